What follows belongs to an exercise in optimizing a design on an open flow for small area; a production flow would make more cautious choices.
Where RTL was checked, it was by simulation tests only, not by an equivalence proof against the original.
Order is by start time. A run may have started before the one above it ended, and the first run may already hold edits.
Not every run is shown, and edits may drop behaviour that the tests do not exercise.
Function not checked in runs 6 and 7: the RTL went through the layout flow alone.
The clock cells of runs 16 to 20 come from the design's own scripts or RTL, not from TritonCTS.
The clock input has no modelled driver; a real chip could not lean on it and would need a root buffer or a full tree.

$ cat design/flow/run.sh
#!/bin/bash
# synth_recipe.tcl (not shown) runs the flow's synth.tcl, then flattens the netlist and writes it again
# the make line also repeats each setting of config.mk as NAME=value (left out here)
make -C /OpenROAD-flow-scripts/flow DESIGN_CONFIG=/design/flow/config.mk WORK_HOME=/design/flow/orfs CLKGATE_MAP_FILE= SYNTH_SCRIPT=/design/flow/synth_recipe.tcl finish
$ cat design/flow/config.mk
export PLATFORM = sky130hd
export DESIGN_NAME = w5300_ctrl
export DESIGN_NICKNAME = w5300_ctrl
export VERILOG_FILES = /design/flow/design.v
export SDC_FILE = /design/flow/constraint.sdc
export NUM_CORES = 4
export LEC_CHECK = 0
export CAP_MARGIN = 20
export CORE_MARGIN = 2
export CORE_UTILIZATION = 40
export SLEW_MARGIN = 20
$ cat design/flow/constraint.sdc
create_clock -name core_clock -period 10.0 [get_ports {clk}]
set_input_delay 2.0000 -clock core_clock [delete_from_list [all_inputs] [get_ports {clk}]]
set_output_delay 2.0000 -clock core_clock [all_outputs]
set_load 0.01 [all_outputs]
$ cat design/flow/design.v
module w5300_init
(
   clk,
   reset,
   w_init_done,
   w_rst,
   w_addr,
   w_wdata,
   w_wr,
   w_wr_en,
   w_rd,
   w_rdata,
   w_cs
);
   parameter P_REG_NUM = 56;
   parameter P_CHK_NUM = 4;
   parameter P_CLK_PD  = 10;
   parameter P_SIG_VD  = 7;
   input          clk;          
   input          reset;        
   output         w_init_done;  
   output         w_rst;        
   output [9:0]   w_addr;       
   output [7:0]   w_wdata;      
   output         w_wr;         
   output         w_wr_en;      
   output         w_rd;         
   input  [7:0]   w_rdata;      
   output         w_cs;         
   reg  [3:0]  clk_tick; 
   always@(posedge clk) begin
      if(reset) begin
         clk_tick <= 0;
      end
      else begin
         clk_tick <= clk_tick + 1'b1;
         if(clk_tick==P_CLK_PD-1)
            clk_tick <= 0;
      end
   end
   wire        fsm_en = (clk_tick==P_CLK_PD-1);
   reg  [1:0]  fsm_st;
   reg         fsm_start;
   reg  [9:0]  fsm_cnt;
   always@(posedge clk) begin
      if(reset) begin
         fsm_st <= 2'b11;
         fsm_start <= 1'b1;
         fsm_cnt <= 0;
      end
      else begin
         if(fsm_en) begin
            case(fsm_st)
               2'b11: begin
                  fsm_cnt <= 0;
                  if(fsm_start) begin
                     fsm_start <= 1'b0;
                     fsm_st <= 2'b00;
                  end
               end
               2'b00: begin
                  fsm_cnt <= fsm_cnt + 1'b1;
                  if(fsm_cnt==(55000/(P_CLK_PD*10))) begin  
                     fsm_cnt <= 0;
                     fsm_st <= 2'b01;
                  end
               end
               2'b01: begin
                  fsm_cnt <= fsm_cnt + 1'b1;
                  if(fsm_cnt==P_REG_NUM-1) begin
                     fsm_cnt <= 0;
                     fsm_st <= 2'b10;
                  end
               end
               2'b10: begin
                  fsm_cnt <= fsm_cnt + 1'b1;
                  if(fsm_cnt==P_CHK_NUM-1) begin
                     fsm_cnt <= 0;
                     fsm_st <= 2'b11;
                  end
               end
               default:
                  fsm_st <= 2'b11;
            endcase
         end
      end
   end
   reg         w_init_done;
   reg         w_rst;  
   reg  [9:0]  w_addr; 
   reg  [7:0]  w_wdata;
   reg         w_wr;  
   reg         w_wr_en; 
   reg         w_rd;   
   reg         w_cs;   
	wire [9:0]	regmem_addr = regmem[fsm_cnt][17:8];
	wire [7:0]	regmem_data = regmem[fsm_cnt][7:0];
	always@* begin
      case(fsm_st)
         2'b11: begin
            w_rst       <= 1'b0;  
            w_addr      <= 0; 
            w_wdata     <= 0;
            w_wr        <= 1'b0;   
            w_wr_en     <= 1'b0;
            w_rd        <= 1'b0;   
            w_cs        <= 1'b0;
            w_init_done <= 1'b0;
         end
         2'b00: begin
            w_rst       <= fsm_cnt<(5000/(P_CLK_PD*10));
            w_addr      <= 0; 
            w_wdata     <= 0;
            w_wr        <= 1'b0;   
            w_wr_en     <= 1'b0;
            w_rd        <= 1'b0;   
            w_cs        <= 1'b0;   
            w_init_done <= 1'b0;
         end
         2'b01: begin
            w_rst       <= 1'b0;  
            w_addr      <= regmem_addr; 
            w_wdata     <= regmem_data;
            w_wr        <= (clk_tick<P_SIG_VD); 
            w_wr_en     <= 1'b1;
            w_rd        <= 1'b0;   
            w_cs        <= (clk_tick<P_SIG_VD);
            w_init_done <= 1'b0;
         end
         2'b10: begin
            w_rst       <= 1'b0;  
            w_addr      <= chkmem[fsm_cnt][17:8]; 
            w_wdata     <= 0;
            w_wr        <= 1'b0;
            w_wr_en     <= 1'b0;
            w_rd        <= (clk_tick<P_SIG_VD);
            w_cs        <= (clk_tick<P_SIG_VD);
            w_init_done <= fsm_en&(fsm_cnt==P_CHK_NUM-1);
         end
         default: begin
            w_rst       <= 1'b0;
            w_addr      <= 0;
            w_wdata     <= 0;
            w_wr        <= 1'b0;
            w_wr_en     <= 1'b0;
            w_rd        <= 1'b0;
            w_cs        <= 1'b0;
            w_init_done <= 1'b0;
         end
      endcase 
   end
   reg  [17:0]    regmem[0:P_REG_NUM-1];
   reg  [17:0]    chkmem[0:P_CHK_NUM-1];
   initial begin
      regmem[0]  = {10'h000,       8'h38};           
      regmem[1]  = {10'h001,       8'h80};           
      regmem[2]  = {10'h004,      8'h00};           
      regmem[3]  = {10'h005,      8'hFF};          
      regmem[4]  = {10'h008,     8'h00};           
      regmem[5]  = {10'h009,     8'h01};          
      regmem[6]  = {10'h00A,     8'h02};          
      regmem[7]  = {10'h00B,     8'h03};          
      regmem[8]  = {10'h00C,     8'h04};          
      regmem[9]  = {10'h00D,     8'h05};          
      regmem[10] = {10'h010,      8'd192};          
      regmem[11] = {10'h011,      8'd168};         
      regmem[12] = {10'h012,      8'd199};         
      regmem[13] = {10'h013,      8'd1};           
      regmem[14] = {10'h014,     8'd255};          
      regmem[15] = {10'h015,     8'd255};         
      regmem[16] = {10'h016,     8'd255};         
      regmem[17] = {10'h017,     8'd0};           
      regmem[18] = {10'h018,     8'd192};          
      regmem[19] = {10'h019,     8'd168};         
      regmem[20] = {10'h01A,     8'd199};         
      regmem[21] = {10'h01B,     8'd110};         
      regmem[22] = {10'h020,     8'h08};           
      regmem[23] = {10'h028,     8'h08};           
      regmem[24] = {10'h021,     8'h08};           
      regmem[25] = {10'h029,     8'h08};           
      regmem[26] = {10'h030,   8'h00};           
      regmem[27] = {10'h031,   8'hFF};
      regmem[28] = {10'h200,    8'h01};  
      regmem[29] = {10'h201,    8'h01|8'h20};
      regmem[30] = {10'h20A, 8'h13};           
      regmem[31] = {10'h20B, 8'h14};      
      regmem[32] = {10'h212,8'h13};           
      regmem[33] = {10'h213,8'h14};           
      regmem[34] = {10'h214,  8'd192};          
      regmem[35] = {10'h215,  8'd168};          
      regmem[36] = {10'h216,  8'd199};      
      regmem[37] = {10'h217,  8'd196};      
      regmem[38] = {10'h204,   8'h00};           
      regmem[39] = {10'h205,   8'h1F};        
      regmem[40] = {10'h218,  8'h05};           
      regmem[41] = {10'h219,  8'hB4};       
      regmem[42] = {10'h240,    8'h00};           
      regmem[43] = {10'h241,    8'h02};  
      regmem[44] = {10'h244,   8'h00};           
      regmem[45] = {10'h245,   8'h1F};        
      regmem[46] = {10'h24A, 8'h13};           
      regmem[47] = {10'h24B, 8'h14};      
      regmem[48] = {10'h252,8'h13};           
      regmem[49] = {10'h253,8'h14};           
      regmem[50] = {10'h254,  8'd192};          
      regmem[51] = {10'h255,  8'd168};          
      regmem[52] = {10'h256,  8'd199};      
      regmem[53] = {10'h257,  8'd196};      
      regmem[54] = {10'h258,  8'h05};           
      regmem[55] = {10'h259,  8'hB4};
      chkmem[0]  = {10'h0FE,      8'h53};
      chkmem[1]  = {10'h0FF,      8'h00};
      chkmem[2]  = {10'h000,       8'h38};
      chkmem[3]  = {10'h001,       8'h00};
   end
endmodule
module w5300_datacomm
(
   clk,
   reset,
   start,
   s_rx_dv,
   s_rx_data,
   s_rx_addr,
   s_rx_done,
   c_tx_en,
   c_tx_addr,
   c_tx_rd,
   c_tx_data,
   c_tx_error,
   c_tx_done,
   w_addr,
   w_wdata,
   w_wr,
   w_wr_en,
   w_rd,
   w_rdata,
   w_cs
);
   parameter P_PROT       = 1'b1;
   parameter TX_ADDR_NBIT = 14;
   parameter RX_ADDR_NBIT = 14;
   parameter P_CLK_PD     = 10;
   parameter P_SIG_VD     = 7;
   parameter P_TIMEOUT    = 32'h0026_25A0;  
   parameter P_SENDOK_CHK = 1'b0;
   parameter P_PROTIME    = 32'h0026_25A0;  
   parameter P_MR_ALIGN   = 8'h01;
   input                      clk;        
   input                      reset;      
   input                      start;      
   output                     s_rx_dv;    
   output [7:0]               s_rx_data;  
   output [RX_ADDR_NBIT-1:0]  s_rx_addr;  
   output                     s_rx_done;  
   input                      c_tx_en;    
   output                     c_tx_rd;    
   output [TX_ADDR_NBIT-1:0]  c_tx_addr;  
   input  [7:0]               c_tx_data;  
   output                     c_tx_error; 
   output                     c_tx_done;  
   output [9:0]               w_addr;     
   output [7:0]               w_wdata;    
   output                     w_wr;       
   output                     w_wr_en;    
   output                     w_rd;       
   input  [7:0]               w_rdata;    
   output                     w_cs;       
   reg  [3:0]  clk_tick; 
   always@(posedge clk) begin
      if(reset) begin
         clk_tick <= 0;
      end
      else begin
         clk_tick <= clk_tick + 1'b1;
         if(clk_tick==P_CLK_PD-1)
            clk_tick <= 0;
      end
   end
   wire                    fsm_en = (clk_tick==P_CLK_PD-1);
   wire                    fsm_rd = (clk_tick==P_SIG_VD-1);
   reg  [2:0]              fsm_st;
   reg  [15:0]             fsm_cnt;
   reg  [15:0]             recv_size;
   reg  [15:0]             send_size;
   reg                     s_rx_dv;  
   reg  [7:0]              s_rx_data;
   reg  [RX_ADDR_NBIT-1:0] s_rx_addr;
   reg                     s_rx_done;
   reg                     c_tx_rd;
   reg  [TX_ADDR_NBIT-1:0] c_tx_addr;
   reg                     c_tx_error;
   reg                     c_tx_done;
   reg  [7:0]              send_data;
   reg                     isfirstsend;
   reg  [31:0]             watchdog;
   reg  [7:0]              fsm_rdata;
   always@(posedge clk) begin
      if(reset) begin
         fsm_st <= 3'b000;
         fsm_cnt <= 0;
         s_rx_dv <= 1'b0;  
         s_rx_data <= 0;
         s_rx_addr <= 0;
         s_rx_done <= 1'b0;
         c_tx_addr <= 0;
         c_tx_error<= 1'b0;
         c_tx_done <= 1'b0;
         recv_size <= 16'hFFFF;
         send_size <= 16'hFFFF;
         isfirstsend <= 1'b1;
         watchdog  <= 0;
         c_tx_rd   <= 1'b0;
         fsm_rdata <= 0;
      end
      else begin
         s_rx_dv    <= 1'b0;
         c_tx_done  <= 1'b0;
         c_tx_error <= 1'b0;
         s_rx_done  <= 1'b0;
         c_tx_rd    <= 1'b0;
         fsm_rdata  <= fsm_rd ? w_rdata : fsm_rdata;
         if(fsm_en) begin
            case(fsm_st)
               3'b000: begin  
                  fsm_cnt     <= 0;
                  s_rx_addr   <= {RX_ADDR_NBIT{1'b1}};
                  c_tx_addr   <= 0;
                  recv_size   <= 0;
                  send_size   <= 0;
                  isfirstsend <= 1'b1;
                  watchdog    <= 0;
                  if(start)  
                     fsm_st   <= 3'b001;
               end
               3'b001: begin  
                  fsm_cnt <= fsm_cnt + 1'b1;
                  s_rx_addr <= {RX_ADDR_NBIT{1'b1}};
                  c_tx_addr <= 0;
                  if(P_PROT==1'b0) begin
                     if(fsm_cnt==1) begin
                        fsm_cnt <= 0;
                        if(fsm_rdata==8'h13)
                           fsm_st <= 3'b010;
                     end
                  end
                  else if(P_PROT==1'b1) begin
                     watchdog <= watchdog + 1'b1;
                     if(watchdog==P_PROTIME) begin  
                        watchdog <= 0;
                        fsm_cnt  <= 0;
                        fsm_st   <= 3'b111;
                     end
                     else if(fsm_cnt==1) begin
                        if(fsm_rdata==8'h22)
                           fsm_cnt <= 2;
                        else
                           fsm_cnt <= 0;
                     end
                     else if(fsm_cnt==2) begin
                        fsm_cnt  <= 0;
                        if(c_tx_en)   
                           fsm_st <= 3'b101;
                        else if((fsm_rdata&8'h04)==8'h04)  
                           fsm_st <= 3'b100;
                        else
                           fsm_cnt <= fsm_cnt;
                     end
                  end
               end
               3'b010: begin  
                  fsm_cnt <= fsm_cnt + 1'b1;
                  if(fsm_cnt!=0) begin
                     fsm_cnt <= fsm_cnt - 1'b1;
                     if(fsm_rdata==8'h08) begin  
                        fsm_cnt <= 0;
                        fsm_st <= 3'b111;
                     end
                     else if((fsm_rdata&8'h01)==8'h01) begin  
                        fsm_cnt <= 0;
                        fsm_st <= 3'b011;
                     end
                  end
               end
               3'b011: begin  
                  fsm_cnt <= 0;
                  if((fsm_rdata&8'h02)==8'h02)  
                     fsm_st <= 3'b110;
                  else if((fsm_rdata&8'h08)==8'h08)  
                     fsm_st <= 3'b111;
                  else if((fsm_rdata&8'h04)==8'h04)  
                     fsm_st <= 3'b100;
                  else if(c_tx_en)   
                     fsm_st <= 3'b101;
               end
               3'b100: begin  
                  if(P_PROT==1'b0) begin
                     if(P_MR_ALIGN) begin  
                        fsm_cnt <= fsm_cnt + 1'b1;
                        if(fsm_cnt==0)
                           recv_size[15:8] <= fsm_rdata;
                        else if(fsm_cnt==1) begin
                           recv_size[7:0]  <= fsm_rdata;
                           if(recv_size[15:8]==0 && fsm_rdata==0)  
                              fsm_cnt <= 0;
                        end
                        else if(fsm_cnt==recv_size*2+1) begin
                           if((fsm_rdata&8'h04)==8'h04)
                              fsm_cnt <= fsm_cnt - 1'b1;  
                        end
                        else if(fsm_cnt==recv_size*2+2) begin
                           fsm_cnt <= 0;
                           fsm_st <= 3'b011;
                           s_rx_addr <= {RX_ADDR_NBIT{1'b1}};
                           s_rx_done <= 1'b1;
                        end
                        if(fsm_cnt==0||fsm_cnt==1||(fsm_cnt<recv_size*2&&fsm_cnt[1])) begin
                           s_rx_dv <= 1'b1;
                           if(fsm_cnt==0||fsm_cnt==1)
                              s_rx_addr <= fsm_cnt;
                           else
                              s_rx_addr <= s_rx_addr + 1'b1;
                        end
                     end
                     else begin
                        fsm_cnt <= fsm_cnt + 1'b1;
                        if(fsm_cnt==1)
                           recv_size[15:8] <= fsm_rdata;
                        else if(fsm_cnt==2) begin
                           recv_size[7:0]  <= fsm_rdata;
                        end
                        else if(fsm_cnt==recv_size+3) begin
                           fsm_cnt <= 0;
                           fsm_st <= 3'b011;
                           s_rx_addr <= {RX_ADDR_NBIT{1'b1}};
                           s_rx_done <= 1'b1;
                        end
                        if(fsm_cnt>=1 && fsm_cnt<=recv_size+2) begin
                           s_rx_dv <= 1'b1;
                           s_rx_addr <= s_rx_addr + 1'b1;
                        end
                     end
                  end
                  else if(P_PROT==1'b1) begin
                     fsm_cnt <= fsm_cnt + 1'b1;
                     if(fsm_cnt==7)
                        recv_size[15:8] <= fsm_rdata;
                     else if(fsm_cnt==8) begin
                        recv_size[7:0]  <= fsm_rdata;
                     end
                     else if(fsm_cnt==recv_size+9) begin
                        fsm_cnt   <= 16'd1;
                        fsm_st    <= 3'b001;
                        s_rx_addr <= {RX_ADDR_NBIT{1'b1}};
                        s_rx_done <= 1'b1;
                     end
                     if(fsm_cnt>=7 && fsm_cnt<=recv_size+8) begin
                        s_rx_dv <= 1'b1;
                        s_rx_addr <= s_rx_addr + 1'b1;
                     end
                  end
                  s_rx_data <= fsm_rdata;
               end
               3'b101: begin  
                  c_tx_addr <= c_tx_addr + 1'b1;
                  c_tx_rd   <= 1'b1;
                  if(fsm_cnt>3 && fsm_cnt>send_size+1) begin
                     c_tx_rd   <= 1'b0;
                     c_tx_addr <= 0;
                  end
                  fsm_cnt <= fsm_cnt + 1'b1;
                  send_data <= c_tx_data;
                  if(fsm_cnt==0+1)
                     send_size <= {send_data,8'h00};
                  else if(fsm_cnt==1+1)
                     send_size <= send_size+(send_data[0] ? send_data+1'b1 : send_data);
                  watchdog <= 0;
                  if(send_size!=0) begin
                     if(fsm_cnt==send_size+3) begin
                        fsm_cnt <= fsm_cnt;
                        watchdog <= watchdog + 1'b1;
                        if((fsm_rdata&8'h02)==8'h02 || watchdog==P_TIMEOUT) begin  
                           fsm_cnt <= 0;
                           fsm_st <= 3'b111;
                        end
                        else if(~P_SENDOK_CHK || isfirstsend || (fsm_rdata&8'h10)==8'h10)  
                           fsm_cnt <= fsm_cnt + 1'b1;
                     end
                     else if(fsm_cnt==send_size+8) begin
                        fsm_cnt <= P_PROT==1'b0 ? 16'd0 : 16'd1;
                        fsm_st  <= P_PROT==1'b0 ? 3'b011 : 3'b001;
                        c_tx_done <= 1'b1;
                        c_tx_addr <= 0;
                        isfirstsend <= 1'b0;
                     end
                  end
               end
               3'b110: begin  
                  fsm_cnt <= fsm_cnt + 1'b1;
                  if(fsm_cnt==1) begin
                     fsm_cnt <= fsm_cnt - 1'b1;
                     if((fsm_rdata&8'h02)==8'h02) begin  
                        fsm_cnt <= 0;
                        fsm_st <= 3'b111;
                     end
                  end
               end
               3'b111: begin  
                  fsm_cnt <= fsm_cnt + 1'b1;
                  if(fsm_cnt==1) begin
                     fsm_cnt <= 0;
                     fsm_st <= 3'b000;
                  end
               end
               default: begin
                  fsm_st <= 3'b000;
               end
            endcase
         end
      end
   end
   reg  [9:0]  w_addr; 
   reg  [7:0]  w_wdata;
   reg         w_wr;   
   reg         w_wr_en; 
   reg         w_rd;   
   reg         w_cs;   
   always@* begin
      case(fsm_st)
         3'b000: begin  
            w_addr      <= 10'h209;
            w_wdata     <= 0;
            w_wr        <= 1'b0;
            w_wr_en     <= 1'b0;
            w_rd        <= (clk_tick<P_SIG_VD);
            w_cs        <= (clk_tick<P_SIG_VD);
         end
         3'b001: begin  
            w_addr      <= P_PROT==1'b0 ? (fsm_cnt==0 ? 10'h203 : 10'h209) : (fsm_cnt==0 ? 10'h243 : (fsm_cnt==1 ? 10'h249 : 10'h247));
            w_wdata     <= 8'h01;
            w_wr        <= fsm_cnt==0 ? (clk_tick<P_SIG_VD) : 1'b0;
            w_wr_en     <= fsm_cnt==0 ? 1'b1 : 1'b0;
            w_rd        <= fsm_cnt==0 ? 1'b0 : (clk_tick<P_SIG_VD);
            w_cs        <= (clk_tick<P_SIG_VD);
         end
         3'b010: begin  
            w_addr      <= fsm_cnt==0 ? 10'h203 : 10'h207; 
            w_wdata     <= 8'h04;
            w_wr        <= fsm_cnt==0 ? (clk_tick<P_SIG_VD) : 1'b0;
            w_wr_en     <= fsm_cnt[0]==0 ? 1'b1 : 1'b0;
            w_rd        <= fsm_cnt==0 ? 1'b0 : (clk_tick<P_SIG_VD);
            w_cs        <= (clk_tick<P_SIG_VD);
         end
         3'b011: begin  
            w_addr      <= 10'h207; 
            w_wdata     <= 0;
            w_wr        <= 1'b0;
            w_wr_en     <= 1'b0;
            w_rd        <= (clk_tick<P_SIG_VD);
            w_cs        <= (clk_tick<P_SIG_VD);
         end
         3'b100: begin  
            if(P_PROT==1'b0) begin
               if(P_MR_ALIGN) begin  
                  w_addr      <=((fsm_cnt==recv_size*2||fsm_cnt==recv_size*2+1)&&recv_size!=0)   ? 10'h207 :
                                ((fsm_cnt==recv_size*2+2&&recv_size!=0) ? 10'h203   :
                                ((fsm_cnt[1:0]==2 ? 10'h230 : 
                                 (fsm_cnt[1:0]==3 ? 10'h231 :
                                 (fsm_cnt[1:0]==0 ? 10'h22A   : 10'h22B))))); 
                  w_wdata     <= (fsm_cnt==recv_size*2&&recv_size!=0) ? 8'h04 : 8'h40;
                  w_wr        <= ((fsm_cnt==recv_size*2||fsm_cnt==recv_size*2+2)&&recv_size!=0) ? (clk_tick<P_SIG_VD) : 1'b0;
                  w_wr_en     <= ((fsm_cnt==recv_size*2||fsm_cnt==recv_size*2+2)&&recv_size!=0) ? 1'b1 : 1'b0;
                  w_rd        <= ((fsm_cnt==recv_size*2||fsm_cnt==recv_size*2+2)&&recv_size!=0) ? 1'b0: (clk_tick<P_SIG_VD);
                  w_cs        <= (clk_tick<P_SIG_VD);
               end
               else begin
                  w_addr      <= (fsm_cnt==0) ? 10'h207 :
                                ((fsm_cnt==recv_size+3&&recv_size!=0) ? 10'h203   :
                                 (fsm_cnt[0]==1 ? 10'h230 : 10'h231)); 
                  w_wdata     <= (fsm_cnt==0) ? 8'h04 : 8'h40;
                  w_wr        <= ((fsm_cnt==0)||(fsm_cnt==recv_size+3&&recv_size!=0)) ? (clk_tick<P_SIG_VD) : 1'b0;
                  w_wr_en     <= ((fsm_cnt==0)||(fsm_cnt==recv_size+3&&recv_size!=0)) ? 1'b1 : 1'b0;
                  w_rd        <= ((fsm_cnt==0)||(fsm_cnt==recv_size+3&&recv_size!=0)) ? 1'b0 : (clk_tick<P_SIG_VD);
                  w_cs        <= (clk_tick<P_SIG_VD);
               end
            end
            else if(P_PROT==1'b1) begin
               w_addr      <= (fsm_cnt==0) ? 10'h247 :
                             ((fsm_cnt==recv_size+9&&recv_size!=0) ? 10'h243   :
                              (fsm_cnt[0]==1 ? 10'h270 : 10'h271)); 
               w_wdata     <= (fsm_cnt==0) ? 8'h04 : 8'h40;
               w_wr        <= ((fsm_cnt==0)||(fsm_cnt==recv_size+9&&recv_size!=0)) ? (clk_tick<P_SIG_VD) : 1'b0;
               w_wr_en     <= ((fsm_cnt==0)||(fsm_cnt==recv_size+9&&recv_size!=0)) ? 1'b1 : 1'b0;
               w_rd        <= ((fsm_cnt==0)||(fsm_cnt==recv_size+9&&recv_size!=0)) ? 1'b0 : (clk_tick<P_SIG_VD);
               w_cs        <= (clk_tick<P_SIG_VD);
            end
				else begin
					w_addr      <= 0; 
					w_wdata     <= 0;
					w_wr        <= 1'b0;
					w_wr_en     <= 1'b0;
					w_rd        <= 1'b0;
					w_cs        <= 1'b0;
				end
         end
         3'b101: begin  
            if(P_PROT==1'b0) begin
               w_addr   <= (fsm_cnt==0) ? 10'h225 : 
                          ((fsm_cnt==1) ? 10'h226 : 
                          ((fsm_cnt==2) ? 10'h227 : 
                          ((fsm_cnt==send_size+3&&send_size!=0) ? 10'h207 :  
                          ((fsm_cnt==send_size+4&&send_size!=0) ? 10'h207 :  
                          ((fsm_cnt==send_size+5&&send_size!=0) ? 10'h221 : 
                          ((fsm_cnt==send_size+6&&send_size!=0) ? 10'h222 : 
                          ((fsm_cnt==send_size+7&&send_size!=0) ? 10'h223 : 
                          ((fsm_cnt==send_size+8&&send_size!=0) ? 10'h203   :  
                           (fsm_cnt[0] ? 10'h22E :
                                         10'h22F))))))))); 
               w_wdata  <= (fsm_cnt==send_size+4&&send_size!=0) ? 8'h10 :
                          ((fsm_cnt==send_size+5&&send_size!=0) ? 8'h00 :
                          ((fsm_cnt==send_size+6&&send_size!=0) ? send_size[15:8] :
                          ((fsm_cnt==send_size+7&&send_size!=0) ? send_size[7:0]  :
                          ((fsm_cnt==send_size+8&&send_size!=0) ? 8'h20 : send_data))));
            end
            else if(P_PROT==1'b1) begin
               w_addr   <= (fsm_cnt==0) ? 10'h265 : 
                          ((fsm_cnt==1) ? 10'h266 : 
                          ((fsm_cnt==2) ? 10'h267 : 
                          ((fsm_cnt==send_size+3&&send_size!=0) ? 10'h247 :  
                          ((fsm_cnt==send_size+4&&send_size!=0) ? 10'h247 :  
                          ((fsm_cnt==send_size+5&&send_size!=0) ? 10'h261 : 
                          ((fsm_cnt==send_size+6&&send_size!=0) ? 10'h262 : 
                          ((fsm_cnt==send_size+7&&send_size!=0) ? 10'h263 : 
                          ((fsm_cnt==send_size+8&&send_size!=0) ? 10'h243   :  
                           (fsm_cnt[0] ? 10'h26E :
                                         10'h26F))))))))); 
               w_wdata  <= (fsm_cnt==send_size+4&&send_size!=0) ? 8'h10 :
                          ((fsm_cnt==send_size+5&&send_size!=0) ? 8'h00 :
                          ((fsm_cnt==send_size+6&&send_size!=0) ? send_size[15:8] :
                          ((fsm_cnt==send_size+7&&send_size!=0) ? send_size[7:0]  :
                          ((fsm_cnt==send_size+8&&send_size!=0) ? 8'h21 : send_data))));
            end
				else begin
					w_addr   <= 0; 
               w_wdata  <= 0;
            end
            w_wr        <= (fsm_cnt==0 || fsm_cnt==1 || fsm_cnt==2 || 
                           (fsm_cnt==send_size+3&&send_size!=0)) ? 1'b0 : (clk_tick<P_SIG_VD);
            w_wr_en     <= (fsm_cnt==0 || fsm_cnt==1 || fsm_cnt==2 || 
                           (fsm_cnt==send_size+3&&send_size!=0)) ? 1'b0 : 1'b1;
            w_rd        <= (fsm_cnt==0 || fsm_cnt==1 || fsm_cnt==2 || 
                           (fsm_cnt==send_size+3&&send_size!=0)) ? (clk_tick<P_SIG_VD) : 1'b0;
            w_cs        <= (clk_tick<P_SIG_VD);
         end
         3'b110: begin  
            if(P_PROT==1'b0)
               w_addr   <= fsm_cnt==0 ? 10'h203 : 10'h207;
            else if(P_PROT==1'b1)
               w_addr   <= fsm_cnt==0 ? 10'h243 : 10'h247;
				else
					w_addr   <= 0; 
            w_wdata     <= 8'h08;
            w_wr        <= fsm_cnt==0 ? (clk_tick<P_SIG_VD) : 1'b0;
            w_wr_en     <= fsm_cnt==0 ? 1'b1 : 1'b0;
            w_rd        <= fsm_cnt==0 ? 1'b0 : (clk_tick<P_SIG_VD);
            w_cs        <= (clk_tick<P_SIG_VD);
         end
         3'b111: begin  
            if(P_PROT==1'b0)
               w_addr   <= fsm_cnt==0 ? 10'h207 : 10'h203;
            else if(P_PROT==1'b1)
               w_addr   <= fsm_cnt==0 ? 10'h247 : 10'h243;
				else
					w_addr   <= 0; 
            w_wdata     <= fsm_cnt==0 ? (8'h10|8'h08|8'h04|8'h02|8'h01) : 
                                        8'h10;
            w_wr        <= (clk_tick<P_SIG_VD);
            w_wr_en     <= 1'b1;
            w_rd        <= 1'b0;
            w_cs        <= (clk_tick<P_SIG_VD);
         end
         default: begin
            w_addr      <= 0; 
            w_wdata     <= 0;
            w_wr        <= 1'b0;
            w_wr_en     <= 1'b0;
            w_rd        <= 1'b0;
            w_cs        <= 1'b0;
         end
      endcase
   end
endmodule
module w5300_ctrl
(
   clk,
   reset,
   start,
   init_done,
   s_rx_dv,
   s_rx_data,
   s_rx_addr,
   s_rx_done,
   c_tx_en,
   c_tx_addr,
   c_tx_rd,
   c_tx_data,
   c_tx_error,
   c_tx_done,
   w_rst,
   w_addr,
   w_wdata,
   w_wr,
   w_wr_en,
   w_rd,
   w_rdata,
   w_cs
);
   input          clk;         
   input          reset;       
   input          start;       
   output         init_done;   
   output         s_rx_dv;     
   output [7:0]   s_rx_data;   
   output [13:0]  s_rx_addr;   
   output         s_rx_done;   
   input          c_tx_en;     
   output [13:0]  c_tx_addr;   
   output         c_tx_rd;     
   input  [7:0]   c_tx_data;   
   output         c_tx_error;  
   output         c_tx_done;   
   output         w_rst;       
   output [9:0]   w_addr;      
   output [7:0]   w_wdata;     
   output         w_wr;        
   output         w_wr_en;     
   output         w_rd;        
   input  [7:0]   w_rdata;     
   output         w_cs;        
   wire        i_done;
   wire        i_rst;
   wire [9:0]  i_addr;
   wire [7:0]  i_wdata;
   wire        i_wr;
   wire        i_wr_en;
   wire        i_rd;
   wire        i_cs;
   wire [9:0]  d_addr;
   wire [7:0]  d_wdata;
   wire        d_wr;
   wire        d_wr_en;
   wire        d_rd;
   wire        d_cs;
   reg         init_done;
   always@(posedge clk) begin
      if(reset)
         init_done <= 1'b0;
      else if(i_done)
         init_done <= 1'b1;
   end
   w5300_init u_init
   (
      .clk        (clk     ),
      .reset      (reset   ),
      .w_init_done(i_done  ),
      .w_rst      (i_rst   ),
      .w_addr     (i_addr  ),
      .w_wdata    (i_wdata ),
      .w_wr       (i_wr    ),
      .w_wr_en    (i_wr_en ),
      .w_rd       (i_rd    ),
      .w_rdata    (w_rdata ),
      .w_cs       (i_cs    )
   );
   w5300_datacomm
   #(
      .P_PROT     (1'b1       ),  
      .P_PROTIME  (32'd1000   )
   )
   u_datacomm
   (
      .clk        (clk          ),
      .reset      (reset | ~init_done),
      .start      (start        ),
      .s_rx_dv    (s_rx_dv      ),
      .s_rx_data  (s_rx_data    ),
      .s_rx_addr  (s_rx_addr    ),
      .s_rx_done  (s_rx_done    ),
      .c_tx_en    (c_tx_en      ),
      .c_tx_addr  (c_tx_addr    ),
      .c_tx_rd    (c_tx_rd      ),
      .c_tx_data  (c_tx_data    ),
      .c_tx_error (c_tx_error   ),
      .c_tx_done  (c_tx_done    ),
      .w_addr     (d_addr       ),
      .w_wdata    (d_wdata      ),
      .w_wr       (d_wr         ),
      .w_wr_en    (d_wr_en      ),
      .w_rd       (d_rd         ),
      .w_rdata    (w_rdata      ),
      .w_cs       (d_cs         )
   );
   assign w_rst   = init_done ? 1'b0    : i_rst;
   assign w_addr  = init_done ? d_addr  : i_addr;
   assign w_wdata = init_done ? d_wdata : i_wdata;
   assign w_wr    = init_done ? d_wr    : i_wr;
   assign w_wr_en = init_done ? d_wr_en : i_wr_en;
   assign w_rd    = init_done ? d_rd    : i_rd;
   assign w_cs    = init_done ? d_cs    : i_cs;
endmodule
==> run_results.csv, run 1 <==
group,metric,value,unit
floorplanning,rows,71,
synthesis,synth_top_flop_cell,"dfxtp_1",
placed_design,place.gp.congestion,0.9862,
floorplanning,start_util,40.36,%
finish,fin_cells,2511,
sta,timing.final.crit_share,75.77,%
sta,finalWorstSetupSlack,2.423,ns
detailed_routing,drc_errors,0,
floorplanning,die_area,39310,um2
placed_design,hpwl,39830,um
floorplanning,coreArea,37400,um2
finish,synthToLayoutAreaGrowth,10.96,%
worst_setup_path,path_class,"reg2out",
synthesis,synth.area.top_cells,"dfxtp_1, ha_1, nand2_1",
detailed_routing,drtIter0Drc,1813,
global_route,grt_usage,27.08,%
synthesis,yosys_warnings,3,
synthesis,synth-seq-cells,179,
worst_setup_path,cp-start-kind,"register",
global_route,grt_pass1_vias,14250,
synthesis,yosysUniqueCellTypes,108,
worst_setup_path,crit_fanout,20,
cts,cts_sinks,179,
cts,clk_latency,0.46,ns
finish,layout_common_cells,"nand2_1, nor2_1, dfxtp_1, a21oi_1, o21ai_0",
sta,fin_skew,0.01890,ns
hold_path,holdCritPathClass,"reg2reg",
finish,fillCellCount,3743,
synthesis,syn_avg_cell_area,7.616,um2
global_route,grt_pass1_wl,83190,um
placed_design,port_buffers,82,
sta,min_period,7.577,ns
synthesis,syn_inst,1982,
global_route,top_usage_layer,"met2",
sta,slew_violations,0,
synthesis,synth_top_area_share,22.68,%
detailed_routing,dr_total_vias,15510,
finish,layout.nets,2101,
cts,cts_buffers,17,
detailed_routing,routed_via_density,6.177,
global_route,gr-total-overflow,0,
sta,worst_pin_slew,1.152,ns
cts,cts_hold_buf,0,
worst_setup_path,critPathRequiredTime,8.00,ns
floorplanning,die_h,198.3,um
cts,ctsResizeCount,0,
sta,relSlewSlack,23.18,%
sta,setup_tns,0,ns
cts,cts_tree,"yes",
synthesis,syn_area,15090,um2
sta,timing.fmax,132.0,MHz
cts,clockRootBuffer,"clkbuf_16",
synthesis,yosys.area.top_type,"dfxtp_1",
cts,cts_setup_buffers,0,
synthesis,synthArstFlopShare,0,%
cts,path_clk_slew,0.07,ns
synthesis,ys_seq_area_share,24.27,%
placed_design,place_ws,3.066,ns
detailed_routing,dr.pass1.iters,7,
sta,rsz0062_at_grt,"no",
sta,holdWs,0.4557,ns
finish,antennaDiodeCount,0,
sta,report.final.hold_viol_count,0,
global_route,grt_use_met3,3.918,%
cts,clk_path_buf_depth,2,
global_route,use_met2,42.55,%
sta,setup_viol,0,
job,max_cap_violations,0,
cts,cts_max_level,4,
floorplanning,die_x,198.3,um
outcome,outcome,"complete, no violations",
detailed_routing,routedWlPerCell,21.25,um
finish,layout_commonest_cell,"nand2_1",
worst_setup_path,cp_data_arrival_time,5.58,ns
global_route,grt_max_degree,61,
global_route,antenna_found_initial,1,
detailed_routing,ant_nets,0,
worst_setup_path,cp-end-kind,"output pin",
floorplanning,ios,85,
synthesis,synth-edff-count,8,
global_route,grt_util_met1,37.63,%
placed_design,dp_cells,2480,
detailed_routing,drt_wl_total,53360,um
finish,drive_gt1_share,6.000,%
per-stage QoR:
| step | utilization [%] | instance area (um2) |
|---|---|---|
| 3_5_place_dp | 43.28 | 16190 |
| 6_report | 44.78 | 16750 |
| 5_1_grt | 44.78 | 16750 |
| 2_1_floorplan | - | 15100 |
| 3_3_place_gp | 43.28 | 16190 |
| 4_1_cts | 44.78 | 16750 |
final cells by class:
class | count | area [um2] | area share (%)
clock inverter | 12 | 120.1 | 0.7172
tap | 511 | 639.4 | 3.817
multi-input combinational | 1626 | 10660 | 63.65
inverter | 57 | 214.0 | 1.277
timing repair buffer | 107 | 1008 | 6.021
sequential | 179 | 3664 | 21.87
clock buffer | 19 | 442.9 | 2.645
per-layer routing:
| metal | share of wire (%) | vias to the layer above |
|---|---|---|
| met5 | 0.024 | - |
| met1 | 45 | 7390 |
| met4 | 3.0 | 2 |
| met3 | 6.6 | 108 |
| li1 | - | 7347 |
| met2 | 45 | 664 |
sequential cells by signal (all words and copies together) (netlist names), 2 cells and up, named ones only:
register and count:
u_init.fsm_cnt 10, u_init.regmem_data 8, u_init.clk_tick 4, u_datacomm.fsm_st 3
u_datacomm.fsm_rdata 8, u_datacomm.fsm_cnt 16, u_init.regmem_addr 8, u_datacomm.s_rx_data 8
u_datacomm.clk_tick 4, u_datacomm.send_size 16, u_datacomm.c_tx_addr 14, u_datacomm.watchdog 32
u_init.fsm_st 2, u_datacomm.send_data 8, u_datacomm.recv_size 16, u_datacomm.s_rx_addr 14
synth_stat cells (13+ instances only):
library cell / n
a21o_1: 19
nor4_1: 28
o21ai_0: 99
o21a_1: 24
dfxtp_1: 171
nand2b_1: 13
a21oi_1: 115
a31oi_1: 28
inv_1: 50
and3_1: 46
o31ai_1: 20
nor2b_1: 19
o211ai_1: 34
nand3_1: 80
a211oi_1: 21
nand2_1: 219
mux2i_1: 18
buf_2: 39
nand4_1: 47
nor3_1: 81
or3_1: 26
a221o_1: 13
xor2_1: 49
o21ai_1: 23
o22ai_1: 17
xnor2_1: 82
nor2_1: 178
clkbuf_1: 62
ha_1: 92
worst max-delay path, cell delays in order, from the launching register on:
cell and delay, ns:
dfxtp_1 0.72, ha_1 0.61, nand3_1 0.69, or3_1 0.63, xnor2_1 0.22, nor3b_1 0.08, nand4_1 0.41, nand2_1 0.15
or3_1 0.33, or4_1 0.41, o21ai_1 0.26, clkdlybuf4s50_1 0.60
cell families after synthesis:
family                     count (synthesis)  share of synthesized area, %
adders and majority gates                 93                         7.759
AOI/OAI and AO/OA                        529                         23.59
and+or+nand+nor                          843                         29.11
xor gates and xnor gates                 139                         8.629
other                                      1                       0.02484
buffers and inverters                    178                         5.272
muxes                                     20                         1.343
DFF                                      179                         24.27
final timing paths:
path / start / end / slack [ns] / depth (start not counted)
max: u_datacomm.send_size[4]$_SDFFE_PP1P_ / w_addr[3] / 2.42 / 11
min: u_datacomm.s_rx_data[4]$_SDFFE_PP0P_ / u_datacomm.s_rx_data[4]$_SDFFE_PP0P_ / 0.46 / 2
max reg2reg: u_datacomm.send_size[4]$_SDFFE_PP1P_ / u_datacomm.c_tx_addr[11]$_SDFFE_PP0P_ / 4.12 / 16
min reg2reg: u_datacomm.s_rx_data[4]$_SDFFE_PP0P_ / u_datacomm.s_rx_data[4]$_SDFFE_PP0P_ / 0.46 / 2
Power of run 1 is not shown: the default activity estimate is doubtful for this run.
==> run 2, diff against run 1 <==
==> design/flow/design.v (replaced) <==
module w5300_ctrl
(
   clk,
   reset,
   start,
   init_done,
   s_rx_dv,
   s_rx_data,
   s_rx_addr,
   s_rx_done,
   c_tx_en,
   c_tx_addr,
   c_tx_rd,
   c_tx_data,
   c_tx_error,
   c_tx_done,
   w_rst,
   w_addr,
   w_wdata,
   w_wr,
   w_wr_en,
   w_rd,
   w_rdata,
   w_cs
);
   input          clk;         
   input          reset;       
   input          start;       
   output         init_done;   
   output         s_rx_dv;     
   output [7:0]   s_rx_data;   
   output [13:0]  s_rx_addr;   
   output         s_rx_done;   
   input          c_tx_en;     
   output [13:0]  c_tx_addr;   
   output         c_tx_rd;     
   input  [7:0]   c_tx_data;   
   output         c_tx_error;  
   output         c_tx_done;   
   output         w_rst;       
   output [9:0]   w_addr;      
   output [7:0]   w_wdata;     
   output         w_wr;        
   output         w_wr_en;     
   output         w_rd;        
   input  [7:0]   w_rdata;     
   output         w_cs;        
   localparam [2:0] ST_IIDLE = 3'b000;   
   localparam [2:0] ST_IRST  = 3'b001;   
   localparam [2:0] ST_ISEQ  = 3'b010;   
   localparam [2:0] ST_CLOSE = 3'b100;   
   localparam [2:0] ST_OPEN  = 3'b101;
   localparam [2:0] ST_RECV  = 3'b110;
   localparam [2:0] ST_SEND  = 3'b111;
   reg  [3:0]  tick;
   wire        t_end = tick[3] & tick[0];                  
   wire        t_smp = tick[2] & tick[1] & ~tick[0];       
   wire        t_stb = ~tick[3] & ~(tick[2] & tick[1] & tick[0]);  
   always @(posedge clk) begin
      if (reset | t_end)
         tick <= 4'd0;
      else
         tick <= tick + 4'd1;
   end
   reg  [2:0]  st;
   reg  [15:0] cnt;        
   reg  [15:0] sz;         
   reg  [9:0]  wd;         
   reg  [13:0] rxa;        
   reg  [7:0]  rdat;       
   reg         rx_dv;
   reg         rx_done;
   reg         tx_done;
   reg         tx_rd;
   wire is_iidle = (st == ST_IIDLE);
   wire is_irst  = (st == ST_IRST);
   wire is_iseq  = (st == ST_ISEQ);
   wire is_close = (st == ST_CLOSE);
   wire is_open  = (st == ST_OPEN);
   wire is_recv  = (st == ST_RECV);
   wire is_send  = (st == ST_SEND);
   wire [15:0] cnt_inc = cnt + 16'd1;
   wire        c_hi0   = (cnt[15:4] == 12'd0);
   wire        c_hi2   = c_hi0 & ~cnt[3] & ~cnt[2];        
   wire        c_eq0   = c_hi2 & ~cnt[1] & ~cnt[0];
   wire        c_eq1   = c_hi2 & ~cnt[1] &  cnt[0];
   wire        c_eq2   = c_hi2 &  cnt[1] & ~cnt[0];
   wire        c_lt3   = c_hi2 & ~(cnt[1] & cnt[0]);
   wire        c_eq7   = c_hi0 & ~cnt[3] & cnt[2] & cnt[1] & cnt[0];
   wire        c_eq8   = c_hi0 &  cnt[3] & ~cnt[2] & ~cnt[1] & ~cnt[0];
   wire        c_gt3   = ~c_hi2;
   wire        c_ge5   = ~c_hi0 | cnt[3] | (cnt[2] & (cnt[1] | cnt[0]));
   wire        c_ge7   = ~c_hi0 | cnt[3] | (cnt[2] & cnt[1] & cnt[0]);
   wire        c_ge9   = ~c_hi0 | (cnt[3] & (cnt[2] | cnt[1] | cnt[0]));
   wire [16:0] u      = {1'b0, cnt} - {1'b0, sz};
   wire        u_hi0  = (u[16:4] == 13'd0);
   wire        u_eq3  = u_hi0 & (u[3:0] == 4'd3);
   wire        u_eq4  = u_hi0 & (u[3:0] == 4'd4);
   wire        u_eq5  = u_hi0 & (u[3:0] == 4'd5);
   wire        u_eq6  = u_hi0 & (u[3:0] == 4'd6);
   wire        u_eq7  = u_hi0 & (u[3:0] == 4'd7);
   wire        u_eq8  = u_hi0 & (u[3:0] == 4'd8);
   wire        u_eq9  = u_hi0 & (u[3:0] == 4'd9);
   wire        u_le8  = u[16] | ((u[15:4] == 12'd0) & (~u[3] | (u[2:0] == 3'd0)));
   wire        u_ge2  = ~u[16] & (u[15:1] != 15'd0);
   wire        sz_nz  = (sz != 16'd0);
   wire        r_dv   = c_ge7 & (~c_ge9 | u_le8);
   wire        r_end  = c_ge9 & u_eq9;
   wire        s_stop = c_gt3 & u_ge2;
   wire        s_chk  = ~c_lt3 & sz_nz & u_eq3;
   wire        s_end  = ~c_lt3 & sz_nz & u_eq8;
   wire        wd_hit = wd[9] & wd[8] & wd[7] & wd[6] & wd[5] & wd[3];  
   always @(posedge clk) begin
      if (reset)
         st <= ST_IIDLE;
      else if (t_end) begin
         case (st)
            ST_IIDLE: st <= ST_IRST;
            ST_IRST:  if (cnt[9] & cnt[5] & cnt[2] & cnt[1]) st <= ST_ISEQ;           
            ST_ISEQ:  if (cnt[5] & cnt[4] & cnt[3] & cnt[1] & cnt[0]) st <= ST_CLOSE;  
            ST_CLOSE: if (cnt[1] & start) st <= ST_OPEN;
            ST_OPEN: begin
               if (wd_hit)
                  st <= ST_CLOSE;
               else if (cnt[1]) begin
                  if (c_tx_en)
                     st <= ST_SEND;
                  else if (rdat[2])
                     st <= ST_RECV;
               end
            end
            ST_RECV:  if (r_end) st <= ST_OPEN;
            ST_SEND: begin
               if (s_chk & rdat[1])
                  st <= ST_CLOSE;
               else if (s_end)
                  st <= ST_OPEN;
            end
            default:  st <= ST_IIDLE;
         endcase
      end
   end
   assign init_done = st[2];
   always @(posedge clk) begin
      if (t_end) begin
         case (st)
            ST_IIDLE: cnt <= 16'd0;
            ST_IRST:  cnt <= (cnt[9] & cnt[5] & cnt[2] & cnt[1]) ? 16'd0 : cnt_inc;
            ST_ISEQ:  cnt <= (cnt[5] & cnt[4] & cnt[3] & cnt[1] & cnt[0]) ? 16'd2 : cnt_inc;
            ST_CLOSE: cnt <= cnt[1] ? (start ? 16'd0 : cnt) : cnt_inc;
            ST_OPEN: begin
               if (wd_hit)
                  cnt <= 16'd0;
               else if (cnt[0])
                  cnt <= (rdat == 8'h22) ? 16'd2 : 16'd0;
               else if (cnt[1])
                  cnt <= (c_tx_en | rdat[2]) ? 16'd0 : cnt;
               else
                  cnt <= 16'd1;
            end
            ST_RECV:  cnt <= r_end ? 16'd1 : cnt_inc;
            ST_SEND:  cnt <= (s_chk & rdat[1]) ? 16'd0 : (s_end ? 16'd1 : cnt_inc);
            default:  cnt <= cnt_inc;
         endcase
      end
   end
   always @(posedge clk) begin
      if (t_end) begin
         if (is_recv) begin
            if (c_eq7) sz[15:8] <= rdat;
            if (c_eq8) sz[7:0]  <= rdat;
         end
         else if (is_send) begin
            if (c_eq1) sz[15:8] <= rdat;
            if (c_eq2) begin
               sz[15:8] <= sz[15:8] + {7'd0, &rdat};
               sz[7:0]  <= {rdat[7:1] + {6'd0, rdat[0]}, 1'b0};
            end
         end
      end
   end
   always @(posedge clk) begin
      if (t_end & (is_open | is_send | is_close))
         wd <= (is_open & ~wd_hit) ? wd + 10'd1 : 10'd0;
   end
   always @(posedge clk) begin
      if (t_end) begin
         if (is_open)
            rxa <= 14'h3FFF;
         else if (is_recv & r_dv)
            rxa <= rxa + 14'd1;
      end
   end
   always @(posedge clk) begin
      if (t_end & is_send)
         rdat <= c_tx_data;
      else if (t_smp & (~is_send | s_chk))
         rdat <= w_rdata;
   end
   always @(posedge clk) begin
      rx_dv   <= ~reset & t_end & is_recv & r_dv;
      rx_done <= ~reset & t_end & is_recv & r_end;
      tx_done <= ~reset & t_end & is_send & s_end;
      tx_rd   <= ~reset & t_end & is_send & ~s_stop;
   end
   assign s_rx_dv    = rx_dv;
   assign s_rx_data  = rdat;
   assign s_rx_addr  = rxa;
   assign s_rx_done  = rx_done;
   assign c_tx_rd    = tx_rd;
   assign c_tx_addr  = cnt[13:0] & {14{~(~sz_nz & c_ge5)}};
   assign c_tx_error = 1'b0;
   assign c_tx_done  = tx_done;
   reg  [17:0] rom;
   always @* begin
      case (cnt[5:0])
         6'd0 : rom = {10'h000,       8'h38};
         6'd1 : rom = {10'h001,       8'h80};
         6'd2 : rom = {10'h004,      8'h00};
         6'd3 : rom = {10'h005,      8'hFF};
         6'd4 : rom = {10'h008,     8'h00};
         6'd5 : rom = {10'h009,     8'h01};
         6'd6 : rom = {10'h00A,     8'h02};
         6'd7 : rom = {10'h00B,     8'h03};
         6'd8 : rom = {10'h00C,     8'h04};
         6'd9 : rom = {10'h00D,     8'h05};
         6'd10: rom = {10'h010,      8'd192};
         6'd11: rom = {10'h011,      8'd168};
         6'd12: rom = {10'h012,      8'd199};
         6'd13: rom = {10'h013,      8'd1};
         6'd14: rom = {10'h014,     8'd255};
         6'd15: rom = {10'h015,     8'd255};
         6'd16: rom = {10'h016,     8'd255};
         6'd17: rom = {10'h017,     8'd0};
         6'd18: rom = {10'h018,     8'd192};
         6'd19: rom = {10'h019,     8'd168};
         6'd20: rom = {10'h01A,     8'd199};
         6'd21: rom = {10'h01B,     8'd110};
         6'd22: rom = {10'h020,     8'h08};
         6'd23: rom = {10'h028,     8'h08};
         6'd24: rom = {10'h021,     8'h08};
         6'd25: rom = {10'h029,     8'h08};
         6'd26: rom = {10'h030,   8'h00};
         6'd27: rom = {10'h031,   8'hFF};
         6'd28: rom = {10'h200,    8'h01};
         6'd29: rom = {10'h201,    8'h01|8'h20};
         6'd30: rom = {10'h20A, 8'h13};
         6'd31: rom = {10'h20B, 8'h14};
         6'd32: rom = {10'h212,8'h13};
         6'd33: rom = {10'h213,8'h14};
         6'd34: rom = {10'h214,  8'd192};
         6'd35: rom = {10'h215,  8'd168};
         6'd36: rom = {10'h216,  8'd199};
         6'd37: rom = {10'h217,  8'd196};
         6'd38: rom = {10'h204,   8'h00};
         6'd39: rom = {10'h205,   8'h1F};
         6'd40: rom = {10'h218,  8'h05};
         6'd41: rom = {10'h219,  8'hB4};
         6'd42: rom = {10'h240,    8'h00};
         6'd43: rom = {10'h241,    8'h02};
         6'd44: rom = {10'h244,   8'h00};
         6'd45: rom = {10'h245,   8'h1F};
         6'd46: rom = {10'h24A, 8'h13};
         6'd47: rom = {10'h24B, 8'h14};
         6'd48: rom = {10'h252,8'h13};
         6'd49: rom = {10'h253,8'h14};
         6'd50: rom = {10'h254,  8'd192};
         6'd51: rom = {10'h255,  8'd168};
         6'd52: rom = {10'h256,  8'd199};
         6'd53: rom = {10'h257,  8'd196};
         6'd54: rom = {10'h258,  8'h05};
         6'd55: rom = {10'h259,  8'hB4};
         6'd56: rom = {10'h0FE,      8'h00};
         6'd57: rom = {10'h0FF,      8'h00};
         6'd58: rom = {10'h000,       8'h00};
         6'd59: rom = {10'h001,       8'h00};
         6'd60: rom = {10'h0FE,      8'h00};
         6'd61: rom = {10'h0FF,      8'h00};
         6'd62: rom = {10'h000,       8'h00};
         default: rom = {10'h001,     8'h00};
      endcase
   end
   wire        seq_chk = cnt[5] & cnt[4] & cnt[3];    
   reg         w_rst;
   reg  [9:0]  w_addr;
   reg  [7:0]  w_wdata;
   reg         w_wr;
   reg         w_wr_en;
   reg         w_rd;
   reg         w_cs;
   always @* begin
      w_rst   = 1'b0;
      w_addr  = rom[17:8];
      w_wdata = rdat;
      w_wr    = 1'b0;
      w_wr_en = 1'b0;
      w_rd    = 1'b0;
      w_cs    = 1'b0;
      case (st)
         ST_IRST: begin
            w_rst = (cnt[9:0] < 10'd50);
         end
         ST_ISEQ: begin
            w_addr  = rom[17:8];
            w_wdata = rom[7:0];
            w_wr    = ~seq_chk & t_stb;
            w_wr_en = ~seq_chk;
            w_rd    = seq_chk & t_stb;
            w_cs    = t_stb;
         end
         ST_CLOSE: begin
            w_addr  = cnt[1] ? 10'h209 : (cnt[0] ? 10'h243 : 10'h247);
            w_wdata = cnt[0] ? 8'h10 : 8'h1F;
            w_wr    = ~cnt[1] & t_stb;
            w_wr_en = ~cnt[1];
            w_rd    = cnt[1] & t_stb;
            w_cs    = t_stb;
         end
         ST_OPEN: begin
            w_addr  = cnt[0] ? 10'h249 : (cnt[1] ? 10'h247 : 10'h243);
            w_wdata = 8'h01;
            w_wr    = ~cnt[0] & ~cnt[1] & t_stb;
            w_wr_en = ~cnt[0] & ~cnt[1];
            w_rd    = (cnt[0] | cnt[1]) & t_stb;
            w_cs    = t_stb;
         end
         ST_RECV: begin
            w_addr  = c_eq0 ? 10'h247 :
                      ((r_end & sz_nz) ? 10'h243 :
                      (cnt[0] ? 10'h270 : 10'h271));
            w_wdata = c_eq0 ? 8'h04 : 8'h40;
            w_wr    = (c_eq0 | (r_end & sz_nz)) & t_stb;
            w_wr_en = (c_eq0 | (r_end & sz_nz));
            w_rd    = ~(c_eq0 | (r_end & sz_nz)) & t_stb;
            w_cs    = t_stb;
         end
         ST_SEND: begin
            w_addr  = c_eq0 ? 10'h265 :
                      (c_eq1 ? 10'h266 :
                      (c_eq2 ? 10'h267 :
                      ((sz_nz & (u_eq3 | u_eq4)) ? 10'h247 :
                      ((sz_nz & u_eq5) ? 10'h261 :
                      ((sz_nz & u_eq6) ? 10'h262 :
                      ((sz_nz & u_eq7) ? 10'h263 :
                      ((sz_nz & u_eq8) ? 10'h243 :
                      (cnt[0] ? 10'h26E : 10'h26F))))))));
            w_wdata = (sz_nz & u_eq4) ? 8'h10 :
                      ((sz_nz & u_eq5) ? 8'h00 :
                      ((sz_nz & u_eq6) ? sz[15:8] :
                      ((sz_nz & u_eq7) ? sz[7:0] :
                      ((sz_nz & u_eq8) ? 8'h21 : rdat))));
            w_wr    = ~(c_lt3 | s_chk) & t_stb;
            w_wr_en = ~(c_lt3 | s_chk);
            w_rd    = (c_lt3 | s_chk) & t_stb;
            w_cs    = t_stb;
         end
         default: ;
      endcase
   end
endmodule
==> run 2 against run 1 <==
Against the previous run: sequential share of layout area up 3.1 points; synthesized cell count down 53%; core utilization grew 2.9 points; count of clock-buffer cells in the layout decreased by 10; cell count shrank 51%; die area shrank 51%; routed wire length decreased by 54%; worst setup slack worse by 0.77 ns; non-clock buffer count shrank 14; fmax fell by 9.2%; clock skew shrank 0.0084 ns; critical endpoint is now w_wdata[3].
==> run_results.csv, run 2 <==
group,metric,value,unit
outcome,outcome,"complete, no violations",
sta,setup_viol,0,
detailed_routing,ant_nets,0,
placed_design,place_ws,2.178,ns
floorplanning,die_area,19390,um2
sta,report.final.hold_viol_count,0,
worst_setup_path,crit_fanout,21,
cts,cts_sinks,75,
global_route,grt_usage,24.92,%
synthesis,synth-edff-count,64,
sta,setup_tns,0,ns
synthesis,yosys_warnings,1,
cts,clockRootBuffer,"clkbuf_16",
cts,clk_path_buf_depth,2,
sta,timing.final.crit_share,83.46,%
sta,finalWorstSetupSlack,1.654,ns
global_route,grt_pass1_vias,6652,
sta,rsz0062_at_grt,"no",
sta,slew_violations,0,
worst_setup_path,cp-end-kind,"output pin",
cts,cts_max_level,3,
synthesis,syn_avg_cell_area,7.776,um2
worst_setup_path,worstPathCellList,"inv_1 -> ha_1 -> fa_1 -> or4b_1 -> nor4_1 -> a21oi_1 -> o221a_1 -> or4_4 -> or3_1 -> or4_4 -> and3_1 -> a211oi_2 -> clkdlybuf4s50_1",
cts,cts_tree,"yes",
synthesis,ys_seq_area_share,29.27,%
floorplanning,coreArea,17960,um2
hold_path,whs_path_depth,1,
worst_setup_path,cp-start-kind,"register",
worst_setup_path,setup.worst_path.start,"cnt[0]$_DFFE_PP_",
global_route,grt_max_degree,49,
cts,cts_setup_buffers,0,
hold_path,holdCritPathClass,"reg2reg",
detailed_routing,drt_wl_total,24730,um
floorplanning,start_util,40.73,%
finish,synthToLayoutAreaGrowth,17.03,%
cts,cts_buffers,9,
synthesis,synthArstFlopShare,0,%
finish,fin_util,47.67,%
synthesis,synth.area.top_cells,"edfxtp_1, ha_1, nor2_1",
placed_design,port_buffers,82,
floorplanning,rows,49,
sta,relSlewSlack,41.06,%
finish,drive_gt1_share,5.847,%
sta,min_period,8.346,ns
worst_setup_path,reg2reg_slack,4.12,ns
worst_setup_path,critPathMostFrequentCell,"or4_4",
detailed_routing,drtIter0Drc,793,
synthesis,yosysMostFrequentCell,"nor2_1",
synthesis,synth_top_flop_cell,"edfxtp_1",
global_route,grt_pass1_wl,38280,um
cts,cts_hold_buf,0,
cts,clk_latency,0.36,ns
worst_setup_path,cp_data_arrival_time,6.35,ns
finish,layout_commonest_cell,"nor2_1",
detailed_routing,routedWlPerCell,20.25,um
detailed_routing,routed_via_density,6.155,
placed_design,hpwl,18300,um
synthesis,yosysUniqueCellTypes,86,
worst_setup_path,path_class,"reg2out",
detailed_routing,dr_total_vias,7515,
cts,path_clk_slew,0.07,ns
sta,fin_skew,0.01048,ns
worst_setup_path,reg2regPathDepth,12,
worst_setup_path,timing.rr.start,"cnt[0]$_DFFE_PP_",
worst_setup_path,r2r-end,"cnt[13]$_DFFE_PP_",
placed_design,dp_cells,1205,
floorplanning,ios,85,
finish,fin_cells,1221,
floorplanning,die_x,139.3,um
detailed_routing,drc_errors,0,
finish,antennaDiodeCount,0,
synthesis,synth-seq-cells,75,
global_route,antenna_found_initial,0,
sta,timing.fmax,119.8,MHz
synthesis,syn_inst,941,
worst_setup_path,crit_slowest_cell,"edfxtp_1",
hold_path,min_to,"tick[0]$_SDFF_PP0_",
synthesis,syn_area,7317,um2
worst_setup_path,cpPeakStageDelay,0.87,ns
synthesis,yosys.area.top_type,"edfxtp_1",
synthesis,synth_top_area_share,26.27,%
placed_design,place.gp.congestion,0.9272,
cts,ctsResizeCount,0,
floorplanning,die_h,139.3,um
finish,largestRegisters,"cnt x16, sz x16, rxa x14",
worst_setup_path,critPathRequiredTime,8.00,ns
finish,layout_common_cells,"nor2_1, nand2_1, clkdlybuf4s50_1, a21oi_1, edfxtp_1",
synthesis,synthTopCellsByCount,"nor2_1, nand2_1, a21oi_1",
finish,fillCellCount,1824,
hold_path,hold_start,"tick[0]$_SDFF_PP0_",
detailed_routing,dr.pass1.iters,7,
global_route,gr-total-overflow,0,
sta,worst_pin_slew,0.8793,ns
job,max_cap_violations,0,
finish,layout.nets,1048,
run 2: cell count changes after synthesis, moves of 29 or more:
cell	before	now
dfxtp_1	171	11
nor3_1	81	34
nand2_1	219	96
buf_2	39	5
nand3_1	80	34
nand4_1	47	18
xor2_1	49	19
nor2_1	178	123
ha_1	92	40
a21oi_1	115	73
edfxtp_1	8	64
xnor2_1	82	29
o21ai_0	99	53
run 2: cells by family after synthesis:
kind of cell / share of synthesized area, %
xor+xnor: 5.746
fa+ha+maj: 7.114
buf+inv: 5.164
simple gates: 27.84
compound gates: 22.13
flops: 29.27
other cells: 0.05125
mux: 2.685
run 2: layout make-up:
type,count,area (um2),area share [%]
clock buffer,9,225.2,2.630
clock inverter,7,63.81,0.7452
sequential,75,2142,25.01
multi-input combinational,773,4811,56.18
tap,229,286.5,3.346
inverter,35,131.4,1.534
timing repair buffer,93,903.4,10.55
run 2: metal layers:
layer,wire length [um],up-vias,GRT usage (%)
li1,-,3567,-
met1,11280,3531,36.39
met2,10790,377,37.13
met3,2063,40,4.508
met4,588,0,8.240
met5,0,-,0
run 2: critical path: cells and delay by family (launching register included):
family | cells | cell delay [ns]
flops | 1 | 0.87
buf+inv | 2 | 1.11
fa+ha+maj | 2 | 0.80
compound gates | 3 | 0.42
simple gates | 6 | 2.78
run 2: how the worst max path moves through the flow:
stage | to | slack [ns] | cells past startpoint
finish | w_wdata[3] | 1.65 | 13
detailed placement | w_wdata[3] | 2.18 | 13
global route | w_wdata[3] | 1.42 | 13
global placement | w_wdata[3] | 2.29 | 13
floorplan | w_wdata[3] | 3.49 | 15
CTS | w_wdata[3] | 1.75 | 13
run 2: through the flow:
step | area, um2 | hold WS, ns
2_1_floorplan | 7321 | 0.4409
3_3_place_gp | 8270 | 0.4637
3_5_place_dp | 8270 | 0.4604
4_1_cts | 8559 | 0.4881
5_1_grt | 8563 | 0.5304
6_report | 8563 | 0.4894
Power of run 2 is not shown: the default activity estimate is doubtful for this run.
==> run 3, diff against run 2 <==
--- a/design/flow/design.v
+++ b/design/flow/design.v
@@ -87,4 +87,5 @@
    wire        c_eq2   = c_hi2 &  cnt[1] & ~cnt[0];
    wire        c_lt3   = c_hi2 & ~(cnt[1] & cnt[0]);
+   wire        c_lt2   = c_hi2 & ~cnt[1];
    wire        c_eq7   = c_hi0 & ~cnt[3] & cnt[2] & cnt[1] & cnt[0];
    wire        c_eq8   = c_hi0 &  cnt[3] & ~cnt[2] & ~cnt[1] & ~cnt[0];
@@ -93,5 +94,15 @@
    wire        c_ge7   = ~c_hi0 | cnt[3] | (cnt[2] & cnt[1] & cnt[0]);
    wire        c_ge9   = ~c_hi0 | (cnt[3] & (cnt[2] | cnt[1] | cnt[0]));
-   wire [16:0] u      = {1'b0, cnt} - {1'b0, sz};
+   wire [16:0] u;
+   wire [16:0] ub;
+   assign ub[0] = 1'b0;
+   genvar gi;
+   generate
+      for (gi = 0; gi < 16; gi = gi + 1) begin : g_sub
+         assign u[gi]    = cnt[gi] ^ sz[gi] ^ ub[gi];
+         assign ub[gi+1] = (~cnt[gi] & sz[gi]) | (~(cnt[gi] ^ sz[gi]) & ub[gi]);
+      end
+   endgenerate
+   assign u[16] = ub[16];
    wire        u_hi0  = (u[16:4] == 13'd0);
    wire        u_eq3  = u_hi0 & (u[3:0] == 4'd3);
@@ -119,5 +130,5 @@
             ST_IRST:  if (cnt[9] & cnt[5] & cnt[2] & cnt[1]) st <= ST_ISEQ;           
             ST_ISEQ:  if (cnt[5] & cnt[4] & cnt[3] & cnt[1] & cnt[0]) st <= ST_CLOSE;  
-            ST_CLOSE: if (cnt[1] & start) st <= ST_OPEN;
+            ST_CLOSE: if (~c_lt2 & start) st <= ST_OPEN;
             ST_OPEN: begin
                if (wd_hit)
@@ -147,6 +158,6 @@
             ST_IIDLE: cnt <= 16'd0;
             ST_IRST:  cnt <= (cnt[9] & cnt[5] & cnt[2] & cnt[1]) ? 16'd0 : cnt_inc;
-            ST_ISEQ:  cnt <= (cnt[5] & cnt[4] & cnt[3] & cnt[1] & cnt[0]) ? 16'd2 : cnt_inc;
-            ST_CLOSE: cnt <= cnt[1] ? (start ? 16'd0 : cnt) : cnt_inc;
+            ST_ISEQ:  cnt <= cnt_inc;
+            ST_CLOSE: cnt <= c_lt2 ? cnt_inc : (start ? 16'd0 : cnt);
             ST_OPEN: begin
                if (wd_hit)
@@ -282,79 +293,61 @@
    end
    wire        seq_chk = cnt[5] & cnt[4] & cnt[3];    
-   reg         w_rst;
-   reg  [9:0]  w_addr;
-   reg  [7:0]  w_wdata;
-   reg         w_wr;
-   reg         w_wr_en;
-   reg         w_rd;
-   reg         w_cs;
+   reg         wen;        
+   reg  [9:0]  addr;
+   reg  [7:0]  wdat;
    always @* begin
-      w_rst   = 1'b0;
-      w_addr  = rom[17:8];
-      w_wdata = rdat;
-      w_wr    = 1'b0;
-      w_wr_en = 1'b0;
-      w_rd    = 1'b0;
-      w_cs    = 1'b0;
+      wen  = 1'b0;
+      addr = rom[17:8];
+      wdat = rdat;
       case (st)
-         ST_IRST: begin
-            w_rst = (cnt[9:0] < 10'd50);
-         end
          ST_ISEQ: begin
-            w_addr  = rom[17:8];
-            w_wdata = rom[7:0];
-            w_wr    = ~seq_chk & t_stb;
-            w_wr_en = ~seq_chk;
-            w_rd    = seq_chk & t_stb;
-            w_cs    = t_stb;
+            wen  = ~seq_chk;
+            addr = rom[17:8];
+            wdat = rom[7:0];
          end
          ST_CLOSE: begin
-            w_addr  = cnt[1] ? 10'h209 : (cnt[0] ? 10'h243 : 10'h247);
-            w_wdata = cnt[0] ? 8'h10 : 8'h1F;
-            w_wr    = ~cnt[1] & t_stb;
-            w_wr_en = ~cnt[1];
-            w_rd    = cnt[1] & t_stb;
-            w_cs    = t_stb;
+            wen  = c_lt2;
+            addr = ~c_lt2 ? 10'h209 : (cnt[0] ? 10'h243 : 10'h247);
+            wdat = cnt[0] ? 8'h10 : 8'h1F;
          end
          ST_OPEN: begin
-            w_addr  = cnt[0] ? 10'h249 : (cnt[1] ? 10'h247 : 10'h243);
-            w_wdata = 8'h01;
-            w_wr    = ~cnt[0] & ~cnt[1] & t_stb;
-            w_wr_en = ~cnt[0] & ~cnt[1];
-            w_rd    = (cnt[0] | cnt[1]) & t_stb;
-            w_cs    = t_stb;
+            wen  = ~cnt[0] & ~cnt[1];
+            addr = cnt[0] ? 10'h249 : (cnt[1] ? 10'h247 : 10'h243);
+            wdat = 8'h01;
          end
          ST_RECV: begin
-            w_addr  = c_eq0 ? 10'h247 :
-                      ((r_end & sz_nz) ? 10'h243 :
-                      (cnt[0] ? 10'h270 : 10'h271));
-            w_wdata = c_eq0 ? 8'h04 : 8'h40;
-            w_wr    = (c_eq0 | (r_end & sz_nz)) & t_stb;
-            w_wr_en = (c_eq0 | (r_end & sz_nz));
-            w_rd    = ~(c_eq0 | (r_end & sz_nz)) & t_stb;
-            w_cs    = t_stb;
+            wen  = c_eq0 | (r_end & sz_nz);
+            addr = c_eq0 ? 10'h247 :
+                   ((r_end & sz_nz) ? 10'h243 :
+                   (cnt[0] ? 10'h270 : 10'h271));
+            wdat = c_eq0 ? 8'h04 : 8'h40;
          end
          ST_SEND: begin
-            w_addr  = c_eq0 ? 10'h265 :
-                      (c_eq1 ? 10'h266 :
-                      (c_eq2 ? 10'h267 :
-                      ((sz_nz & (u_eq3 | u_eq4)) ? 10'h247 :
-                      ((sz_nz & u_eq5) ? 10'h261 :
-                      ((sz_nz & u_eq6) ? 10'h262 :
-                      ((sz_nz & u_eq7) ? 10'h263 :
-                      ((sz_nz & u_eq8) ? 10'h243 :
-                      (cnt[0] ? 10'h26E : 10'h26F))))))));
-            w_wdata = (sz_nz & u_eq4) ? 8'h10 :
-                      ((sz_nz & u_eq5) ? 8'h00 :
-                      ((sz_nz & u_eq6) ? sz[15:8] :
-                      ((sz_nz & u_eq7) ? sz[7:0] :
-                      ((sz_nz & u_eq8) ? 8'h21 : rdat))));
-            w_wr    = ~(c_lt3 | s_chk) & t_stb;
-            w_wr_en = ~(c_lt3 | s_chk);
-            w_rd    = (c_lt3 | s_chk) & t_stb;
-            w_cs    = t_stb;
+            wen  = ~(c_lt3 | s_chk);
+            addr = c_eq0 ? 10'h265 :
+                   (c_eq1 ? 10'h266 :
+                   (c_eq2 ? 10'h267 :
+                   ((sz_nz & (u_eq3 | u_eq4)) ? 10'h247 :
+                   ((sz_nz & u_eq5) ? 10'h261 :
+                   ((sz_nz & u_eq6) ? 10'h262 :
+                   ((sz_nz & u_eq7) ? 10'h263 :
+                   ((sz_nz & u_eq8) ? 10'h243 :
+                   (cnt[0] ? 10'h26E : 10'h26F))))))));
+            wdat = (sz_nz & u_eq4) ? 8'h10 :
+                   ((sz_nz & u_eq5) ? 8'h00 :
+                   ((sz_nz & u_eq6) ? sz[15:8] :
+                   ((sz_nz & u_eq7) ? sz[7:0] :
+                   ((sz_nz & u_eq8) ? 8'h21 : rdat))));
          end
          default: ;
       endcase
    end
+   wire        bus_on = st[2] | st[1];    
+   assign w_rst   = is_irst & (cnt[9:0] < 10'd50);
+   assign w_addr  = addr;
+   assign w_wdata = wdat;
+   assign w_wr_en = wen;
+   assign w_cs    = bus_on & t_stb;
+   assign w_wr    = w_cs & wen;
+   assign w_rd    = w_cs & ~wen;
 endmodule
==> run 3 against run 2 <==
Against the previous run: still clean; global-route usage is 0.63 points higher; register-to-register slack worse by 2.1 ns; design area is 5.3% lower; clock skew is 0.0015 ns higher; sequential cell count stayed put; critical path type unchanged; highest routed layer unchanged.
==> run_results.csv, run 3 <==
group,metric,value,unit
worst_setup_path,critPathRequiredTime,8.00,ns
worst_setup_path,cp_data_arrival_time,7.76,ns
worst_setup_path,reg2regPathDepth,27,
placed_design,place_area,7656,um2
synthesis,ys_seq_area_share,32.72,%
finish,final_area,8110,um2
floorplanning,rows,46,
cts,clockRootBuffer,"clkbuf_16",
detailed_routing,routed_via_density,6.051,
synthesis,synth-compound-area-share,18.77,%
synthesis,syn_area,6546,um2
detailed_routing,drtIter0Drc,952,
job,max_cap_violations,0,
worst_setup_path,critPathBufInv,6,
worst_setup_path,crit_fanout,4,
sta,holdWs,0.5081,ns
finish,layout_commonest_cell,"nor2_1",
detailed_routing,dr.pass1.iters,7,
finish,fin_util,50.87,%
worst_setup_path,cp-end-kind,"output pin",
worst_setup_path,crit_slowest_cell,"or4_4",
sta,finalWorstSetupSlack,0.2431,ns
worst_setup_path,cpPeakStageDelay,0.55,ns
detailed_routing,dr_total_vias,6493,
sta,setup_viol,0,
worst_setup_path,path_class,"reg2out",
detailed_routing,drc_errors,0,
placed_design,port_buffers,82,
sta,timing.fmax,102.5,MHz
global_route,antenna_found_initial,0,
finish,synthToLayoutAreaGrowth,23.89,%
floorplanning,ios,85,
floorplanning,die_h,131.9,um
synthesis,synthTopCellsByCount,"nor2_1, nand2_1, edfxtp_1",
outcome,outcome,"complete, no violations",
synthesis,yosys_warnings,1,
finish,antennaDiodeCount,0,
synthesis,synth_top_family_by_area,"simple AND/OR/NAND/NOR gates",
hold_path,whs_path_depth,1,
global_route,grt_usage,25.55,%
global_route,grt_max_degree,47,
synthesis,synth-seq-cells,75,
sta,report.final.hold_viol_count,0,
synthesis,synth-edff-count,64,
global_route,grt_pass1_vias,6180,
cts,cts_hold_buf,0,
sta,worst_pin_slew,1.021,ns
floorplanning,start_util,41.06,%
cts,clk_path_buf_depth,2,
synthesis,synth.area.top_cells,"edfxtp_1, nor2_1, fa_1",
cts,cts_buffers,9,
detailed_routing,ant_nets,0,
cts,clk_latency,0.35,ns
cts,cts_max_level,3,
finish,layout_common_cells,"nor2_1, nand2_1, clkdlybuf4s50_1, edfxtp_1, a21oi_1",
worst_setup_path,crit_family,"adder cells",
sta,fin_skew,0.01196,ns
finish,fillCellCount,1528,
synthesis,synth_xor_area_share,5.352,%
sta,relSlewSlack,31.54,%
detailed_routing,drt_wl_total,22510,um
synthesis,syn_avg_cell_area,8.502,um2
cts,cts_tree,"yes",
placed_design,hpwl,16470,um
synthesis,yosys.area.top_type,"edfxtp_1",
sta,slew_violations,0,
sta,min_period,9.757,ns
synthesis,synth.area.mux_share,3.307,%
cts,cts_sinks,75,
floorplanning,die_area,17410,um2
worst_setup_path,cp.depth,28,
synthesis,synthAdderAreaFrac,8.983,%
cts,path_clk_slew,0.07,ns
finish,regArea,2142,um2
sta,timing.final.crit_share,97.57,%
synthesis,yosysMostFrequentCell,"nor2_1",
synthesis,synthArstFlopShare,0,%
synthesis,synth_top_area_share,29.36,%
placed_design,place_ws,-0.1595,ns
synthesis,yosysUniqueCellTypes,76,
worst_setup_path,critPathMostFrequentCell,"fa_2",
hold_path,holdCritPathClass,"reg2reg",
finish,drive_gt1_share,11.32,%
global_route,grt_pass1_wl,35170,um
floorplanning,die_x,131.9,um
global_route,gr-total-overflow,0,
synthesis,synthSimpleGateAreaFrac,25.48,%
finish,layout.nets,910,
finish,largestRegisters,"cnt x16, sz x16, rxa x14",
synthesis,synth_top_flop_cell,"edfxtp_1",
finish,multi_input_area,4136,um2
synthesis,syn_inst,770,
floorplanning,coreArea,15940,um2
worst_setup_path,cp-start-kind,"register",
detailed_routing,routedWlPerCell,20.98,um
placed_design,place.gp.congestion,1.020,
run 3: cell count changes in the layout (fill, tap and decap cells not counted), sizes merged, moves of 7 or more:
cell           change
a21oi             -27
buf               +26
clkdlybuf4s50     -17
dlygate4sd2       +15
fa                +14
ha                -17
nand2             -28
nor2              -19
nor2b             -12
nor3               -9
o21ai             -12
or4                -7
xor2               -7
run 3: logic make-up after synthesis:
family                   Yosys count
AND/OR/NAND/NOR                  322
XOR/XNOR                          40
adder cells (fa/ha/maj)           38
AO/OA/AOI/OAI                    188
multiplexers                      18
other                              1
flip-flops                        75
buffers and inverters             88
run 3: final cells by class:
class,count,area share (%)
Clock inverter,6,1.188
Clock buffer,10,2.947
Timing Repair Buffer,119,13.31
Sequential cell,75,26.41
Multi-Input combinational cell,608,51.00
Inverter,39,1.805
Tap cell,216,3.332
run 3: through the flow:
stage / setup TNS, ns / cells
floorplan: 0 / 771
global placement: 0 / 1049
CTS: 0 / 1072
detailed placement: -0.8813 / 1049
finish: 0 / 1073
global route: -0.006377 / 1073
run 3: metal layers:
| layer | up-vias | global-route usage, % | wire length (um) |
|---|---|---|---|
| li1 | 2981 | - | - |
| met4 | 0 | 8.998 | 612 |
| met2 | 335 | 40.48 | 10400 |
| met3 | 60 | 5.344 | 1820 |
| met5 | - | 0 | 0 |
| met1 | 3117 | 34.62 | 9672 |
run 3: path summary, 6_finish.rpt:
kind,start,end,slack (ns)
max reg2reg,cnt[0]$_DFFE_PP_,cnt[1]$_DFFE_PP_,2.03
min,tick[0]$_SDFF_PP0_,tick[0]$_SDFF_PP0_,0.51
max,cnt[0]$_DFFE_PP_,w_wdata[3],0.24
min reg2reg,tick[0]$_SDFF_PP0_,tick[0]$_SDFF_PP0_,0.51
run 3: repair_timing:
action	CTS	global route
setup endpoints to repair	17	17
pin swaps	6	6
buffers inserted	7	1
resized for setup	34	9
Power of run 3 is not shown: the default activity estimate is doubtful for this run.
==> run 4, diff against run 3 <==
==> design/flow/flow/run.sh (new file) <==
#!/bin/bash
# Standard ORFS layout, with the smallest buffer (buf_1) on every input and output port.
set -euo pipefail
export BUFFER_PORTS_ARGS="-buffer_cell sky130_fd_sc_hd__buf_1"
bash standard.sh synth > synth.log 2>&1
bash standard.sh finish > finish.log 2>&1
==> design/flow/standard.sh (new file) <==
#!/bin/bash
# synth_recipe.tcl (not shown) runs the flow's synth.tcl, then flattens the netlist and writes it again
# the make line also repeats each setting of config.mk as NAME=value (left out here)
make -C /OpenROAD-flow-scripts/flow DESIGN_CONFIG=/design/flow/config.mk WORK_HOME=/design/flow/orfs CLKGATE_MAP_FILE= SYNTH_SCRIPT=/design/flow/synth_recipe.tcl "${@:-finish}"
removed: design/flow/run.sh
==> run 4 against run 3 <==
Against the previous run: still clean on timing, DRC and antenna; sequential cell count is the same; cell count shrank 1.2%; core utilization shrank 4.0 points; largest cell class unchanged.
==> run_results.csv, run 4 <==
group,metric,value,unit
detailed_routing,routed_via_density,5.930,
job,max_cap_violations,0,
worst_setup_path,critPathMostFrequentCell,"fa_2",
synthesis,synth-edff-count,64,
outcome,outcome,"complete, no violations",
synthesis,syn_area,6546,um2
finish,synthToLayoutAreaGrowth,14.07,%
synthesis,synthTopCellsByCount,"nor2_1, nand2_1, edfxtp_1",
cts,clk_latency,0.35,ns
floorplanning,die_h,131.9,um
worst_setup_path,cp-start-kind,"register",
worst_setup_path,timing.rr.start,"sz[0]$_SDFFCE_PN0P_",
global_route,grt_max_degree,47,
synthesis,syn_avg_cell_area,8.502,um2
detailed_routing,ant_nets,0,
worst_setup_path,crit_slowest_cell,"a2111o_1",
synthesis,synthArstFlopShare,0,%
finish,antennaDiodeCount,0,
global_route,grt_pass1_vias,5963,
worst_setup_path,setup.worst_path.start,"sz[0]$_SDFFCE_PN0P_",
global_route,grt_use_met3,4.998,%
worst_setup_path,cpPeakStageDelay,0.43,ns
synthesis,yosysMostFrequentCell,"nor2_1",
cts,cts_buffers,9,
synthesis,synth_top_area_share,29.36,%
worst_setup_path,critPathBufInv,6,
worst_setup_path,path_class,"reg2out",
global_route,use_met2,36.05,%
cts,clockRootBuffer,"clkbuf_16",
detailed_routing,drt_wl_total,21030,um
sta,relSlewSlack,34.47,%
placed_design,place_ws,0.1446,ns
worst_setup_path,critPathRequiredTime,8.00,ns
finish,drive_gt1_share,9.834,%
placed_design,hpwl,15470,um
synthesis,yosysUniqueCellTypes,76,
sta,min_period,9.718,ns
hold_path,hold_start,"tick[0]$_SDFF_PP0_",
detailed_routing,dr_total_vias,6286,
finish,layout_common_cells,"nor2_1, buf_1, nand2_1, edfxtp_1, a21oi_1",
detailed_routing,routedWlPerCell,19.84,um
cts,cts_max_level,3,
floorplanning,die_area,17410,um2
finish,fin_util,46.84,%
global_route,grt_util_met1,33.96,%
synthesis,yosys_warnings,1,
sta,timing.final.crit_share,97.18,%
cts,cts_tree,"yes",
hold_path,holdCritPathClass,"reg2reg",
sta,fin_skew,0.009204,ns
global_route,grt_pass1_wl,33420,um
sta,report.final.hold_viol_count,0,
floorplanning,rows,46,
worst_setup_path,reg2reg_slack,2.09,ns
sta,timing.fmax,102.9,MHz
worst_setup_path,cp-end-kind,"output pin",
global_route,gr-total-overflow,0,
finish,layout_commonest_cell,"nor2_1",
global_route,top_usage_layer,"met2",
synthesis,yosys.area.top_type,"edfxtp_1",
synthesis,synth-seq-cells,75,
detailed_routing,drtIter0Drc,1025,
worst_setup_path,crit_fanout,5,
placed_design,place.gp.congestion,0.9957,
sta,slew_violations,0,
cts,cts_sinks,75,
detailed_routing,drc_errors,0,
worst_setup_path,cp_data_arrival_time,7.72,ns
placed_design,port_buffers,82,
detailed_routing,dr.pass1.iters,5,
cts,path_clk_slew,0.06,ns
synthesis,synth.area.top_cells,"edfxtp_1, nor2_1, fa_1",
finish,largestRegisters,"cnt x16, sz x16, rxa x14",
sta,finalWorstSetupSlack,0.2822,ns
global_route,antenna_found_initial,0,
floorplanning,start_util,41.06,%
floorplanning,coreArea,15940,um2
sta,setup_tns,0,ns
sta,worst_pin_slew,0.9829,ns
global_route,grt_usage,24.35,%
synthesis,syn_inst,770,
cts,clk_path_buf_depth,2,
sta,rsz0062_at_grt,"no",
sta,setup_viol,0,
finish,layout.nets,897,
floorplanning,die_x,131.9,um
synthesis,synth_top_flop_cell,"edfxtp_1",
worst_setup_path,crit_family,"adder cells",
synthesis,ys_seq_area_share,32.72,%
floorplanning,ios,85,
==> run 4: cell counts after synthesis <==
Identical to the previous run, type by type.
==> run 4: worst paths after layout <==
| kind | to | cells past startpoint |
|---|---|---|
| max | w_wr | 28 |
| min | tick[0]$_SDFF_PP0_ | 1 |
| max reg2reg | cnt[1]$_DFFE_PP_ | 26 |
| min reg2reg | tick[0]$_SDFF_PP0_ | 1 |
==> run 4: repair_timing <==
action | in CTS | in global routing
gates resized for setup | 5 | 17
setup buffers | 2 | 2
hold buffers | 0 | 0
pin swaps | 1 | 3
endpoints found under the setup margin | 12 | 16
hold endpoints to repair | 0 | 0
==> run 4: final cells by class <==
class | instances | area [um2]
timing repair buffer | 106 | 490.5
fill | 1606 | 8476
tap | 216 | 270.3
multi-input combinational | 608 | 4106
clock inverter | 5 | 58.81
sequential | 75 | 2142
inverter | 39 | 146.4
clock buffer | 11 | 252.7
==> run 4: cells by family (layout without fill, tap and decap cells) <==
group           after synthesis  in the layout  share of synthesized area (%)
fa+ha+maj                    38             38                          8.983
mux                          18             18                          3.307
xor+xnor                     40             40                          5.352
compound gates              188            188                          18.77
simple gates                322            322                          25.48
other cells                   1              2                        0.05728
buf+inv                      88            161                          5.333
flops                        75             75                          32.72
==> run 4: metal layers <==
metal / up-vias / part of all wire, %
met5: - / 0
met4: 0 / 4.0
met3: 61 / 8.1
met2: 308 / 45
met1: 2970 / 43
li1: 2947 / -
==> run 4: through the flow <==
step / cell area [um2] / hold slack [ns] / instances
3_5_place_dp: 7076 / 0.4807 / 1040
2_1_floorplan: 6550 / 0.4482 / 771
4_1_cts: 7416 / 0.4938 / 1058
5_1_grt: 7467 / 0.5241 / 1060
6_report: 7467 / 0.5027 / 1060
3_3_place_gp: 7076 / 0.4755 / 1040
Power of run 4 is not shown: the default activity estimate is doubtful for this run.
==> run 5, diff against run 4 <==
==> design/flow/flow/run.sh (replaced) <==
#!/bin/bash
# Layout flow: the standard synthesis, then the combinational logic between the
# registers re-mapped for area by ABC (registers, their names and cell types untouched),
# then the standard ORFS layout with the smallest buffer (buf_1) on every port.
set -euo pipefail
here=$(pwd)
R=$here/orfs/results/sky130hd/w5300_ctrl/base
LIB=$FLOW_HOME/platforms/sky130hd/lib/sky130_fd_sc_hd__tt_025C_1v80.lib
export BUFFER_PORTS_ARGS="-buffer_cell sky130_fd_sc_hd__buf_1"

bash standard.sh synth > synth.log 2>&1

cp $R/1_2_yosys.v $here/std_synth.v
cat > $here/resyn.ys <<EOT
read_liberty -ignore_miss_func -ignore_miss_dir -ignore_miss_data_latch $LIB
blackbox sky130_fd_sc_hd__*df* sky130_fd_sc_hd__*dl* sky130_fd_sc_hd__sdf* sky130_fd_sc_hd__conb_1
read_verilog $here/std_synth.v
hierarchy -top $FLOW_TOP
flatten
read_liberty -lib -overwrite -ignore_miss_dir $LIB
opt -purge
abc -liberty $LIB -dont_use sky130_fd_sc_hd__lpflow_bleeder_1 -dont_use sky130_fd_sc_hd__lpflow_clkbufkapwr_1 -dont_use sky130_fd_sc_hd__lpflow_clkbufkapwr_16 -dont_use sky130_fd_sc_hd__lpflow_clkbufkapwr_2 -dont_use sky130_fd_sc_hd__lpflow_clkbufkapwr_4 -dont_use sky130_fd_sc_hd__lpflow_clkbufkapwr_8 -dont_use sky130_fd_sc_hd__lpflow_clkinvkapwr_1 -dont_use sky130_fd_sc_hd__lpflow_clkinvkapwr_16 -dont_use sky130_fd_sc_hd__lpflow_clkinvkapwr_2 -dont_use sky130_fd_sc_hd__lpflow_clkinvkapwr_4 -dont_use sky130_fd_sc_hd__lpflow_clkinvkapwr_8 -dont_use sky130_fd_sc_hd__lpflow_decapkapwr_12 -dont_use sky130_fd_sc_hd__lpflow_decapkapwr_3 -dont_use sky130_fd_sc_hd__lpflow_decapkapwr_4 -dont_use sky130_fd_sc_hd__lpflow_decapkapwr_6 -dont_use sky130_fd_sc_hd__lpflow_decapkapwr_8 -dont_use sky130_fd_sc_hd__lpflow_inputiso0n_1 -dont_use sky130_fd_sc_hd__lpflow_inputiso0p_1 -dont_use sky130_fd_sc_hd__lpflow_inputiso1n_1 -dont_use sky130_fd_sc_hd__lpflow_inputiso1p_1 -dont_use sky130_fd_sc_hd__lpflow_inputisolatch_1 -dont_use sky130_fd_sc_hd__lpflow_isobufsrc_1 -dont_use sky130_fd_sc_hd__lpflow_isobufsrc_16 -dont_use sky130_fd_sc_hd__lpflow_isobufsrc_2 -dont_use sky130_fd_sc_hd__lpflow_isobufsrc_4 -dont_use sky130_fd_sc_hd__lpflow_isobufsrc_8 -dont_use sky130_fd_sc_hd__lpflow_isobufsrckapwr_16 -dont_use sky130_fd_sc_hd__lpflow_lsbuf_lh_hl_isowell_tap_1 -dont_use sky130_fd_sc_hd__lpflow_lsbuf_lh_hl_isowell_tap_2 -dont_use sky130_fd_sc_hd__lpflow_lsbuf_lh_hl_isowell_tap_4 -dont_use sky130_fd_sc_hd__lpflow_lsbuf_lh_isowell_4 -dont_use sky130_fd_sc_hd__lpflow_lsbuf_lh_isowell_tap_1 -dont_use sky130_fd_sc_hd__lpflow_lsbuf_lh_isowell_tap_2 -dont_use sky130_fd_sc_hd__lpflow_lsbuf_lh_isowell_tap_4 -dont_use sky130_fd_sc_hd__probe_p_8 -dont_use sky130_fd_sc_hd__probec_p_8  -script $here/flow/area.abc
opt_clean -purge
hilomap -singleton -hicell sky130_fd_sc_hd__conb_1 HI -locell sky130_fd_sc_hd__conb_1 LO
splitnets
opt_clean -purge
select -set ports i:* o:*
rename -hide w:* @ports %d
stat -liberty $LIB
check -assert -mapped
write_verilog -noattr -nohex -nodec $R/1_2_yosys.v
EOT
yosys -s $here/resyn.ys > resyn.log 2>&1

bash standard.sh finish > finish.log 2>&1
==> design/flow/flow/area.abc (new file) <==
strash
&get -n
&deepsyn -T 40
&put
dch -f
amap
topo
==> run 5 against run 4 <==
Against the previous run: fmax increased by 15%; clock skew decreased by 0.00079 ns; die area decreased by 21%; count of clock-buffer cells in the layout unchanged; worst hold slack improved by 0.0048 ns; routed wire length decreased by 9.4%.
==> run_results.csv, run 5 <==
group,metric,value,unit
outcome,outcome,"complete, no violations",
floorplanning,rows,41,
detailed_routing,dr.pass1.iters,5,
worst_setup_path,critPathRequiredTime,8.00,ns
finish,multi_input_area,2636,um2
finish,regArea,2142,um2
placed_design,hpwl,14910,um
cts,clockRootBuffer,"clkbuf_16",
finish,largestRegisters,"cnt x16, sz x16, rxa x14",
cts,cts_setup_buffers,0,
finish,fillCellCount,1305,
sta,slew_violations,0,
global_route,gr-total-overflow,0,
cts,cts_max_level,3,
detailed_routing,routedWlPerCell,19.73,um
worst_setup_path,cp-start-kind,"register",
detailed_routing,dr_total_vias,5712,
cts,ctsResizeCount,0,
global_route,grt_max_degree,19,
floorplanning,ios,85,
global_route,grt_pass1_wl,29990,um
synthesis,syn_area,5135,um2
sta,holdWs,0.5074,ns
sta,worst_pin_slew,1.057,ns
finish,layout.nets,809,
finish,antennaDiodeCount,0,
detailed_routing,routed_via_density,5.913,
hold_path,holdCritPathClass,"reg2reg",
sta,rsz0062_at_grt,"no",
finish,drive_gt1_share,2.267,%
finish,synthToLayoutAreaGrowth,16.72,%
worst_setup_path,worstPathCellList,"clkinv_1 -> o22ai_1 -> o22ai_1 -> nand2_1 -> o21ai_0 -> nand2_1 -> o21ai_0 -> nand2_1 -> a311oi_1 -> nor3_1 -> nor3_1 -> o31ai_1 -> nor3_1 -> or4_1 -> or3_1 -> nor3_1 -> clkinv_1 -> nor2_1 -> nand2_1 -> o211ai_1 -> buf_1",
cts,cts_hold_buf,0,
sta,setup_viol,0,
cts,clk_path_buf_depth,2,
worst_setup_path,cpPeakStageDelay,0.76,ns
floorplanning,start_util,40.86,%
worst_setup_path,path_class,"reg2out",
cts,cts_tree,"yes",
detailed_routing,drc_errors,0,
worst_setup_path,crit_slowest_cell,"edfxtp_1",
detailed_routing,drtIter0Drc,755,
cts,cts_sinks,75,
placed_design,port_buffers,82,
cts,path_clk_slew,0.06,ns
worst_setup_path,cp-end-kind,"output pin",
cts,clk_latency,0.34,ns
floorplanning,die_h,117.3,um
synthesis,syn_avg_cell_area,7.453,um2
finish,layout_common_cells,"nor2_1, clkinv_1, buf_1, edfxtp_1, o21ai_0",
worst_setup_path,reg2reg_slack,3.78,ns
sta,timing.final.crit_share,84.38,%
sta,report.final.hold_viol_count,0,
worst_setup_path,cp_data_arrival_time,6.44,ns
sta,timing.fmax,118.5,MHz
finish,layout_commonest_cell,"nor2_1",
sta,relSlewSlack,27.69,%
global_route,grt_usage,27.89,%
detailed_routing,drt_wl_total,19060,um
sta,fin_skew,0.008417,ns
floorplanning,coreArea,12570,um2
synthesis,yosys_warnings,1,
cts,cts_buffers,9,
floorplanning,die_x,117.3,um
global_route,antenna_found_initial,0,
job,max_cap_violations,0,
synthesis,syn_inst,689,
worst_setup_path,crit_fanout,17,
sta,min_period,8.438,ns
floorplanning,die_area,13760,um2
global_route,grt_pass1_vias,5328,
detailed_routing,ant_nets,0,
placed_design,place.gp.congestion,1.041,
sta,setup_tns,0,ns
run 5: layer usage:
metal	share of wire [%]	wire, um	track usage (%)	vias up
met5	0	0	0	-
met4	2.5	486	9.413	0
met3	9.8	1864	6.663	37
met2	43	8149	41.12	300
met1	45	8562	40.10	2668
li1	-	-	-	2707
run 5: cell type report:
cell class | instances | area share [%]
flip-flops and latches | 75 | 35.74
multi-input cells | 519 | 43.99
inverters | 96 | 6.013
well taps | 172 | 3.591
repair buffers | 88 | 5.887
clock inverters | 5 | 0.8977
clock buffers | 11 | 3.883
run 5: critical path: cells and delay by family (launching register included):
kind	cells	cell delay [ns]
compound gates	7	1.60
buf+inv	3	1.01
flops	1	0.76
simple gates	11	2.72
run 5: final timing paths:
path                                          from  depth (start not counted)                  to
worst min-delay path            tick[0]$_SDFF_PP0_                          1  tick[0]$_SDFF_PP0_
worst max-delay path              cnt[1]$_DFFE_PP_                         21          w_wdata[0]
worst max register to register    cnt[1]$_DFFE_PP_                         23  st[0]$_SDFFE_PP0P_
worst min register to register  tick[0]$_SDFF_PP0_                          1  tick[0]$_SDFF_PP0_
run 5: per-stage QoR:
| step | cells | worst slack (ns) | area [um2] | util [%] |
|---|---|---|---|---|
| after global placement | 950 | 2.311 | 5707 | 45.41 |
| after CTS | 966 | 1.725 | 5993 | 47.69 |
| after detailed placement | 950 | 2.102 | 5707 | 45.41 |
| after global routing | 966 | 1.047 | 5993 | 47.69 |
| final | 966 | 1.562 | 5993 | 47.69 |
| after floorplan | 690 | 3.318 | 5139 | - |
Power of run 5 is not shown: the default activity estimate is doubtful for this run.
==> run 6, diff against run 5 <==
--- a/design/flow/design.v
+++ b/design/flow/design.v
@@ -69,8 +69,5 @@
    reg  [13:0] rxa;        
    reg  [7:0]  rdat;       
-   reg         rx_dv;
-   reg         rx_done;
-   reg         tx_done;
-   reg         tx_rd;
+   reg         pls;        
    wire is_iidle = (st == ST_IIDLE);
    wire is_irst  = (st == ST_IRST);
@@ -129,5 +126,5 @@
             ST_IIDLE: st <= ST_IRST;
             ST_IRST:  if (cnt[9] & cnt[5] & cnt[2] & cnt[1]) st <= ST_ISEQ;           
-            ST_ISEQ:  if (cnt[5] & cnt[4] & cnt[3] & cnt[1] & cnt[0]) st <= ST_CLOSE;  
+            ST_ISEQ:  if (cnt[6] & cnt[4] & cnt[3] & cnt[2] & cnt[0]) st <= ST_CLOSE;  
             ST_CLOSE: if (~c_lt2 & start) st <= ST_OPEN;
             ST_OPEN: begin
@@ -157,5 +154,5 @@
          case (st)
             ST_IIDLE: cnt <= 16'd0;
-            ST_IRST:  cnt <= (cnt[9] & cnt[5] & cnt[2] & cnt[1]) ? 16'd0 : cnt_inc;
+            ST_IRST:  cnt <= (cnt[9] & cnt[5] & cnt[2] & cnt[1]) ? 16'd34 : cnt_inc;
             ST_ISEQ:  cnt <= cnt_inc;
             ST_CLOSE: cnt <= c_lt2 ? cnt_inc : (start ? 16'd0 : cnt);
@@ -210,87 +207,85 @@
    end
    always @(posedge clk) begin
-      rx_dv   <= ~reset & t_end & is_recv & r_dv;
-      rx_done <= ~reset & t_end & is_recv & r_end;
-      tx_done <= ~reset & t_end & is_send & s_end;
-      tx_rd   <= ~reset & t_end & is_send & ~s_stop;
+      pls <= ~reset & t_end & ((is_recv & (r_dv | r_end)) | (is_send & (s_end | ~s_stop)));
    end
-   assign s_rx_dv    = rx_dv;
+   wire        wd_zero = (wd == 10'd0);
+   assign s_rx_dv    = pls & is_recv;
    assign s_rx_data  = rdat;
    assign s_rx_addr  = rxa;
-   assign s_rx_done  = rx_done;
-   assign c_tx_rd    = tx_rd;
+   assign s_rx_done  = pls & is_open & ~wd_zero;
+   assign c_tx_rd    = pls & is_send;
    assign c_tx_addr  = cnt[13:0] & {14{~(~sz_nz & c_ge5)}};
    assign c_tx_error = 1'b0;
-   assign c_tx_done  = tx_done;
+   assign c_tx_done  = pls & is_open & wd_zero;
    reg  [17:0] rom;
    always @* begin
       case (cnt[5:0])
-         6'd0 : rom = {10'h000,       8'h38};
-         6'd1 : rom = {10'h001,       8'h80};
-         6'd2 : rom = {10'h004,      8'h00};
-         6'd3 : rom = {10'h005,      8'hFF};
-         6'd4 : rom = {10'h008,     8'h00};
-         6'd5 : rom = {10'h009,     8'h01};
-         6'd6 : rom = {10'h00A,     8'h02};
-         6'd7 : rom = {10'h00B,     8'h03};
-         6'd8 : rom = {10'h00C,     8'h04};
-         6'd9 : rom = {10'h00D,     8'h05};
-         6'd10: rom = {10'h010,      8'd192};
-         6'd11: rom = {10'h011,      8'd168};
-         6'd12: rom = {10'h012,      8'd199};
-         6'd13: rom = {10'h013,      8'd1};
-         6'd14: rom = {10'h014,     8'd255};
-         6'd15: rom = {10'h015,     8'd255};
-         6'd16: rom = {10'h016,     8'd255};
-         6'd17: rom = {10'h017,     8'd0};
-         6'd18: rom = {10'h018,     8'd192};
-         6'd19: rom = {10'h019,     8'd168};
-         6'd20: rom = {10'h01A,     8'd199};
-         6'd21: rom = {10'h01B,     8'd110};
-         6'd22: rom = {10'h020,     8'h08};
-         6'd23: rom = {10'h028,     8'h08};
-         6'd24: rom = {10'h021,     8'h08};
-         6'd25: rom = {10'h029,     8'h08};
-         6'd26: rom = {10'h030,   8'h00};
-         6'd27: rom = {10'h031,   8'hFF};
-         6'd28: rom = {10'h200,    8'h01};
-         6'd29: rom = {10'h201,    8'h01|8'h20};
-         6'd30: rom = {10'h20A, 8'h13};
-         6'd31: rom = {10'h20B, 8'h14};
-         6'd32: rom = {10'h212,8'h13};
-         6'd33: rom = {10'h213,8'h14};
-         6'd34: rom = {10'h214,  8'd192};
-         6'd35: rom = {10'h215,  8'd168};
-         6'd36: rom = {10'h216,  8'd199};
-         6'd37: rom = {10'h217,  8'd196};
-         6'd38: rom = {10'h204,   8'h00};
-         6'd39: rom = {10'h205,   8'h1F};
-         6'd40: rom = {10'h218,  8'h05};
-         6'd41: rom = {10'h219,  8'hB4};
-         6'd42: rom = {10'h240,    8'h00};
-         6'd43: rom = {10'h241,    8'h02};
-         6'd44: rom = {10'h244,   8'h00};
-         6'd45: rom = {10'h245,   8'h1F};
-         6'd46: rom = {10'h24A, 8'h13};
-         6'd47: rom = {10'h24B, 8'h14};
-         6'd48: rom = {10'h252,8'h13};
-         6'd49: rom = {10'h253,8'h14};
-         6'd50: rom = {10'h254,  8'd192};
-         6'd51: rom = {10'h255,  8'd168};
-         6'd52: rom = {10'h256,  8'd199};
-         6'd53: rom = {10'h257,  8'd196};
-         6'd54: rom = {10'h258,  8'h05};
-         6'd55: rom = {10'h259,  8'hB4};
-         6'd56: rom = {10'h0FE,      8'h00};
-         6'd57: rom = {10'h0FF,      8'h00};
-         6'd58: rom = {10'h000,       8'h00};
-         6'd59: rom = {10'h001,       8'h00};
-         6'd60: rom = {10'h0FE,      8'h00};
-         6'd61: rom = {10'h0FF,      8'h00};
-         6'd62: rom = {10'h000,       8'h00};
-         default: rom = {10'h001,     8'h00};
+         6'd0 : rom = {10'h20A, 8'h13};    
+         6'd1 : rom = {10'h20B, 8'h14};    
+         6'd2 : rom = {10'h212,8'h13};    
+         6'd3 : rom = {10'h213,8'h14};    
+         6'd4 : rom = {10'h214,  8'd192};    
+         6'd5 : rom = {10'h215,  8'd168};    
+         6'd6 : rom = {10'h216,  8'd199};    
+         6'd7 : rom = {10'h217,  8'd196};    
+         6'd8 : rom = {10'h204,   8'h00};    
+         6'd9 : rom = {10'h205,   8'h1F};    
+         6'd10: rom = {10'h218,  8'h05};    
+         6'd11: rom = {10'h219,  8'hB4};    
+         6'd12: rom = {10'h240,    8'h00};    
+         6'd13: rom = {10'h241,    8'h02};    
+         6'd14: rom = {10'h244,   8'h00};    
+         6'd15: rom = {10'h245,   8'h1F};    
+         6'd16: rom = {10'h24A, 8'h13};    
+         6'd17: rom = {10'h24B, 8'h14};    
+         6'd18: rom = {10'h252,8'h13};    
+         6'd19: rom = {10'h253,8'h14};    
+         6'd20: rom = {10'h254,  8'd192};    
+         6'd21: rom = {10'h255,  8'd168};    
+         6'd22: rom = {10'h256,  8'd199};    
+         6'd23: rom = {10'h257,  8'd196};    
+         6'd24: rom = {10'h258,  8'h05};    
+         6'd25: rom = {10'h259,  8'hB4};    
+         6'd26: rom = {10'h0FE,       8'h00};    
+         6'd27: rom = {10'h0FF,       8'h00};    
+         6'd28: rom = {10'h000,       8'h00};    
+         6'd29: rom = {10'h001,       8'h00};    
+         6'd30: rom = 18'd0;
+         6'd31: rom = 18'd0;
+         6'd32: rom = 18'd0;
+         6'd33: rom = 18'd0;
+         6'd34: rom = {10'h000,       8'h38};    
+         6'd35: rom = {10'h001,       8'h80};    
+         6'd36: rom = {10'h004,      8'h00};    
+         6'd37: rom = {10'h005,      8'hFF};    
+         6'd38: rom = {10'h008,     8'h00};    
+         6'd39: rom = {10'h009,     8'h01};    
+         6'd40: rom = {10'h00A,     8'h02};    
+         6'd41: rom = {10'h00B,     8'h03};    
+         6'd42: rom = {10'h00C,     8'h04};    
+         6'd43: rom = {10'h00D,     8'h05};    
+         6'd44: rom = {10'h010,      8'd192};    
+         6'd45: rom = {10'h011,      8'd168};    
+         6'd46: rom = {10'h012,      8'd199};    
+         6'd47: rom = {10'h013,      8'd1};    
+         6'd48: rom = {10'h014,     8'd255};    
+         6'd49: rom = {10'h015,     8'd255};    
+         6'd50: rom = {10'h016,     8'd255};    
+         6'd51: rom = {10'h017,     8'd0};    
+         6'd52: rom = {10'h018,     8'd192};    
+         6'd53: rom = {10'h019,     8'd168};    
+         6'd54: rom = {10'h01A,     8'd199};    
+         6'd55: rom = {10'h01B,     8'd110};    
+         6'd56: rom = {10'h020,     8'h08};    
+         6'd57: rom = {10'h028,     8'h08};    
+         6'd58: rom = {10'h021,     8'h08};    
+         6'd59: rom = {10'h029,     8'h08};    
+         6'd60: rom = {10'h030,   8'h00};    
+         6'd61: rom = {10'h031,   8'hFF};    
+         6'd62: rom = {10'h200,    8'h01};    
+         default: rom = {10'h201,    8'h01|8'h20};    
       endcase
    end
-   wire        seq_chk = cnt[5] & cnt[4] & cnt[3];    
+   wire        seq_chk = cnt[6] & cnt[4] & cnt[3] & (cnt[2] | cnt[1]);    
    reg         wen;        
    reg  [9:0]  addr;
==> design/flow/flow/run.sh (replaced) <==
#!/bin/bash
# Layout flow: the standard synthesis, then the combinational logic between the
# registers re-mapped for area by ABC (registers, their names and cell types untouched;
# four ABC runs with different seeds, the smallest kept), then the standard ORFS layout
# with the smallest buffer (buf_1) on every port.
set -euo pipefail
here=$(pwd)
R=$here/orfs/results/sky130hd/w5300_ctrl/base
LIB=$FLOW_HOME/platforms/sky130hd/lib/sky130_fd_sc_hd__tt_025C_1v80.lib
export BUFFER_PORTS_ARGS="-buffer_cell sky130_fd_sc_hd__buf_1"

bash standard.sh synth > synth.log 2>&1

cp $R/1_2_yosys.v $here/std_synth.v
for n in 1 2 3 4; do
  sed "s/@SEED@/$n/" $here/flow/area.abc > $here/area_$n.abc
  cat > $here/resyn_$n.ys <<EOT
read_liberty -ignore_miss_func -ignore_miss_dir -ignore_miss_data_latch $LIB
blackbox sky130_fd_sc_hd__*df* sky130_fd_sc_hd__*dl* sky130_fd_sc_hd__sdf* sky130_fd_sc_hd__conb_1
read_verilog $here/std_synth.v
hierarchy -top $FLOW_TOP
flatten
read_liberty -lib -overwrite -ignore_miss_dir $LIB
opt -purge
abc -liberty $LIB -dont_use sky130_fd_sc_hd__lpflow_bleeder_1 -dont_use sky130_fd_sc_hd__lpflow_clkbufkapwr_1 -dont_use sky130_fd_sc_hd__lpflow_clkbufkapwr_16 -dont_use sky130_fd_sc_hd__lpflow_clkbufkapwr_2 -dont_use sky130_fd_sc_hd__lpflow_clkbufkapwr_4 -dont_use sky130_fd_sc_hd__lpflow_clkbufkapwr_8 -dont_use sky130_fd_sc_hd__lpflow_clkinvkapwr_1 -dont_use sky130_fd_sc_hd__lpflow_clkinvkapwr_16 -dont_use sky130_fd_sc_hd__lpflow_clkinvkapwr_2 -dont_use sky130_fd_sc_hd__lpflow_clkinvkapwr_4 -dont_use sky130_fd_sc_hd__lpflow_clkinvkapwr_8 -dont_use sky130_fd_sc_hd__lpflow_decapkapwr_12 -dont_use sky130_fd_sc_hd__lpflow_decapkapwr_3 -dont_use sky130_fd_sc_hd__lpflow_decapkapwr_4 -dont_use sky130_fd_sc_hd__lpflow_decapkapwr_6 -dont_use sky130_fd_sc_hd__lpflow_decapkapwr_8 -dont_use sky130_fd_sc_hd__lpflow_inputiso0n_1 -dont_use sky130_fd_sc_hd__lpflow_inputiso0p_1 -dont_use sky130_fd_sc_hd__lpflow_inputiso1n_1 -dont_use sky130_fd_sc_hd__lpflow_inputiso1p_1 -dont_use sky130_fd_sc_hd__lpflow_inputisolatch_1 -dont_use sky130_fd_sc_hd__lpflow_isobufsrc_1 -dont_use sky130_fd_sc_hd__lpflow_isobufsrc_16 -dont_use sky130_fd_sc_hd__lpflow_isobufsrc_2 -dont_use sky130_fd_sc_hd__lpflow_isobufsrc_4 -dont_use sky130_fd_sc_hd__lpflow_isobufsrc_8 -dont_use sky130_fd_sc_hd__lpflow_isobufsrckapwr_16 -dont_use sky130_fd_sc_hd__lpflow_lsbuf_lh_hl_isowell_tap_1 -dont_use sky130_fd_sc_hd__lpflow_lsbuf_lh_hl_isowell_tap_2 -dont_use sky130_fd_sc_hd__lpflow_lsbuf_lh_hl_isowell_tap_4 -dont_use sky130_fd_sc_hd__lpflow_lsbuf_lh_isowell_4 -dont_use sky130_fd_sc_hd__lpflow_lsbuf_lh_isowell_tap_1 -dont_use sky130_fd_sc_hd__lpflow_lsbuf_lh_isowell_tap_2 -dont_use sky130_fd_sc_hd__lpflow_lsbuf_lh_isowell_tap_4 -dont_use sky130_fd_sc_hd__probe_p_8 -dont_use sky130_fd_sc_hd__probec_p_8  -script $here/area_$n.abc
opt_clean -purge
hilomap -singleton -hicell sky130_fd_sc_hd__conb_1 HI -locell sky130_fd_sc_hd__conb_1 LO
splitnets
opt_clean -purge
select -set ports i:* o:*
rename -hide w:* @ports %d
tee -o $here/area_$n.txt stat -liberty $LIB
check -assert -mapped
write_verilog -noattr -nohex -nodec $here/cand_$n.v
EOT
  yosys -s $here/resyn_$n.ys > resyn_$n.log 2>&1 &
done
wait
best=""; bestarea=""
for n in 1 2 3 4; do
  if [[ -f $here/cand_$n.v ]]; then
    a=$(awk '/Chip area/ {print $NF}' $here/area_$n.txt)
    echo "seed $n: $a" >> resyn_pick.log
    if [[ -z "$best" ]] || awk -v a="$a" -v b="$bestarea" 'BEGIN{exit !(a<b)}'; then best=$n; bestarea=$a; fi
  fi
done
echo "kept seed $best ($bestarea)" >> resyn_pick.log
cp $here/cand_$best.v $R/1_2_yosys.v

bash standard.sh finish > finish.log 2>&1
==> design/flow/flow/area.abc (replaced) <==
strash
&get -n
&deepsyn -T 60 -S @SEED@
&put
dch -f
amap
topo
--- a/design/flow/config.mk
+++ b/design/flow/config.mk
@@ -9,3 +9,6 @@
 export CORE_MARGIN = 2
 export CORE_UTILIZATION = 40
+export CTS_BUF_LIST = sky130_fd_sc_hd__clkbuf_8
+export CTS_CLUSTER_DIAMETER = 200
+export CTS_CLUSTER_SIZE = 40
 export SLEW_MARGIN = 20
==> run 6 against run 5 <==
Against the previous run: still clean; synthesized cell count fell by 1.7%; register-to-register slack got worse by 0.07 ns; design area fell by 3.3%; sequential cell count fell by 3; worst hold slack got worse by 0.012 ns; critical path depth rose by 4; global-route usage rose by 0.50 points; largest cell class unchanged.
==> run_results.csv, run 6 <==
group,metric,value,unit
detailed_routing,drtIter0Drc,1014,
placed_design,port_buffers,82,
placed_design,place.gp.congestion,1.072,
floorplanning,die_area,13470,um2
worst_setup_path,cp-end-kind,"output pin",
sta,timing.fmax,122.0,MHz
floorplanning,coreArea,12160,um2
global_route,grt_usage,28.39,%
detailed_routing,drt_wl_total,18630,um
cts,cts_buffers,9,
cts,path_clk_slew,0.08,ns
floorplanning,start_util,41.32,%
synthesis,syn_inst,677,
cts,cts_hold_buf,0,
sta,slew_violations,0,
finish,layout.nets,797,
sta,setup_tns,0,ns
sta,fin_skew,0.01026,ns
synthesis,yosys_warnings,1,
hold_path,min_to,"tick[2]$_SDFF_PP0_",
finish,antennaDiodeCount,0,
worst_setup_path,timing.rr.start,"cnt[1]$_DFFE_PP_",
detailed_routing,routedWlPerCell,19.61,um
global_route,grt_max_degree,18,
global_route,grt_pass1_wl,28850,um
cts,cts_tree,"yes",
sta,report.final.hold_viol_count,0,
placed_design,place_area,5590,um2
worst_setup_path,cp-start-kind,"register",
finish,largestRegisters,"cnt x16, sz x16, rxa x14",
cts,cts_sinks,72,
global_route,gr-total-overflow,0,
finish,layout_common_cells,"nor2_1, clkinv_1, buf_1, edfxtp_1, nand2_1",
floorplanning,rows,40,
synthesis,syn_area,5025,um2
floorplanning,die_x,116.1,um
sta,timing.final.crit_share,81.97,%
detailed_routing,ant_nets,0,
outcome,outcome,"complete, no violations",
finish,drive_gt1_share,2.941,%
cts,clk_latency,0.37,ns
hold_path,whs_path_depth,2,
worst_setup_path,r2r-end,"cnt[0]$_DFFE_PP_",
global_route,grt_pass1_vias,5098,
floorplanning,die_h,116.1,um
detailed_routing,wl_met3,1950,um
finish,layout_commonest_cell,"nor2_1",
detailed_routing,dr.pass1.iters,6,
finish,synthToLayoutAreaGrowth,15.34,%
hold_path,holdCritPathClass,"reg2reg",
worst_setup_path,reg2regPathDepth,23,
sta,min_period,8.197,ns
worst_setup_path,crit_fanout,15,
floorplanning,ios,85,
job,max_cap_violations,0,
detailed_routing,wl_met1,8075,um
cts,ctsResizeCount,0,
placed_design,hpwl,14290,um
worst_setup_path,path_class,"reg2out",
sta,relSlewSlack,29.72,%
detailed_routing,wl_met2,8075,um
worst_setup_path,cp_data_arrival_time,6.20,ns
cts,clockRootBuffer,"clkbuf_8",
finish,final_area,5796,um2
sta,rsz0062_at_grt,"no",
sta,worst_pin_slew,1.054,ns
detailed_routing,dr_total_vias,5685,
worst_setup_path,reg2reg_slack,3.71,ns
sta,setup_viol,0,
cts,clk_path_buf_depth,2,
hold_path,hold_start,"tick[2]$_SDFF_PP0_",
detailed_routing,routed_via_density,5.984,
cts,cts_max_level,3,
detailed_routing,routed.top_layer,"met4",
global_route,antenna_found_initial,0,
cts,cts_setup_buffers,0,
detailed_routing,drc_errors,0,
finish,fillCellCount,1238,
synthesis,syn_avg_cell_area,7.422,um2
worst_setup_path,critPathRequiredTime,8.00,ns
==> run 6: cell count changes in the layout (fill, tap and decap cells not counted), sizes merged, moves of 4 or more <==
cell / delta
a31oi: -5
a22oi: +4
nor4: -4
or2: -4
o221a: -4
a211oi: +4
o22ai: +6
o21ai: -6
nor3: -6
clkinv: -5
nand2: +7
==> run 6: area by class of cell <==
| cell class | count | area [um2] | area share (%) |
|---|---|---|---|
| multi-input cells | 514 | 2608 | 44.99 |
| flip-flops and latches | 72 | 2082 | 35.92 |
| repair buffers | 88 | 352.8 | 6.088 |
| inverters | 92 | 345.3 | 5.959 |
| well taps | 168 | 210.2 | 3.627 |
| clock buffers | 10 | 137.6 | 2.375 |
| clock inverters | 6 | 60.06 | 1.036 |
==> run 6: stage by stage <==
stage / utilization (%) / std cells / hold slack, ns / worst slack (ns)
after detailed placement: 45.97 / 933 / 0.4776 / 2.410
final: 47.65 / 950 / 0.4957 / 1.803
after floorplan: - / 678 / 0.4396 / 3.615
after global routing: 47.65 / 950 / 0.5385 / 1.280
after global placement: 45.95 / 933 / 0.4472 / 2.636
after CTS: 47.59 / 949 / 0.5012 / 1.960
==> run 6: worst max-delay path by stage <==
stage / from / end / slack (ns) / cells after the start
after global placement: cnt[1]$_DFFE_PP_ / w_rd / 2.64 / 25
after CTS: cnt[1]$_DFFE_PP_ / w_rd / 1.96 / 25
final: cnt[1]$_DFFE_PP_ / w_rd / 1.80 / 25
after global routing: cnt[1]$_DFFE_PP_ / w_rd / 1.28 / 25
after floorplan: cnt[1]$_DFFE_PP_ / w_rd / 3.62 / 24
after detailed placement: cnt[1]$_DFFE_PP_ / w_rd / 2.41 / 25
==> run 6: critical path, stage by stage, from the launching register on <==
cell and delay [ns]:
edfxtp_1 0.63, clkinv_1 0.48, o22ai_1 0.48, o22ai_1 0.17, nand2_1 0.09, o21ai_0 0.10, nand2_1 0.11, o21a_1 0.14
a211oi_1 0.07, nor3_1 0.13, nor3_1 0.06, nor3_1 0.13, nor3_1 0.06, or3_1 0.32, a21oi_1 0.19, a21oi_1 0.07
nor4b_1 0.66, nand4_1 0.24, nor4_1 0.45, nor2_1 0.20, o21ai_0 0.15, o21ai_0 0.12, nor3_1 0.36, clkinv_1 0.15
nor2_1 0.12, buf_1 0.16
==> run 6: routing by layer <==
metal | track usage, % | vias up
met4 | 9.841 | 0
met3 | 6.328 | 45
li1 | - | 2658
met2 | 41.48 | 365
met5 | 0 | -
met1 | 41.43 | 2617
Power of run 6 is not shown: the default activity estimate is doubtful for this run.
==> run 7, diff against run 6 <==
--- a/design/flow/config.mk
+++ b/design/flow/config.mk
@@ -8,7 +8,7 @@
 export CAP_MARGIN = 20
 export CORE_MARGIN = 2
-export CORE_UTILIZATION = 40
-export CTS_BUF_LIST = sky130_fd_sc_hd__clkbuf_8
-export CTS_CLUSTER_DIAMETER = 200
-export CTS_CLUSTER_SIZE = 40
+export CORE_UTILIZATION = 60
+export CTS_BUF_LIST = sky130_fd_sc_hd__clkbuf_16
+export CTS_CLUSTER_DIAMETER = 300
+export CTS_CLUSTER_SIZE = 80
 export SLEW_MARGIN = 20
==> run 7 against run 6 <==
Against the previous run: die area down 32%; routed wire length down 5.3%; global-route usage up 10 points; sequential cell count unchanged; via count up 3.8%; register-to-register slack better by 0.05 ns; first-iteration DRC count down 16%.
==> run_results.csv, run 7 <==
group,metric,value,unit
worst_setup_path,path_class,"reg2out",
finish,regArea,2082,um2
detailed_routing,drtIter0Drc,855,
cts,clockRootBuffer,"clkbuf_16",
placed_design,dp_cells,870,
detailed_routing,wl_met2,7761,um
finish,largestRegisters,"cnt x16, sz x16, rxa x14",
worst_setup_path,cp_data_arrival_time,6.25,ns
sta,setup_viol,0,
detailed_routing,routedWlPerCell,19.91,um
sta,report.final.hold_viol_count,0,
sta,setup_tns,0,ns
floorplanning,die_area,9123,um2
synthesis,syn_area,5025,um2
sta,timing.fmax,121.2,MHz
worst_setup_path,critPathMostFrequentCell,"nor3_1",
detailed_routing,routed.top_layer,"met4",
cts,ctsResizeCount,0,
global_route,grt_pass1_vias,5320,
global_route,grt_usage,38.85,%
finish,fin_util,71.21,%
placed_design,place_area,5505,um2
floorplanning,rows,33,
finish,antennaDiodeCount,0,
global_route,gr-total-overflow,0,
detailed_routing,wl_met3,2058,um
worst_setup_path,reg2regPathDepth,23,
worst_setup_path,cp-end-kind,"output pin",
floorplanning,die_h,95.52,um
worst_setup_path,critPathBufInv,4,
detailed_routing,dr.pass1.iters,8,
global_route,antenna_found_initial,0,
placed_design,hpwl,13130,um
worst_setup_path,cpPeakStageDelay,0.59,ns
detailed_routing,wl_met1,6862,um
finish,layout_common_cells,"nor2_1, clkinv_1, buf_1, edfxtp_1, nand2_1",
detailed_routing,routed_via_density,6.658,
placed_design,place.gp.congestion,1.076,
sta,rsz0062_at_grt,"no",
global_route,grt_max_degree,18,
floorplanning,ios,85,
finish,fillCellCount,667,
finish,synthToLayoutAreaGrowth,15.86,%
cts,cts_setup_buffers,0,
finish,drive_gt1_share,2.689,%
finish,layout.nets,796,
finish,final_area,5822,um2
synthesis,syn_avg_cell_area,7.422,um2
floorplanning,die_x,95.52,um
worst_setup_path,crit_fanout,15,
finish,multi_input_area,2604,um2
floorplanning,coreArea,8175,um2
worst_setup_path,crit_slowest_cell,"edfxtp_1",
detailed_routing,ant_nets,0,
sta,timing.final.crit_share,82.52,%
sta,min_period,8.252,ns
cts,cts_max_level,3,
cts,clk_latency,0.34,ns
sta,fin_skew,0.006080,ns
finish,fin_cells,886,
detailed_routing,drt_wl_total,17640,um
worst_setup_path,critPathRequiredTime,8.00,ns
synthesis,yosys_warnings,1,
cts,clk_path_buf_depth,2,
detailed_routing,dr_total_vias,5899,
hold_path,whs_path_depth,2,
detailed_routing,drc_errors,0,
floorplanning,start_util,61.46,%
sta,worst_pin_slew,1.133,ns
cts,path_clk_slew,0.06,ns
placed_design,port_buffers,82,
worst_setup_path,crit_family,"simple AND/OR/NAND/NOR gates",
cts,cts_buffers,9,
global_route,grt_pass1_wl,27020,um
cts,cts_sinks,72,
hold_path,holdCritPathClass,"reg2reg",
worst_setup_path,cp-start-kind,"register",
job,max_cap_violations,0,
synthesis,syn_inst,677,
finish,layout_commonest_cell,"nor2_1",
outcome,outcome,"complete, no violations",
worst_setup_path,cp.depth,24,
worst_setup_path,worstPathCellList,"clkinv_1 -> o22ai_1 -> o22ai_1 -> nand2_1 -> o21ai_0 -> nand2_1 -> o21a_1 -> a211oi_1 -> nor3_1 -> nor3_1 -> nor3_1 -> nor3_1 -> or3_1 -> a21oi_1 -> a21oi_1 -> nor4b_1 -> nand4_1 -> nor2_1 -> clkinv_1 -> nor3_1 -> clkinv_1 -> o22ai_1 -> o32a_1 -> buf_1",
sta,relSlewSlack,23.87,%
cts,cts_tree,"yes",
cts,cts_hold_buf,0,
sta,slew_violations,0,
-- run 7: cell type report --
class | instances | share of cell area [%]
Clock inverter | 6 | 1.096
Timing Repair Buffer | 87 | 5.932
Multi-Input combinational cell | 514 | 44.72
Clock buffer | 10 | 4.298
Inverter | 92 | 5.932
Sequential cell | 72 | 35.76
Tap cell | 105 | 2.257
-- run 7: metrics by stage --
stage / setup WS [ns] / hold WS, ns
3_3_place_gp: 2.753 / 0.4508
4_1_cts: 2.031 / 0.4777
2_1_floorplan: 3.615 / 0.4396
3_5_place_dp: 2.416 / 0.4683
6_report: 1.748 / 0.4758
5_1_grt: 1.388 / 0.5002
-- run 7: final timing paths --
| check | from | to | slack (ns) |
|---|---|---|---|
| setup / recovery | cnt[1]$_DFFE_PP_ | w_wdata[5] | 1.75 |
| hold / removal | tick[2]$_SDFF_PP0_ | tick[2]$_SDFF_PP0_ | 0.48 |
| setup reg to reg | cnt[1]$_DFFE_PP_ | cnt[0]$_DFFE_PP_ | 3.76 |
| hold reg to reg | tick[2]$_SDFF_PP0_ | tick[2]$_SDFF_PP0_ | 0.48 |
-- run 7: worst min-delay path, delay by kind of cell, from the launching register on --
family | cells | cell delay (ns)
flops | 1 | 0.32
buf+inv | 1 | 0.06
compound gates | 1 | 0.05
-- run 7: metal layers --
layer / global-route usage (%) / vias to the layer above
met1: 51.37 / 2660
met2: 60.09 / 477
li1: - / 2658
met3: 8.300 / 104
met5: 0 / -
met4: 20.12 / 0
Power of run 7 is not shown: the default activity estimate is doubtful for this run.
==> run 8, diff against run 7 <==
--- a/design/flow/design.v
+++ b/design/flow/design.v
@@ -77,5 +77,4 @@
    wire is_recv  = (st == ST_RECV);
    wire is_send  = (st == ST_SEND);
-   wire [15:0] cnt_inc = cnt + 16'd1;
    wire        c_hi0   = (cnt[15:4] == 12'd0);
    wire        c_hi2   = c_hi0 & ~cnt[3] & ~cnt[2];        
@@ -119,4 +118,5 @@
    wire        s_end  = ~c_lt3 & sz_nz & u_eq8;
    wire        wd_hit = wd[9] & wd[8] & wd[7] & wd[6] & wd[5] & wd[3];  
+   wire        i_rst_end = cnt[9] & cnt[5] & cnt[2] & cnt[1];     
    always @(posedge clk) begin
       if (reset)
@@ -125,5 +125,5 @@
          case (st)
             ST_IIDLE: st <= ST_IRST;
-            ST_IRST:  if (cnt[9] & cnt[5] & cnt[2] & cnt[1]) st <= ST_ISEQ;           
+            ST_IRST:  if (i_rst_end) st <= ST_ISEQ;
             ST_ISEQ:  if (cnt[6] & cnt[4] & cnt[3] & cnt[2] & cnt[0]) st <= ST_CLOSE;  
             ST_CLOSE: if (~c_lt2 & start) st <= ST_OPEN;
@@ -150,26 +150,18 @@
    end
    assign init_done = st[2];
-   always @(posedge clk) begin
-      if (t_end) begin
-         case (st)
-            ST_IIDLE: cnt <= 16'd0;
-            ST_IRST:  cnt <= (cnt[9] & cnt[5] & cnt[2] & cnt[1]) ? 16'd34 : cnt_inc;
-            ST_ISEQ:  cnt <= cnt_inc;
-            ST_CLOSE: cnt <= c_lt2 ? cnt_inc : (start ? 16'd0 : cnt);
-            ST_OPEN: begin
-               if (wd_hit)
-                  cnt <= 16'd0;
-               else if (cnt[0])
-                  cnt <= (rdat == 8'h22) ? 16'd2 : 16'd0;
-               else if (cnt[1])
-                  cnt <= (c_tx_en | rdat[2]) ? 16'd0 : cnt;
-               else
-                  cnt <= 16'd1;
-            end
-            ST_RECV:  cnt <= r_end ? 16'd1 : cnt_inc;
-            ST_SEND:  cnt <= (s_chk & rdat[1]) ? 16'd0 : (s_end ? 16'd1 : cnt_inc);
-            default:  cnt <= cnt_inc;
-         endcase
-      end
+   wire        o_go      = c_tx_en | rdat[2];
+   wire        cnt_clr   = is_iidle |
+                           (is_close & ~c_lt2 & start) |
+                           (is_open & (wd_hit | (cnt[0] & (rdat != 8'h22)) | (cnt[1] & o_go))) |
+                           (is_send & s_chk & rdat[1]);
+   wire        cnt_one   = (is_recv & r_end) | (is_send & s_end);
+   wire        cnt_ld    = cnt_clr | cnt_one | (is_irst & i_rst_end);
+   wire        cnt_hold  = (is_close & ~c_lt2) | (is_open & cnt[1]);
+   wire [15:0] cnt_ldv   = {10'd0, ~cnt_clr & ~cnt_one, 3'd0, ~cnt_clr & ~cnt_one, cnt_one};
+   always @(posedge clk) begin
+      if (t_end & cnt_ld)
+         cnt <= cnt_ldv;
+      else
+         cnt <= cnt + {15'd0, t_end & ~cnt_hold};
    end
    always @(posedge clk) begin
@@ -189,14 +181,14 @@
    end
    always @(posedge clk) begin
-      if (t_end & (is_open | is_send | is_close))
-         wd <= (is_open & ~wd_hit) ? wd + 10'd1 : 10'd0;
+      if (t_end & (is_close | is_send | (is_open & wd_hit)))
+         wd <= 10'd0;
+      else
+         wd <= wd + {9'd0, t_end & is_open};
    end
    always @(posedge clk) begin
-      if (t_end) begin
-         if (is_open)
-            rxa <= 14'h3FFF;
-         else if (is_recv & r_dv)
-            rxa <= rxa + 14'd1;
-      end
+      if (t_end & is_open)
+         rxa <= 14'h3FFF;
+      else
+         rxa <= rxa + {13'd0, t_end & is_recv & r_dv};
    end
    always @(posedge clk) begin
--- a/design/flow/flow/run.sh
+++ b/design/flow/flow/run.sh
@@ -3,5 +3,5 @@
 # registers re-mapped for area by ABC (registers, their names and cell types untouched;
 # four ABC runs with different seeds, the smallest kept), then the standard ORFS layout
-# with the smallest buffer (buf_1) on every port.
+# with the smallest buffer (buf_1) on every port and a clock tree of clkbuf_8.
 set -euo pipefail
 here=$(pwd)
@@ -9,4 +9,6 @@
 LIB=$FLOW_HOME/platforms/sky130hd/lib/sky130_fd_sc_hd__tt_025C_1v80.lib
 export BUFFER_PORTS_ARGS="-buffer_cell sky130_fd_sc_hd__buf_1"
+# clock tree of clkbuf_8 only, without dummy loads
+export CTS_ARGS="-sink_clustering_enable -repair_clock_nets -dont_use_dummy_load -buf_list sky130_fd_sc_hd__clkbuf_8 -sink_clustering_size 40 -sink_clustering_max_diameter 200"
 
 bash standard.sh synth > synth.log 2>&1
--- a/design/flow/config.mk
+++ b/design/flow/config.mk
@@ -8,7 +8,4 @@
 export CAP_MARGIN = 20
 export CORE_MARGIN = 2
-export CORE_UTILIZATION = 60
-export CTS_BUF_LIST = sky130_fd_sc_hd__clkbuf_16
-export CTS_CLUSTER_DIAMETER = 300
-export CTS_CLUSTER_SIZE = 80
+export CORE_UTILIZATION = 55
 export SLEW_MARGIN = 20
==> run 8 against run 7 <==
Against the previous run: global-route usage down 3.4 points; highest routed layer unchanged; via count decreased by 4.6%; design area is 9.4% lower; worst hold slack worse by 0.012 ns; count of clock-buffer cells in the layout down 1; largest cell class unchanged; die area rose by 1.5%; cell count grew 0.45%.
==> run_results.csv, run 8 <==
group,metric,value,unit
outcome,outcome,"complete, no violations",
worst_setup_path,cp_data_arrival_time,5.82,ns
worst_setup_path,r2r-end,"cnt[0]$_DFF_P_",
detailed_routing,ant_nets,0,
sta,setup_viol,0,
worst_setup_path,reg2reg_slack,3.71,ns
placed_design,hpwl,12620,um
synthesis,syn_inst,690,
cts,path_clk_slew,0.06,ns
sta,relSlewSlack,29.99,%
worst_setup_path,cpPeakStageDelay,0.83,ns
detailed_routing,dr_total_vias,5629,
cts,cts_buffers,9,
placed_design,port_buffers,82,
global_route,grt_usage,35.48,%
detailed_routing,drtIter0Drc,655,
job,max_cap_violations,0,
worst_setup_path,timing.rr.start,"cnt[0]$_DFF_P_",
worst_setup_path,reg2regPathDepth,28,
cts,cts_sinks,72,
floorplanning,start_util,56.95,%
floorplanning,die_h,96.24,um
global_route,gr-total-overflow,0,
sta,min_period,7.820,ns
detailed_routing,drt_wl_total,16080,um
worst_setup_path,crit_slowest_cell,"dfxtp_1",
worst_setup_path,endpoint,"w_rd",
detailed_routing,drc_errors,0,
detailed_routing,routed_via_density,6.325,
finish,synthToLayoutAreaGrowth,12.75,%
floorplanning,ios,85,
finish,layout_commonest_cell,"nor2_1",
finish,antennaDiodeCount,0,
worst_setup_path,setup.worst_path.start,"cnt[0]$_DFF_P_",
sta,rsz0062_at_grt,"no",
cts,cts_hold_buf,0,
placed_design,dp_cells,881,
cts,clk_latency,0.35,ns
synthesis,syn_area,4679,um2
sta,slew_violations,0,
worst_setup_path,critPathMostFrequentCell,"nor2_1",
cts,cts_max_level,3,
finish,fin_cells,890,
worst_setup_path,cp-end-kind,"output pin",
sta,timing.final.crit_share,78.20,%
finish,regArea,1682,um2
finish,largestRegisters,"cnt x16, sz x16, rxa x14",
cts,clockRootBuffer,"clkbuf_8",
cts,clk_path_buf_depth,2,
global_route,grt_max_degree,21,
floorplanning,rows,33,
floorplanning,coreArea,8217,um2
hold_path,holdCritPathClass,"reg2reg",
worst_setup_path,crit_fanout,20,
detailed_routing,dr.pass1.iters,6,
floorplanning,die_area,9262,um2
finish,layout_common_cells,"nor2_1, clkinv_1, buf_1, o21ai_0, dfxtp_1",
floorplanning,die_x,96.24,um
sta,timing.fmax,127.9,MHz
sta,worst_pin_slew,1.040,ns
synthesis,yosys_warnings,1,
placed_design,place.gp.congestion,1.016,
cts,cts_tree,"yes",
finish,fillCellCount,774,
finish,layout.nets,807,
sta,fin_skew,0.01855,ns
detailed_routing,routedWlPerCell,18.06,um
global_route,grt_pass1_vias,5020,
sta,report.final.hold_viol_count,0,
finish,drive_gt1_share,1.656,%
synthesis,syn_avg_cell_area,6.782,um2
cts,cts_setup_buffers,0,
sta,setup_tns,0,ns
finish,multi_input_area,2656,um2
worst_setup_path,cp-start-kind,"register",
worst_setup_path,path_class,"reg2out",
global_route,grt_pass1_wl,24960,um
cts,ctsResizeCount,0,
worst_setup_path,critPathRequiredTime,8.00,ns
global_route,antenna_found_initial,0,
## run 8: stage by stage
step | worst slack [ns] | hold WS [ns] | area, um2 | utilization (%)
floorplan | 3.762 | 0.4141 | 4683 | -
global placement | 2.926 | 0.4439 | 5152 | 62.71
detailed placement | 2.748 | 0.4483 | 5152 | 62.71
CTS | 2.368 | 0.4629 | 5276 | 64.22
global route | 1.593 | 0.4801 | 5276 | 64.22
finish | 2.180 | 0.4642 | 5276 | 64.22
## run 8: final cells by class
| class | instances | share of cell area (%) |
|---|---|---|
| multi-input cells | 525 | 50.34 |
| flip-flops and latches | 72 | 31.87 |
| inverters | 94 | 6.687 |
| repair buffers | 85 | 6.260 |
| well taps | 105 | 2.490 |
| clock buffers | 9 | 2.348 |
## run 8: worst max-delay path, delay by kind of cell (launching register included)
family          cells  cell delay (ns)
flops               1             0.83
simple gates       17             2.39
buf+inv             4             1.03
compound gates      7             1.24
## run 8: worst min-delay path by stage
stage	startpoint	end	slack [ns]	depth (start not counted)
floorplan	tick[0]$_SDFF_PP0_	tick[0]$_SDFF_PP0_	0.41	1
global placement	tick[0]$_SDFF_PP0_	tick[0]$_SDFF_PP0_	0.44	1
detailed placement	tick[0]$_SDFF_PP0_	tick[0]$_SDFF_PP0_	0.45	1
CTS	tick[0]$_SDFF_PP0_	tick[0]$_SDFF_PP0_	0.46	1
global route	tick[0]$_SDFF_PP0_	tick[0]$_SDFF_PP0_	0.48	1
finish	tick[0]$_SDFF_PP0_	tick[0]$_SDFF_PP0_	0.46	1
## run 8: per-layer routing
layer / global-route usage, % / share of wire, % / wire [um]
met1: 48.12 / 42 / 6816
met2: 55.73 / 45 / 7155
met3: 7.048 / 9.9 / 1595
met4: 13.21 / 3.2 / 509
met5: 0 / 0 / 0
Power of run 8 is not shown: the default activity estimate is doubtful for this run.
==> run 9, diff against run 8 <==
--- a/design/flow/flow/run.sh
+++ b/design/flow/flow/run.sh
@@ -3,5 +3,5 @@
 # registers re-mapped for area by ABC (registers, their names and cell types untouched;
 # four ABC runs with different seeds, the smallest kept), then the standard ORFS layout
-# with the smallest buffer (buf_1) on every port and a clock tree of clkbuf_8.
+# with the smallest buffer (buf_1) on every port.
 set -euo pipefail
 here=$(pwd)
@@ -9,6 +9,4 @@
 LIB=$FLOW_HOME/platforms/sky130hd/lib/sky130_fd_sc_hd__tt_025C_1v80.lib
 export BUFFER_PORTS_ARGS="-buffer_cell sky130_fd_sc_hd__buf_1"
-# clock tree of clkbuf_8 only, without dummy loads
-export CTS_ARGS="-sink_clustering_enable -repair_clock_nets -dont_use_dummy_load -buf_list sky130_fd_sc_hd__clkbuf_8 -sink_clustering_size 40 -sink_clustering_max_diameter 200"
 
 bash standard.sh synth > synth.log 2>&1
--- a/design/flow/config.mk
+++ b/design/flow/config.mk
@@ -8,4 +8,7 @@
 export CAP_MARGIN = 20
 export CORE_MARGIN = 2
-export CORE_UTILIZATION = 55
+export CORE_UTILIZATION = 40
+export CTS_BUF_LIST = sky130_fd_sc_hd__clkbuf_8
+export CTS_CLUSTER_DIAMETER = 200
+export CTS_CLUSTER_SIZE = 40
 export SLEW_MARGIN = 20
==> run 9 against run 8 <==
Against the previous run: sequential cell count unchanged; synthesized cell count stayed put; critical endpoint unchanged; fmax is 1.1% higher; clock skew decreased by 0.0028 ns; first-iteration DRC count decreased by 7.2%.
==> run_results.csv, run 9 <==
group,metric,value,unit
sta,setup_viol,0,
global_route,grt_max_degree,21,
floorplanning,coreArea,11420,um2
detailed_routing,dr_total_vias,5443,
floorplanning,die_x,112.2,um
placed_design,hpwl,13480,um
detailed_routing,ant_nets,0,
sta,setup_tns,0,ns
global_route,grt_pass1_vias,4996,
floorplanning,die_area,12580,um2
sta,worst_pin_slew,0.9394,ns
global_route,grt_pass1_wl,26920,um
worst_setup_path,critPathRequiredTime,8.00,ns
cts,cts_tree,"yes",
worst_setup_path,critPathBufInv,4,
worst_setup_path,cp_data_arrival_time,5.73,ns
finish,layout_common_cells,"nor2_1, clkinv_1, buf_1, o21ai_0, dfxtp_1",
sta,relSlewSlack,37.14,%
detailed_routing,routed_via_density,5.809,
placed_design,place.gp.congestion,0.9752,
cts,clk_latency,0.38,ns
worst_setup_path,r2r-end,"cnt[0]$_DFF_P_",
sta,min_period,7.733,ns
worst_setup_path,cp-end-kind,"output pin",
worst_setup_path,cpPeakStageDelay,0.73,ns
detailed_routing,drc_errors,0,
worst_setup_path,crit_slowest_cell,"dfxtp_1",
worst_setup_path,reg2regPathDepth,28,
synthesis,syn_inst,690,
job,max_cap_violations,0,
cts,cts_buffers,9,
hold_path,whs_path_depth,1,
synthesis,syn_avg_cell_area,6.782,um2
sta,timing.fmax,129.3,MHz
cts,cts_hold_buf,0,
sta,report.final.hold_viol_count,0,
cts,cts_sinks,72,
hold_path,hold_start,"tick[0]$_SDFF_PP0_",
cts,ctsResizeCount,0,
global_route,gr-total-overflow,0,
finish,antennaDiodeCount,0,
sta,rsz0062_at_grt,"no",
finish,largestRegisters,"cnt x16, sz x16, rxa x14",
synthesis,yosys_warnings,1,
cts,path_clk_slew,0.07,ns
hold_path,holdCritPathClass,"reg2reg",
cts,cts_setup_buffers,0,
cts,cts_max_level,3,
worst_setup_path,path_class,"reg2out",
detailed_routing,dr.pass1.iters,5,
global_route,grt_usage,27.36,%
detailed_routing,drtIter0Drc,608,
floorplanning,start_util,40.98,%
detailed_routing,routedWlPerCell,18.15,um
worst_setup_path,crit_fanout,17,
sta,fin_skew,0.01574,ns
global_route,antenna_found_initial,0,
finish,layout.nets,809,
sta,timing.final.crit_share,77.33,%
cts,clockRootBuffer,"clkbuf_8",
worst_setup_path,cp-start-kind,"register",
finish,layout_commonest_cell,"nor2_1",
detailed_routing,drt_wl_total,17000,um
floorplanning,die_h,112.2,um
finish,drive_gt1_share,2.519,%
finish,synthToLayoutAreaGrowth,16.02,%
floorplanning,ios,85,
floorplanning,rows,39,
hold_path,min_to,"tick[0]$_SDFF_PP0_",
sta,slew_violations,0,
worst_setup_path,reg2reg_slack,3.81,ns
worst_setup_path,critPathMostFrequentCell,"nor2_1",
worst_setup_path,timing.rr.start,"cnt[1]$_DFF_P_",
outcome,outcome,"complete, no violations",
worst_setup_path,crit_family,"simple AND/OR/NAND/NOR gates",
synthesis,syn_area,4679,um2
cts,clk_path_buf_depth,2,
placed_design,port_buffers,82,
run 9: per-stage QoR:
step                hold WS, ns  instances  utilization [%]  setup slack [ns]  area, um2
finish                   0.4693        937            47.55             2.267       5429
floorplan                0.4141        691                -             3.762       4683
global placement         0.4479        921            45.67             2.943       5215
CTS                      0.4643        937            47.55             2.376       5429
detailed placement       0.4450        921            45.67             2.800       5215
global route             0.4759        937            47.55             1.815       5429
run 9: worst max-delay path by stage:
stage | start | end | slack [ns] | depth (start not counted)
after CTS | cnt[1]$_DFF_P_ | w_rd | 2.38 | 28
after floorplan | cnt[0]$_DFF_P_ | w_rd | 3.76 | 27
after global placement | cnt[1]$_DFF_P_ | w_rd | 2.94 | 28
final | cnt[1]$_DFF_P_ | w_rd | 2.27 | 28
after detailed placement | cnt[1]$_DFF_P_ | w_rd | 2.80 | 28
after global routing | cnt[1]$_DFF_P_ | w_wdata[2] | 1.82 | 29
run 9: layout make-up:
type / count / area, um2
multi-input cells: 525 / 2656
fillers: 1220 / 5989
flip-flops and latches: 72 / 1682
clock buffers: 9 / 123.9
clock inverters: 7 / 90.09
well taps: 143 / 178.9
inverters: 94 / 352.8
repair buffers: 87 / 345.3
run 9: layer usage:
layer / part of all wire, % / track usage [%]
met3: 8.0 / 5.778
met4: 3.3 / 11.54
met5: 0 / 0
met2: 42 / 39.32
met1: 46 / 39.76
Power of run 9 is not shown: the default activity estimate is doubtful for this run.
==> run 10, diff against run 9 <==
--- a/design/flow/design.v
+++ b/design/flow/design.v
@@ -126,5 +126,5 @@
             ST_IIDLE: st <= ST_IRST;
             ST_IRST:  if (i_rst_end) st <= ST_ISEQ;
-            ST_ISEQ:  if (cnt[6] & cnt[4] & cnt[3] & cnt[2] & cnt[0]) st <= ST_CLOSE;  
+            ST_ISEQ:  if (cnt[6] & cnt[5] & cnt[2] & cnt[0]) st <= ST_CLOSE;  
             ST_CLOSE: if (~c_lt2 & start) st <= ST_OPEN;
             ST_OPEN: begin
@@ -158,5 +158,5 @@
    wire        cnt_ld    = cnt_clr | cnt_one | (is_irst & i_rst_end);
    wire        cnt_hold  = (is_close & ~c_lt2) | (is_open & cnt[1]);
-   wire [15:0] cnt_ldv   = {10'd0, ~cnt_clr & ~cnt_one, 3'd0, ~cnt_clr & ~cnt_one, cnt_one};
+   wire [15:0] cnt_ldv   = {10'd0, ~cnt_clr & ~cnt_one, 1'b0, ~cnt_clr & ~cnt_one, 1'b0, ~cnt_clr & ~cnt_one, cnt_one};   
    always @(posedge clk) begin
       if (t_end & cnt_ld)
@@ -213,71 +213,71 @@
    always @* begin
       case (cnt[5:0])
-         6'd0 : rom = {10'h20A, 8'h13};    
-         6'd1 : rom = {10'h20B, 8'h14};    
-         6'd2 : rom = {10'h212,8'h13};    
-         6'd3 : rom = {10'h213,8'h14};    
-         6'd4 : rom = {10'h214,  8'd192};    
-         6'd5 : rom = {10'h215,  8'd168};    
-         6'd6 : rom = {10'h216,  8'd199};    
-         6'd7 : rom = {10'h217,  8'd196};    
-         6'd8 : rom = {10'h204,   8'h00};    
-         6'd9 : rom = {10'h205,   8'h1F};    
-         6'd10: rom = {10'h218,  8'h05};    
-         6'd11: rom = {10'h219,  8'hB4};    
-         6'd12: rom = {10'h240,    8'h00};    
-         6'd13: rom = {10'h241,    8'h02};    
-         6'd14: rom = {10'h244,   8'h00};    
-         6'd15: rom = {10'h245,   8'h1F};    
-         6'd16: rom = {10'h24A, 8'h13};    
-         6'd17: rom = {10'h24B, 8'h14};    
-         6'd18: rom = {10'h252,8'h13};    
-         6'd19: rom = {10'h253,8'h14};    
-         6'd20: rom = {10'h254,  8'd192};    
-         6'd21: rom = {10'h255,  8'd168};    
-         6'd22: rom = {10'h256,  8'd199};    
-         6'd23: rom = {10'h257,  8'd196};    
-         6'd24: rom = {10'h258,  8'h05};    
-         6'd25: rom = {10'h259,  8'hB4};    
-         6'd26: rom = {10'h0FE,       8'h00};    
-         6'd27: rom = {10'h0FF,       8'h00};    
-         6'd28: rom = {10'h000,       8'h00};    
-         6'd29: rom = {10'h001,       8'h00};    
-         6'd30: rom = 18'd0;
-         6'd31: rom = 18'd0;
-         6'd32: rom = 18'd0;
-         6'd33: rom = 18'd0;
-         6'd34: rom = {10'h000,       8'h38};    
-         6'd35: rom = {10'h001,       8'h80};    
-         6'd36: rom = {10'h004,      8'h00};    
-         6'd37: rom = {10'h005,      8'hFF};    
-         6'd38: rom = {10'h008,     8'h00};    
-         6'd39: rom = {10'h009,     8'h01};    
-         6'd40: rom = {10'h00A,     8'h02};    
-         6'd41: rom = {10'h00B,     8'h03};    
-         6'd42: rom = {10'h00C,     8'h04};    
-         6'd43: rom = {10'h00D,     8'h05};    
-         6'd44: rom = {10'h010,      8'd192};    
-         6'd45: rom = {10'h011,      8'd168};    
-         6'd46: rom = {10'h012,      8'd199};    
-         6'd47: rom = {10'h013,      8'd1};    
-         6'd48: rom = {10'h014,     8'd255};    
-         6'd49: rom = {10'h015,     8'd255};    
-         6'd50: rom = {10'h016,     8'd255};    
-         6'd51: rom = {10'h017,     8'd0};    
-         6'd52: rom = {10'h018,     8'd192};    
-         6'd53: rom = {10'h019,     8'd168};    
-         6'd54: rom = {10'h01A,     8'd199};    
-         6'd55: rom = {10'h01B,     8'd110};    
-         6'd56: rom = {10'h020,     8'h08};    
-         6'd57: rom = {10'h028,     8'h08};    
-         6'd58: rom = {10'h021,     8'h08};    
-         6'd59: rom = {10'h029,     8'h08};    
-         6'd60: rom = {10'h030,   8'h00};    
-         6'd61: rom = {10'h031,   8'hFF};    
-         6'd62: rom = {10'h200,    8'h01};    
-         default: rom = {10'h201,    8'h01|8'h20};    
+         6'd0 : rom = {10'h020,     8'h08};    
+         6'd1 : rom = {10'h028,     8'h08};    
+         6'd2 : rom = {10'h021,     8'h08};    
+         6'd3 : rom = {10'h029,     8'h08};    
+         6'd4 : rom = {10'h030,   8'h00};    
+         6'd5 : rom = {10'h031,   8'hFF};    
+         6'd6 : rom = {10'h200,    8'h01};    
+         6'd7 : rom = {10'h201,    8'h01|8'h20};    
+         6'd8 : rom = {10'h20A, 8'h13};    
+         6'd9 : rom = {10'h20B, 8'h14};    
+         6'd10: rom = {10'h212,8'h13};    
+         6'd11: rom = {10'h213,8'h14};    
+         6'd12: rom = {10'h214,  8'd192};    
+         6'd13: rom = {10'h215,  8'd168};    
+         6'd14: rom = {10'h216,  8'd199};    
+         6'd15: rom = {10'h217,  8'd196};    
+         6'd16: rom = {10'h204,   8'h00};    
+         6'd17: rom = {10'h205,   8'h1F};    
+         6'd18: rom = {10'h218,  8'h05};    
+         6'd19: rom = {10'h219,  8'hB4};    
+         6'd20: rom = {10'h240,    8'h00};    
+         6'd21: rom = {10'h241,    8'h02};    
+         6'd22: rom = {10'h244,   8'h00};    
+         6'd23: rom = {10'h245,   8'h1F};    
+         6'd24: rom = {10'h24A, 8'h13};    
+         6'd25: rom = {10'h24B, 8'h14};    
+         6'd26: rom = {10'h252,8'h13};    
+         6'd27: rom = {10'h253,8'h14};    
+         6'd28: rom = {10'h254,  8'd192};    
+         6'd29: rom = {10'h255,  8'd168};    
+         6'd30: rom = {10'h256,  8'd199};    
+         6'd31: rom = {10'h257,  8'd196};    
+         6'd32: rom = {10'h258,  8'h05};    
+         6'd33: rom = {10'h259,  8'hB4};    
+         6'd34: rom = {10'h0FE,       8'h00};    
+         6'd35: rom = {10'h0FF,       8'h00};    
+         6'd36: rom = {10'h000,       8'h00};    
+         6'd37: rom = {10'h001,       8'h00};    
+         6'd38: rom = 18'd0;
+         6'd39: rom = 18'd0;
+         6'd40: rom = 18'd0;
+         6'd41: rom = 18'd0;
+         6'd42: rom = {10'h000,       8'h38};    
+         6'd43: rom = {10'h001,       8'h80};    
+         6'd44: rom = {10'h004,      8'h00};    
+         6'd45: rom = {10'h005,      8'hFF};    
+         6'd46: rom = {10'h008,     8'h00};    
+         6'd47: rom = {10'h009,     8'h01};    
+         6'd48: rom = {10'h00A,     8'h02};    
+         6'd49: rom = {10'h00B,     8'h03};    
+         6'd50: rom = {10'h00C,     8'h04};    
+         6'd51: rom = {10'h00D,     8'h05};    
+         6'd52: rom = {10'h010,      8'd192};    
+         6'd53: rom = {10'h011,      8'd168};    
+         6'd54: rom = {10'h012,      8'd199};    
+         6'd55: rom = {10'h013,      8'd1};    
+         6'd56: rom = {10'h014,     8'd255};    
+         6'd57: rom = {10'h015,     8'd255};    
+         6'd58: rom = {10'h016,     8'd255};    
+         6'd59: rom = {10'h017,     8'd0};    
+         6'd60: rom = {10'h018,     8'd192};    
+         6'd61: rom = {10'h019,     8'd168};    
+         6'd62: rom = {10'h01A,     8'd199};    
+         default: rom = {10'h01B,     8'd110};    
       endcase
    end
-   wire        seq_chk = cnt[6] & cnt[4] & cnt[3] & (cnt[2] | cnt[1]);    
+   wire        seq_chk = cnt[6] & cnt[5] & (cnt[2] | cnt[1]);    
    reg         wen;        
    reg  [9:0]  addr;
--- a/design/flow/flow/run.sh
+++ b/design/flow/flow/run.sh
@@ -3,5 +3,5 @@
 # registers re-mapped for area by ABC (registers, their names and cell types untouched;
 # four ABC runs with different seeds, the smallest kept), then the standard ORFS layout
-# with the smallest buffer (buf_1) on every port.
+# with the smallest buffer (buf_1) on every port and a clock tree of clkbuf_8.
 set -euo pipefail
 here=$(pwd)
@@ -9,4 +9,6 @@
 LIB=$FLOW_HOME/platforms/sky130hd/lib/sky130_fd_sc_hd__tt_025C_1v80.lib
 export BUFFER_PORTS_ARGS="-buffer_cell sky130_fd_sc_hd__buf_1"
+# clock tree of clkbuf_8 only, without dummy loads
+export CTS_ARGS="-sink_clustering_enable -repair_clock_nets -dont_use_dummy_load -buf_list sky130_fd_sc_hd__clkbuf_8 -sink_clustering_size 40 -sink_clustering_max_diameter 200"
 
 bash standard.sh synth > synth.log 2>&1
--- a/design/flow/config.mk
+++ b/design/flow/config.mk
@@ -8,7 +8,4 @@
 export CAP_MARGIN = 20
 export CORE_MARGIN = 2
-export CORE_UTILIZATION = 40
-export CTS_BUF_LIST = sky130_fd_sc_hd__clkbuf_8
-export CTS_CLUSTER_DIAMETER = 200
-export CTS_CLUSTER_SIZE = 40
+export CORE_UTILIZATION = 55
 export SLEW_MARGIN = 20
==> run 10 against run 9 <==
Against the previous run: count of clock-buffer cells in the layout unchanged; register-to-register slack lost 0.18 ns; synthesized cell count is 0.14% higher; first-iteration DRC count increased by 3.9%; critical path depth fell by 3; cell count down 5.0%; still clean; clock skew increased by 0.0093 ns; highest routed layer unchanged; fmax fell by 12%; die area is 26% lower; sequential share of layout area up 0.61 points; design area shrank 1.9%; global-route usage rose by 9.1 points.
==> run_results.csv, run 10 <==
group,metric,value,unit
outcome,outcome,"complete, no violations",
worst_setup_path,critPathBufInv,4,
finish,synthToLayoutAreaGrowth,12.72,%
detailed_routing,drc_errors,0,
worst_setup_path,critPathRequiredTime,8.00,ns
finish,fillCellCount,783,
sta,min_period,8.810,ns
placed_design,hpwl,13260,um
cts,clk_path_buf_depth,2,
placed_design,place_area,5182,um2
floorplanning,start_util,57.20,%
worst_setup_path,cp-start-kind,"register",
sta,fin_skew,0.02508,ns
cts,clockRootBuffer,"clkbuf_8",
worst_setup_path,crit_fanout,20,
floorplanning,coreArea,8258,um2
global_route,antenna_found_initial,0,
cts,cts_setup_buffers,0,
detailed_routing,routedWlPerCell,19.29,um
sta,setup_tns,0,ns
cts,cts_tree,"yes",
finish,layout.nets,807,
sta,report.final.hold_viol_count,0,
sta,rsz0062_at_grt,"no",
detailed_routing,dr.pass1.iters,6,
job,max_cap_violations,0,
detailed_routing,routed_via_density,6.449,
cts,cts_max_level,3,
sta,slew_violations,0,
floorplanning,rows,33,
finish,drive_gt1_share,1.783,%
synthesis,syn_inst,691,
global_route,gr-total-overflow,0,
worst_setup_path,crit_family,"simple AND/OR/NAND/NOR gates",
detailed_routing,dr_total_vias,5740,
detailed_routing,ant_nets,0,
hold_path,holdCritPathClass,"reg2reg",
synthesis,syn_area,4723,um2
finish,layout_common_cells,"nor2_1, clkinv_1, buf_1, nand2_1, dfxtp_1",
finish,fin_util,64.47,%
worst_setup_path,crit_slowest_cell,"dfxtp_1",
global_route,grt_usage,36.42,%
cts,cts_hold_buf,0,
cts,ctsResizeCount,0,
finish,layout_commonest_cell,"nor2_1",
floorplanning,ios,85,
global_route,grt_pass1_wl,27590,um
placed_design,port_buffers,82,
detailed_routing,drt_wl_total,17160,um
synthesis,yosys_warnings,1,
worst_setup_path,cp_data_arrival_time,6.81,ns
finish,multi_input_area,2704,um2
floorplanning,die_h,96.67,um
finish,antennaDiodeCount,0,
cts,clk_latency,0.37,ns
detailed_routing,drtIter0Drc,632,
cts,path_clk_slew,0.07,ns
sta,setup_viol,0,
worst_setup_path,path_class,"reg2out",
finish,largestRegisters,"cnt x16, sz x16, rxa x14",
sta,worst_pin_slew,0.9404,ns
worst_setup_path,cp-end-kind,"output pin",
global_route,grt_pass1_vias,5279,
synthesis,syn_avg_cell_area,6.835,um2
finish,final_area,5324,um2
cts,cts_sinks,72,
finish,regArea,1682,um2
sta,relSlewSlack,37.18,%
floorplanning,die_x,96.67,um
placed_design,place.gp.congestion,1.044,
global_route,grt_max_degree,21,
cts,cts_buffers,9,
sta,timing.fmax,113.5,MHz
worst_setup_path,cpPeakStageDelay,0.70,ns
sta,timing.final.crit_share,88.10,%
floorplanning,die_area,9345,um2
## run 10: area by class of cell
cell class / instances / area share (%)
inverter: 96 / 6.769
sequential: 72 / 31.59
tap: 105 / 2.468
clock buffer: 9 / 2.327
multi-input combinational: 524 / 50.79
timing repair buffer: 84 / 6.063
## run 10: layer usage
metal  vias to the layer above  track usage [%]  share of wire [%]  wire (um)
met1                      2616            50.00                 42       7151
met3                        55            9.393                 12       2008
met4                         0            12.13                3.2        551
met5                         -                0                  0          0
met2                       422            56.09                 43       7453
li1                       2647                -                  -          -
## run 10: final timing paths
check | startpoint | to | slack (ns) | cells after the start
hold reg to reg | rxa[13]$_SDFF_PP1_ | rxa[13]$_SDFF_PP1_ | 0.48 | 1
setup reg to reg | cnt[1]$_DFF_P_ | st[0]$_SDFFE_PP0P_ | 3.63 | 22
hold / removal | rxa[13]$_SDFF_PP1_ | rxa[13]$_SDFF_PP1_ | 0.48 | 1
setup / recovery | cnt[1]$_DFF_P_ | w_wdata[5] | 1.19 | 25
## run 10: stage by stage
step	hold WS [ns]	setup slack, ns	cells
global placement	0.4547	1.926	880
global route	0.5104	0.5024	890
finish	0.4802	1.190	890
detailed placement	0.4706	1.800	880
floorplan	0.4295	3.223	692
CTS	0.4849	1.383	889
Power of run 10 is not shown: the default activity estimate is doubtful for this run.
==> run 11, diff against run 10 <==
--- a/design/flow/design.v
+++ b/design/flow/design.v
@@ -90,31 +90,21 @@
    wire        c_ge7   = ~c_hi0 | cnt[3] | (cnt[2] & cnt[1] & cnt[0]);
    wire        c_ge9   = ~c_hi0 | (cnt[3] & (cnt[2] | cnt[1] | cnt[0]));
-   wire [16:0] u;
-   wire [16:0] ub;
-   assign ub[0] = 1'b0;
-   genvar gi;
-   generate
-      for (gi = 0; gi < 16; gi = gi + 1) begin : g_sub
-         assign u[gi]    = cnt[gi] ^ sz[gi] ^ ub[gi];
-         assign ub[gi+1] = (~cnt[gi] & sz[gi]) | (~(cnt[gi] ^ sz[gi]) & ub[gi]);
-      end
-   endgenerate
-   assign u[16] = ub[16];
-   wire        u_hi0  = (u[16:4] == 13'd0);
-   wire        u_eq3  = u_hi0 & (u[3:0] == 4'd3);
-   wire        u_eq4  = u_hi0 & (u[3:0] == 4'd4);
-   wire        u_eq5  = u_hi0 & (u[3:0] == 4'd5);
-   wire        u_eq6  = u_hi0 & (u[3:0] == 4'd6);
-   wire        u_eq7  = u_hi0 & (u[3:0] == 4'd7);
-   wire        u_eq8  = u_hi0 & (u[3:0] == 4'd8);
-   wire        u_eq9  = u_hi0 & (u[3:0] == 4'd9);
-   wire        u_le8  = u[16] | ((u[15:4] == 12'd0) & (~u[3] | (u[2:0] == 3'd0)));
-   wire        u_ge2  = ~u[16] & (u[15:1] != 15'd0);
    wire        sz_nz  = (sz != 16'd0);
-   wire        r_dv   = c_ge7 & (~c_ge9 | u_le8);
-   wire        r_end  = c_ge9 & u_eq9;
-   wire        s_stop = c_gt3 & u_ge2;
-   wire        s_chk  = ~c_lt3 & sz_nz & u_eq3;
-   wire        s_end  = ~c_lt3 & sz_nz & u_eq8;
+   wire        c_eqsz = (cnt[15:1] == sz[15:1]) & (cnt[0] == (sz[0] | is_send));
+   wire        c_eq9  = c_hi0 & cnt[3] & ~cnt[2] & ~cnt[1] & cnt[0];
+   wire        c_max  = &cnt;
+   wire        ph_on  = (wd[3:0] != 4'd0);
+   wire        ph3    = (wd[3:0] == 4'd3);
+   wire        ph4    = (wd[3:0] == 4'd4);
+   wire        ph5    = (wd[3:0] == 4'd5);
+   wire        ph6    = (wd[3:0] == 4'd6);
+   wire        ph7    = (wd[3:0] == 4'd7);
+   wire        ph8    = (wd[3:0] == 4'd8);
+   wire        r_end  = c_ge9 & c_eqsz;
+   wire        r_dv   = c_ge7 & ~r_end;
+   wire        s_det  = ~c_lt3 & sz_nz & c_eqsz;
+   wire        s_stop = ph_on | (~sz_nz & c_gt3);
+   wire        s_chk  = ph3;
+   wire        s_end  = ph8;
    wire        wd_hit = wd[9] & wd[8] & wd[7] & wd[6] & wd[5] & wd[3];  
    wire        i_rst_end = cnt[9] & cnt[5] & cnt[2] & cnt[1];     
@@ -165,24 +155,22 @@
          cnt <= cnt + {15'd0, t_end & ~cnt_hold};
    end
-   always @(posedge clk) begin
-      if (t_end) begin
-         if (is_recv) begin
-            if (c_eq7) sz[15:8] <= rdat;
-            if (c_eq8) sz[7:0]  <= rdat;
-         end
-         else if (is_send) begin
-            if (c_eq1) sz[15:8] <= rdat;
-            if (c_eq2) begin
-               sz[15:8] <= sz[15:8] + {7'd0, &rdat};
-               sz[7:0]  <= {rdat[7:1] + {6'd0, rdat[0]}, 1'b0};
-            end
-         end
-      end
+   wire        sz_hi  = (is_recv & c_eq7) | (is_send & c_eq1);
+   wire        sz_all = (is_recv & c_eq8) | (is_send & c_eq2);
+   wire [15:0] sz_new = {sz[15:8], rdat} + (is_recv ? 16'd9 : {15'd0, rdat[0]});
+   always @(posedge clk) begin
+      if (t_end & sz_hi)
+         sz[15:8] <= rdat;
+      if (t_end & sz_all)
+         sz <= sz_new;
    end
+   wire        wd_clr = is_close | (is_open & (wd_hit | (cnt[1] & c_tx_en))) |
+                        (is_send & (s_end | c_max));
    always @(posedge clk) begin
-      if (t_end & (is_close | is_send | (is_open & wd_hit)))
+      if (t_end & wd_clr)
          wd <= 10'd0;
+      else if (t_end & is_send & s_det)
+         wd <= 10'd2;
       else
-         wd <= wd + {9'd0, t_end & is_open};
+         wd <= wd + {9'd0, t_end & (is_open | (is_send & ph_on))};
    end
    always @(posedge clk) begin
@@ -304,7 +292,7 @@
          end
          ST_RECV: begin
-            wen  = c_eq0 | (r_end & sz_nz);
+            wen  = c_eq0 | (r_end & ~c_eq9);
             addr = c_eq0 ? 10'h247 :
-                   ((r_end & sz_nz) ? 10'h243 :
+                   ((r_end & ~c_eq9) ? 10'h243 :
                    (cnt[0] ? 10'h270 : 10'h271));
             wdat = c_eq0 ? 8'h04 : 8'h40;
@@ -315,15 +303,15 @@
                    (c_eq1 ? 10'h266 :
                    (c_eq2 ? 10'h267 :
-                   ((sz_nz & (u_eq3 | u_eq4)) ? 10'h247 :
-                   ((sz_nz & u_eq5) ? 10'h261 :
-                   ((sz_nz & u_eq6) ? 10'h262 :
-                   ((sz_nz & u_eq7) ? 10'h263 :
-                   ((sz_nz & u_eq8) ? 10'h243 :
+                   ((ph3 | ph4) ? 10'h247 :
+                   (ph5 ? 10'h261 :
+                   (ph6 ? 10'h262 :
+                   (ph7 ? 10'h263 :
+                   (ph8 ? 10'h243 :
                    (cnt[0] ? 10'h26E : 10'h26F))))))));
-            wdat = (sz_nz & u_eq4) ? 8'h10 :
-                   ((sz_nz & u_eq5) ? 8'h00 :
-                   ((sz_nz & u_eq6) ? sz[15:8] :
-                   ((sz_nz & u_eq7) ? sz[7:0] :
-                   ((sz_nz & u_eq8) ? 8'h21 : rdat))));
+            wdat = ph4 ? 8'h10 :
+                   (ph5 ? 8'h00 :
+                   (ph6 ? sz[15:8] :
+                   (ph7 ? sz[7:0] :
+                   (ph8 ? 8'h21 : rdat))));
          end
          default: ;
--- a/design/flow/flow/run.sh
+++ b/design/flow/flow/run.sh
@@ -2,5 +2,5 @@
 # Layout flow: the standard synthesis, then the combinational logic between the
 # registers re-mapped for area by ABC (registers, their names and cell types untouched;
-# four ABC runs with different seeds, the smallest kept), then the standard ORFS layout
+# eight ABC runs with different seeds, four at a time, the smallest kept), then the standard ORFS layout
 # with the smallest buffer (buf_1) on every port and a clock tree of clkbuf_8.
 set -euo pipefail
@@ -15,5 +15,5 @@
 
 cp $R/1_2_yosys.v $here/std_synth.v
-for n in 1 2 3 4; do
+for n in 1 2 3 4 5 6 7 8; do
   sed "s/@SEED@/$n/" $here/flow/area.abc > $here/area_$n.abc
   cat > $here/resyn_$n.ys <<EOT
@@ -37,8 +37,9 @@
 EOT
   yosys -s $here/resyn_$n.ys > resyn_$n.log 2>&1 &
+  if (( n % 4 == 0 )); then wait; fi
 done
 wait
 best=""; bestarea=""
-for n in 1 2 3 4; do
+for n in 1 2 3 4 5 6 7 8; do
   if [[ -f $here/cand_$n.v ]]; then
     a=$(awk '/Chip area/ {print $NF}' $here/area_$n.txt)
==> run 11 against run 10 <==
Against the previous run: still clean on timing, DRC and antenna; synthesized cell count is 9.4% lower; global-route usage grew 1.0 points; core utilization grew 0.40 points; design area shrank 5.4%; register-to-register slack is essentially flat; cell count fell by 7.5%; critical path type unchanged.
==> run_results.csv, run 11 <==
group,metric,value,unit
sta,slew_violations,0,
worst_setup_path,cpPeakStageDelay,0.60,ns
worst_setup_path,crit_family,"simple AND/OR/NAND/NOR gates",
sta,timing.fmax,154.6,MHz
sta,rsz0062_at_grt,"no",
worst_setup_path,reg2reg_slack,3.64,ns
detailed_routing,drt_wl_total,16260,um
detailed_routing,routed_via_density,6.588,
detailed_routing,routedWlPerCell,19.76,um
cts,cts_setup_buffers,0,
cts,cts_tree,"yes",
worst_setup_path,worstPathCellList,"clkinv_1 -> nor3_1 -> a2111oi_0 -> o21a_1 -> o21ai_0 -> nor2_1 -> or4_1 -> or2_0 -> o311ai_0 -> nand3_1 -> o21ai_0 -> buf_1",
outcome,outcome,"complete, no violations",
finish,layout_commonest_cell,"nor2_1",
worst_setup_path,critPathRequiredTime,8.00,ns
floorplanning,start_util,57.31,%
placed_design,hpwl,12530,um
sta,setup_tns,0,ns
floorplanning,coreArea,7767,um2
hold_path,whs_path_depth,1,
cts,clk_path_buf_depth,2,
finish,fillCellCount,734,
worst_setup_path,cp_data_arrival_time,4.47,ns
floorplanning,ios,85,
cts,clockRootBuffer,"clkbuf_8",
floorplanning,die_x,93.97,um
worst_setup_path,crit_slowest_cell,"dfxtp_1",
cts,cts_sinks,72,
hold_path,holdCritPathClass,"reg2reg",
worst_setup_path,crit_fanout,17,
finish,drive_gt1_share,1.664,%
placed_design,place_area,4913,um2
sta,setup_viol,0,
sta,min_period,6.470,ns
detailed_routing,dr_total_vias,5422,
global_route,gr-total-overflow,0,
global_route,grt_pass1_vias,4944,
finish,layout_common_cells,"nor2_1, buf_1, clkinv_1, dfxtp_1, o21ai_0",
floorplanning,die_h,93.97,um
cts,path_clk_slew,0.06,ns
cts,ctsResizeCount,0,
cts,cts_max_level,3,
global_route,grt_usage,37.42,%
global_route,antenna_found_initial,0,
sta,report.final.hold_viol_count,0,
placed_design,port_buffers,82,
global_route,grt_pass1_wl,25500,um
worst_setup_path,timing.rr.start,"cnt[5]$_DFF_P_",
cts,clk_latency,0.37,ns
synthesis,yosys_warnings,1,
synthesis,syn_area,4452,um2
synthesis,syn_avg_cell_area,7.111,um2
hold_path,hold_start,"tick[0]$_SDFF_PP0_",
sta,holdWs,0.4681,ns
worst_setup_path,cp-end-kind,"output pin",
hold_path,min_to,"tick[0]$_SDFF_PP0_",
synthesis,syn_inst,626,
sta,timing.final.crit_share,64.70,%
sta,worst_pin_slew,0.8088,ns
worst_setup_path,path_class,"reg2out",
worst_setup_path,critPathMostFrequentCell,"o21ai_0",
sta,relSlewSlack,46.08,%
finish,synthToLayoutAreaGrowth,13.18,%
worst_setup_path,r2r-end,"wd[8]$_SDFF_PP0_",
worst_setup_path,reg2regPathDepth,21,
worst_setup_path,critPathBufInv,2,
worst_setup_path,setup.worst_path.start,"cnt[1]$_DFF_P_",
worst_setup_path,cp-start-kind,"register",
detailed_routing,drtIter0Drc,763,
finish,antennaDiodeCount,0,
floorplanning,rows,32,
finish,final_area,5039,um2
sta,fin_skew,0.03591,ns
placed_design,place.gp.congestion,1.068,
job,max_cap_violations,0,
global_route,grt_max_degree,19,
detailed_routing,ant_nets,0,
detailed_routing,drc_errors,0,
finish,largestRegisters,"cnt x16, sz x16, rxa x14",
detailed_routing,dr.pass1.iters,9,
cts,cts_hold_buf,0,
finish,layout.nets,743,
cts,cts_buffers,9,
floorplanning,die_area,8829,um2
-- run 11: metal layers --
metal | share of wire, % | up-vias | global-route usage [%]
met3 | 12 | 72 | 9.711
met4 | 4.4 | 0 | 17.27
met2 | 44 | 435 | 56.55
li1 | - | 2467 | -
met5 | 0 | - | 0
met1 | 40 | 2448 | 50.15
-- run 11: how the worst max path moves through the flow --
| stage | endpoint | slack (ns) | cells after the start |
|---|---|---|---|
| floorplan | w_wdata[2] | 4.72 | 13 |
| global placement | wd[3]$_SDFF_PP0_ | 4.03 | 21 |
| detailed placement | wd[3]$_SDFF_PP0_ | 3.82 | 21 |
| CTS | w_wdata[2] | 3.76 | 12 |
| global route | wd[8]$_SDFF_PP0_ | 3.04 | 21 |
| finish | w_wdata[2] | 3.53 | 12 |
-- run 11: worst register-to-register path: cells and delay by family (launching register included) --
kind                   cells  cell delay (ns)
AOI/OAI and AO/OA          3             0.65
buffers and inverters      1             0.21
DFF                        1             0.45
and+or+nand+nor           17             4.91
-- run 11: layout make-up --
| type | count | area [um2] | share of cell area, % |
|---|---|---|---|
| repair buffers | 85 | 330.3 | 6.556 |
| flip-flops and latches | 72 | 1682 | 33.37 |
| clock buffers | 9 | 123.9 | 2.458 |
| inverters | 81 | 304.0 | 6.034 |
| multi-input cells | 474 | 2471 | 49.04 |
| well taps | 102 | 127.6 | 2.533 |
-- run 11: metrics by stage --
stage / worst slack (ns) / instances / utilization (%)
2_1_floorplan: 4.723 / 627 / -
3_3_place_gp: 4.026 / 814 / 63.26
3_5_place_dp: 3.817 / 814 / 63.26
4_1_cts: 3.758 / 823 / 64.85
5_1_grt: 3.039 / 823 / 64.87
6_report: 3.530 / 823 / 64.87
Power of run 11 is not shown: the default activity estimate is doubtful for this run.
==> run 12, diff against run 11 <==
--- a/design/flow/design.v
+++ b/design/flow/design.v
@@ -72,5 +72,4 @@
    wire is_iidle = (st == ST_IIDLE);
    wire is_irst  = (st == ST_IRST);
-   wire is_iseq  = (st == ST_ISEQ);
    wire is_close = (st == ST_CLOSE);
    wire is_open  = (st == ST_OPEN);
@@ -103,5 +102,5 @@
    wire        r_end  = c_ge9 & c_eqsz;
    wire        r_dv   = c_ge7 & ~r_end;
-   wire        s_det  = ~c_lt3 & sz_nz & c_eqsz;
+   wire        s_det  = ~c_lt3 & c_eqsz;       
    wire        s_stop = ph_on | (~sz_nz & c_gt3);
    wire        s_chk  = ph3;
--- a/design/flow/flow/run.sh
+++ b/design/flow/flow/run.sh
@@ -2,5 +2,5 @@
 # Layout flow: the standard synthesis, then the combinational logic between the
 # registers re-mapped for area by ABC (registers, their names and cell types untouched;
-# eight ABC runs with different seeds, four at a time, the smallest kept), then the standard ORFS layout
+# twelve ABC runs with different seeds, four at a time, the smallest kept), then the standard ORFS layout
 # with the smallest buffer (buf_1) on every port and a clock tree of clkbuf_8.
 set -euo pipefail
@@ -15,5 +15,5 @@
 
 cp $R/1_2_yosys.v $here/std_synth.v
-for n in 1 2 3 4 5 6 7 8; do
+for n in 1 2 3 4 5 6 7 8 9 10 11 12; do
   sed "s/@SEED@/$n/" $here/flow/area.abc > $here/area_$n.abc
   cat > $here/resyn_$n.ys <<EOT
@@ -41,5 +41,5 @@
 wait
 best=""; bestarea=""
-for n in 1 2 3 4 5 6 7 8; do
+for n in 1 2 3 4 5 6 7 8 9 10 11 12; do
   if [[ -f $here/cand_$n.v ]]; then
     a=$(awk '/Chip area/ {print $NF}' $here/area_$n.txt)
==> design/flow/flow/area.abc (replaced) <==
strash
&get -n
&deepsyn -T 90 -S @SEED@
&put
dch -f
amap
topo
==> run 12 against run 11 <==
Against the previous run: still clean on timing, DRC and antenna; first-iteration DRC count grew 1.4%; sequential share of layout area up 0.13 points; via count increased by 0.83%; critical endpoint is now w_addr[0].
==> run_results.csv, run 12 <==
group,metric,value,unit
floorplanning,ios,85,
global_route,grt_max_degree,21,
global_route,grt_pass1_wl,25240,um
finish,fillCellCount,692,
finish,largestRegisters,"cnt x16, sz x16, rxa x14",
floorplanning,start_util,57.26,%
global_route,gr-total-overflow,0,
cts,cts_max_level,3,
sta,timing.final.crit_share,62.22,%
worst_setup_path,cpPeakStageDelay,0.51,ns
finish,layout_common_cells,"nor2_1, clkinv_1, buf_1, o21ai_0, dfxtp_1",
global_route,top_usage_layer,"met2",
global_route,grt_pass1_vias,5056,
global_route,grt_use_met3,8.266,%
detailed_routing,drc_errors,0,
detailed_routing,drt_wl_total,16100,um
floorplanning,die_area,8823,um2
sta,setup_viol,0,
placed_design,port_buffers,82,
synthesis,yosys_warnings,1,
cts,path_clk_slew,0.07,ns
synthesis,syn_avg_cell_area,6.972,um2
detailed_routing,routed_via_density,6.563,
finish,layout_commonest_cell,"nor2_1",
sta,relSlewSlack,26.66,%
worst_setup_path,crit_slowest_cell,"or4_1",
finish,synthToLayoutAreaGrowth,12.83,%
cts,clk_latency,0.36,ns
global_route,grt_util_met1,48.65,%
sta,timing.fmax,160.7,MHz
detailed_routing,dr.pass1.iters,11,
worst_setup_path,path_class,"reg2out",
finish,drive_gt1_share,1.368,%
cts,clk_path_buf_depth,2,
placed_design,place.gp.congestion,1.035,
worst_setup_path,cp-start-kind,"register",
sta,holdWs,0.4698,ns
cts,cts_sinks,72,
cts,cts_tree,"yes",
placed_design,hpwl,12450,um
sta,worst_pin_slew,1.095,ns
hold_path,holdCritPathClass,"reg2reg",
cts,cts_hold_buf,0,
detailed_routing,dr_total_vias,5467,
worst_setup_path,critPathMostFrequentCell,"nor2_1",
worst_setup_path,worstPathCellList,"clkinv_1 -> nand2_1 -> or4_1 -> or4_1 -> or3_1 -> nor2_1 -> clkinv_1 -> nor2_1 -> nor2_1 -> nand2_1 -> nor3b_1 -> nor4_1 -> nor3_1 -> buf_1",
sta,report.final.hold_viol_count,0,
global_route,antenna_found_initial,0,
sta,min_period,6.222,ns
finish,antennaDiodeCount,0,
job,max_cap_violations,0,
sta,setup_tns,0,ns
cts,cts_buffers,9,
detailed_routing,ant_nets,0,
floorplanning,rows,32,
sta,rsz0062_at_grt,"no",
outcome,outcome,"complete, no violations",
cts,cts_setup_buffers,0,
global_route,use_met2,57.44,%
worst_setup_path,crit_fanout,13,
worst_setup_path,critPathRequiredTime,8.00,ns
cts,clockRootBuffer,"clkbuf_8",
cts,ctsResizeCount,0,
detailed_routing,routedWlPerCell,19.33,um
floorplanning,die_h,93.93,um
floorplanning,die_x,93.93,um
detailed_routing,drtIter0Drc,774,
sta,fin_skew,0.02517,ns
finish,layout.nets,753,
global_route,grt_usage,36.92,%
sta,slew_violations,0,
worst_setup_path,cp_data_arrival_time,4.22,ns
synthesis,syn_area,4448,um2
floorplanning,coreArea,7767,um2
synthesis,syn_inst,638,
worst_setup_path,cp-end-kind,"output pin",
run 12: metrics by stage:
| stage | cell area [um2] | instances | util [%] | setup WS (ns) |
|---|---|---|---|---|
| CTS | 5019 | 833 | 64.61 | 3.884 |
| global placement | 4895 | 824 | 63.02 | 4.385 |
| floorplan | 4452 | 639 | - | 4.846 |
| global route | 5019 | 833 | 64.61 | 3.495 |
| detailed placement | 4895 | 824 | 63.02 | 4.152 |
| finish | 5019 | 833 | 64.61 | 3.778 |
run 12: cell type report:
type / count / area, um2 / area share, %
clock buffer: 9 / 123.9 / 2.468
sequential: 72 / 1682 / 33.51
inverter: 91 / 341.6 / 6.806
tap: 102 / 127.6 / 2.543
multi-input combinational: 476 / 2429 / 48.39
timing repair buffer: 83 / 315.3 / 6.283
run 12: worst paths after layout:
| path | startpoint | to | slack, ns | depth (start not counted) |
|---|---|---|---|---|
| max reg2reg | cnt[4]$_SDFF_PP0_ | wd[8]$_SDFF_PP0_ | 3.95 | 20 |
| max | cnt[4]$_SDFF_PP0_ | w_addr[0] | 3.78 | 14 |
| min reg2reg | tick[1]$_SDFF_PP0_ | tick[1]$_SDFF_PP0_ | 0.47 | 2 |
| min | tick[1]$_SDFF_PP0_ | tick[1]$_SDFF_PP0_ | 0.47 | 2 |
run 12: metal layers:
metal | up-vias | routed length (um) | part of all wire [%]
met2 | 408 | 7015 | 44
met4 | 0 | 842 | 5.2
met3 | 93 | 1915 | 12
met5 | - | 0 | 0
met1 | 2488 | 6328 | 39
li1 | 2478 | - | -
run 12: worst max-delay path: cells and delay by family, from the launching register on:
| kind | cells | cell delay (ns) |
|---|---|---|
| and+or+nand+nor | 11 | 2.87 |
| buffers and inverters | 3 | 0.61 |
| DFF | 1 | 0.39 |
Power of run 12 is not shown: the default activity estimate is doubtful for this run.
==> run 13, diff against run 12 <==
--- a/design/flow/design.v
+++ b/design/flow/design.v
@@ -86,5 +86,4 @@
    wire        c_eq8   = c_hi0 &  cnt[3] & ~cnt[2] & ~cnt[1] & ~cnt[0];
    wire        c_gt3   = ~c_hi2;
-   wire        c_ge5   = ~c_hi0 | cnt[3] | (cnt[2] & (cnt[1] | cnt[0]));
    wire        c_ge7   = ~c_hi0 | cnt[3] | (cnt[2] & cnt[1] & cnt[0]);
    wire        c_ge9   = ~c_hi0 | (cnt[3] & (cnt[2] | cnt[1] | cnt[0]));
@@ -174,8 +173,8 @@
    end
    always @(posedge clk) begin
-      if (t_end & is_open)
-         rxa <= 14'h3FFF;
+      if (t_end & (is_open | (is_send & s_stop)))
+         rxa <= 14'd0;
       else
-         rxa <= rxa + {13'd0, t_end & is_recv & r_dv};
+         rxa <= rxa + {13'd0, (t_end & is_send) | (pls & is_recv)};
    end
    always @(posedge clk) begin
@@ -194,5 +193,5 @@
    assign s_rx_done  = pls & is_open & ~wd_zero;
    assign c_tx_rd    = pls & is_send;
-   assign c_tx_addr  = cnt[13:0] & {14{~(~sz_nz & c_ge5)}};
+   assign c_tx_addr  = rxa;
    assign c_tx_error = 1'b0;
    assign c_tx_done  = pls & is_open & wd_zero;
==> run 13 against run 12 <==
Against the previous run: still clean; sequential cell count did not move; die area shrank 1.7%; cell count shrank 4.1%; non-clock buffer count rose by 1; fmax is 2.0% lower; clock skew up 0.0070 ns; synthesized area decreased by 1.8%; register-to-register slack better by 0.03 ns; first-iteration DRC count shrank 36%; worst hold slack improved by 0.011 ns; synthesized cell count shrank 5.5%; worst setup slack worse by 0.13 ns; critical endpoint is now w_wdata[2]; highest routed layer unchanged.
==> run_results.csv, run 13 <==
group,metric,value,unit
global_route,grt_pass1_wl,25060,um
worst_setup_path,critPathRequiredTime,8.00,ns
synthesis,syn_area,4369,um2
hold_path,min_to,"tick[2]$_SDFF_PP0_",
global_route,grt_pass1_vias,4877,
detailed_routing,drt_wl_total,15900,um
worst_setup_path,crit_fanout,13,
placed_design,place_ws,4.251,ns
worst_setup_path,cpPeakStageDelay,0.71,ns
global_route,grt_max_degree,25,
worst_setup_path,crit_slowest_cell,"dfxtp_1",
synthesis,yosys_warnings,1,
detailed_routing,routedWlPerCell,19.90,um
worst_setup_path,crit_family,"simple AND/OR/NAND/NOR gates",
sta,setup_tns,0,ns
sta,finalWorstSetupSlack,3.648,ns
hold_path,holdCritPathClass,"reg2reg",
finish,synthToLayoutAreaGrowth,13.23,%
global_route,antenna_found_initial,0,
floorplanning,ios,85,
worst_setup_path,r2r-end,"wd[0]$_SDFF_PP0_",
cts,clk_latency,0.36,ns
cts,cts_max_level,3,
finish,layout_common_cells,"nor2_1, buf_1, clkinv_1, dfxtp_1, nand2_1",
floorplanning,die_area,8673,um2
synthesis,syn_inst,603,
global_route,gr-total-overflow,0,
cts,cts_buffers,9,
worst_setup_path,critPathBufInv,3,
finish,antennaDiodeCount,0,
sta,rsz0062_at_grt,"no",
detailed_routing,ant_nets,0,
worst_setup_path,critPathMostFrequentCell,"nor2_1",
cts,clockRootBuffer,"clkbuf_8",
worst_setup_path,path_class,"reg2out",
finish,largestRegisters,"cnt x16, sz x16, rxa x14",
sta,slew_violations,0,
cts,clk_path_buf_depth,2,
floorplanning,coreArea,7727,um2
floorplanning,rows,32,
sta,worst_pin_slew,0.9229,ns
cts,path_clk_slew,0.06,ns
detailed_routing,dr.pass1.iters,6,
placed_design,hpwl,12270,um
worst_setup_path,cp-start-kind,"register",
cts,cts_hold_buf,0,
synthesis,syn_avg_cell_area,7.246,um2
floorplanning,die_x,93.13,um
finish,layout.nets,719,
sta,min_period,6.352,ns
detailed_routing,drtIter0Drc,496,
finish,multi_input_area,2387,um2
worst_setup_path,cp_data_arrival_time,4.35,ns
worst_setup_path,timing.rr.start,"cnt[3]$_DFF_P_",
finish,drive_gt1_share,1.578,%
worst_setup_path,cp-end-kind,"output pin",
finish,layout_commonest_cell,"nor2_1",
sta,timing.fmax,157.4,MHz
detailed_routing,routed_via_density,6.563,
detailed_routing,dr_total_vias,5244,
cts,cts_tree,"yes",
hold_path,whs_path_depth,2,
sta,report.final.hold_viol_count,0,
placed_design,port_buffers,82,
sta,setup_viol,0,
outcome,outcome,"complete, no violations",
worst_setup_path,reg2regPathDepth,22,
cts,ctsResizeCount,0,
global_route,grt_usage,37.18,%
floorplanning,start_util,56.54,%
finish,fillCellCount,670,
cts,cts_setup_buffers,0,
hold_path,hold_start,"tick[2]$_SDFF_PP0_",
sta,relSlewSlack,38.25,%
placed_design,place.gp.congestion,1.047,
job,max_cap_violations,0,
finish,regArea,1682,um2
cts,cts_sinks,72,
worst_setup_path,reg2reg_slack,3.98,ns
sta,fin_skew,0.03215,ns
worst_setup_path,worstPathCellList,"clkinv_1 -> nor2_1 -> clkinv_1 -> nor2_1 -> nor2_1 -> a221oi_1 -> o311a_1 -> nor2_1 -> nand2_1 -> nand2_1 -> a21o_1 -> nor4b_1 -> a211oi_1 -> buf_1",
detailed_routing,drc_errors,0,
sta,timing.final.crit_share,63.52,%
floorplanning,die_h,93.13,um
[run 13: cell count changes in the layout (fill, tap and decap cells not counted), moves of 8 or more]
cell      delta
o21a_1       +9
clkinv_1    -10
nor2_1      -16
o22a_1      +10
a21oi_1      -8
o22ai_1     -14
a22o_1       -8
o21ai_0     -12
[run 13: worst max path at each step]
stage,slack (ns),to,depth (start not counted),from
2_1_floorplan,5.33,w_wdata[2],13,cnt[1]$_DFF_P_
3_3_place_gp,4.26,w_wdata[2],14,cnt[1]$_DFF_P_
3_5_place_dp,4.25,w_wdata[2],14,cnt[1]$_DFF_P_
4_1_cts,3.87,w_wdata[2],14,cnt[1]$_DFF_P_
5_1_grt,3.42,w_wdata[2],14,cnt[1]$_DFF_P_
6_report,3.65,w_wdata[2],14,cnt[1]$_DFF_P_
[run 13: metrics by stage]
| stage | cell area, um2 | util (%) | instances | hold slack (ns) |
|---|---|---|---|---|
| after floorplan | 4373 | - | 604 | 0.4190 |
| after global placement | 4823 | 62.42 | 790 | 0.4355 |
| after global routing | 4947 | 64.02 | 799 | 0.5003 |
| after CTS | 4947 | 64.02 | 799 | 0.4870 |
| after detailed placement | 4823 | 62.42 | 790 | 0.4773 |
| final | 4947 | 64.02 | 799 | 0.4810 |
[run 13: final cells by class]
type / count / area share [%]
multi-input cells: 451 / 48.25
flip-flops and latches: 72 / 33.99
repair buffers: 84 / 6.525
inverters: 81 / 6.146
well taps: 102 / 2.580
clock buffers: 9 / 2.504
[run 13: layer usage]
layer	part of all wire (%)	track usage [%]	wire length, um
met4	4.7	15.44	741
met1	38	47.47	6038
met5	0	0	0
met2	46	61.65	7378
met3	11	7.413	1743
[run 13: worst register-to-register path, stage by stage (launching register included)]
cell	delay [ns]
dfxtp_1	0.50
nor2_1	0.45
clkinv_1	0.35
nor3_1	0.64
nor2_1	0.19
a311oi_1	0.31
nand2_1	0.20
nor2_1	0.32
nand2_1	0.22
nor2_1	0.24
nand2_1	0.12
nor2_1	0.20
nand2_1	0.12
nor2_1	0.17
nand2_1	0.10
nor2_1	0.18
nand2_1	0.11
nor2_1	0.17
nand2_1	0.12
nor3_1	0.54
o2111ai_1	0.22
nand2b_1	0.31
a2111oi_0	0.11
Power of run 13 is not shown: the default activity estimate is doubtful for this run.
==> run 14, diff against run 13 <==
--- a/design/flow/design.v
+++ b/design/flow/design.v
@@ -155,9 +155,29 @@
    wire        sz_hi  = (is_recv & c_eq7) | (is_send & c_eq1);
    wire        sz_all = (is_recv & c_eq8) | (is_send & c_eq2);
-   wire [15:0] sz_new = {sz[15:8], rdat} + (is_recv ? 16'd9 : {15'd0, rdat[0]});
+   wire [15:0] sz_sh  = {sz[7:0], rdat};
+   wire        k0     = sz_all & (is_recv | rdat[0]);
+   wire        k3     = sz_all & is_recv;
+   wire [16:0] sz_c;
+   wire [15:0] sz_new;
+   assign sz_c[0] = 1'b0;
+   genvar gi;
+   generate
+      for (gi = 0; gi < 16; gi = gi + 1) begin : g_szadd
+         if (gi == 0) begin : g_b0
+            assign sz_new[gi]  = sz_sh[gi] ^ k0;
+            assign sz_c[gi+1]  = sz_sh[gi] & k0;
+         end
+         else if (gi == 3) begin : g_b3
+            assign sz_new[gi]  = sz_sh[gi] ^ k3 ^ sz_c[gi];
+            assign sz_c[gi+1]  = (sz_sh[gi] & k3) | (sz_sh[gi] & sz_c[gi]) | (k3 & sz_c[gi]);
+         end
+         else begin : g_bn
+            assign sz_new[gi]  = sz_sh[gi] ^ sz_c[gi];
+            assign sz_c[gi+1]  = sz_sh[gi] & sz_c[gi];
+         end
+      end
+   endgenerate
    always @(posedge clk) begin
-      if (t_end & sz_hi)
-         sz[15:8] <= rdat;
-      if (t_end & sz_all)
+      if (t_end & (sz_hi | sz_all))
          sz <= sz_new;
    end
==> run 14 against run 13 <==
Against the previous run: still clean on timing, DRC and antenna; synthesized cell count up 0.50%; design area down 0.53%; worst hold slack worse by 0.0053 ns; critical path depth down 1; synthesized area down 0.60%; first-iteration DRC count up 9.9%; count of clock-buffer cells in the layout unchanged; sequential share of layout area up 0.18 points; clock skew down 0.0028 ns; fmax up 0.49%; die area down 0.58%.
==> run_results.csv, run 14 <==
group,metric,value,unit
sta,slew_violations,0,
floorplanning,die_area,8623,um2
cts,cts_sinks,72,
cts,cts_buffers,9,
placed_design,place_ws,4.051,ns
cts,clk_path_buf_depth,2,
floorplanning,coreArea,7687,um2
worst_setup_path,r2r-end,"wd[8]$_SDFF_PP0_",
detailed_routing,routedWlPerCell,18.68,um
detailed_routing,dr_total_vias,5075,
global_route,grt_use_met3,6.672,%
finish,layout_common_cells,"nor2_1, clkinv_1, buf_1, dfxtp_1, nand2_1",
finish,fillCellCount,691,
synthesis,syn_avg_cell_area,7.167,um2
sta,timing.final.crit_share,63.21,%
finish,largestRegisters,"cnt x16, sz x16, rxa x14",
finish,drive_gt1_share,1.571,%
floorplanning,die_h,92.86,um
hold_path,holdCritPathClass,"reg2reg",
job,max_cap_violations,0,
worst_setup_path,critPathRequiredTime,8.00,ns
detailed_routing,routed_via_density,6.328,
sta,min_period,6.321,ns
cts,clockRootBuffer,"clkbuf_8",
global_route,grt_util_met1,45.48,%
worst_setup_path,reg2reg_slack,3.82,ns
floorplanning,rows,32,
global_route,grt_pass1_vias,4635,
sta,setup_tns,0,ns
placed_design,dp_cells,793,
sta,finalWorstSetupSlack,3.679,ns
finish,synthToLayoutAreaGrowth,13.31,%
global_route,use_met2,54.65,%
worst_setup_path,path_class,"reg2out",
cts,cts_max_level,3,
worst_setup_path,cp-end-kind,"output pin",
sta,setup_viol,0,
sta,worst_pin_slew,1.098,ns
detailed_routing,drt_wl_total,14980,um
cts,cts_hold_buf,0,
hold_path,hold_start,"tick[1]$_SDFF_PP0_",
sta,rsz0062_at_grt,"no",
finish,multi_input_area,2342,um2
hold_path,whs_path_depth,2,
floorplanning,die_x,92.86,um
worst_setup_path,reg2regPathDepth,28,
cts,path_clk_slew,0.06,ns
detailed_routing,drc_errors,0,
worst_setup_path,timing.rr.start,"cnt[4]$_SDFF_PP0_",
global_route,grt_max_degree,18,
synthesis,syn_inst,606,
synthesis,syn_area,4343,um2
worst_setup_path,cp_data_arrival_time,4.32,ns
global_route,grt_pass1_wl,23370,um
finish,regArea,1682,um2
worst_setup_path,cp-start-kind,"register",
sta,fin_skew,0.02936,ns
finish,final_area,4921,um2
global_route,grt_usage,34.93,%
placed_design,port_buffers,82,
sta,report.final.hold_viol_count,0,
finish,fin_cells,802,
detailed_routing,ant_nets,0,
cts,cts_tree,"yes",
placed_design,place.gp.congestion,1.016,
global_route,gr-total-overflow,0,
placed_design,place_area,4797,um2
cts,cts_setup_buffers,0,
finish,layout.nets,722,
cts,clk_latency,0.36,ns
sta,timing.fmax,158.2,MHz
hold_path,min_to,"tick[1]$_SDFF_PP0_",
worst_setup_path,crit_fanout,14,
finish,antennaDiodeCount,0,
detailed_routing,drtIter0Drc,545,
outcome,outcome,"complete, no violations",
cts,ctsResizeCount,0,
placed_design,hpwl,11400,um
finish,layout_commonest_cell,"nor2_1",
global_route,antenna_found_initial,0,
global_route,top_usage_layer,"met2",
detailed_routing,dr.pass1.iters,5,
synthesis,yosys_warnings,1,
floorplanning,start_util,56.49,%
sta,relSlewSlack,24.92,%
floorplanning,ios,85,
-- run 14: routing by layer --
layer / vias up / part of all wire [%]
li1: 2380 / -
met1: 2244 / 39
met2: 364 / 45
met3: 87 / 11
met4: 0 / 5.4
met5: - / 0
-- run 14: through the flow --
stage / util (%) / hold WS (ns)
after CTS: 64.01 / 0.4777
after global placement: 62.40 / 0.4462
after floorplan: - / 0.4350
after global routing: 64.01 / 0.4913
final: 64.01 / 0.4757
after detailed placement: 62.40 / 0.4675
-- run 14: worst max path at each step --
stage,startpoint,endpoint,depth (start not counted)
after floorplan,cnt[9]$_SDFF_PP0_,w_wr,14
after global placement,cnt[4]$_SDFF_PP0_,wd[5]$_SDFF_PP0_,28
after detailed placement,cnt[4]$_SDFF_PP0_,wd[8]$_SDFF_PP0_,28
after CTS,cnt[4]$_SDFF_PP0_,w_wr,16
after global routing,cnt[4]$_SDFF_PP0_,wd[8]$_SDFF_PP0_,28
final,cnt[4]$_SDFF_PP0_,w_wr,13
-- run 14: critical path, stage by stage (launching register included) --
cell and delay (ns):
dfxtp_1 0.47, nor2_1 0.33, clkinv_1 0.19, or4_1 0.49, or4_1 0.50, nor3_1 0.40, nor2_1 0.07, o21ai_0 0.61
nor2_1 0.13, nor2_1 0.14, or3_1 0.16, o2111ai_1 0.16, and3_1 0.23, buf_1 0.12
-- run 14: layout make-up --
type	instances	share of cell area (%)
Multi-Input combinational cell	449	47.60
Timing Repair Buffer	84	6.560
Sequential cell	72	34.17
Tap cell	102	2.593
Inverter	86	6.560
Clock buffer	9	2.517
Power of run 14 is not shown: the default activity estimate is doubtful for this run.
==> run 15, diff against run 14 <==
--- a/design/flow/design.v
+++ b/design/flow/design.v
@@ -92,11 +92,11 @@
    wire        c_eq9  = c_hi0 & cnt[3] & ~cnt[2] & ~cnt[1] & cnt[0];
    wire        c_max  = &cnt;
-   wire        ph_on  = (wd[3:0] != 4'd0);
-   wire        ph3    = (wd[3:0] == 4'd3);
-   wire        ph4    = (wd[3:0] == 4'd4);
-   wire        ph5    = (wd[3:0] == 4'd5);
-   wire        ph6    = (wd[3:0] == 4'd6);
-   wire        ph7    = (wd[3:0] == 4'd7);
-   wire        ph8    = (wd[3:0] == 4'd8);
+   wire        ph_on  = (wd[4:0] != 5'd0);
+   wire        ph3    = wd[3] & ~wd[2] & wd[0];                 
+   wire        ph4    = wd[3] & wd[2] & ~wd[1] & ~wd[0];        
+   wire        ph5    = wd[3] & wd[2] & ~wd[1] &  wd[0];        
+   wire        ph6    = wd[3] & wd[2] &  wd[1] & ~wd[0];        
+   wire        ph7    = wd[3] & wd[2] &  wd[1] &  wd[0];        
+   wire        ph8    = wd[4];                                  
    wire        r_end  = c_ge9 & c_eqsz;
    wire        r_dv   = c_ge7 & ~r_end;
@@ -188,5 +188,5 @@
          wd <= 10'd0;
       else if (t_end & is_send & s_det)
-         wd <= 10'd2;
+         wd <= 10'd10;
       else
          wd <= wd + {9'd0, t_end & (is_open | (is_send & ph_on))};
==> run 15 against run 14 <==
Against the previous run: register-to-register slack worse by 0.26 ns; fmax is 2.2% lower; sequential share of layout area is 0.061 points higher; critical path depth is 1 lower; clock skew is 0.0071 ns lower; count of clock-buffer cells in the layout stayed put; core utilization is 0.11 points lower; largest cell class unchanged; via count is 0.51% higher; global-route usage is 0.50 points higher.
==> run_results.csv, run 15 <==
group,metric,value,unit
finish,largestRegisters,"cnt x16, sz x16, rxa x14",
sta,finalWorstSetupSlack,3.539,ns
detailed_routing,drt_wl_total,15120,um
cts,cts_sinks,72,
worst_setup_path,crit_slowest_cell,"dfxtp_1",
synthesis,syn_avg_cell_area,7.260,um2
sta,report.final.hold_viol_count,0,
hold_path,min_to,"tick[0]$_SDFF_PP0_",
global_route,grt_pass1_wl,23920,um
worst_setup_path,path_class,"reg2out",
cts,cts_max_level,3,
detailed_routing,dr_total_vias,5101,
worst_setup_path,reg2reg_slack,3.56,ns
hold_path,holdCritPathClass,"reg2reg",
detailed_routing,routed_via_density,6.441,
placed_design,place_ws,3.778,ns
floorplanning,die_area,8606,um2
global_route,antenna_found_initial,0,
sta,worst_pin_slew,0.8005,ns
worst_setup_path,cp-end-kind,"output pin",
job,max_cap_violations,0,
detailed_routing,drc_errors,0,
hold_path,hold_start,"tick[0]$_SDFF_PP0_",
sta,min_period,6.461,ns
detailed_routing,dr.pass1.iters,7,
detailed_routing,routedWlPerCell,19.09,um
worst_setup_path,cp_data_arrival_time,4.46,ns
placed_design,port_buffers,82,
finish,layout_commonest_cell,"nor2_1",
finish,antennaDiodeCount,0,
finish,fin_util,63.90,%
sta,relSlewSlack,45.25,%
cts,ctsResizeCount,0,
global_route,grt_max_degree,17,
finish,synthToLayoutAreaGrowth,13.34,%
cts,cts_buffers,9,
placed_design,hpwl,11810,um
detailed_routing,ant_nets,0,
global_route,grt_usage,35.43,%
worst_setup_path,critPathBufInv,3,
worst_setup_path,crit_family,"compound AO/OA/AOI/OAI gates",
worst_setup_path,r2r-end,"sz[15]$_DFFE_PP_",
sta,setup_viol,0,
global_route,grt_pass1_vias,4629,
floorplanning,die_x,92.77,um
finish,drive_gt1_share,1.594,%
hold_path,whs_path_depth,1,
floorplanning,die_h,92.77,um
sta,timing.fmax,154.8,MHz
worst_setup_path,crit_fanout,16,
worst_setup_path,timing.rr.start,"cnt[5]$_DFF_P_",
cts,clk_path_buf_depth,2,
finish,layout_common_cells,"nor2_1, buf_1, clkinv_1, dfxtp_1, nand2_1",
cts,clockRootBuffer,"clkbuf_8",
cts,path_clk_slew,0.07,ns
detailed_routing,drtIter0Drc,598,
cts,cts_hold_buf,0,
worst_setup_path,cpPeakStageDelay,0.73,ns
worst_setup_path,cp-start-kind,"register",
finish,layout.nets,712,
placed_design,place.gp.congestion,1.003,
sta,holdWs,0.4845,ns
sta,fin_skew,0.02226,ns
sta,rsz0062_at_grt,"no",
cts,cts_setup_buffers,0,
synthesis,syn_area,4334,um2
cts,clk_latency,0.36,ns
global_route,gr-total-overflow,0,
floorplanning,coreArea,7687,um2
floorplanning,ios,85,
worst_setup_path,worstPathCellList,"clkinv_1 -> a221oi_1 -> o2111ai_1 -> a2111oi_0 -> o2111ai_1 -> nor3_1 -> clkinv_1 -> o211ai_1 -> nor3b_1 -> a2111oi_0 -> nor2_1 -> buf_1",
cts,cts_tree,"yes",
synthesis,yosys_warnings,1,
outcome,outcome,"complete, no violations",
floorplanning,start_util,56.38,%
sta,timing.final.crit_share,64.61,%
sta,setup_tns,0,ns
sta,slew_violations,0,
floorplanning,rows,32,
worst_setup_path,critPathRequiredTime,8.00,ns
worst_setup_path,reg2regPathDepth,33,
synthesis,syn_inst,597,
## run 15: worst reg2reg max path, delay by kind of cell, from the launching register on
family	cells	cell delay, ns
and+or+nand+nor	21	4.20
buffers and inverters	9	1.11
DFF	1	0.44
AOI/OAI and AO/OA	3	0.40
## run 15: routing by layer
metal | track usage, % | wire length, um | up-vias
li1 | - | - | 2353
met1 | 46.31 | 6116 | 2310
met3 | 8.299 | 1596 | 74
met2 | 55.92 | 6651 | 364
met5 | 0 | 0 | -
met4 | 15.69 | 757 | 0
## run 15: worst max path at each step
stage	endpoint	depth (start not counted)	from
floorplan	w_rd	12	cnt[5]$_DFF_P_
global placement	sz[15]$_DFFE_PP_	33	cnt[5]$_DFF_P_
detailed placement	sz[15]$_DFFE_PP_	33	cnt[5]$_DFF_P_
CTS	sz[15]$_DFFE_PP_	33	cnt[5]$_DFF_P_
global route	sz[15]$_DFFE_PP_	33	cnt[5]$_DFF_P_
finish	w_wr	12	cnt[1]$_DFF_P_
## run 15: final cells by class
cell class	instances	area, um2
timing repair buffer	83	315.3
multi-input combinational	446	2364
clock buffer	9	123.9
sequential	72	1682
inverter	80	300.3
fill	703	2775
tap	102	127.6
## run 15: metrics by stage
| step | instances | cell area (um2) |
|---|---|---|
| floorplan | 598 | 4338 |
| global placement | 783 | 4788 |
| detailed placement | 783 | 4788 |
| CTS | 792 | 4912 |
| global route | 792 | 4912 |
| finish | 792 | 4912 |
Power of run 15 is not shown: the default activity estimate is doubtful for this run.
==> run 16, diff against run 15 <==
--- a/design/flow/flow/run.sh
+++ b/design/flow/flow/run.sh
@@ -3,5 +3,5 @@
 # registers re-mapped for area by ABC (registers, their names and cell types untouched;
 # twelve ABC runs with different seeds, four at a time, the smallest kept), then the standard ORFS layout
-# with the smallest buffer (buf_1) on every port and a clock tree of clkbuf_8.
+# with the smallest buffer (buf_1) on every port and a one-level clock tree.
 set -euo pipefail
 here=$(pwd)
@@ -9,6 +9,7 @@
 LIB=$FLOW_HOME/platforms/sky130hd/lib/sky130_fd_sc_hd__tt_025C_1v80.lib
 export BUFFER_PORTS_ARGS="-buffer_cell sky130_fd_sc_hd__buf_1"
-# clock tree of clkbuf_8 only, without dummy loads
-export CTS_ARGS="-sink_clustering_enable -repair_clock_nets -dont_use_dummy_load -buf_list sky130_fd_sc_hd__clkbuf_8 -sink_clustering_size 40 -sink_clustering_max_diameter 200"
+# clock tree: the clock port drives four clkbuf_16, one per quadrant of the registers
+# (flow/cts.tcl, sourced before CTS, stands in for TritonCTS)
+export PRE_CTS_TCL=$here/flow/cts.tcl
 
 bash standard.sh synth > synth.log 2>&1
==> design/flow/flow/cts.tcl (new file) <==
# Clock tree: the clock port drives four clkbuf_16, one per quadrant of the registers,
# each placed at the centre of its registers (in place of TritonCTS's deeper tree).
proc clock_tree_synthesis { args } {
  set block [ord::get_db_block]
  set clknet [[$block findBTerm clk] getNet]
  set master [[ord::get_db] findMaster sky130_fd_sc_hd__clkbuf_16]
  set pts {}
  foreach it [$clknet getITerms] {
    set b [[$it getInst] getBBox]
    lappend pts [list [expr {([$b xMin] + [$b xMax]) / 2}] [expr {([$b yMin] + [$b yMax]) / 2}] $it]
  }
  set pts [lsort -integer -index 0 $pts]
  set h [expr {[llength $pts] / 2}]
  set groups {}
  foreach half [list [lrange $pts 0 [expr {$h - 1}]] [lrange $pts $h end]] {
    set half [lsort -integer -index 1 $half]
    set q [expr {[llength $half] / 2}]
    lappend groups [lrange $half 0 [expr {$q - 1}]] [lrange $half $q end]
  }
  set g 0
  foreach grp $groups {
    set inst [odb::dbInst_create $block $master "clkbuf_leaf_$g"]
    set net [odb::dbNet_create $block "clknet_leaf_$g"]
    $net setSigType CLOCK
    set sx 0; set sy 0
    foreach p $grp {
      set it [lindex $p 2]
      $it disconnect
      $it connect $net
      set sx [expr {$sx + [lindex $p 0]}]
      set sy [expr {$sy + [lindex $p 1]}]
    }
    [$inst findITerm A] connect $clknet
    [$inst findITerm X] connect $net
    set n [llength $grp]
    $inst setLocation [expr {$sx / $n}] [expr {$sy / $n}]
    $inst setPlacementStatus PLACED
    puts "mycts: clkbuf_leaf_$g drives $n clock pins"
    incr g
  }
  set_propagated_clock [all_clocks]
}
==> run 16 against run 15 <==
Against the previous run: worst setup slack improved by 0.031 ns; global-route usage is 1.4 points lower; register-to-register slack is essentially flat; die area unchanged.
==> run_results.csv, run 16 <==
group,metric,value,unit
sta,rsz0062_at_grt,"no",
job,max_cap_violations,0,
global_route,grt_usage,34.07,%
hold_path,holdCritPathClass,"reg2reg",
detailed_routing,dr_total_vias,5137,
sta,relSlewSlack,45.47,%
floorplanning,die_area,8606,um2
worst_setup_path,critPathMostFrequentCell,"nor2_1",
synthesis,syn_area,4334,um2
placed_design,place_ws,3.778,ns
finish,largestRegisters,"cnt x16, sz x16, rxa x14",
global_route,use_met2,55.50,%
floorplanning,start_util,56.38,%
worst_setup_path,cp_data_arrival_time,6.32,ns
global_route,grt_pass1_wl,23660,um
global_route,gr-total-overflow,0,
placed_design,port_buffers,82,
detailed_routing,drtIter0Drc,684,
finish,drive_gt1_share,0.8759,%
floorplanning,rows,32,
detailed_routing,drc_errors,0,
finish,fillCellCount,704,
floorplanning,ios,85,
sta,fin_skew,0.01721,ns
sta,slew_violations,0,
floorplanning,die_h,92.77,um
worst_setup_path,r2r-end,"sz[15]$_DFFE_PP_",
worst_setup_path,cp-start-kind,"register",
cts,path_clk_slew,0.09,ns
finish,regArea,1682,um2
detailed_routing,drt_wl_total,14920,um
placed_design,place.gp.congestion,1.003,
global_route,grt_util_met1,46.26,%
floorplanning,die_x,92.77,um
cts,cts_hold_buf,0,
sta,timing.final.crit_share,64.30,%
worst_setup_path,critPathRequiredTime,9.89,ns
finish,layout_common_cells,"nor2_1, buf_1, clkinv_1, dfxtp_1, nand2_1",
sta,timing.fmax,155.5,MHz
worst_setup_path,cpPeakStageDelay,0.49,ns
global_route,grt_pass1_vias,4574,
cts,cts_setup_buffers,0,
detailed_routing,routedWlPerCell,18.96,um
sta,min_period,6.430,ns
placed_design,hpwl,11810,um
global_route,antenna_found_initial,0,
finish,antennaDiodeCount,0,
finish,layout_commonest_cell,"nor2_1",
global_route,grt_use_met3,4.312,%
synthesis,syn_inst,597,
outcome,outcome,"complete, no violations",
global_route,grt_max_degree,19,
hold_path,hold_start,"tick[0]$_SDFF_PP0_",
sta,holdWs,0.4895,ns
worst_setup_path,path_class,"reg2reg",
hold_path,min_to,"tick[0]$_SDFF_PP0_",
sta,finalWorstSetupSlack,3.570,ns
worst_setup_path,cp-end-kind,"register",
worst_setup_path,reg2regPathDepth,33,
worst_setup_path,reg2reg_slack,3.57,ns
sta,setup_tns,0,ns
sta,setup_viol,0,
global_route,top_usage_layer,"met2",
floorplanning,coreArea,7687,um2
synthesis,yosys_warnings,1,
hold_path,whs_path_depth,1,
finish,synthToLayoutAreaGrowth,12.79,%
detailed_routing,dr.pass1.iters,6,
cts,ctsResizeCount,0,
worst_setup_path,crit_fanout,12,
detailed_routing,routed_via_density,6.527,
finish,multi_input_area,2364,um2
worst_setup_path,crit_slowest_cell,"or4_1",
finish,fin_cells,787,
sta,report.final.hold_viol_count,0,
sta,worst_pin_slew,0.7974,ns
placed_design,dp_cells,783,
finish,layout.nets,707,
cts,clk_latency,0.15,ns
detailed_routing,ant_nets,0,
synthesis,syn_avg_cell_area,7.260,um2
worst_setup_path,timing.rr.start,"cnt[5]$_DFF_P_",
## run 16: how the worst max path moves through the flow
stage / start / to / slack, ns / cells past startpoint
4_1_cts: cnt[5]$_DFF_P_ / sz[15]$_DFFE_PP_ / 3.72 / 33
3_3_place_gp: cnt[5]$_DFF_P_ / sz[15]$_DFFE_PP_ / 4.02 / 33
2_1_floorplan: cnt[5]$_DFF_P_ / w_rd / 4.78 / 12
6_report: cnt[5]$_DFF_P_ / sz[15]$_DFFE_PP_ / 3.57 / 33
3_5_place_dp: cnt[5]$_DFF_P_ / sz[15]$_DFFE_PP_ / 3.78 / 33
5_1_grt: cnt[5]$_DFF_P_ / sz[15]$_DFFE_PP_ / 2.91 / 33
## run 16: final cells by class
cell class	instances	area share, %
Multi-Input combinational cell	446	48.35
Sequential cell	72	34.40
Timing Repair Buffer	83	6.450
Inverter	80	6.143
Tap cell	102	2.611
Buffer	4	2.048
## run 16: metal layers
metal | vias to the layer above | part of all wire, %
li1 | 2346 | -
met1 | 2325 | 40
met2 | 384 | 44
met3 | 82 | 10
met4 | 0 | 5.5
met5 | - | 0
## run 16: worst max-delay path, delay by kind of cell (launching register included)
kind | cells | cell delay, ns
simple gates | 21 | 4.21
flops | 1 | 0.44
compound gates | 3 | 0.41
buf+inv | 9 | 1.10
## run 16: metrics by stage
stage | util (%) | instance area (um2)
2_1_floorplan | - | 4338
3_3_place_gp | 62.29 | 4788
3_5_place_dp | 62.29 | 4788
4_1_cts | 63.59 | 4888
5_1_grt | 63.59 | 4888
6_report | 63.59 | 4888
Power of run 16 is not shown: the default activity estimate is doubtful for this run.
==> run 17, diff against run 16 <==
--- a/design/flow/design.v
+++ b/design/flow/design.v
@@ -101,5 +101,5 @@
    wire        r_end  = c_ge9 & c_eqsz;
    wire        r_dv   = c_ge7 & ~r_end;
-   wire        s_det  = ~c_lt3 & c_eqsz;       
+   wire        s_det  = ~c_lt3 & ~ph_on & c_eqsz;    
    wire        s_stop = ph_on | (~sz_nz & c_gt3);
    wire        s_chk  = ph3;
@@ -179,5 +179,5 @@
    endgenerate
    always @(posedge clk) begin
-      if (t_end & (sz_hi | sz_all))
+      if (t_end & (sz_hi | sz_all | (is_send & ph6)))
          sz <= sz_new;
    end
@@ -329,7 +329,6 @@
             wdat = ph4 ? 8'h10 :
                    (ph5 ? 8'h00 :
-                   (ph6 ? sz[15:8] :
-                   (ph7 ? sz[7:0] :
-                   (ph8 ? 8'h21 : rdat))));
+                   ((ph6 | ph7) ? sz[15:8] :
+                   (ph8 ? 8'h21 : rdat)));
          end
          default: ;
==> run 17 against run 16 <==
Against the previous run: highest routed layer unchanged; via count is 6.0% lower; still clean; fmax is 0.50% lower; synthesized cell count is 1.0% lower; sequential share of layout area is 0.42 points higher; first-iteration DRC count is 22% lower; sequential cell count stayed put; core utilization is 0.10 points lower; largest cell class unchanged; critical path type unchanged; routed wire length is 8.4% lower; register-to-register slack worse by 0.03 ns.
==> run_results.csv, run 17 <==
group,metric,value,unit
job,max_cap_violations,0,
synthesis,yosys_warnings,1,
floorplanning,die_h,92.05,um
floorplanning,ios,85,
worst_setup_path,timing.rr.start,"cnt[5]$_DFF_P_",
worst_setup_path,critPathRequiredTime,9.89,ns
worst_setup_path,r2r-end,"sz[15]$_DFFE_PP_",
detailed_routing,drtIter0Drc,535,
finish,largestRegisters,"cnt x16, sz x16, rxa x14",
finish,drive_gt1_share,0.8837,%
worst_setup_path,cp_data_arrival_time,6.35,ns
floorplanning,rows,32,
detailed_routing,drc_errors,0,
worst_setup_path,crit_fanout,12,
detailed_routing,dr.pass1.iters,8,
detailed_routing,ant_nets,0,
floorplanning,die_area,8473,um2
sta,relSlewSlack,36.07,%
cts,ctsResizeCount,0,
cts,cts_setup_buffers,0,
finish,layout_common_cells,"nor2_1, clkinv_1, buf_1, dfxtp_1, nand2_1",
sta,rsz0062_at_grt,"no",
outcome,outcome,"complete, no violations",
detailed_routing,routedWlPerCell,17.49,um
floorplanning,coreArea,7607,um2
detailed_routing,dr_total_vias,4831,
global_route,grt_max_degree,19,
cts,cts_hold_buf,0,
global_route,grt_pass1_vias,4424,
global_route,grt_usage,31.93,%
floorplanning,die_x,92.05,um
sta,worst_pin_slew,0.9347,ns
detailed_routing,drt_wl_total,13660,um
sta,setup_tns,0,ns
worst_setup_path,reg2regPathDepth,35,
sta,report.final.hold_viol_count,0,
floorplanning,start_util,56.05,%
sta,slew_violations,0,
worst_setup_path,path_class,"reg2reg",
finish,layout.nets,701,
sta,min_period,6.462,ns
cts,clk_latency,0.15,ns
hold_path,min_to,"tick[0]$_SDFF_PP0_",
hold_path,hold_start,"tick[0]$_SDFF_PP0_",
sta,timing.final.crit_share,64.62,%
synthesis,syn_inst,591,
finish,regArea,1682,um2
finish,multi_input_area,2278,um2
placed_design,hpwl,10840,um
synthesis,syn_avg_cell_area,7.215,um2
hold_path,whs_path_depth,1,
sta,setup_viol,0,
worst_setup_path,critPathMostFrequentCell,"nor2_1",
sta,fin_skew,0.01601,ns
worst_setup_path,reg2reg_slack,3.54,ns
hold_path,holdCritPathClass,"reg2reg",
placed_design,place.gp.congestion,1.092,
finish,layout_commonest_cell,"nor2_1",
detailed_routing,routed_via_density,6.186,
finish,synthToLayoutAreaGrowth,13.26,%
global_route,gr-total-overflow,0,
placed_design,port_buffers,82,
worst_setup_path,crit_slowest_cell,"or4_1",
sta,timing.fmax,154.7,MHz
worst_setup_path,cp-end-kind,"register",
global_route,grt_pass1_wl,22200,um
cts,path_clk_slew,0.09,ns
worst_setup_path,cp-start-kind,"register",
finish,antennaDiodeCount,0,
global_route,antenna_found_initial,0,
worst_setup_path,cpPeakStageDelay,0.47,ns
finish,fillCellCount,714,
synthesis,syn_area,4264,um2
## run 17: cell type report
type,instances,area share (%)
Buffer,4,2.073
Inverter,87,6.762
Multi-Input combinational cell,433,47.18
Sequential cell,72,34.82
Tap cell,102,2.642
Timing Repair Buffer,83,6.528
## run 17: how the worst max path moves through the flow
stage	startpoint	end	slack [ns]	depth (start not counted)
finish	cnt[5]$_DFF_P_	sz[15]$_DFFE_PP_	3.54	35
global route	cnt[5]$_DFF_P_	sz[15]$_DFFE_PP_	2.59	34
CTS	cnt[5]$_DFF_P_	sz[15]$_DFFE_PP_	3.64	34
detailed placement	cnt[5]$_DFF_P_	sz[15]$_DFFE_PP_	3.71	34
global placement	cnt[5]$_DFF_P_	sz[15]$_DFFE_PP_	3.94	35
floorplan	cnt[5]$_DFF_P_	sz[15]$_DFFE_PP_	4.63	34
## run 17: per-layer routing
metal	GRT usage (%)	vias up	share of wire, %	routed length (um)
met2	52.27	311	45	6168
met5	0	-	0	0
li1	-	2296	-	-
met3	5.423	57	11	1502
met4	7.338	0	3.2	435
met1	44.31	2167	41	5556
## run 17: per-stage QoR
| stage | hold slack, ns | std cells | worst slack (ns) | area (um2) | utilization (%) |
|---|---|---|---|---|---|
| after CTS | 0.4727 | 781 | 3.639 | 4818 | 63.34 |
| after floorplan | 0.4139 | 592 | 4.627 | 4268 | - |
| after detailed placement | 0.4535 | 777 | 3.713 | 4718 | 62.02 |
| after global placement | 0.4372 | 777 | 3.939 | 4718 | 62.02 |
| final | 0.4929 | 781 | 3.538 | 4830 | 63.49 |
| after global routing | 0.5156 | 781 | 2.590 | 4830 | 63.49 |
## run 17: worst max-delay path: cells and delay by family, from the launching register on
kind,cells,cell delay (ns)
AO/OA/AOI/OAI,2,0.20
buffers and inverters,10,1.15
flip-flops,1,0.37
AND/OR/NAND/NOR,23,4.47
Power of run 17 is not shown: the default activity estimate is doubtful for this run.
==> run 18, diff against run 17 <==
--- a/design/flow/flow/run.sh
+++ b/design/flow/flow/run.sh
@@ -9,5 +9,5 @@
 LIB=$FLOW_HOME/platforms/sky130hd/lib/sky130_fd_sc_hd__tt_025C_1v80.lib
 export BUFFER_PORTS_ARGS="-buffer_cell sky130_fd_sc_hd__buf_1"
-# clock tree: the clock port drives four clkbuf_16, one per quadrant of the registers
+# clock tree: the clock port drives three clkbuf_16, one per strip of the registers
 # (flow/cts.tcl, sourced before CTS, stands in for TritonCTS)
 export PRE_CTS_TCL=$here/flow/cts.tcl
==> design/flow/flow/cts.tcl (replaced) <==
# Clock tree: the clock port drives three clkbuf_16, one per vertical strip of the
# registers, each placed at the centre of its registers (in place of TritonCTS).
proc clock_tree_synthesis { args } {
  set block [ord::get_db_block]
  set clknet [[$block findBTerm clk] getNet]
  set master [[ord::get_db] findMaster sky130_fd_sc_hd__clkbuf_16]
  set pts {}
  foreach it [$clknet getITerms] {
    set b [[$it getInst] getBBox]
    lappend pts [list [expr {([$b xMin] + [$b xMax]) / 2}] [expr {([$b yMin] + [$b yMax]) / 2}] $it]
  }
  set pts [lsort -integer -index 0 $pts]
  set n [llength $pts]
  set groups [list [lrange $pts 0 [expr {$n / 3 - 1}]] \
                   [lrange $pts [expr {$n / 3}] [expr {2 * $n / 3 - 1}]] \
                   [lrange $pts [expr {2 * $n / 3}] end]]
  set g 0
  foreach grp $groups {
    set inst [odb::dbInst_create $block $master "clkbuf_leaf_$g"]
    set net [odb::dbNet_create $block "clknet_leaf_$g"]
    $net setSigType CLOCK
    set sx 0; set sy 0
    foreach p $grp {
      set it [lindex $p 2]
      $it disconnect
      $it connect $net
      set sx [expr {$sx + [lindex $p 0]}]
      set sy [expr {$sy + [lindex $p 1]}]
    }
    [$inst findITerm A] connect $clknet
    [$inst findITerm X] connect $net
    set k [llength $grp]
    $inst setLocation [expr {$sx / $k}] [expr {$sy / $k}]
    $inst setPlacementStatus PLACED
    puts "mycts: clkbuf_leaf_$g drives $k clock pins"
    incr g
  }
  set_propagated_clock [all_clocks]
}
==> run 18 against run 17 <==
Against the previous run: still clean on timing, DRC and antenna; critical path depth is 1 lower; clock skew down 0.00083 ns; core utilization decreased by 0.33 points; first-iteration DRC count decreased by 4.3%; die area stayed put; worst setup slack worse by 0.032 ns; synthesized area did not move; worst hold slack gained 0.0043 ns; design area shrank 0.52%.
==> run_results.csv, run 18 <==
group,metric,value,unit
finish,antennaDiodeCount,0,
detailed_routing,routedWlPerCell,17.87,um
synthesis,syn_inst,591,
placed_design,dp_cells,777,
cts,cts_setup_buffers,0,
sta,fin_skew,0.01519,ns
synthesis,yosys_warnings,1,
sta,worst_pin_slew,1.100,ns
outcome,outcome,"complete, no violations",
finish,layout_commonest_cell,"nor2_1",
finish,layout_common_cells,"nor2_1, clkinv_1, buf_1, dfxtp_1, nand2_1",
finish,synthToLayoutAreaGrowth,12.68,%
placed_design,port_buffers,82,
placed_design,place.gp.congestion,1.092,
finish,largestRegisters,"cnt x16, sz x16, rxa x14",
worst_setup_path,cp-start-kind,"register",
finish,fin_cells,780,
worst_setup_path,crit_slowest_cell,"nor3_1",
detailed_routing,drt_wl_total,13940,um
hold_path,holdCritPathClass,"reg2reg",
sta,rsz0062_at_grt,"no",
global_route,grt_usage,32.17,%
worst_setup_path,cp_data_arrival_time,6.42,ns
sta,setup_tns,0,ns
finish,drive_gt1_share,0.7375,%
detailed_routing,drtIter0Drc,512,
cts,clk_latency,0.17,ns
worst_setup_path,critPathMostFrequentCell,"nor2_1",
worst_setup_path,cpPeakStageDelay,0.53,ns
floorplanning,coreArea,7607,um2
detailed_routing,routed_via_density,6.215,
synthesis,syn_avg_cell_area,7.215,um2
global_route,grt_max_degree,25,
job,max_cap_violations,0,
detailed_routing,ant_nets,0,
worst_setup_path,crit_fanout,12,
synthesis,syn_area,4264,um2
floorplanning,ios,85,
sta,min_period,6.494,ns
placed_design,hpwl,10840,um
global_route,grt_pass1_vias,4419,
sta,holdWs,0.4972,ns
worst_setup_path,critPathRequiredTime,9.92,ns
sta,setup_viol,0,
cts,ctsResizeCount,0,
sta,slew_violations,0,
finish,layout.nets,700,
global_route,antenna_found_initial,0,
floorplanning,rows,32,
floorplanning,die_h,92.05,um
worst_setup_path,reg2reg_slack,3.51,ns
worst_setup_path,cp-end-kind,"register",
detailed_routing,dr.pass1.iters,6,
detailed_routing,drc_errors,0,
sta,timing.final.crit_share,64.94,%
floorplanning,die_x,92.05,um
sta,relSlewSlack,24.76,%
detailed_routing,dr_total_vias,4848,
floorplanning,start_util,56.05,%
worst_setup_path,path_class,"reg2reg",
sta,timing.fmax,154.0,MHz
global_route,gr-total-overflow,0,
floorplanning,die_area,8473,um2
finish,fin_util,63.16,%
cts,cts_hold_buf,0,
global_route,grt_pass1_wl,22340,um
cts,path_clk_slew,0.10,ns
sta,report.final.hold_viol_count,0,
## run 18: final cells by class
| cell class | instances | area, um2 |
|---|---|---|
| Fill cell | 721 | 2803 |
| Multi-Input combinational cell | 433 | 2278 |
| Timing Repair Buffer | 83 | 315.3 |
| Inverter | 87 | 326.6 |
| Sequential cell | 72 | 1682 |
| Buffer | 3 | 75.07 |
| Tap cell | 102 | 127.6 |
## run 18: per-layer routing
metal / vias up / part of all wire, % / GRT usage (%)
met5: - / 0 / 0
met4: 0 / 2.9 / 7.338
met3: 49 / 11 / 5.259
met2: 314 / 46 / 53.74
met1: 2190 / 41 / 43.89
li1: 2295 / - / -
## run 18: stage by stage
step	instance area [um2]	setup slack (ns)
6_report	4805	3.506
5_1_grt	4805	2.618
4_1_cts	4793	3.634
3_5_place_dp	4718	3.713
3_3_place_gp	4718	3.939
2_1_floorplan	4268	4.627
## run 18: critical path: cells and delay by family (launching register included)
kind,cells,cell delay [ns]
compound gates,2,0.21
flops,1,0.37
buf+inv,11,1.33
simple gates,21,4.32
## run 18: worst paths after layout
path	from	cells after the start	end
max	cnt[5]$_DFF_P_	34	sz[15]$_DFFE_PP_
min	tick[0]$_SDFF_PP0_	1	tick[0]$_SDFF_PP0_
max reg2reg	cnt[5]$_DFF_P_	34	sz[15]$_DFFE_PP_
min reg2reg	tick[0]$_SDFF_PP0_	1	tick[0]$_SDFF_PP0_
Power of run 18 is not shown: the default activity estimate is doubtful for this run.
==> run 19, diff against run 18 <==
--- a/design/flow/design.v
+++ b/design/flow/design.v
@@ -88,5 +88,5 @@
    wire        c_ge7   = ~c_hi0 | cnt[3] | (cnt[2] & cnt[1] & cnt[0]);
    wire        c_ge9   = ~c_hi0 | (cnt[3] & (cnt[2] | cnt[1] | cnt[0]));
-   wire        sz_nz  = (sz != 16'd0);
+   wire        sz_nz  = (sz[15:1] != 15'd0);    
    wire        c_eqsz = (cnt[15:1] == sz[15:1]) & (cnt[0] == (sz[0] | is_send));
    wire        c_eq9  = c_hi0 & cnt[3] & ~cnt[2] & ~cnt[1] & cnt[0];
@@ -106,5 +106,5 @@
    wire        s_end  = ph8;
    wire        wd_hit = wd[9] & wd[8] & wd[7] & wd[6] & wd[5] & wd[3];  
-   wire        i_rst_end = cnt[9] & cnt[5] & cnt[2] & cnt[1];     
+   wire        i_rst_end = cnt[9] & cnt[5] & cnt[4] & cnt[2];     
    always @(posedge clk) begin
       if (reset)
@@ -139,12 +139,13 @@
    assign init_done = st[2];
    wire        o_go      = c_tx_en | rdat[2];
-   wire        cnt_clr   = is_iidle |
-                           (is_close & ~c_lt2 & start) |
+   wire        cnt_clr   = (is_close & ~c_lt2 & start) |
                            (is_open & (wd_hit | (cnt[0] & (rdat != 8'h22)) | (cnt[1] & o_go))) |
                            (is_send & s_chk & rdat[1]);
    wire        cnt_one   = (is_recv & r_end) | (is_send & s_end);
-   wire        cnt_ld    = cnt_clr | cnt_one | (is_irst & i_rst_end);
+   wire        cnt_l42   = is_irst & i_rst_end;
+   wire        cnt_l14   = is_iidle;
+   wire        cnt_ld    = cnt_clr | cnt_one | cnt_l42 | cnt_l14;
    wire        cnt_hold  = (is_close & ~c_lt2) | (is_open & cnt[1]);
-   wire [15:0] cnt_ldv   = {10'd0, ~cnt_clr & ~cnt_one, 1'b0, ~cnt_clr & ~cnt_one, 1'b0, ~cnt_clr & ~cnt_one, cnt_one};   
+   wire [15:0] cnt_ldv   = {10'd0, cnt_l42, 1'b0, cnt_l42 | cnt_l14, cnt_l14, cnt_l42 | cnt_l14, cnt_one};   
    always @(posedge clk) begin
       if (t_end & cnt_ld)
@@ -336,5 +337,5 @@
    end
    wire        bus_on = st[2] | st[1];    
-   assign w_rst   = is_irst & (cnt[9:0] < 10'd50);
+   assign w_rst   = is_irst & (cnt[9:6] == 4'd0);
    assign w_addr  = addr;
    assign w_wdata = wdat;
==> run 19 against run 18 <==
Against the previous run: global-route usage increased by 0.095 points; register-to-register slack improved by 0.52 ns; via count decreased by 0.91%; sequential cell count did not move; worst setup slack improved by 0.52 ns; core utilization shrank 0.48 points; die area is 0.48% lower; routed wire length decreased by 0.24%; critical path type unchanged; still clean on timing, DRC and antenna; fmax up 8.7%; design area is 0.76% lower; first-iteration DRC count down 14%.
==> run_results.csv, run 19 <==
group,metric,value,unit
job,max_cap_violations,0,
detailed_routing,routedWlPerCell,18.05,um
placed_design,place.gp.congestion,1.019,
global_route,grt_pass1_vias,4426,
worst_setup_path,path_class,"reg2reg",
global_route,antenna_found_initial,0,
floorplanning,start_util,55.77,%
cts,path_clk_slew,0.11,ns
sta,timing.final.crit_share,59.73,%
sta,min_period,5.973,ns
global_route,grt_pass1_wl,22110,um
floorplanning,ios,85,
detailed_routing,ant_nets,0,
worst_setup_path,critPathBufInv,2,
detailed_routing,dr.pass1.iters,5,
finish,antennaDiodeCount,0,
worst_setup_path,cp-start-kind,"register",
global_route,grt_max_degree,25,
sta,slew_violations,0,
sta,rsz0062_at_grt,"no",
finish,synthToLayoutAreaGrowth,12.39,%
placed_design,port_buffers,82,
finish,fillCellCount,720,
placed_design,hpwl,10930,um
worst_setup_path,cp-end-kind,"register",
detailed_routing,wl_met2,6565,um
floorplanning,coreArea,7607,um2
worst_setup_path,crit_fanout,8,
detailed_routing,routed_via_density,6.239,
synthesis,syn_inst,581,
sta,report.final.hold_viol_count,0,
finish,largestRegisters,"cnt x16, sz x16, rxa x14",
floorplanning,die_area,8433,um2
cts,ctsResizeCount,0,
detailed_routing,wl_met1,5529,um
synthesis,syn_area,4243,um2
detailed_routing,routed.top_layer,"met4",
floorplanning,rows,32,
cts,cts_hold_buf,0,
synthesis,syn_avg_cell_area,7.303,um2
detailed_routing,dr_total_vias,4804,
worst_setup_path,cp_data_arrival_time,6.00,ns
synthesis,yosys_warnings,1,
finish,layout_commonest_cell,"nor2_1",
cts,clk_latency,0.17,ns
finish,drive_gt1_share,0.7485,%
sta,setup_viol,0,
finish,layout_common_cells,"nor2_1, buf_1, clkinv_1, dfxtp_1, nor3_1",
detailed_routing,drc_errors,0,
global_route,gr-total-overflow,0,
sta,setup_tns,0,ns
detailed_routing,drt_wl_total,13900,um
global_route,grt_usage,32.27,%
sta,timing.fmax,167.4,MHz
sta,relSlewSlack,43.94,%
floorplanning,die_h,91.83,um
detailed_routing,drtIter0Drc,439,
outcome,outcome,"complete, no violations",
worst_setup_path,cpPeakStageDelay,0.62,ns
sta,fin_skew,0.02131,ns
worst_setup_path,crit_family,"simple AND/OR/NAND/NOR gates",
worst_setup_path,crit_slowest_cell,"or4_1",
floorplanning,die_x,91.83,um
sta,worst_pin_slew,0.8409,ns
worst_setup_path,critPathMostFrequentCell,"nor2_1",
finish,layout.nets,690,
cts,cts_setup_buffers,0,
hold_path,holdCritPathClass,"reg2reg",
detailed_routing,wl_met3,1244,um
worst_setup_path,critPathRequiredTime,10.02,ns
-- run 19: worst paths after layout --
check                                   startpoint                 end  slack (ns)  depth (start not counted)
worst max-delay path             cnt[6]$_SDFF_PP0_    wd[8]$_SDFF_PP0_        4.03                         25
worst min-delay path            tick[1]$_SDFF_PP0_  tick[1]$_SDFF_PP0_        0.47                          2
worst max register to register   cnt[6]$_SDFF_PP0_    wd[8]$_SDFF_PP0_        4.03                         25
worst min register to register  tick[1]$_SDFF_PP0_  tick[1]$_SDFF_PP0_        0.47                          2
-- run 19: layout make-up --
| cell class | instances | area, um2 | area share [%] |
|---|---|---|---|
| flip-flops and latches | 72 | 1682 | 35.27 |
| repair buffers | 83 | 315.3 | 6.612 |
| multi-input cells | 441 | 2310 | 48.44 |
| plain buffers | 3 | 75.07 | 1.574 |
| well taps | 102 | 127.6 | 2.676 |
| inverters | 69 | 259.0 | 5.432 |
-- run 19: per-stage QoR --
stage	worst slack, ns	area, um2	std cells	utilization [%]	hold WS (ns)
after detailed placement	4.284	4690	767	61.64	0.4598
after global placement	4.243	4690	767	61.64	0.4521
final	4.027	4768	770	62.68	0.4726
after global routing	3.622	4768	770	62.68	0.5052
after floorplan	5.384	4247	582	-	0.4405
after CTS	4.175	4765	770	62.63	0.4715
-- run 19: worst min-delay path: stages, from the launching register on --
cell	delay, ns
dfxtp_1	0.31
clkinv_1	0.06
a211oi_1	0.06
-- run 19: layer usage --
metal  GRT usage, %  vias to the layer above
met1          41.30                     2178
met3          4.848                       49
met4          10.70                        0
li1               -                     2275
met2          55.88                      302
met5              0                        -
Power of run 19 is not shown: the default activity estimate is doubtful for this run.
==> run 20, diff against run 19 <==
--- a/design/flow/flow/run.sh
+++ b/design/flow/flow/run.sh
@@ -2,5 +2,5 @@
 # Layout flow: the standard synthesis, then the combinational logic between the
 # registers re-mapped for area by ABC (registers, their names and cell types untouched;
-# twelve ABC runs with different seeds, four at a time, the smallest kept), then the standard ORFS layout
+# sixteen ABC runs with different seeds, four at a time, the smallest kept), then the standard ORFS layout
 # with the smallest buffer (buf_1) on every port and a one-level clock tree.
 set -euo pipefail
@@ -16,5 +16,5 @@
 
 cp $R/1_2_yosys.v $here/std_synth.v
-for n in 1 2 3 4 5 6 7 8 9 10 11 12; do
+for n in 1 2 3 4 5 6 7 8 9 10 11 12 13 14 15 16; do
   sed "s/@SEED@/$n/" $here/flow/area.abc > $here/area_$n.abc
   cat > $here/resyn_$n.ys <<EOT
@@ -42,5 +42,5 @@
 wait
 best=""; bestarea=""
-for n in 1 2 3 4 5 6 7 8 9 10 11 12; do
+for n in 1 2 3 4 5 6 7 8 9 10 11 12 13 14 15 16; do
   if [[ -f $here/cand_$n.v ]]; then
     a=$(awk '/Chip area/ {print $NF}' $here/area_$n.txt)
==> design/flow/flow/area.abc (replaced) <==
strash
&get -n
&deepsyn -T 120 -S @SEED@
&put
dch -f
amap
topo
==> run 20 against run 19 <==
Against the previous run: synthesized area decreased by 0.15%; sequential cell count unchanged; via count increased by 0.44%; critical endpoint is now sz[15]$_DFFE_PP_.
==> run_results.csv, run 20 <==
group,metric,value,unit
finish,antennaDiodeCount,0,
global_route,grt_pass1_wl,21690,um
finish,layout_common_cells,"nor2_1, buf_1, clkinv_1, dfxtp_1, nand2_1",
synthesis,syn_area,4237,um2
detailed_routing,drt_wl_total,13560,um
cts,clk_latency,0.16,ns
global_route,grt_use_met3,4.437,%
cts,path_clk_slew,0.10,ns
worst_setup_path,reg2reg_slack,3.88,ns
finish,drive_gt1_share,0.6015,%
global_route,gr-total-overflow,0,
sta,relSlewSlack,33.50,%
worst_setup_path,crit_slowest_cell,"dfxtp_1",
worst_setup_path,critPathMostFrequentCell,"nor2_1",
detailed_routing,drc_errors,0,
detailed_routing,ant_nets,0,
global_route,antenna_found_initial,0,
global_route,grt_util_met1,45.14,%
detailed_routing,routedWlPerCell,17.68,um
sta,setup_viol,0,
detailed_routing,dr_total_vias,4825,
synthesis,yosys_warnings,1,
worst_setup_path,cp_data_arrival_time,6.03,ns
finish,layout.nets,687,
sta,worst_pin_slew,0.9723,ns
sta,min_period,6.118,ns
floorplanning,rows,32,
placed_design,place.gp.congestion,1.065,
hold_path,holdCritPathClass,"reg2reg",
finish,largestRegisters,"cnt x16, sz x16, rxa x14",
cts,cts_hold_buf,0,
cts,cts_setup_buffers,0,
worst_setup_path,cpPeakStageDelay,0.49,ns
detailed_routing,dr.pass1.iters,6,
sta,report.final.hold_viol_count,0,
global_route,use_met2,49.08,%
finish,synthToLayoutAreaGrowth,12.32,%
floorplanning,start_util,55.69,%
sta,timing.fmax,163.5,MHz
synthesis,syn_avg_cell_area,7.330,um2
outcome,outcome,"complete, no violations",
floorplanning,die_area,8421,um2
placed_design,port_buffers,82,
synthesis,syn_inst,578,
worst_setup_path,crit_fanout,16,
sta,fin_skew,0.01481,ns
job,max_cap_violations,0,
sta,setup_tns,0,ns
global_route,top_usage_layer,"met2",
global_route,grt_pass1_vias,4282,
global_route,grt_usage,31.46,%
finish,layout_commonest_cell,"nor2_1",
sta,timing.final.crit_share,61.18,%
floorplanning,die_x,91.77,um
worst_setup_path,cp-end-kind,"register",
sta,rsz0062_at_grt,"no",
global_route,grt_max_degree,25,
detailed_routing,drtIter0Drc,505,
sta,slew_violations,0,
cts,ctsResizeCount,0,
worst_setup_path,path_class,"reg2reg",
worst_setup_path,critPathRequiredTime,9.91,ns
floorplanning,coreArea,7607,um2
detailed_routing,routed_via_density,6.291,
floorplanning,ios,85,
placed_design,hpwl,10780,um
floorplanning,die_h,91.77,um
worst_setup_path,cp-start-kind,"register",
-- run 20: cell count changes in the layout (fill, tap and decap cells not counted), sizes merged, moves of 3 or more --
cell / delta
a21oi: +6
nand2: +4
nor3b: -5
o21ai: -5
nor4: +5
nor2: -20
nand3: +8
nor3: -8
clkinv: +11
a21o: -3
-- run 20: final cells by class --
cell class	count	area, um2
fillers	725	2849
multi-input cells	427	2258
flip-flops and latches	72	1682
repair buffers	83	315.3
inverters	80	300.3
well taps	102	127.6
plain buffers	3	75.07
-- run 20: path summary, 6_finish.rpt --
check | from | end | cells after the start
worst max-delay path | cnt[5]$_DFF_P_ | sz[15]$_DFFE_PP_ | 31
worst min-delay path | tick[0]$_SDFF_PP0_ | tick[0]$_SDFF_PP0_ | 1
worst max register to register | cnt[5]$_DFF_P_ | sz[15]$_DFFE_PP_ | 31
worst min register to register | tick[0]$_SDFF_PP0_ | tick[0]$_SDFF_PP0_ | 1
-- run 20: metal layers --
| layer | up-vias | part of all wire [%] |
|---|---|---|
| met5 | - | 0 |
| met4 | 0 | 4.1 |
| met3 | 52 | 11 |
| met2 | 350 | 43 |
| met1 | 2152 | 42 |
| li1 | 2271 | - |
-- run 20: critical path, delay by kind of cell (launching register included) --
family / cells / cell delay (ns)
buffers and inverters: 7 / 0.76
AOI/OAI and AO/OA: 3 / 0.45
and+or+nand+nor: 21 / 4.17
DFF: 1 / 0.49
-- run 20: metrics by stage --
stage	cell area [um2]	util (%)	setup slack (ns)	cells	hold slack (ns)
final	4758	62.55	3.882	767	0.4739
after global routing	4758	62.55	2.933	767	0.5105
after CTS	4758	62.55	3.977	767	0.4774
after detailed placement	4683	61.56	4.054	764	0.4531
after global placement	4683	61.56	4.252	764	0.4411
after floorplan	4240	-	4.793	579	0.4256
Power of run 20 is not shown: the default activity estimate is doubtful for this run.

==> port drivers added, routing unchanged <==
In the flow no input, the clock included, has a driving cell. The finished layouts below were timed again as built, in two steps.
Step 1 sets driving cells, clkbuf_16 on the clock port and buf_2 on the other inputs (assumed; they add their load-dependent delay and slew).
Step 2 also shifts input and output timing later by t, the mid clock arrival at the registers, as if the neighbouring blocks saw the same clock.
a / b / c = ideal ports / drivers / drivers and shift; a / b = the first two.
| run | t (ns) | setup WS [ns] | worst hold slack (ns) | worst data-port slew with drivers (ns) |
|---|---|---|---|---|
| run 1 | 0.510 | 2.423 / 2.366 / 2.876 | 0.456 / 0.456 / 0.456 | 0.06 |
| run 2 | 0.398 | 1.654 / 1.609 / 2.007 | 0.489 / 0.489 / 0.489 | 0.04 |
| run 3 | 0.386 | 0.243 / 0.201 / 0.587 | 0.508 / 0.508 / 0.508 | 0.04 |
| run 4 | 0.389 | 0.282 / 0.240 / 0.629 | 0.503 / 0.503 / 0.503 | 0.04 |
| run 5 | 0.381 | 1.562 / 1.517 / 1.898 | 0.507 / 0.507 / 0.507 | 0.03 |
| run 6 | 0.398 | 1.803 / 1.768 / 2.166 | 0.496 / 0.496 / 0.496 | 0.03 |
| run 7 | 0.375 | 1.748 / 1.711 / 2.086 | 0.476 / 0.476 / 0.476 | 0.05 |
| run 8 | 0.377 | 2.180 / 2.146 / 2.523 | 0.464 / 0.464 / 0.464 | 0.03 |
| run 9 | 0.404 | 2.267 / 2.230 / 2.635 | 0.469 / 0.469 / 0.469 | 0.03 |
| run 10 | 0.394 | 1.190 / 1.153 / 1.546 | 0.480 / 0.480 / 0.480 | 0.03 |
| run 11 | 0.386 | 3.530 / 3.494 / 3.636 | 0.468 / 0.468 / 0.468 | 0.03 |
| run 12 | 0.384 | 3.778 / 3.744 / 3.952 | 0.470 / 0.470 / 0.470 | 0.03 |
| run 13 | 0.376 | 3.648 / 3.612 / 3.983 | 0.481 / 0.481 / 0.481 | 0.04 |
| run 14 | 0.378 | 3.679 / 3.644 / 3.823 | 0.476 / 0.476 / 0.476 | 0.04 |
| run 15 | 0.379 | 3.539 / 3.506 / 3.561 | 0.484 / 0.484 / 0.484 | 0.04 |
| run 16 | 0.226 | 3.570 / 3.570 / 3.570 | 0.490 / 0.490 / 0.490 | 0.04 |
| run 17 | 0.228 | 3.538 / 3.538 / 3.538 | 0.493 / 0.493 / 0.493 | 0.04 |
| run 18 | 0.222 | 3.506 / 3.506 / 3.506 | 0.497 / 0.497 / 0.497 | 0.04 |
| run 19 | 0.225 | 4.027 / 4.023 / 4.027 | 0.473 / 0.473 / 0.473 | 0.03 |
| run 20 | 0.225 | 3.882 / 3.882 / 3.882 | 0.474 / 0.474 / 0.474 | 0.03 |
After both steps every run listed still meets setup and hold.
